This design comes from an exercise in tuning for small area on the open sky130 flow, not from production work.
At most, simulation tests tie the RTL to the original design; equivalence was not proved.
The runs stand in the order in which they began. Some may have run side by side, so a run need not build on the results above it, and the first need not be the original design.
Not every run is shown, and edits may drop behaviour that the tests do not exercise.
The RTL of runs 13 to 15 was laid out without a check of its function.
The flow treats the clock pin as an ideal source, which a real chip does not have.

`design/flow/design.v`:
```
module uart_receiver
(
    input  clock,
    input  reset_n,
    input  rx,
    output reg [7:0] byte_data,
    output           byte_ready
);
    parameter  clock_frequency        = 50000000;
    parameter  baud_rate              = 9600;
    localparam clock_cycles_in_symbol = clock_frequency / baud_rate;
    reg rx_sync1, rx_sync;
    always @(posedge clock or negedge reset_n)
    begin
        if (! reset_n)
        begin
            rx_sync1 <= 1;
            rx_sync  <= 1;
        end
        else
        begin
            rx_sync1 <= rx;
            rx_sync  <= rx_sync1;
        end
    end
    reg prev_rx_sync;
    always @(posedge clock or negedge reset_n)
    begin
        if (! reset_n)
            prev_rx_sync <= 1;
        else
            prev_rx_sync <= rx_sync;
    end
    wire start_bit_edge = prev_rx_sync & ! rx_sync;
    reg [31:0] counter;
    reg        load_counter;
    reg [31:0] load_counter_value;
    always @(posedge clock or negedge reset_n)
    begin
        if (! reset_n)
            counter <= 0;
        else if (load_counter)
            counter <= load_counter_value;
        else if (counter != 0)
            counter <= counter - 1;
    end
    wire counter_done = counter == 1;
    reg       shift;
    reg [7:0] shifted_1;
    assign    byte_ready = shifted_1 [0];
    always @ (posedge clock or negedge reset_n)
    begin
        if (! reset_n)
        begin
            shifted_1 <= 0;
        end
        else if (shift)
        begin
            if (shifted_1 == 0)
                shifted_1 <= 8'b10000000;
            else
                shifted_1 <= shifted_1 >> 1;
            byte_data <= { rx, byte_data [7:1] };
        end
        else if (byte_ready)
        begin
            shifted_1 <= 0;
        end
    end
    reg idle, idle_r;
    always @*
    begin
        idle  = idle_r;
        shift = 0;
        load_counter        = 0;
        load_counter_value  = 0;
        if (idle)
        begin
            if (start_bit_edge)
            begin
                load_counter       = 1;
                load_counter_value = clock_cycles_in_symbol * 3 / 2;
                idle = 0;
            end
        end
        else if (counter_done)
        begin
            shift = 1;
            load_counter       = 1;
            load_counter_value = clock_cycles_in_symbol;
        end
        else if (byte_ready)
        begin
            idle = 1;
        end
    end
    always @ (posedge clock or negedge reset_n)
    begin
        if (! reset_n)
            idle_r <= 1;
        else
            idle_r <= idle;
    end
endmodule
module sonn
(
    input  clock,
    input  reset_n,
    input  rx,
	 output reg [15:0]hword
);
reg [1:0]count2;
wire [7:0]byte_data;
reg [31:0]wordd;
reg wready;
wire byte_ready;
always@(posedge clock)
if (! reset_n)
hword=16'b0;
else if (wready)
hword={4'b0000,wordd[19:16],wordd[11:8],wordd[3:0]};
always @(posedge clock)
    if (! reset_n)
	     begin
	     wordd <= 32'b0;
	     count2 <= 2'd0;
	     wready <= 1'b0;
	     end
	  else if (byte_ready)
	     	case(count2)
			2'd0:begin 
				wready<=1'b0;
					if(byte_data==8'h52)
						count2<=2'd1;
					end
			2'd1:begin wordd[23:16]<=byte_data; count2<=2'd2;end
			2'd2:begin wordd[15:8]<=byte_data; count2<=2'd3;end
			2'd3:begin wordd[7:0]<=byte_data; count2<=2'd0;wready<=1'b1;end
			default begin 
				wready<=1'b0;
					if(byte_data==8'h52)
						count2<=count2+1'b1;
					end
			endcase
uart_receiver uart(clock,reset_n,rx,byte_data,byte_ready);
endmodule
module note(clk,reset_n,notein,noteout);
input clk,reset_n;
input [6:0]notein;
output reg noteout;
reg [19:0]div;
reg [19:0]cnt;
reg eocnt; 
always @*
begin
  case (notein)
    0: div = 191114;  
    1: div = 180385;  
    2: div = 170262;  
    3: div = 160705;  
    4: div = 151686;  
    5: div = 143173;  
    6: div = 135136;  
    7: div = 127552;  
    8: div = 120389;  
    9: div = 113636;  
    10:div = 107259;  
    11:div = 101239;  
    12:div = 95558;  
    13:div = 90194;  
    14:div = 85132;  
    15:div = 80354;  
    16:div = 75845;  
    17:div = 71558;  
    18:div = 67567;  
    19:div = 63775;  
    20:div = 60197;  
    21:div = 28403;  
    22:div = 53629;  
    23:div = 50619;  
    24:div = 47777;  
    25:div = 45097;  
    26:div = 42566;  
    27:div = 40176;  
    28:div = 37921;  
  default: div = 1; 
  endcase
end
always @(posedge clk)
begin 
if(~reset_n)
begin
  noteout<=0;
  cnt <= 0;
end
else
    if(cnt == div)
	 begin
        cnt <= 0;
		  noteout <= ~noteout;
	 end
    else
        cnt <= cnt + 1'b1;
end
endmodule
module buzz(clk,reset_n,en,tim,tone);
input clk,reset_n,en;
input [1:0]tim;
output reg tone;
wire [6:0]notein;
wire noteout;
assign notein=21;
reg [27:0]counter,div,div1;
reg ene;
note note1(clk,reset_n,notein,noteout);
always@(posedge clk)
if(~reset_n)
begin
 counter<=28'b0;
 ene<=1'b0;
end
else
begin
  counter<=counter+1;
  if(counter==div)
	 ene<=1'b1;
  if(counter==div1 | counter>60_000_000)
   begin
	 counter<=28'b0;
	 ene<=1'b0;
   end
end
always@(posedge clk)
begin
  case(tim)
	0:begin div<=28'd 5_000_000; div1<=28'd 12_000_000; end
	1:begin div<=28'd 10_000_000; div1<=28'd 20_000_000; end
	2:begin div<=28'd 25_000_000; div1<=28'd 35_000_000; end
	3:begin div<=28'd 50_000_000; div1<=28'd 60_000_000; end
   default begin div<=28'd 10_000_000; div1<=28'd 20_000_000; end
  endcase
end
always@(posedge clk)
tone<=en&noteout&ene;
endmodule
module sonic(clk,trig,reset_n,en,echo,out);
input clk,echo,reset_n,en;
output reg trig;
output reg[23:0]out;
reg [23:0]count;
reg [23:0]countp;
always@(posedge clk)
if(~reset_n)
begin
 countp<=24'b0;
 count<=24'b0;
 trig<=1'b0;
 out<=24'b0;
end
else 
if(en)
begin
	countp<=countp+1'b1;
	if(countp==1)
	 trig<=1'b1;
	if(echo)
		count<=count+1'b1;	
	if(countp==501)
		trig<=1'b0;
	if(countp==2500001)
		begin
			if (count>1800001)			
				out<=24'hfff;
			else
				out<=count/24'd2900; 
			countp<=24'b0;
			count<=24'b0;
		end
end
endmodule					
module usonic_top
(
    input         clk,
    input         reset_n,
    input         rx,         
    input         echo,       
    input  [ 3:0] control,    
    output [15:0] hword,      
    output [23:0] usonic,     
    output        trig,       
    output        tone        
);
sonn sonna
(
 .clock   ( clk     ),
 .reset_n ( reset_n ),
 .rx      ( rx      ),
 .hword   ( hword   )
);
buzz buzz
(
 .clk     ( clk          ),
 .reset_n ( reset_n      ),
 .en      ( control[0]   ),
 .tim     ( control[2:1] ),
 .tone    ( tone         )
);
sonic sonica
(
 .clk     ( clk        ),
 .trig    ( trig       ),
 .reset_n ( reset_n    ),
 .en      ( control[3] ),
 .echo    ( echo       ),
 .out     ( usonic     )
);
endmodule
```
`design/flow/run.sh`:
```
#!/bin/bash
# synth_recipe.tcl (not shown) runs the flow's synth.tcl, then flattens the netlist and writes it again
# the make line also repeats each setting of config.mk as NAME=value (left out here)
make -C /OpenROAD-flow-scripts/flow DESIGN_CONFIG=/design/flow/config.mk WORK_HOME=/design/flow/orfs CLKGATE_MAP_FILE= SYNTH_SCRIPT=/design/flow/synth_recipe.tcl finish
```
`design/flow/config.mk`:
```
export PLATFORM = sky130hd
export DESIGN_NAME = usonic_top
export DESIGN_NICKNAME = usonic_top
export VERILOG_FILES = /design/flow/design.v
export SDC_FILE = /design/flow/constraint.sdc
export NUM_CORES = 4
export LEC_CHECK = 0
export CAP_MARGIN = 20
export CORE_MARGIN = 2
export CORE_UTILIZATION = 40
export SLEW_MARGIN = 20
```
`design/flow/constraint.sdc`:
```
create_clock -name core_clock -period 20.0 [get_ports {clk}]
set_input_delay 4.0000 -clock core_clock [delete_from_list [all_inputs] [get_ports {clk}]]
set_output_delay 4.0000 -clock core_clock [all_outputs]
set_load 0.01 [all_outputs]
```
==> qor.csv, run 1 <==
stage,metric,value,unit
status,status,finished clean,
critical_path,"delay-heaviest family, CP",compound AO/OA/AOI/OAI gates,
critical_path,Crit. End Element,flip-flop,
hold_path,Hold Crit Class,reg2reg,
floorplan,row count,72,
critical_path,maximum fanout along the worst path,24,
sta,Worst Tran Pin Value,1030,ps
cells_and_area,register area,4410,µm²
sta,RSZ-0062 raised after global routing,false,
sta,Final Hold Fails,0,
placement,RD Place Congestion,0.923,
cells_and_area,fillers,3948,
critical_path,CP max stage delay,840,ps
clocking,TritonCTS buffer count,23,
critical_path,CP Launch Type,flip-flop,
logic_synthesis,Synth Warn #,5,
cells_and_area,fin cells,2474,
floorplan,die area,41000,µm²
clocking,clk buf depth,3,
logic_synthesis,Post-synth EDFFs,8,
clocking,CTS Root Cell,clkbuf_16,
sta,Final Cycle Share,65.9,%
cells_and_area,most frequent cells in the layout,"236 x nor2_1, 176 x nand2_1, 153 x dfxtp_1",
route,initial drt markers,1013,
grt,GRT Overall Usage,18.9,%
sta,Slew HR,31.7,%
sta,Tmin final,13190,ps
clocking,CTS resizes,0,
clocking,Post-CTS Setup Repair Bufs,0,
cells_and_area,Antenna Cells,0,
route,routed len/inst,15.7,µm
cells_and_area,"most common cell after layout, fill and taps aside",nor2_1,
route,DRT Pass-1 Iters,5,
sta,setup_tns,0,ps
floorplan,Die Width,203,µm
logic_synthesis,"Seq/Total Area, Yosys",28.0,%
route,post-route ant nets,0,
critical_path,CP arrival,13650,ps
clocking,H-tree depth,1,
sta,worst clock skew,12.8,ps
placement,PortBufs,34,
placement,final HPWL from detailed placement,28.3,mm
run,Max-Cap Viols,0,
clocking,CTS Hold Bufs,0,
floorplan,Initial Utilization,40.7,%
sta,final setup vio count,0,
clocking,clock-pin slew on the worst setup and hold paths,60,ps
grt,number of global-route vias before repair,13500,
sta,"Slew Viols, Final",0,
clocking,Worst-Skew Late Latency,530,ps
route,Detailed Route WL,38.9,mm
placement,placed cells,2438,
cells_and_area,share of cells above drive strength 1,8.28,%
cells_and_area,Final #Nets,1972,
critical_path,worst path bufs/invs,1,
cells_and_area,synth-to-layout area growth,7.40,%
floorplan,Die Y,203,µm
floorplan,Ports,50,
grt,first-pass GRT wire length,66.8,mm
grt,largest net degree at the start of global routing,73,
route,Vias per Instance,5.81,
grt,initial antenna violation count,1,
route,vias,14400,
cells_and_area,combined area of the multi-input logic cells,10600,µm²
clocking,TritonCTS clock tree,built,
critical_path,worst path required time,20470,ps
critical_path,Crit Path Category,reg2reg,
route,Residual DRC,0,
sta,Max Clk Rate,0.0758,GHz
logic_synthesis,top_reg_cell synth,dfxtp_1,
logic_synthesis,Syn Area/Cell,7.94,µm²
logic_synthesis,Synth Cell Area,15800,µm²
logic_synthesis,ys async rst share,21.5,%
critical_path,slowest CP cell,a21oi_1,
grt,total congestion overflow,0,
logic_synthesis,Yosys reg bits,205,
logic_synthesis,unique cell type count in the Yosys netlist,137,
floorplan,Core Region,38700,µm²
clocking,CTS sink count,205,
logic_synthesis,Post-Syn Instances,1987,
==> sequential cells by signal, summed over array words and instances (netlist names), 10 cells and up <==
| name | flops |
|---|---|
| sonna.uart.counter | 32 |
| sonica.countp | 24 |
| buzz.div | 10 |
| sonna.hword | 12 |
| buzz.note1.cnt | 20 |
| sonica.count | 24 |
| buzz.counter | 28 |
| sonica.out | 13 |
| sonna.wordd | 12 |
==> cell type report <==
cell class / count / area share, %
clock buffers: 33 / 3.80
clock inverters: 3 / 0.199
inverters: 44 / 0.975
repair buffers: 42 / 2.35
multi-input cells: 1629 / 62.8
well taps: 518 / 3.83
flip-flops and latches: 205 / 26.0
==> stage by stage <==
stage / cell area [µm²] / hold slack, ps / util (%) / setup WS [ps]
4_1_cts: 16900 / 360 / 43.7 / 6970
3_5_place_dp: 16300 / 348 / 42.0 / 7030
6_report: 16900 / 359 / 43.7 / 6810
3_3_place_gp: 16300 / 347 / 42.0 / 7480
2_1_floorplan: 15800 / 345 / - / 10360
5_1_grt: 16900 / 364 / 43.7 / 5690
==> worst reg2reg max path: cells and delay by family (launching register included) <==
| family | cells | cell delay, ps |
|---|---|---|
| buffers and inverters | 1 | 190 |
| and+or+nand+nor | 9 | 2500 |
| AOI/OAI and AO/OA | 25 | 8930 |
| muxes | 2 | 760 |
| DFF | 1 | 780 |
==> cells by family after synthesis <==
| logic type | Yosys count | synth area share, % |
|---|---|---|
| muxes | 50 | 3.34 |
| AOI/OAI and AO/OA | 533 | 25.6 |
| buffers and inverters | 169 | 5.01 |
| DFF | 205 | 28.0 |
| xor gates and xnor gates | 177 | 10.1 |
| and+or+nand+nor | 831 | 26.4 |
| adders and majority gates | 21 | 1.63 |
| other | 1 | 0.0238 |
==> per-layer routing <==
layer	vias up	global-route usage (%)	share of wire (%)
met5	-	0	0
met4	0	4.46	1.9
met3	57	2.52	4.3
met2	316	30.3	45
met1	6851	26.8	49
li1	7162	-	-
==> path summary, 6_finish.rpt <==
| check | slack [ps] | cells past startpoint | endpoint | from |
|---|---|---|---|---|
| max reg2reg | 6810 | 37 | sonica.out[0]$_SDFFE_PN0P_ | sonica.count[14]$_SDFFE_PN0P_ |
| min reg2reg | 360 | 0 | sonna.uart.rx_sync$_DFF_PN1_ | sonna.uart.rx_sync1$_DFF_PN1_ |
| min in group asynchronous | 3940 | 2 | sonna.uart.counter[9]$_DFFE_PN0P_ | reset_n |
| max | 6810 | 37 | sonica.out[0]$_SDFFE_PN0P_ | sonica.count[14]$_SDFFE_PN0P_ |
| max in group asynchronous | 15570 | 2 | sonna.uart.shifted_1[1]$_DFFE_PN0P_ | reset_n |
| min | 360 | 0 | sonna.uart.rx_sync$_DFF_PN1_ | sonna.uart.rx_sync1$_DFF_PN1_ |
==> synthesized netlist by cell type (11+ instances only) <==
library cell    n  area, µm²
nor2b_1        25        156
buf_2          18       90.1
o221ai_1       11       96.3
and3_1         38        238
inv_1          39        146
a211oi_1       20        150
nor2_1        236        886
o211ai_1       25        188
a21o_1         14        105
buf_4          27        203
nor4_1         28        175
nor3_1         72        360
and2_1         20        125
o31ai_1        11       82.6
nand2b_1       15       93.8
xnor2_1        93        815
ha_1           19        238
or3_1          30        188
o22ai_1        21        131
xor2_1         79        692
a22oi_1        11       82.6
nand4_1        23        144
dfxtp_1       153       3060
a21oi_1        82        410
o21ai_0        92        460
mux2i_1        37        370
nand3_1        99        495
a21boi_0       17        128
o21ai_1        19       95.1
o21a_1         18        135
dfrtp_1        40       1000
a31oi_1        20        125
nand2_1       176        661
clkbuf_1       70        263
Power of run 1 is not shown: the default activity estimate is doubtful for this run.
==> run 2: changes to the inputs <==
==> design/flow/design.v (replaced) <==
module uart_receiver
(
    input            clock,
    input            reset_n,
    input            rx,
    output reg [3:0] nib,
    output           is_r,
    output           byte_ready
);
    reg rx_sync1, rx_sync, prev_rx_sync;
    always @(posedge clock or negedge reset_n)
        if (!reset_n) begin
            rx_sync1     <= 1'b1;
            rx_sync      <= 1'b1;
            prev_rx_sync <= 1'b1;
        end else begin
            rx_sync1     <= rx;
            rx_sync      <= rx_sync1;
            prev_rx_sync <= rx_sync;
        end
    wire start_bit_edge = prev_rx_sync & !rx_sync;
    reg [3:0]  st;
    reg [12:0] cnt;
    reg        hi_r;
    wire idle  = (st == 4'd0);
    wire done  = (cnt == 13'd1412);
    wire load  = idle & start_bit_edge;
    wire shift = !idle & !byte_ready & done;
    assign byte_ready = (st == 4'd9);
    assign is_r = hi_r & (nib == 4'h2);
    always @(posedge clock or negedge reset_n)
        if (!reset_n)
            st <= 4'd0;
        else if (byte_ready)
            st <= 4'd0;
        else if (load | shift)
            st <= st + 4'd1;
    always @(posedge clock) begin
        if (load)
            cnt <= 13'd0;
        else if (done)
            cnt <= 13'd2347;
        else
            cnt <= {cnt[11:0], ~(cnt[12]^cnt[3]^cnt[2]^cnt[0])};
        if (shift & (st <= 4'd4))
            nib <= {rx, nib[3:1]};
        if (shift & (st >= 4'd5))
            hi_r <= (hi_r | (st == 4'd5)) & (rx == st[0]);
    end
endmodule
module sonn
(
    input         clock,
    input         reset_n,
    input         rx,
    output [15:0] hword
);
wire [3:0] nib;
wire       is_r;
wire       byte_ready;
reg  [1:0]  count2;
reg  [7:0]  digits;    
reg         wload;     
reg  [11:0] hw;
always @(posedge clock)
    if (!reset_n) begin
        count2 <= 2'd0;
        wload  <= 1'b0;
        hw     <= 12'd0;
    end else begin
        wload <= byte_ready & (count2 == 2'd3);
        if (wload)
            hw <= {digits, nib};
        if (byte_ready)
            case (count2)
                2'd0: if (is_r) count2 <= 2'd1;
                2'd1: count2 <= 2'd2;
                2'd2: count2 <= 2'd3;
                2'd3: count2 <= 2'd0;
            endcase
    end
always @(posedge clock)
    if (byte_ready) begin
        if (count2 == 2'd1) digits[7:4] <= nib;
        if (count2 == 2'd2) digits[3:0] <= nib;
    end
assign hword = {4'b0000, hw};
uart_receiver uart(.clock(clock), .reset_n(reset_n), .rx(rx),
                   .nib(nib), .is_r(is_r), .byte_ready(byte_ready));
endmodule
module note(clk, reset_n, noteout);
input clk, reset_n;
output reg noteout;
reg [14:0] cnt;
always @(posedge clk)
    if (!reset_n) begin
        noteout <= 1'b0;
        cnt     <= 15'd0;
    end else if (cnt == 15'd17151) begin
        cnt     <= 15'd0;
        noteout <= ~noteout;
    end else
        cnt <= {cnt[13:0], ~(cnt[14]^cnt[13])};
endmodule
module buzz(clk, reset_n, en, tim, tone);
input clk, reset_n, en;
input [1:0] tim;
output reg tone;
wire noteout;
note note1(.clk(clk), .reset_n(reset_n), .noteout(noteout));
reg [1:0]  tim_r;
reg [19:0] lo;
reg        lo_z, lo_o;
reg [5:0]  hi;
reg        ene;
reg [5:0] hon, hoff;
always @*
    case (tim_r)
        2'd0: begin hon = 6'd5;  hoff = 6'd12; end
        2'd1: begin hon = 6'd10; hoff = 6'd20; end
        2'd2: begin hon = 6'd25; hoff = 6'd35; end
        default: begin hon = 6'd50; hoff = 6'd60; end
    endcase
wire lo_wrap = (lo == 20'd801525);
wire restart = (lo_z & (hi == hoff)) | (lo_o & (hi == 6'd60));
wire lo_clr  = restart | lo_wrap;
always @(posedge clk) begin
    tim_r <= tim;
    lo_o  <= lo_z;
    if (!reset_n) begin
        lo   <= 20'd0;
        lo_z <= 1'b1;
        hi   <= 6'd0;
        ene  <= 1'b0;
    end else begin
        lo_z <= lo_clr;
        lo   <= lo_clr ? 20'd0 : {lo[18:0], ~(lo[19]^lo[16])};
        hi   <= restart ? 6'd0 : hi + {5'd0, lo_wrap};
        if (restart)
            ene <= 1'b0;
        else if (lo_z & (hi == hon))
            ene <= 1'b1;
    end
end
always @(posedge clk)
    tone <= en & noteout & ene;
endmodule
module sonic(clk, trig, reset_n, en, echo, out);
input clk, echo, reset_n, en;
output reg trig;
output [23:0] out;
reg [21:0] cp;
reg [11:0] r;
reg [9:0]  q;
reg [9:0]  oq;
wire cend  = (cp == 22'd3080819);
wire rwrap = (r == 12'd2214);
wire qsat  = q[9] & q[8];
always @(posedge clk)
    if (!reset_n) begin
        cp   <= 22'd0;
        r    <= 12'd0;
        q    <= 10'd0;
        trig <= 1'b0;
        oq   <= 10'd0;
    end else if (en) begin
        cp <= cend ? 22'd0 : {cp[20:0], ~(cp[21]^cp[20])};
        if (cp == 22'd1)
            trig <= 1'b1;
        if (cp == 22'd1791997)
            trig <= 1'b0;
        if (cend) begin
            oq <= q;
            r  <= 12'd0;
            q  <= 10'd0;
        end else if (echo) begin
            r <= rwrap ? 12'd0 : {r[10:0], ~(r[11]^r[5]^r[3]^r[0])};
            if ((q == 10'd620) & (r == 12'd3349))
                q <= 10'h3ff;
            else if (rwrap & !qsat)
                q <= q + 10'd1;
        end
    end
assign out = {12'd0, {2{oq[9] & oq[8]}}, oq};
endmodule
module usonic_top
(
    input         clk,
    input         reset_n,
    input         rx,         
    input         echo,       
    input  [ 3:0] control,    
    output [15:0] hword,      
    output [23:0] usonic,     
    output        trig,       
    output        tone        
);
sonn sonna
(
 .clock   ( clk     ),
 .reset_n ( reset_n ),
 .rx      ( rx      ),
 .hword   ( hword   )
);
buzz buzz
(
 .clk     ( clk          ),
 .reset_n ( reset_n      ),
 .en      ( control[0]   ),
 .tim     ( control[2:1] ),
 .tone    ( tone         )
);
sonic sonica
(
 .clk     ( clk        ),
 .trig    ( trig       ),
 .reset_n ( reset_n    ),
 .en      ( control[3] ),
 .echo    ( echo       ),
 .out     ( usonic     )
);
endmodule
==> qor.csv, run 2 <==
stage,metric,value,unit
logic_synthesis,Post-Syn Instances,599,
clocking,TritonCTS buffer count,17,
critical_path,CP Launch Type,input port,
logic_synthesis,Syn Area/Cell,10.1,µm²
cells_and_area,Antenna Cells,0,
placement,PortBufs,33,
sta,"Slew Viols, Final",0,
sta,RSZ-0062 raised after global routing,false,
status,status,finished clean,
floorplan,Core Region,15000,µm²
critical_path,Crit. End Element,flip-flop,
floorplan,row count,45,
logic_synthesis,ys async rst share,4.64,%
sta,Tmin final,6110,ps
critical_path,maximum fanout along the worst path,29,
critical_path,CP arrival,6400,ps
sta,worst clock skew,7.51,ps
cells_and_area,biggest regs,"sonica.cp: 22 flops, buzz.lo: 20 flops, buzz.note1.cnt: 15 flops",
grt,number of global-route vias before repair,4149,
clocking,TritonCTS clock tree,built,
sta,Final Hold Fails,0,
floorplan,Ports,50,
sta,final setup vio count,0,
clocking,CTS Root Cell,clkbuf_16,
critical_path,worst path required time,20300,ps
logic_synthesis,Synth Warn #,5,
logic_synthesis,main area contributors after synthesis,"dfxtp_1 43%, edfxtp_1 6.4%, mux2i_1 5.6%",
cells_and_area,max reg flops,22,
sta,Max Clk Rate,0.164,GHz
logic_synthesis,top-area cell type share of the netlist area,43.2,%
route,Residual DRC,0,
run,Max-Cap Viols,0,
cells_and_area,"most common cell after layout, fill and taps aside",dfxtp_1,
route,Vias per Instance,5.10,
logic_synthesis,Yosys reg bits,151,
cells_and_area,share of cells above drive strength 1,7.18,%
logic_synthesis,unique cell type count in the Yosys netlist,63,
logic_synthesis,Synth top cells by count,"131 x dfxtp_1, 59 x nor2_1, 47 x nand2_1",
logic_synthesis,top_reg_cell synth,dfxtp_1,
sta,Slew HR,44.6,%
critical_path,CP max stage delay,750,ps
logic_synthesis,Synth Cell Area,6070,µm²
sta,Final Cycle Share,30.5,%
route,vias,4228,
route,initial drt markers,219,
grt,initial antenna violation count,0,
logic_synthesis,Post-synth EDFFs,13,
grt,total congestion overflow,0,
cells_and_area,synth-to-layout area growth,17.0,%
clocking,clk buf depth,2,
logic_synthesis,most frequent cell after synthesis,dfxtp_1,
clocking,CTS Hold Bufs,0,
route,DRT Pass-1 Iters,5,
floorplan,Die Y,127,µm
grt,GRT Overall Usage,15.0,%
cells_and_area,most frequent cells in the layout,"131 x dfxtp_1, 59 x nor2_1, 47 x nand2_1",
route,post-route ant nets,0,
grt,largest net degree at the start of global routing,47,
clocking,clock-pin slew on the worst setup and hold paths,60,ps
route,routed len/inst,13.5,µm
clocking,H-tree depth,4,
clocking,CTS resizes,0,
critical_path,crit-path cells,clkdlybuf4s50_1 > buf_4 > clkinv_1 > o31ai_4 > or2_2 > o221ai_1,
cells_and_area,Largest Register,sonica.cp,
clocking,Worst-Skew Late Latency,430,ps
cells_and_area,Final #Nets,652,
sta,Worst Tran Pin Value,827,ps
logic_synthesis,"Seq/Total Area, Yosys",52.6,%
clocking,CTS sink count,151,
sta,setup_tns,0,ps
floorplan,die area,16200,µm²
floorplan,Initial Utilization,40.4,%
hold_path,Hold Crit Class,reg2reg,
critical_path,Crit Path Category,in2reg,
floorplan,Die Width,127,µm
logic_synthesis,Synth area leader,dfxtp_1,
grt,first-pass GRT wire length,19.4,mm
critical_path,slowest CP cell,o31ai_4,
placement,RD Place Congestion,0.845,
placement,final HPWL from detailed placement,7.58,mm
clocking,Post-CTS Setup Repair Bufs,0,
route,Detailed Route WL,11.2,mm
-- run 2: cell types whose count changed after synthesis, moves of 53 or more --
cell	previous run	this run
nand2_1	176	47
nor3_1	72	11
a21oi_1	82	29
nand3_1	99	11
xor2_1	79	7
o21ai_0	92	9
xnor2_1	93	11
nor2_1	236	59
-- run 2: worst paths after layout --
kind | endpoint | startpoint | slack [ps] | depth (start not counted)
max | sonica.q[8]$_SDFFE_PN0P_ | control[3] | 13890 | 6
min | sonna.uart.rx_sync$_DFF_PN1_ | sonna.uart.rx_sync1$_DFF_PN1_ | 360 | 0
max reg2reg | sonica.q[8]$_SDFFE_PN0P_ | sonica.cp[8]$_SDFFE_PN0P_ | 17300 | 5
min reg2reg | sonna.uart.rx_sync$_DFF_PN1_ | sonna.uart.rx_sync1$_DFF_PN1_ | 360 | 0
max in group asynchronous | sonna.uart.prev_rx_sync$_DFF_PN1_ | reset_n | 15790 | 2
min in group asynchronous | sonna.uart.st[1]$_DFFE_PN0P_ | reset_n | 3930 | 2
-- run 2: stage by stage --
stage	setup slack, ps	instances	hold slack (ps)	area [µm²]	utilization (%)
finish	13890	829	359	7100	47.2
global route	13700	829	366	7100	47.2
CTS	13910	829	363	7100	47.2
detailed placement	13460	797	350	6490	43.2
global placement	13510	797	348	6490	43.2
floorplan	14450	614	345	6130	-
-- run 2: routing by layer --
layer  global-route usage, %  wire [µm]
met1                    17.9       5330
met3                    6.28        479
met5                       0          0
met2                    24.2       5280
met4                    5.56        138
-- run 2: logic make-up (layout without fill, tap and decap cells) --
group / count (synthesis) / after routing / synth area share (%)
AND/OR/NAND/NOR: 232 / 232 / 20.7
flip-flops: 151 / 151 / 52.6
AO/OA/AOI/OAI: 86 / 86 / 9.79
buffers and inverters: 59 / 86 / 4.78
multiplexers: 35 / 35 / 5.79
XOR/XNOR: 19 / 19 / 2.97
adder cells (fa/ha/maj): 16 / 16 / 3.30
other: 1 / 16 / 0.0618
-- run 2: final cells by class --
cell class | instances | area (µm²)
clock buffer | 18 | 450
clock inverter | 14 | 161
fill | 1409 | 7930
inverter | 19 | 71.3
multi-input combinational | 404 | 2640
sequential | 151 | 3190
tap | 188 | 235
timing repair buffer | 35 | 345
-- run 2: critical path, delay by kind of cell --
kind | cells | cell delay [ps]
simple gates | 1 | 280
compound gates | 2 | 870
buf+inv | 3 | 1230
Power of run 2 is not shown: the default activity estimate is doubtful for this run.
==> run 3: changes to the inputs <==
--- a/design/flow/config.mk
+++ b/design/flow/config.mk
@@ -9,3 +9,3 @@
 export CORE_MARGIN = 2
-export CORE_UTILIZATION = 40
+export CORE_UTILIZATION = 70
 export SLEW_MARGIN = 20
==> qor.csv, run 3 <==
stage,metric,value,unit
floorplan,row count,33,
sta,final setup vio count,0,
cells_and_area,fin area,6960,µm²
sta,Final Hold Fails,0,
clocking,Worst-Skew Late Latency,520,ps
critical_path,R2R Path Start,sonica.cp[8]$_SDFFE_PN0P_,
sta,post-route setup slack,13980,ps
placement,final HPWL from detailed placement,7.69,mm
grt,number of global-route vias before repair,4309,
route,Detailed Route WL,11.9,mm
logic_synthesis,Synth area leader,dfxtp_1,
hold_path,Min-Delay Startpoint,sonna.uart.rx_sync1$_DFF_PN1_,
logic_synthesis,Yosys reg bits,151,
clocking,CTS sink count,151,
clocking,clk buf depth,2,
hold_path,Hold Crit Class,reg2reg,
floorplan,Die Width,97.1,µm
cells_and_area,synth-to-layout area growth,14.6,%
placement,Place WS,13500,ps
critical_path,Crit. End Element,flip-flop,
cells_and_area,biggest regs,"sonica.cp: 22 flops, buzz.lo: 20 flops, buzz.note1.cnt: 15 flops",
logic_synthesis,ys async rst share,4.64,%
placement,PortBufs,33,
clocking,TritonCTS buffer count,17,
status,status,finished clean,
logic_synthesis,mux contribution to synthesized area,5.79,%
sta,WHS,364,ps
sta,setup_tns,0,ps
route,routed len/inst,15.9,µm
run,Max-Cap Viols,0,
logic_synthesis,Synth top cells by count,"131 x dfxtp_1, 59 x nor2_1, 47 x nand2_1",
clocking,H-tree depth,4,
logic_synthesis,main area contributors after synthesis,"dfxtp_1 43%, edfxtp_1 6.4%, mux2i_1 5.6%",
logic_synthesis,Post-Syn Instances,599,
sta,Max Clk Rate,0.166,GHz
route,vias,4409,
cells_and_area,most frequent cells in the layout,"131 x dfxtp_1, 59 x nor2_1, 47 x nand2_1",
logic_synthesis,Synth Cell Area,6070,µm²
cells_and_area,Final #Nets,652,
logic_synthesis,most frequent cell after synthesis,dfxtp_1,
logic_synthesis,Post-Synth XOR/XNOR Area,2.97,%
logic_synthesis,largest family of logic cells by synthesized area,simple AND/OR/NAND/NOR gates,
sta,Tmin final,6020,ps
critical_path,CP startpoint,control[3],
clocking,clock-pin slew on the worst setup and hold paths,60,ps
sta,Final Cycle Share,30.1,%
cells_and_area,share of cells above drive strength 1,7.02,%
route,Residual DRC,0,
placement,Placed Area,6380,µm²
grt,first-pass GRT wire length,20.8,mm
cells_and_area,Largest Register,sonica.cp,
floorplan,Core Region,8300,µm²
route,Vias per Instance,5.91,
route,DRT Pass-1 Iters,6,
logic_synthesis,Simple-Gate Fraction of Synth Area,20.7,%
sta,worst clock skew,10.4,ps
critical_path,CP Launch Type,input port,
logic_synthesis,"Seq/Total Area, Yosys",52.6,%
grt,largest net degree at the start of global routing,47,
critical_path,CP arrival,6400,ps
logic_synthesis,unique cell type count in the Yosys netlist,63,
grt,total congestion overflow,0,
clocking,CTS Hold Bufs,0,
route,initial drt markers,191,
cells_and_area,Antenna Cells,0,
floorplan,die area,9430,µm²
cells_and_area,max reg flops,22,
critical_path,worst path required time,20380,ps
floorplan,Die Y,97.1,µm
logic_synthesis,complex-gate fraction of the synthesized area,9.79,%
logic_synthesis,Post-synth EDFFs,13,
sta,Slew HR,46.6,%
clocking,TritonCTS clock tree,built,
grt,GRT Overall Usage,26.7,%
critical_path,Crit Path Category,in2reg,
route,post-route ant nets,0,
clocking,CTS Root Cell,clkbuf_8,
grt,initial antenna violation count,0,
clocking,CTS resizes,0,
sta,RSZ-0062 raised after global routing,false,
logic_synthesis,Syn Area/Cell,10.1,µm²
floorplan,Initial Utilization,73.1,%
logic_synthesis,post-synthesis adder-cell area fraction,3.30,%
floorplan,Ports,50,
critical_path,maximum fanout along the worst path,29,
placement,RD Place Congestion,0.925,
sta,"Slew Viols, Final",0,
cells_and_area,"most common cell after layout, fill and taps aside",dfxtp_1,
logic_synthesis,Synth Warn #,5,
sta,Worst Tran Pin Value,799,ps
clocking,Post-CTS Setup Repair Bufs,0,
logic_synthesis,top-area cell type share of the netlist area,43.2,%
logic_synthesis,top_reg_cell synth,dfxtp_1,
run 3: changes by cell type in the layout (fill, tap and decap cells not counted):
cell / change
clkinv_4: -2
bufinv_16: -1
clkbuf_1: +1
clkbuf_16: -1
clkbuf_8: +1
inv_4: +1
inv_8: +1
run 3: per-layer routing:
layer | GRT usage (%) | vias to the layer above | routed length, µm
met5 | 0 | - | 0
met4 | 9.21 | 0 | 257
met3 | 6.04 | 29 | 593
met2 | 45.5 | 135 | 5970
met1 | 33.7 | 2101 | 5070
li1 | - | 2144 | -
run 3: layout make-up:
type / instances / area, µm²
Sequential cell: 151 / 3190
Multi-Input combinational cell: 404 / 2640
Fill cell: 470 / 1340
Clock buffer: 19 / 443
Timing Repair Buffer: 35 / 345
Clock inverter: 13 / 131
Tap cell: 105 / 131
Inverter: 19 / 71.3
run 3: kinds of logic after synthesis:
| kind of cell | count (synthesis) |
|---|---|
| muxes | 35 |
| DFF | 151 |
| other | 1 |
| buffers and inverters | 59 |
| xor gates and xnor gates | 19 |
| and+or+nand+nor | 232 |
| AOI/OAI and AO/OA | 86 |
| adders and majority gates | 16 |
run 3: path summary, 6_finish.rpt:
| kind | end | slack, ps | cells past startpoint |
|---|---|---|---|
| min in group asynchronous | sonna.uart.st[1]$_DFFE_PN0P_ | 3830 | 2 |
| min reg2reg | sonna.uart.rx_sync$_DFF_PN1_ | 360 | 0 |
| min | sonna.uart.rx_sync$_DFF_PN1_ | 360 | 0 |
| max reg2reg | sonica.q[3]$_SDFFE_PN0P_ | 17280 | 5 |
| max in group asynchronous | sonna.uart.prev_rx_sync$_DFF_PN1_ | 15890 | 2 |
| max | sonica.q[3]$_SDFFE_PN0P_ | 13980 | 6 |
run 3: worst max-delay path, stage by stage:
cell             delay [ps]
clkdlybuf4s50_1         460
buf_4                   360
clkinv_1                400
o31ai_4                 760
or2_2                   280
o221ai_1                120
run 3: per-stage QoR:
stage	cells	util, %
3_3_place_gp	714	76.9
6_report	746	83.8
5_1_grt	746	83.8
4_1_cts	746	83.8
2_1_floorplan	614	-
3_5_place_dp	714	76.9
Power of run 3 is not shown: the default activity estimate is doubtful for this run.
==> run 4: changes to the inputs <==
--- a/design/flow/config.mk
+++ b/design/flow/config.mk
@@ -10,2 +10,3 @@
 export CORE_UTILIZATION = 70
+export CTS_BUF_LIST = sky130_fd_sc_hd__clkbuf_8
 export SLEW_MARGIN = 20
==> qor.csv, run 4 <==
stage,metric,value,unit
critical_path,worst path required time,20310,ps
clocking,clk buf depth,2,
critical_path,CP Launch Type,input port,
floorplan,Initial Utilization,73.1,%
placement,PortBufs,33,
logic_synthesis,Post-synth EDFFs,13,
critical_path,Crit. End Element,flip-flop,
floorplan,Die Y,97.1,µm
route,vias,4369,
critical_path,CP arrival,6400,ps
floorplan,Core Region,8300,µm²
grt,total congestion overflow,0,
clocking,CTS Root Cell,clkbuf_8,
sta,worst clock skew,13.0,ps
clocking,TritonCTS buffer count,17,
status,status,finished clean,
logic_synthesis,most frequent cell after synthesis,dfxtp_1,
logic_synthesis,"Seq/Total Area, Yosys",52.6,%
clocking,CTS sink count,151,
sta,final setup vio count,0,
logic_synthesis,Synth area leader,dfxtp_1,
grt,GRT Overall Usage,25.9,%
sta,Tmin final,6090,ps
floorplan,row count,33,
floorplan,die area,9430,µm²
placement,final HPWL from detailed placement,7.69,mm
cells_and_area,Largest Register,sonica.cp,
floorplan,Ports,50,
logic_synthesis,top-area cell type share of the netlist area,43.2,%
placement,RD Place Congestion,0.925,
logic_synthesis,Syn Area/Cell,10.1,µm²
sta,Worst Tran Pin Value,830,ps
clocking,Worst-Skew Late Latency,450,ps
clocking,H-tree depth,4,
cells_and_area,max reg flops,22,
sta,Final Cycle Share,30.4,%
sta,Slew HR,44.4,%
logic_synthesis,unique cell type count in the Yosys netlist,63,
cells_and_area,most frequent cells in the layout,"131 x dfxtp_1, 59 x nor2_1, 47 x nand2_1",
grt,largest net degree at the start of global routing,47,
hold_path,Hold Crit Class,reg2reg,
clocking,Post-CTS Setup Repair Bufs,0,
clocking,TritonCTS clock tree,built,
route,routed len/inst,15.4,µm
cells_and_area,share of cells above drive strength 1,7.02,%
route,Detailed Route WL,11.5,mm
run,Max-Cap Viols,0,
logic_synthesis,Synth Cell Area,6070,µm²
route,DRT Pass-1 Iters,5,
route,Residual DRC,0,
sta,RSZ-0062 raised after global routing,false,
cells_and_area,biggest regs,"sonica.cp: 22 flops, buzz.lo: 20 flops, buzz.note1.cnt: 15 flops",
logic_synthesis,Synth Warn #,5,
cells_and_area,Final #Nets,652,
grt,first-pass GRT wire length,20.1,mm
cells_and_area,synth-to-layout area growth,11.8,%
logic_synthesis,main area contributors after synthesis,"dfxtp_1 43%, edfxtp_1 6.4%, mux2i_1 5.6%",
floorplan,Die Width,97.1,µm
logic_synthesis,top_reg_cell synth,dfxtp_1,
cells_and_area,"most common cell after layout, fill and taps aside",dfxtp_1,
logic_synthesis,ys async rst share,4.64,%
clocking,CTS Hold Bufs,0,
cells_and_area,Antenna Cells,0,
route,post-route ant nets,0,
grt,number of global-route vias before repair,4263,
logic_synthesis,Yosys reg bits,151,
logic_synthesis,Post-Syn Instances,599,
route,initial drt markers,146,
critical_path,maximum fanout along the worst path,29,
logic_synthesis,Synth top cells by count,"131 x dfxtp_1, 59 x nor2_1, 47 x nand2_1",
sta,Max Clk Rate,0.164,GHz
sta,setup_tns,0,ps
sta,"Slew Viols, Final",0,
clocking,CTS resizes,0,
grt,initial antenna violation count,0,
route,Vias per Instance,5.86,
critical_path,Crit Path Category,in2reg,
clocking,clock-pin slew on the worst setup and hold paths,80,ps
sta,Final Hold Fails,0,
[run 4: cell counts after synthesis]
No cell type changed its count.
[run 4: cell type report]
| class | count | area, µm² |
|---|---|---|
| tap | 105 | 131 |
| timing repair buffer | 35 | 345 |
| clock buffer | 17 | 234 |
| fill | 502 | 1520 |
| sequential | 151 | 3190 |
| clock inverter | 15 | 165 |
| multi-input combinational | 404 | 2640 |
| inverter | 19 | 71.3 |
[run 4: cell families after synthesis]
| kind of cell | count (synthesis) | synth area share, % |
|---|---|---|
| and+or+nand+nor | 232 | 20.7 |
| DFF | 151 | 52.6 |
| AOI/OAI and AO/OA | 86 | 9.79 |
| buffers and inverters | 59 | 4.78 |
| muxes | 35 | 5.79 |
| xor gates and xnor gates | 19 | 2.97 |
| adders and majority gates | 16 | 3.30 |
| other | 1 | 0.0618 |
[run 4: worst paths after layout]
| check | cells past startpoint | endpoint | start | slack [ps] |
|---|---|---|---|---|
| max in group asynchronous | 2 | sonna.uart.prev_rx_sync$_DFF_PN1_ | reset_n | 15820 |
| min in group asynchronous | 2 | sonna.uart.st[1]$_DFFE_PN0P_ | reset_n | 3900 |
| worst min register to register | 0 | sonna.uart.rx_sync$_DFF_PN1_ | sonna.uart.rx_sync1$_DFF_PN1_ | 370 |
| worst min-delay path | 0 | sonna.uart.rx_sync$_DFF_PN1_ | sonna.uart.rx_sync1$_DFF_PN1_ | 370 |
| worst max register to register | 5 | sonica.q[8]$_SDFFE_PN0P_ | sonica.cp[8]$_SDFFE_PN0P_ | 17280 |
| worst max-delay path | 6 | sonica.q[8]$_SDFFE_PN0P_ | control[3] | 13910 |
[run 4: metrics by stage]
step / worst slack [ps] / instances / area [µm²] / hold WS [ps] / util (%)
finish: 13910 / 746 / 6780 / 368 / 81.7
global route: 13750 / 746 / 6780 / 372 / 81.7
CTS: 13950 / 746 / 6780 / 368 / 81.7
detailed placement: 13500 / 714 / 6380 / 353 / 76.9
global placement: 13560 / 714 / 6380 / 350 / 76.9
floorplan: 14450 / 614 / 6130 / 345 / -
[run 4: layer usage]
metal	wire, µm	GRT usage (%)	vias to the layer above	share of wire [%]
met5	0	0	-	0
met4	221	10.3	0	1.9
met2	5760	43.7	114	50
li1	-	-	2137	-
met3	469	5.04	23	4.1
met1	5050	32.8	2095	44
[run 4: worst max-delay path, stage by stage]
cell and delay [ps]:
clkdlybuf4s50_1 460, buf_4 370, clkinv_1 400, o31ai_4 750, or2_2 290, o221ai_1 120
Power of run 4 is not shown: the default activity estimate is doubtful for this run.
==> run 5: changes to the inputs <==
==> design/flow/flow/run.sh (new file) <==
#!/bin/bash
# Own layout flow: the standard flow (standard.sh, unchanged synthesis),
# with the port buffers made of the smallest buffer cell and one tie cell
# for all constant outputs. Each tool's output goes to its own log here.
set -euo pipefail
bash standard.sh \
  "BUFFER_PORTS_ARGS=-buffer_cell sky130_fd_sc_hd__buf_1" \
  "SKIP_REPAIR_TIE_FANOUT=1" \
  finish > flow_orfs.log 2>&1
==> design/flow/standard.sh (new file) <==
#!/bin/bash
# synth_recipe.tcl (not shown) runs the flow's synth.tcl, then flattens the netlist and writes it again
# the make line also repeats each setting of config.mk as NAME=value (left out here)
make -C /OpenROAD-flow-scripts/flow DESIGN_CONFIG=/design/flow/config.mk WORK_HOME=/design/flow/orfs CLKGATE_MAP_FILE= SYNTH_SCRIPT=/design/flow/synth_recipe.tcl "${@:-finish}"
removed: design/flow/run.sh
==> qor.csv, run 5 <==
stage,metric,value,unit
grt,most used routing layer,met2,
sta,Slew HR,43.4,%
critical_path,maximum fanout along the worst path,29,
grt,total congestion overflow,0,
floorplan,Initial Utilization,73.1,%
clocking,TritonCTS clock tree,built,
critical_path,Crit. End Element,flip-flop,
critical_path,worst path required time,20300,ps
clocking,CTS Root Cell,clkbuf_8,
route,Residual DRC,0,
route,initial drt markers,182,
logic_synthesis,most frequent cell after synthesis,dfxtp_1,
cells_and_area,Largest Register,sonica.cp,
critical_path,CP max stage delay,740,ps
logic_synthesis,main area contributors after synthesis,"dfxtp_1 43%, edfxtp_1 6.4%, mux2i_1 5.6%",
floorplan,row count,33,
route,DRT Pass-1 Iters,5,
sta,Final Cycle Share,28.5,%
placement,final HPWL from detailed placement,7.50,mm
critical_path,R2R Path Start,sonica.cp[10]$_SDFFE_PN0P_,
cells_and_area,Final #Nets,637,
logic_synthesis,top_reg_cell synth,dfxtp_1,
grt,largest net degree at the start of global routing,47,
critical_path,Crit Path Category,in2reg,
logic_synthesis,"Seq/Total Area, Yosys",52.6,%
logic_synthesis,Yosys reg bits,151,
critical_path,"delay-heaviest family, CP",compound AO/OA/AOI/OAI gates,
cells_and_area,"most common cell after layout, fill and taps aside",dfxtp_1,
grt,first-pass GRT wire length,19.0,mm
route,post-route ant nets,0,
clocking,CTS Hold Bufs,0,
route,routed len/inst,15.4,µm
hold_path,Hold Crit Class,reg2reg,
critical_path,worst path bufs/invs,3,
clocking,TritonCTS buffer count,17,
grt,met3 GRT Util,5.68,%
cells_and_area,biggest regs,"sonica.cp: 22 flops, buzz.lo: 20 flops, buzz.note1.cnt: 15 flops",
logic_synthesis,top-area cell type share of the netlist area,43.2,%
floorplan,die area,9430,µm²
clocking,Worst-Skew Late Latency,440,ps
placement,RD Place Congestion,0.868,
critical_path,slowest CP cell,o31ai_4,
clocking,H-tree depth,4,
clocking,clk buf depth,2,
clocking,Post-CTS Setup Repair Bufs,0,
grt,number of global-route vias before repair,4139,
logic_synthesis,unique cell type count in the Yosys netlist,63,
cells_and_area,Antenna Cells,0,
critical_path,CP Launch Type,input port,
grt,initial antenna violation count,0,
logic_synthesis,Post-synth EDFFs,13,
critical_path,crit-path cells,buf_1 > buf_4 > clkinv_1 > o31ai_4 > or2_2 > o221ai_1,
sta,Final Hold Fails,0,
floorplan,Ports,50,
sta,worst clock skew,12.4,ps
floorplan,Die Y,97.1,µm
logic_synthesis,Synth top cells by count,"131 x dfxtp_1, 59 x nor2_1, 47 x nand2_1",
cells_and_area,synth-to-layout area growth,7.75,%
critical_path,CP startpoint,control[3],
critical_path,R2R Setup Slk,17290,ps
clocking,clock-pin slew on the worst setup and hold paths,90,ps
logic_synthesis,ys async rst share,4.64,%
logic_synthesis,Synth area leader,dfxtp_1,
cells_and_area,share of cells above drive strength 1,7.35,%
grt,GR Layer Usage met1,29.7,%
run,Max-Cap Viols,0,
route,Detailed Route WL,11.2,mm
critical_path,CP arrival,6010,ps
critical_path,R2R depth,5,
grt,grt met2 use,42.3,%
grt,GRT Overall Usage,24.5,%
logic_synthesis,Syn Area/Cell,10.1,µm²
critical_path,WP depth,6,
critical_path,crit path to,sonica.q[8]$_SDFFE_PN0P_,
sta,Tmin final,5710,ps
logic_synthesis,Synth Warn #,5,
sta,Worst Tran Pin Value,843,ps
cells_and_area,fillers,550,
placement,PortBufs,33,
sta,setup_tns,0,ps
sta,RSZ-0062 raised after global routing,false,
sta,final setup vio count,0,
clocking,CTS sink count,151,
floorplan,Core Region,8300,µm²
cells_and_area,most frequent cells in the layout,"131 x dfxtp_1, 59 x nor2_1, 47 x nand2_1",
logic_synthesis,Synth Cell Area,6070,µm²
route,Vias per Instance,5.83,
route,vias,4261,
logic_synthesis,Post-Syn Instances,599,
cells_and_area,combined area of the multi-input logic cells,2590,µm²
clocking,CTS resizes,0,
floorplan,Die Width,97.1,µm
sta,Max Clk Rate,0.175,GHz
status,status,finished clean,
cells_and_area,register area,3190,µm²
cells_and_area,max reg flops,22,
critical_path,R2R Path End,sonica.q[8]$_SDFFE_PN0P_,
sta,"Slew Viols, Final",0,
run 5: stage by stage:
stage                     utilization (%)  cells  setup WS, ps  hold slack (ps)  instance area, µm²
after floorplan                         -    599         14450              345                6070
after global placement               73.8    699         13940              351                6120
after detailed placement             73.8    699         13850              348                6120
after CTS                            78.8    731         14310              365                6540
after global routing                 78.8    731         14160              370                6540
final                                78.8    731         14290              364                6540
run 5: layout make-up:
class / instances / share of cell area (%)
clock buffer: 17 / 3.58
sequential: 151 / 48.8
inverter: 19 / 1.09
timing repair buffer: 35 / 2.12
tap: 105 / 2.01
clock inverter: 15 / 2.83
multi-input combinational: 389 / 39.6
run 5: kinds of logic after synthesis:
kind of cell | Yosys count | synth area share (%)
adder cells (fa/ha/maj) | 16 | 3.30
AND/OR/NAND/NOR | 232 | 20.7
other | 1 | 0.0618
multiplexers | 35 | 5.79
AO/OA/AOI/OAI | 86 | 9.79
XOR/XNOR | 19 | 2.97
buffers and inverters | 59 | 4.78
flip-flops | 151 | 52.6
run 5: how the worst min path moves through the flow:
stage	from	endpoint	slack (ps)	cells past startpoint
final	sonna.uart.rx_sync1$_DFF_PN1_	sonna.uart.rx_sync$_DFF_PN1_	360	0
after global routing	sonna.uart.rx_sync1$_DFF_PN1_	sonna.uart.rx_sync$_DFF_PN1_	370	0
after CTS	sonna.uart.rx_sync1$_DFF_PN1_	sonna.uart.rx_sync$_DFF_PN1_	360	0
after detailed placement	sonna.uart.rx_sync1$_DFF_PN1_	sonna.uart.rx_sync$_DFF_PN1_	350	0
after global placement	sonna.uart.rx_sync1$_DFF_PN1_	sonna.uart.rx_sync$_DFF_PN1_	350	0
after floorplan	sonna.uart.rx_sync1$_DFF_PN1_	sonna.uart.rx_sync$_DFF_PN1_	350	0
run 5: per-layer routing:
layer  share of wire (%)  wire length, µm
met1                  43             4800
met2                  51             5690
met3                 4.9              546
met4                 1.8              198
met5                   0                0
Power of run 5 is not shown: the default activity estimate is doubtful for this run.
==> run 6: changes to the inputs <==
==> design/flow/flow/run.sh (replaced) <==
#!/bin/bash
# Own layout flow: the standard flow (standard.sh) with
#  - synthesis as standard, but ABC maps the logic with flow/abc_map.script
#    (area-oriented); registers are mapped before ABC, so they are unchanged;
#  - port buffers made of the smallest buffer cell, one tie cell for all
#    constant outputs;
#  - clock tree of clkbuf_8 without dummy loads.
# Each step's output goes to its own log file here.
set -euo pipefail
HERE=$PWD
rm -rf "$HERE/scripts_abc"
cp -r "$FLOW_HOME/scripts" "$HERE/scripts_abc"
cp "$HERE/flow/abc_map.script" "$HERE/scripts_abc/abc_speed.script"
bash standard.sh "SCRIPTS_DIR=$HERE/scripts_abc" synth > "$HERE/log_synth.log" 2>&1
bash standard.sh \
  "BUFFER_PORTS_ARGS=-buffer_cell sky130_fd_sc_hd__buf_1" \
  "SKIP_REPAIR_TIE_FANOUT=1" \
  "CTS_ARGS=-sink_clustering_enable -repair_clock_nets -dont_use_dummy_load -buf_list sky130_fd_sc_hd__clkbuf_8" \
  finish > "$HERE/log_layout.log" 2>&1
==> design/flow/flow/abc_map.script (new file) <==
strash
&get -n
&st
&dch
&nf
&st
&syn2
&if -g -K 6
&synch2
&nf
&put
strash
dch -f
amap
strash
dch -f
amap
topo
dnsize -c
--- a/design/flow/config.mk
+++ b/design/flow/config.mk
@@ -10,3 +10,2 @@
 export CORE_UTILIZATION = 70
-export CTS_BUF_LIST = sky130_fd_sc_hd__clkbuf_8
 export SLEW_MARGIN = 20
==> qor.csv, run 6 <==
stage,metric,value,unit
cells_and_area,most frequent cells in the layout,"131 x dfxtp_1, 108 x nor2_1, 72 x clkinv_1",
logic_synthesis,Yosys reg bits,151,
sta,Tmin final,6200,ps
critical_path,CP max stage delay,610,ps
sta,post-route setup slack,13800,ps
cells_and_area,synth-to-layout area growth,7.13,%
critical_path,slowest CP cell,clkinv_1,
sta,Final Cycle Share,31.0,%
floorplan,Die Y,94.5,µm
sta,Final Hold Fails,0,
sta,final setup vio count,0,
status,status,finished clean,
route,DRT Pass-1 Iters,5,
cells_and_area,max reg flops,22,
hold_path,Hold Crit Class,reg2reg,
placement,Place WS,13460,ps
logic_synthesis,Synth Warn #,5,
cells_and_area,"most common cell after layout, fill and taps aside",dfxtp_1,
clocking,TritonCTS buffer count,17,
critical_path,Crit Path Category,in2reg,
clocking,CTS sink count,151,
route,Detailed Route WL,10.8,mm
placement,PortBufs,33,
floorplan,row count,33,
logic_synthesis,top-area cell type share of the netlist area,45.7,%
floorplan,Core Region,8090,µm²
floorplan,Ports,50,
sta,"Slew Viols, Final",0,
logic_synthesis,Post-Syn Instances,617,
critical_path,crit-path cells,buf_1 > buf_4 > clkinv_1 > buf_4 > nor2_1 > clkinv_1 > a221oi_1,
cells_and_area,share of cells above drive strength 1,3.97,%
grt,total congestion overflow,0,
cells_and_area,Final #Nets,681,
clocking,Worst-Skew Late Latency,430,ps
clocking,Post-CTS Setup Repair Bufs,0,
logic_synthesis,most frequent cell after synthesis,dfxtp_1,
clocking,TritonCTS clock tree,built,
route,initial drt markers,271,
sta,Slew HR,44.0,%
logic_synthesis,Synth area leader,dfxtp_1,
cells_and_area,Largest Register,sonica.cp,
grt,first-pass GRT wire length,18.2,mm
route,vias,4469,
grt,number of global-route vias before repair,4194,
logic_synthesis,top_reg_cell synth,dfxtp_1,
logic_synthesis,Post-synth EDFFs,13,
grt,initial antenna violation count,0,
critical_path,"delay-heaviest family, CP",buffers and inverters,
route,Residual DRC,0,
critical_path,worst path required time,20300,ps
cells_and_area,Antenna Cells,0,
critical_path,CP arrival,6500,ps
floorplan,die area,8940,µm²
critical_path,worst path bufs/invs,5,
cells_and_area,fillers,605,
route,routed len/inst,14.3,µm
cells_and_area,biggest regs,"sonica.cp: 22 flops, buzz.lo: 20 flops, buzz.note1.cnt: 15 flops",
clocking,CTS Hold Bufs,0,
grt,GRT Overall Usage,25.9,%
cells_and_area,combined area of the multi-input logic cells,2150,µm²
sta,RSZ-0062 raised after global routing,false,
critical_path,maximum fanout along the worst path,27,
logic_synthesis,"Seq/Total Area, Yosys",55.6,%
sta,worst clock skew,27.5,ps
route,Vias per Instance,5.88,
placement,final HPWL from detailed placement,7.63,mm
logic_synthesis,Synth top cells by count,"131 x dfxtp_1, 108 x nor2_1, 72 x clkinv_1",
sta,Worst Tran Pin Value,833,ps
logic_synthesis,main area contributors after synthesis,"dfxtp_1 46%, nor2_1 7.1%, edfxtp_1 6.8%",
sta,Max Clk Rate,0.161,GHz
grt,largest net degree at the start of global routing,29,
clocking,clock-pin slew on the worst setup and hold paths,60,ps
floorplan,Die Width,94.5,µm
placement,RD Place Congestion,0.924,
floorplan,Initial Utilization,70.9,%
logic_synthesis,Syn Area/Cell,9.30,µm²
cells_and_area,register area,3190,µm²
logic_synthesis,ys async rst share,4.64,%
clocking,H-tree depth,4,
critical_path,CP Launch Type,input port,
critical_path,Crit. End Element,flip-flop,
route,post-route ant nets,0,
logic_synthesis,unique cell type count in the Yosys netlist,39,
clocking,clk buf depth,2,
clocking,CTS Root Cell,clkbuf_8,
clocking,CTS resizes,0,
run,Max-Cap Viols,0,
sta,setup_tns,0,ps
logic_synthesis,Synth Cell Area,5740,µm²
==> run 6: cell types whose count changed in the layout (fill, tap and decap cells not counted), moves of 8 or more <==
cell      before  now
mux2i_1       34    0
inv_1         17    0
nor2_1        59  108
o22ai_1        5   46
nand2_1       47   22
and2_1        43    0
xnor2_1       11    0
clkinv_1       1   72
a21oi_1       29   20
nor4b_1        9    1
nand4_1       12   21
nor2b_1        0   19
==> run 6: path summary, 6_finish.rpt <==
path / startpoint / endpoint / slack, ps / cells past startpoint
worst min register to register: sonna.uart.rx_sync1$_DFF_PN1_ / sonna.uart.rx_sync$_DFF_PN1_ / 360 / 0
max in group asynchronous: reset_n / sonna.uart.rx_sync$_DFF_PN1_ / 16190 / 2
worst min-delay path: sonna.uart.rx_sync1$_DFF_PN1_ / sonna.uart.rx_sync$_DFF_PN1_ / 360 / 0
worst max-delay path: reset_n / sonica.cp[17]$_SDFFE_PN0P_ / 13800 / 7
min in group asynchronous: reset_n / sonna.uart.st[2]$_DFFE_PN0P_ / 3540 / 2
worst max register to register: sonica.cp[20]$_SDFFE_PN0P_ / sonica.cp[17]$_SDFFE_PN0P_ / 16840 / 10
==> run 6: logic make-up after synthesis <==
logic type      synth area share [%]
simple gates                    20.5
buf+inv                         6.93
other cells                   0.0654
flops                           55.6
compound gates                  13.3
fa+ha+maj                       3.49
==> run 6: layout make-up <==
class | instances | area share, %
clock buffers | 17 | 3.81
well taps | 105 | 2.14
multi-input cells | 377 | 35.0
repair buffers | 38 | 2.69
inverters | 72 | 4.40
flip-flops and latches | 151 | 51.9
==> run 6: per-stage QoR <==
step | cells | hold WS (ps) | utilization (%) | instance area, µm²
after CTS | 759 | 365 | 75.8 | 6140
final | 760 | 364 | 76.0 | 6150
after global placement | 742 | 358 | 72.9 | 5900
after global routing | 760 | 368 | 76.0 | 6150
after floorplan | 617 | 338 | - | 5740
after detailed placement | 742 | 357 | 72.9 | 5900
==> run 6: routing by layer <==
layer  share of wire (%)  GRT usage (%)  wire length [µm]
met1                  44           33.0              4820
met4                 1.3           9.42               146
met3                 6.4           7.98               695
met2                  48           41.9              5170
met5                   0              0                 0
Power of run 6 is not shown: the default activity estimate is doubtful for this run.
==> run 7: changes to the inputs <==
--- a/design/flow/flow/run.sh
+++ b/design/flow/flow/run.sh
@@ -17,3 +17,3 @@
   "SKIP_REPAIR_TIE_FANOUT=1" \
-  "CTS_ARGS=-sink_clustering_enable -repair_clock_nets -dont_use_dummy_load -buf_list sky130_fd_sc_hd__clkbuf_8" \
+  "CTS_ARGS=-sink_clustering_enable -repair_clock_nets -dont_use_dummy_load -buf_list {sky130_fd_sc_hd__clkbuf_4 sky130_fd_sc_hd__clkbuf_8} -sink_clustering_size 10" \
   finish > "$HERE/log_layout.log" 2>&1
==> qor.csv, run 7 <==
stage,metric,value,unit
grt,initial antenna violation count,0,
clocking,clock-pin slew on the worst setup and hold paths,60,ps
cells_and_area,Largest Register,sonica.cp,
floorplan,Die Y,94.5,µm
sta,Final Cycle Share,31.0,%
critical_path,CP arrival,6500,ps
placement,RD Place Congestion,0.924,
clocking,TritonCTS clock tree,built,
cells_and_area,Antenna Cells,0,
logic_synthesis,Post-Syn Instances,617,
critical_path,worst path bufs/invs,5,
sta,Final Hold Fails,0,
logic_synthesis,Post-synth EDFFs,13,
logic_synthesis,Synth Cell Area,5740,µm²
sta,Max Clk Rate,0.161,GHz
status,status,finished clean,
grt,number of global-route vias before repair,4194,
logic_synthesis,"Seq/Total Area, Yosys",55.6,%
placement,final HPWL from detailed placement,7.63,mm
grt,GRT Overall Usage,25.9,%
critical_path,maximum fanout along the worst path,27,
clocking,CTS sink count,151,
grt,largest net degree at the start of global routing,29,
logic_synthesis,top-area cell type share of the netlist area,45.7,%
sta,setup_tns,0,ps
route,initial drt markers,271,
sta,final setup vio count,0,
cells_and_area,Final #Nets,681,
clocking,clk buf depth,2,
critical_path,worst path required time,20300,ps
floorplan,Initial Utilization,70.9,%
sta,"Slew Viols, Final",0,
critical_path,WP depth,7,
critical_path,R2R depth,10,
logic_synthesis,Synth Warn #,5,
sta,worst clock skew,27.5,ps
critical_path,CP max stage delay,610,ps
critical_path,crit-path cells,buf_1 > buf_4 > clkinv_1 > buf_4 > nor2_1 > clkinv_1 > a221oi_1,
run,Max-Cap Viols,0,
logic_synthesis,Syn Area/Cell,9.30,µm²
logic_synthesis,Synth area leader,dfxtp_1,
floorplan,Die Width,94.5,µm
floorplan,die area,8940,µm²
logic_synthesis,ys async rst share,4.64,%
grt,total congestion overflow,0,
critical_path,Crit Path Category,in2reg,
critical_path,Crit. End Element,flip-flop,
hold_path,Hold Crit Class,reg2reg,
route,DRT Pass-1 Iters,5,
route,vias,4469,
critical_path,"delay-heaviest family, CP",buffers and inverters,
cells_and_area,"most common cell after layout, fill and taps aside",dfxtp_1,
critical_path,CP Launch Type,input port,
route,Detailed Route WL,10.8,mm
logic_synthesis,unique cell type count in the Yosys netlist,39,
floorplan,row count,33,
sta,Slew HR,44.0,%
logic_synthesis,Synth top cells by count,"131 x dfxtp_1, 108 x nor2_1, 72 x clkinv_1",
floorplan,Core Region,8090,µm²
clocking,Post-CTS Setup Repair Bufs,0,
placement,PortBufs,33,
route,routed len/inst,14.3,µm
sta,Tmin final,6200,ps
route,post-route ant nets,0,
cells_and_area,fillers,605,
logic_synthesis,main area contributors after synthesis,"dfxtp_1 46%, nor2_1 7.1%, edfxtp_1 6.8%",
clocking,CTS Hold Bufs,0,
critical_path,R2R Setup Slk,16840,ps
logic_synthesis,Yosys reg bits,151,
clocking,TritonCTS buffer count,17,
cells_and_area,biggest regs,"sonica.cp: 22 flops, buzz.lo: 20 flops, buzz.note1.cnt: 15 flops",
floorplan,Ports,50,
clocking,H-tree depth,4,
clocking,CTS resizes,0,
critical_path,slowest CP cell,clkinv_1,
route,Residual DRC,0,
sta,Worst Tran Pin Value,833,ps
logic_synthesis,most frequent cell after synthesis,dfxtp_1,
cells_and_area,most frequent cells in the layout,"131 x dfxtp_1, 108 x nor2_1, 72 x clkinv_1",
cells_and_area,synth-to-layout area growth,7.13,%
logic_synthesis,top_reg_cell synth,dfxtp_1,
sta,RSZ-0062 raised after global routing,false,
clocking,CTS Root Cell,clkbuf_8,
grt,first-pass GRT wire length,18.2,mm
clocking,Worst-Skew Late Latency,430,ps
cells_and_area,max reg flops,22,
cells_and_area,share of cells above drive strength 1,3.97,%
hold_path,worst hold path cell count,0,
route,Vias per Instance,5.88,
-- run 7: cell counts after synthesis --
Identical to the previous run, type by type.
-- run 7: layout make-up --
cell class,count,area (µm²),area share (%)
Clock buffer,17,234,3.81
Inverter,72,270,4.40
Multi-Input combinational cell,377,2150,35.0
Sequential cell,151,3190,51.9
Tap cell,105,131,2.14
Timing Repair Buffer,38,165,2.69
-- run 7: logic make-up after synthesis --
logic type / share of synthesized area (%)
AND/OR/NAND/NOR: 20.5
flip-flops: 55.6
AO/OA/AOI/OAI: 13.3
buffers and inverters: 6.93
adder cells (fa/ha/maj): 3.49
other: 0.0654
-- run 7: worst paths after layout --
kind | from | end
max in group asynchronous | reset_n | sonna.uart.rx_sync$_DFF_PN1_
max | reset_n | sonica.cp[17]$_SDFFE_PN0P_
min | sonna.uart.rx_sync1$_DFF_PN1_ | sonna.uart.rx_sync$_DFF_PN1_
max reg2reg | sonica.cp[20]$_SDFFE_PN0P_ | sonica.cp[17]$_SDFFE_PN0P_
min in group asynchronous | reset_n | sonna.uart.st[2]$_DFFE_PN0P_
min reg2reg | sonna.uart.rx_sync1$_DFF_PN1_ | sonna.uart.rx_sync$_DFF_PN1_
-- run 7: per-layer routing --
metal / part of all wire, % / GRT usage [%] / vias to the layer above
met1: 44 / 33.0 / 2068
met2: 48 / 41.9 / 155
li1: - / - / 2224
met5: 0 / 0 / -
met4: 1.3 / 9.42 / 0
met3: 6.4 / 7.98 / 22
-- run 7: stage by stage --
stage	setup slack [ps]	instances	util, %	hold WS (ps)	cell area (µm²)
2_1_floorplan	14240	617	-	338	5740
3_3_place_gp	13660	742	72.9	358	5900
3_5_place_dp	13460	742	72.9	357	5900
4_1_cts	13900	759	75.8	365	6140
5_1_grt	13590	760	76.0	368	6150
6_report	13800	760	76.0	364	6150
Power of run 7 is not shown: the default activity estimate is doubtful for this run.
==> run 8: changes to the inputs <==
--- a/design/flow/design.v
+++ b/design/flow/design.v
@@ -24,4 +24,6 @@
     reg        hi_r;
+wire [12:0] cnt_x  = cnt ^ 13'h1555;
+wire [12:0] cnt_nx = {cnt_x[11:0], ~(cnt_x[12]^cnt_x[3]^cnt_x[2]^cnt_x[0])} ^ 13'h1555;
     wire idle  = (st == 4'd0);
-    wire done  = (cnt == 13'd1412);
+    wire done  = (cnt == 13'h37c);
     wire load  = idle & start_bit_edge;
@@ -39,7 +41,7 @@
         if (load)
-            cnt <= 13'd0;
+            cnt <= 13'h0;
         else if (done)
-            cnt <= 13'd2347;
+            cnt <= 13'h719;
         else
-            cnt <= {cnt[11:0], ~(cnt[12]^cnt[3]^cnt[2]^cnt[0])};
+            cnt <= cnt_nx;
         if (shift & (st <= 4'd4))
@@ -94,2 +96,4 @@
 reg [14:0] cnt;
+wire [14:0] cnt_x  = cnt ^ 15'h5555;
+wire [14:0] cnt_nx = {cnt_x[13:0], ~(cnt_x[14]^cnt_x[13])} ^ 15'h5555;
 always @(posedge clk)
@@ -97,8 +101,8 @@
         noteout <= 1'b0;
-        cnt     <= 15'd0;
-    end else if (cnt == 15'd17151) begin
-        cnt     <= 15'd0;
+        cnt     <= 15'h0;
+    end else if (cnt == 15'h41aa) begin
+        cnt     <= 15'h0;
         noteout <= ~noteout;
     end else
-        cnt <= {cnt[13:0], ~(cnt[14]^cnt[13])};
+        cnt <= cnt_nx;
 endmodule
@@ -115,2 +119,4 @@
 reg        ene;
+wire [19:0] lo_x  = lo ^ 20'h55555;
+wire [19:0] lo_nx = {lo_x[18:0], ~(lo_x[19]^lo_x[16])} ^ 20'h55555;
 reg [5:0] hon, hoff;
@@ -123,3 +129,3 @@
     endcase
-wire lo_wrap = (lo == 20'd801525);
+wire lo_wrap = (lo == 20'h41653);
 wire restart = (lo_z & (hi == hoff)) | (lo_o & (hi == 6'd60));
@@ -130,3 +136,3 @@
     if (!reset_n) begin
-        lo   <= 20'd0;
+        lo   <= 20'h0;
         lo_z <= 1'b1;
@@ -136,3 +142,3 @@
         lo_z <= lo_clr;
-        lo   <= lo_clr ? 20'd0 : {lo[18:0], ~(lo[19]^lo[16])};
+        lo   <= lo_clr ? 20'h0 : lo_nx;
         hi   <= restart ? 6'd0 : hi + {5'd0, lo_wrap};
@@ -152,2 +158,4 @@
 reg [21:0] cp;
+wire [21:0] cp_x  = cp ^ 22'h155555;
+wire [21:0] cp_nx = {cp_x[20:0], ~(cp_x[21]^cp_x[20])} ^ 22'h155555;
 reg [11:0] r;
@@ -155,25 +163,27 @@
 reg [9:0]  oq;
-wire cend  = (cp == 22'd3080819);
-wire rwrap = (r == 12'd2214);
+wire [11:0] r_x  = r ^ 12'h0;
+wire [11:0] r_nx = {r_x[10:0], ~(r_x[11]^r_x[5]^r_x[3]^r_x[0])} ^ 12'h0;
+wire rwrap = (r == 12'h8a6);
 wire qsat  = q[9] & q[8];
+wire wend = (cp == 22'h1afe2e);
 always @(posedge clk)
     if (!reset_n) begin
-        cp   <= 22'd0;
-        r    <= 12'd0;
+        cp   <= 22'h0;
+        trig <= 1'b0;
+        r    <= 12'h0;
         q    <= 10'd0;
-        trig <= 1'b0;
         oq   <= 10'd0;
     end else if (en) begin
-        cp <= cend ? 22'd0 : {cp[20:0], ~(cp[21]^cp[20])};
-        if (cp == 22'd1)
+        cp <= wend ? 22'h0 : cp_nx;
+        if (cp == 22'h3fffff)
             trig <= 1'b1;
-        if (cp == 22'd1791997)
+        if (cp == 22'h932ab)
             trig <= 1'b0;
-        if (cend) begin
+        if (wend) begin
             oq <= q;
-            r  <= 12'd0;
+            r  <= 12'h0;
             q  <= 10'd0;
         end else if (echo) begin
-            r <= rwrap ? 12'd0 : {r[10:0], ~(r[11]^r[5]^r[3]^r[0])};
-            if ((q == 10'd620) & (r == 12'd3349))
+            r <= rwrap ? 12'h0 : r_nx;
+            if ((q == 10'd620) & (r == 12'hd15))
                 q <= 10'h3ff;
--- a/design/flow/flow/run.sh
+++ b/design/flow/flow/run.sh
@@ -17,3 +17,3 @@
   "SKIP_REPAIR_TIE_FANOUT=1" \
-  "CTS_ARGS=-sink_clustering_enable -repair_clock_nets -dont_use_dummy_load -buf_list {sky130_fd_sc_hd__clkbuf_4 sky130_fd_sc_hd__clkbuf_8} -sink_clustering_size 10" \
+  "CTS_ARGS=-sink_clustering_enable -repair_clock_nets -dont_use_dummy_load -buf_list sky130_fd_sc_hd__clkbuf_8" \
   finish > "$HERE/log_layout.log" 2>&1
==> qor.csv, run 8 <==
stage,metric,value,unit
run,Max-Cap Viols,0,
logic_synthesis,Syn Area/Cell,9.53,µm²
logic_synthesis,mux contribution to synthesized area,0,%
hold_path,Hold Path Sink,sonna.uart.rx_sync$_DFF_PN1_,
cells_and_area,Final #Nets,655,
critical_path,R2R depth,9,
cells_and_area,synth-to-layout area growth,6.86,%
route,met3 WL post-DR,456,µm
critical_path,crit-path cells,clkbuf_2 > clkinv_1 > nor4_2 > buf_4 > clkinv_1 > nand2_1 > o22a_1 > nor2_1,
clocking,TritonCTS buffer count,17,
grt,GRT Overall Usage,27.1,%
floorplan,die area,8810,µm²
cells_and_area,max reg flops,22,
critical_path,Crit. End Element,flip-flop,
floorplan,row count,32,
grt,number of global-route vias before repair,4121,
hold_path,worst hold path cell count,0,
logic_synthesis,Post-Syn Instances,593,
route,Detailed Route WL,11.3,mm
sta,"Slew Viols, Final",0,
critical_path,CP arrival,6600,ps
clocking,clk buf depth,2,
logic_synthesis,main area contributors after synthesis,"dfxtp_1 46%, nor2_1 8.6%, edfxtp_1 6.9%",
sta,Slew HR,36.1,%
sta,Worst Tran Pin Value,952,ps
placement,RD Place Congestion,0.867,
sta,Max Clk Rate,0.158,GHz
route,DRT Pass-1 Iters,4,
cells_and_area,Largest Register,sonica.cp,
logic_synthesis,Synth top cells by count,"131 x dfxtp_1, 129 x nor2_1, 62 x clkinv_1",
clocking,clock-pin slew on the worst setup and hold paths,60,ps
route,Vias per Instance,5.96,
hold_path,Min-Delay Startpoint,sonna.uart.rx_sync1$_DFF_PN1_,
logic_synthesis,Yosys reg bits,151,
floorplan,Die Width,93.9,µm
logic_synthesis,complex-gate fraction of the synthesized area,15.4,%
cells_and_area,most frequent cells in the layout,"131 x dfxtp_1, 129 x nor2_1, 62 x clkinv_1",
floorplan,Die Y,93.9,µm
logic_synthesis,most frequent cell after synthesis,dfxtp_1,
route,routed len/inst,15.5,µm
grt,largest net degree at the start of global routing,44,
cells_and_area,share of cells above drive strength 1,3.97,%
logic_synthesis,unique cell type count in the Yosys netlist,44,
sta,RSZ-0062 raised after global routing,false,
critical_path,CP max stage delay,660,ps
placement,PortBufs,33,
critical_path,R2R Setup Slk,17030,ps
logic_synthesis,Synth area leader,dfxtp_1,
logic_synthesis,Synth Cell Area,5650,µm²
logic_synthesis,Synth Warn #,5,
grt,total congestion overflow,0,
logic_synthesis,post-synthesis adder-cell area fraction,3.54,%
clocking,CTS Hold Bufs,0,
floorplan,Core Region,7770,µm²
clocking,CTS Root Cell,clkbuf_8,
logic_synthesis,Simple-Gate Fraction of Synth Area,18.0,%
logic_synthesis,Post-synth EDFFs,13,
critical_path,slowest CP cell,clkinv_1,
critical_path,R2R Path End,buzz.lo[10]$_SDFF_PP0_,
route,initial drt markers,244,
clocking,H-tree depth,4,
grt,first-pass GRT wire length,18.8,mm
hold_path,Hold Crit Class,reg2reg,
route,post-route ant nets,0,
clocking,Worst-Skew Late Latency,450,ps
logic_synthesis,"Seq/Total Area, Yosys",56.5,%
cells_and_area,Antenna Cells,0,
clocking,CTS sink count,151,
clocking,CTS resizes,0,
cells_and_area,biggest regs,"sonica.cp: 22 flops, buzz.lo: 20 flops, buzz.note1.cnt: 15 flops",
route,Highest Signal Layer,met4,
logic_synthesis,top_reg_cell synth,dfxtp_1,
sta,post-route setup slack,13680,ps
grt,initial antenna violation count,0,
sta,final setup vio count,0,
route,met2 WL post-DR,5.75,mm
cells_and_area,"most common cell after layout, fill and taps aside",dfxtp_1,
logic_synthesis,Post-Synth XOR/XNOR Area,0.155,%
sta,worst clock skew,36.4,ps
logic_synthesis,ys async rst share,4.64,%
route,vias,4358,
route,Residual DRC,0,
critical_path,Crit Path Category,in2reg,
sta,Final Hold Fails,0,
sta,setup_tns,0,ps
placement,Place WS,12750,ps
route,M1 WL,5.00,mm
sta,Final Cycle Share,31.6,%
clocking,Post-CTS Setup Repair Bufs,0,
logic_synthesis,top-area cell type share of the netlist area,46.4,%
logic_synthesis,largest family of logic cells by synthesized area,simple AND/OR/NAND/NOR gates,
critical_path,worst path required time,20270,ps
critical_path,R2R Path Start,buzz.tim_r[0]$_DFF_P_,
status,status,finished clean,
floorplan,Initial Utilization,72.8,%
placement,final HPWL from detailed placement,7.87,mm
sta,Tmin final,6320,ps
clocking,TritonCTS clock tree,built,
critical_path,most frequent CP cell,clkinv_1,
critical_path,CP Launch Type,input port,
floorplan,Ports,50,
critical_path,maximum fanout along the worst path,26,
run 8: cell types whose count changed in the layout (fill, tap and decap cells not counted), sizes merged, moves of 5 or more:
cell / previous run / this run
o22ai: 46 / 20
nor2: 108 / 129
and3: 17 / 3
nor2b: 19 / 6
a221oi: 4 / 15
o221a: 0 / 11
o22a: 0 / 11
clkinv: 72 / 62
nand4: 21 / 12
nor3: 15 / 21
o311a: 5 / 0
or3: 7 / 2
run 8: area by class of cell:
type	count	area (µm²)
Multi-Input combinational cell	363	2110
Clock buffer	17	234
Inverter	62	233
Tap cell	102	128
Sequential cell	151	3190
Timing Repair Buffer	36	148
Fill cell	556	1730
run 8: stage by stage:
step	utilization (%)	instances	hold WS, ps	cell area [µm²]
floorplan	-	593	345	5650
global placement	74.8	714	346	5810
detailed placement	74.8	714	351	5810
CTS	77.8	731	360	6040
global route	77.8	731	361	6040
finish	77.8	731	361	6040
run 8: worst max-delay path by stage:
stage	start	to	slack, ps
finish	control[3]	sonica.r[1]$_SDFFE_PN0P_	13680
global route	control[3]	sonica.r[11]$_SDFFE_PN0P_	13390
CTS	control[3]	sonica.r[1]$_SDFFE_PN0P_	13150
detailed placement	control[3]	sonica.r[11]$_SDFFE_PN0P_	12750
global placement	control[3]	sonica.r[3]$_SDFFE_PN0P_	12930
floorplan	control[3]	sonica.r[10]$_SDFFE_PN0P_	13230
run 8: per-layer routing:
layer / global-route usage [%] / vias up
met2: 46.5 / 105
met1: 33.8 / 2088
met5: 0 / -
met4: 7.73 / 0
li1: - / 2155
met3: 7.06 / 10
run 8: cell families after synthesis:
family	Yosys count
simple gates	225
flops	151
compound gates	120
buf+inv	79
fa+ha+maj	16
xor+xnor	1
other cells	1
run 8: worst max-delay path, delay by kind of cell:
family	cells	cell delay, ps
AOI/OAI and AO/OA	1	190
buffers and inverters	4	1610
and+or+nand+nor	3	780
Power of run 8 is not shown: the default activity estimate is doubtful for this run.
==> run 9: changes to the inputs <==
--- a/design/flow/flow/run.sh
+++ b/design/flow/flow/run.sh
@@ -6,3 +6,4 @@
 #    constant outputs;
-#  - clock tree of clkbuf_8 without dummy loads.
+#  - clock tree of clkbuf_4 without dummy loads; flow/post_cts.tcl then swaps
+#    the clock buffers whose flip-flops see a slow clock edge for clkbuf_8.
 # Each step's output goes to its own log file here.
@@ -17,3 +18,4 @@
   "SKIP_REPAIR_TIE_FANOUT=1" \
-  "CTS_ARGS=-sink_clustering_enable -repair_clock_nets -dont_use_dummy_load -buf_list sky130_fd_sc_hd__clkbuf_8" \
+  "CTS_ARGS=-sink_clustering_enable -repair_clock_nets -dont_use_dummy_load -buf_list sky130_fd_sc_hd__clkbuf_4" \
+  "POST_CTS_TCL=$HERE/flow/post_cts.tcl" \
   finish > "$HERE/log_layout.log" 2>&1
==> design/flow/flow/abc_map.script (replaced) <==
strash
&get -n
&deepsyn -T 120
&put
strash
dch -f
amap
strash
dch -f
amap
topo
dnsize -c
==> design/flow/flow/post_cts.tcl (new file) <==
# Clock-tree touch-up after CTS: a clock buffer whose flip-flop clock pins
# see a slow edge (estimated from placement) is swapped for the next larger
# clkbuf, then the placement is legalised again.
set clkbuf_up [dict create sky130_fd_sc_hd__clkbuf_2 sky130_fd_sc_hd__clkbuf_4 sky130_fd_sc_hd__clkbuf_4 sky130_fd_sc_hd__clkbuf_8 sky130_fd_sc_hd__clkbuf_8 sky130_fd_sc_hd__clkbuf_16]
set slew_limit 0.100
set swapped 0
for {set pass 0} {$pass < 4} {incr pass} {
  estimate_parasitics -placement
  set todo [dict create]
  foreach p [get_pins */CLK] {
    set s [expr max([get_property $p slew_max_rise], [get_property $p slew_max_fall])]
    if {$s <= $slew_limit} continue
    set net [get_nets -of_objects $p]
    foreach d [get_pins -of_objects $net] {
      if {[get_property $d direction] ne "output"} continue
      set inst [get_cells -of_objects $d]
      dict set todo [get_full_name $inst] [get_property $inst ref_name]
    }
  }
  if {[dict size $todo] == 0} break
  dict for {name ref} $todo {
    if {![dict exists $clkbuf_up $ref]} continue
    replace_cell [get_cells $name] [dict get $clkbuf_up $ref]
    incr swapped
  }
}
puts "post_cts: swapped $swapped clock buffers"
if {$swapped > 0} {
  estimate_parasitics -placement
  detailed_placement
  check_placement -verbose
}
==> qor.csv, run 9 <==
stage,metric,value,unit
status,status,finished clean,
route,initial drt markers,154,
floorplan,Core Region,7650,µm²
hold_path,Hold Path Sink,sonna.uart.rx_sync$_DFF_PN1_,
cells_and_area,most frequent cells in the layout,"131 x dfxtp_1, 99 x clkinv_1, 83 x nor2_1",
sta,Slew HR,37.1,%
sta,Final Hold Fails,0,
logic_synthesis,Synth area leader,dfxtp_1,
route,Vias per Instance,5.52,
logic_synthesis,Synth top cells by count,"131 x dfxtp_1, 99 x clkinv_1, 84 x nor2_1",
logic_synthesis,ys async rst share,4.64,%
sta,Final Cycle Share,32.8,%
sta,Worst Tran Pin Value,944,ps
route,routed len/inst,13.3,µm
floorplan,Die Width,92.4,µm
clocking,TritonCTS clock tree,built,
critical_path,R2R Setup Slk,16080,ps
logic_synthesis,Synth Cell Area,5460,µm²
critical_path,CP Launch Type,input port,
grt,number of global-route vias before repair,3703,
floorplan,Die Y,92.4,µm
clocking,clock-pin slew on the worst setup and hold paths,90,ps
logic_synthesis,mux contribution to synthesized area,0,%
logic_synthesis,Post-synth EDFFs,13,
route,DRT Pass-1 Iters,5,
route,vias,3970,
grt,GRT Overall Usage,24.3,%
route,post-route ant nets,0,
run,Max-Cap Viols,0,
critical_path,CP arrival,6980,ps
cells_and_area,Antenna Cells,0,
hold_path,Min-Delay Startpoint,sonna.uart.rx_sync1$_DFF_PN1_,
cells_and_area,combined area of the multi-input logic cells,1780,µm²
cells_and_area,fillers,583,
logic_synthesis,top-area cell type share of the netlist area,48.0,%
sta,setup_tns,0,ps
critical_path,R2R Path End,sonica.q[8]$_SDFFE_PN0P_,
hold_path,Hold Crit Class,reg2reg,
grt,largest net degree at the start of global routing,21,
logic_synthesis,"Seq/Total Area, Yosys",58.4,%
sta,"Slew Viols, Final",0,
critical_path,worst path required time,20420,ps
clocking,Worst-Skew Late Latency,530,ps
cells_and_area,max reg flops,22,
logic_synthesis,Simple-Gate Fraction of Synth Area,15.6,%
critical_path,Crit. End Element,flip-flop,
floorplan,Ports,50,
grt,initial antenna violation count,0,
floorplan,Initial Utilization,71.4,%
floorplan,row count,32,
cells_and_area,"most common cell after layout, fill and taps aside",dfxtp_1,
cells_and_area,register area,3190,µm²
critical_path,Crit Path Category,in2reg,
logic_synthesis,complex-gate fraction of the synthesized area,12.9,%
logic_synthesis,post-synthesis adder-cell area fraction,3.66,%
placement,PortBufs,33,
hold_path,worst hold path cell count,0,
sta,Max Clk Rate,0.152,GHz
sta,worst clock skew,31.8,ps
placement,final HPWL from detailed placement,6.96,mm
cells_and_area,Final #Nets,643,
logic_synthesis,unique cell type count in the Yosys netlist,39,
critical_path,R2R depth,13,
sta,final setup vio count,0,
logic_synthesis,Post-Synth XOR/XNOR Area,0.160,%
route,Residual DRC,0,
route,Detailed Route WL,9.54,mm
grt,total congestion overflow,0,
logic_synthesis,top_reg_cell synth,dfxtp_1,
logic_synthesis,most frequent cell after synthesis,dfxtp_1,
cells_and_area,biggest regs,"sonica.cp: 22 flops, buzz.lo: 20 flops, buzz.note1.cnt: 15 flops",
logic_synthesis,Synth Warn #,5,
cells_and_area,synth-to-layout area growth,5.36,%
clocking,CTS sink count,151,
sta,RSZ-0062 raised after global routing,false,
sta,Tmin final,6560,ps
critical_path,R2R Path Start,sonica.cp[3]$_SDFFE_PN0P_,
logic_synthesis,main area contributors after synthesis,"dfxtp_1 48%, edfxtp_1 7.1%, clkinv_1 6.8%",
cells_and_area,share of cells above drive strength 1,3.57,%
logic_synthesis,Post-Syn Instances,583,
logic_synthesis,largest family of logic cells by synthesized area,simple AND/OR/NAND/NOR gates,
critical_path,maximum fanout along the worst path,14,
floorplan,die area,8530,µm²
logic_synthesis,Yosys reg bits,151,
placement,RD Place Congestion,0.840,
cells_and_area,Largest Register,sonica.cp,
grt,first-pass GRT wire length,16.5,mm
logic_synthesis,Syn Area/Cell,9.37,µm²
-- run 9: critical path, stage by stage --
cell	delay [ps]
buf_1	520
nand2_1	470
nor2_1	470
clkinv_1	410
nor2_1	260
clkinv_1	140
nor2_1	260
a211oi_1	120
a311o_1	340
-- run 9: layout make-up --
type,count,share of cell area (%)
well taps,102,2.22
multi-input cells,316,30.8
inverters,99,6.46
flip-flops and latches,151,55.4
clock buffers,17,2.76
repair buffers,34,2.28
-- run 9: logic make-up (layout without fill, tap and decap cells) --
kind of cell,Yosys count,count (layout)
DFF,151,151
and+or+nand+nor,186,186
other,1,1
AOI/OAI and AO/OA,112,112
buffers and inverters,116,150
xor gates and xnor gates,1,1
adders and majority gates,16,16
-- run 9: how the worst max path moves through the flow --
| stage | startpoint | endpoint | slack [ps] | cells after the start |
|---|---|---|---|---|
| after global routing | reset_n | sonica.q[8]$_SDFFE_PN0P_ | 13160 | 9 |
| after global placement | reset_n | sonica.q[8]$_SDFFE_PN0P_ | 12760 | 10 |
| final | reset_n | sonica.q[8]$_SDFFE_PN0P_ | 13440 | 9 |
| after floorplan | reset_n | sonica.q[8]$_SDFFE_PN0P_ | 13650 | 9 |
| after detailed placement | reset_n | sonica.q[8]$_SDFFE_PN0P_ | 12940 | 9 |
-- run 9: metal layers --
metal | track usage, % | vias up | routed length (µm)
li1 | - | 2045 | -
met1 | 31.6 | 1838 | 4510
met2 | 38.4 | 77 | 4570
met3 | 7.73 | 10 | 368
met4 | 8.83 | 0 | 89
met5 | 0 | - | 0
-- run 9: per-stage QoR --
step	setup slack [ps]	instances	hold WS [ps]	area, µm²	util, %
final	13440	719	355	5760	75.3
after global placement	12760	702	347	5600	73.2
after detailed placement	12940	702	351	5600	73.2
after floorplan	13650	583	345	5460	-
after global routing	13160	719	361	5760	75.3
Power of run 9 is not shown: the default activity estimate is doubtful for this run.
==> run 10: changes to the inputs <==
==> design/flow/flow/abc_map.script (replaced) <==
strash
&get -n
&deepsyn -T 60
&put
strash
&get -n
&dch -f
&nf -R 1000
&put
strash
&get -n
&dch -f
&nf -R 1000
&put
topo
dnsize -c
--- a/design/flow/flow/post_cts.tcl
+++ b/design/flow/flow/post_cts.tcl
@@ -4,3 +4,3 @@
 set clkbuf_up [dict create sky130_fd_sc_hd__clkbuf_2 sky130_fd_sc_hd__clkbuf_4 sky130_fd_sc_hd__clkbuf_4 sky130_fd_sc_hd__clkbuf_8 sky130_fd_sc_hd__clkbuf_8 sky130_fd_sc_hd__clkbuf_16]
-set slew_limit 0.100
+set slew_limit 0.110
 set swapped 0
==> qor.csv, run 10 <==
stage,metric,value,unit
grt,first-pass GRT wire length,16.6,mm
route,initial drt markers,308,
sta,Worst Tran Pin Value,948,ps
route,DRT Pass-1 Iters,4,
logic_synthesis,"Seq/Total Area, Yosys",59.6,%
floorplan,Die Width,91.5,µm
cells_and_area,max reg flops,22,
critical_path,CP arrival,6750,ps
critical_path,CP Launch Type,input port,
cells_and_area,fin area,5630,µm²
run,Max-Cap Viols,0,
placement,RD Place Congestion,0.829,
cells_and_area,biggest regs,"sonica.cp: 22 flops, buzz.lo: 20 flops, buzz.note1.cnt: 15 flops",
cells_and_area,most frequent cells in the layout,"131 x dfxtp_1, 67 x nor2_1, 40 x nand2_1",
floorplan,Core Region,7330,µm²
route,post-route ant nets,0,
sta,Slew HR,35.2,%
critical_path,Crit. End Element,flip-flop,
logic_synthesis,most frequent cell after synthesis,dfxtp_1,
logic_synthesis,Synth Cell Area,5360,µm²
clocking,TritonCTS clock tree,built,
grt,met3 GRT Util,6.64,%
logic_synthesis,main area contributors after synthesis,"dfxtp_1 49%, edfxtp_1 7.3%, a22o_1 5.6%",
clocking,clock-pin slew on the worst setup and hold paths,100,ps
logic_synthesis,Syn Area/Cell,10.4,µm²
sta,Final Hold Fails,0,
cells_and_area,Largest Register,sonica.cp,
grt,number of global-route vias before repair,3653,
critical_path,maximum fanout along the worst path,20,
hold_path,Hold Crit Class,reg2reg,
sta,final setup vio count,0,
cells_and_area,fillers,516,
floorplan,Ports,50,
sta,RSZ-0062 raised after global routing,false,
clocking,CTS sink count,151,
route,vias,3711,
floorplan,Initial Utilization,73.1,%
placement,final HPWL from detailed placement,6.59,mm
sta,WHS,353,ps
grt,total congestion overflow,0,
cells_and_area,synth-to-layout area growth,5.16,%
route,Residual DRC,0,
floorplan,die area,8370,µm²
route,routed len/inst,14.5,µm
sta,Final Cycle Share,31.8,%
cells_and_area,share of cells above drive strength 1,4.02,%
floorplan,Die Y,91.5,µm
logic_synthesis,top-area cell type share of the netlist area,49.0,%
cells_and_area,Util after Layout,76.8,%
logic_synthesis,Post-Syn Instances,513,
logic_synthesis,Synth Warn #,5,
sta,Tmin final,6360,ps
route,Detailed Route WL,9.34,mm
logic_synthesis,Synth area leader,dfxtp_1,
critical_path,Crit Path Category,in2reg,
grt,most used routing layer,met2,
logic_synthesis,top_reg_cell synth,dfxtp_1,
grt,GR Layer Usage met1,31.8,%
logic_synthesis,ys async rst share,4.64,%
cells_and_area,"most common cell after layout, fill and taps aside",dfxtp_1,
logic_synthesis,unique cell type count in the Yosys netlist,43,
route,Vias per Instance,5.74,
sta,Max Clk Rate,0.157,GHz
logic_synthesis,Post-synth EDFFs,13,
sta,"Slew Viols, Final",0,
grt,GRT Overall Usage,24.6,%
hold_path,worst hold path cell count,0,
critical_path,R2R depth,9,
grt,initial antenna violation count,0,
logic_synthesis,Synth top cells by count,"131 x dfxtp_1, 68 x nor2_1, 40 x nand2_1",
cells_and_area,Final #Nets,573,
clocking,Worst-Skew Late Latency,510,ps
cells_and_area,Antenna Cells,0,
critical_path,worst path required time,20400,ps
status,status,finished clean,
logic_synthesis,Yosys reg bits,151,
placement,PortBufs,33,
grt,largest net degree at the start of global routing,21,
placement,Placed Area,5480,µm²
sta,setup_tns,0,ps
grt,grt met2 use,39.1,%
sta,worst clock skew,30.9,ps
floorplan,row count,31,
-- run 10: layer usage --
layer	routed length (µm)	vias up
met5	0	-
met4	58	0
met3	453	5
met2	4410	79
met1	4420	1751
li1	-	1876
-- run 10: per-stage QoR --
stage	setup WS [ps]	std cells
3_5_place_dp	12830	629
3_3_place_gp	12950	629
6_report	13640	646
5_1_grt	13270	646
2_1_floorplan	13850	513
-- run 10: final cells by class --
cell class | count | area, µm² | area share (%)
multi-input cells | 329 | 1980 | 35.1
well taps | 99 | 124 | 2.20
repair buffers | 34 | 131 | 2.33
clock buffers | 17 | 146 | 2.60
inverters | 16 | 60.1 | 1.07
flip-flops and latches | 151 | 3190 | 56.7
-- run 10: kinds of logic (layout without fill, tap and decap cells) --
group	Yosys count	in the layout	synth area share, %
buffers and inverters	33	67	3.50
flip-flops	151	151	59.6
AO/OA/AOI/OAI	104	104	13.1
XOR/XNOR	20	20	3.27
other	1	1	0.0700
adder cells (fa/ha/maj)	16	16	3.74
multiplexers	1	1	0.210
AND/OR/NAND/NOR	187	187	16.5
-- run 10: path summary, 6_finish.rpt --
kind	endpoint	slack [ps]	startpoint
setup / recovery	sonica.q[4]$_SDFFE_PN0P_	13640	reset_n
hold / removal	sonna.uart.rx_sync$_DFF_PN1_	350	sonna.uart.rx_sync1$_DFF_PN1_
setup reg to reg	buzz.lo[0]$_SDFF_PP0_	16690	buzz.tim_r[0]$_DFF_P_
hold reg to reg	sonna.uart.rx_sync$_DFF_PN1_	350	sonna.uart.rx_sync1$_DFF_PN1_
max in group asynchronous	sonna.uart.prev_rx_sync$_DFF_PN1_	16310	reset_n
min in group asynchronous	sonna.uart.st[3]$_DFFE_PN0P_	3420	reset_n
-- run 10: worst max-delay path, stage by stage --
cell      delay (ps)
buf_1             70
buf_4            250
clkinv_1         190
nor2_2           560
clkinv_1         260
a22oi_1          810
o21bai_1         350
o21ai_0          170
o31ai_1           90
Power of run 10 is not shown: the default activity estimate is doubtful for this run.
==> run 11: changes to the inputs <==
--- a/design/flow/flow/run.sh
+++ b/design/flow/flow/run.sh
@@ -3,3 +3,4 @@
 #  - synthesis as standard, but ABC maps the logic with flow/abc_map.script
-#    (area-oriented); registers are mapped before ABC, so they are unchanged;
+#    (area-oriented) and no separate half-adder mapping (ADDER_MAP_FILE
+#    empty); registers are mapped before ABC, so they are unchanged;
 #  - port buffers made of the smallest buffer cell, one tie cell for all
@@ -14,3 +15,3 @@
 cp "$HERE/flow/abc_map.script" "$HERE/scripts_abc/abc_speed.script"
-bash standard.sh "SCRIPTS_DIR=$HERE/scripts_abc" synth > "$HERE/log_synth.log" 2>&1
+bash standard.sh "SCRIPTS_DIR=$HERE/scripts_abc" "ADDER_MAP_FILE=" synth > "$HERE/log_synth.log" 2>&1
 bash standard.sh \
==> qor.csv, run 11 <==
stage,metric,value,unit
sta,Worst Tran Pin Value,894,ps
sta,Max Clk Rate,0.160,GHz
run,Max-Cap Viols,0,
logic_synthesis,Synth Warn #,5,
sta,"Slew Viols, Final",0,
cells_and_area,most frequent cells in the layout,"131 x dfxtp_1, 74 x nor2_1, 48 x nand2_1",
clocking,Worst-Skew Late Latency,510,ps
route,Residual DRC,0,
status,status,finished clean,
placement,final HPWL from detailed placement,6.02,mm
floorplan,Ports,50,
sta,final setup vio count,0,
grt,first-pass GRT wire length,14.7,mm
critical_path,maximum fanout along the worst path,22,
critical_path,Crit. End Element,flip-flop,
cells_and_area,Antenna Cells,0,
route,initial drt markers,215,
hold_path,worst hold path cell count,0,
logic_synthesis,main area contributors after synthesis,"dfxtp_1 51%, edfxtp_1 7.6%, a22o_1 5.6%",
cells_and_area,fillers,511,
logic_synthesis,top-area cell type share of the netlist area,51.0,%
logic_synthesis,ys async rst share,4.64,%
critical_path,CP max stage delay,540,ps
grt,number of global-route vias before repair,3342,
critical_path,WP depth,12,
sta,RSZ-0062 raised after global routing,false,
clocking,CTS sink count,151,
floorplan,Core Region,7180,µm²
cells_and_area,share of cells above drive strength 1,4.10,%
clocking,clock-pin slew on the worst setup and hold paths,80,ps
placement,PortBufs,33,
critical_path,CP arrival,6660,ps
cells_and_area,"most common cell after layout, fill and taps aside",dfxtp_1,
route,Vias per Instance,5.67,
logic_synthesis,Syn Area/Cell,10.3,µm²
floorplan,Initial Utilization,71.7,%
critical_path,slowest CP cell,nor2_1,
logic_synthesis,Synth top cells by count,"131 x dfxtp_1, 74 x nor2_1, 48 x nand2_1",
clocking,TritonCTS clock tree,built,
critical_path,CP startpoint,reset_n,
route,DRT Pass-1 Iters,5,
critical_path,"delay-heaviest family, CP",simple AND/OR/NAND/NOR gates,
floorplan,die area,8050,µm²
logic_synthesis,"Seq/Total Area, Yosys",62.1,%
logic_synthesis,top_reg_cell synth,dfxtp_1,
critical_path,worst path bufs/invs,2,
sta,Final Cycle Share,31.2,%
cells_and_area,Final #Nets,546,
route,routed len/inst,13.4,µm
critical_path,crit path to,sonica.q[9]$_SDFFE_PN0P_,
cells_and_area,Largest Register,sonica.cp,
logic_synthesis,Synth Cell Area,5140,µm²
floorplan,Die Y,89.7,µm
route,Detailed Route WL,8.53,mm
cells_and_area,max reg flops,22,
logic_synthesis,unique cell type count in the Yosys netlist,38,
grt,initial antenna violation count,0,
critical_path,CP Launch Type,input port,
grt,GRT Overall Usage,22.4,%
logic_synthesis,Post-synth EDFFs,13,
cells_and_area,biggest regs,"sonica.cp: 22 flops, buzz.lo: 20 flops, buzz.note1.cnt: 15 flops",
grt,total congestion overflow,0,
critical_path,R2R depth,13,
logic_synthesis,Post-Syn Instances,501,
sta,Slew HR,40.4,%
logic_synthesis,most frequent cell after synthesis,dfxtp_1,
floorplan,row count,31,
sta,setup_tns,0,ps
hold_path,Hold Crit Class,reg2reg,
critical_path,R2R Setup Slk,16940,ps
critical_path,Crit Path Category,in2reg,
route,post-route ant nets,0,
critical_path,crit-path cells,buf_1 > buf_4 > nand3_1 > nor2_1 > and3_1 > nand3_1 > nor3_1 > nand2_1 > and2_0 > nor2b_1 > a21oi_1 > nor2_1,
critical_path,worst path required time,20430,ps
route,vias,3602,
logic_synthesis,Yosys reg bits,151,
sta,Tmin final,6230,ps
sta,worst clock skew,29.1,ps
floorplan,Die Width,89.7,µm
sta,Final Hold Fails,0,
logic_synthesis,Synth area leader,dfxtp_1,
critical_path,R2R Path Start,sonica.cp[21]$_SDFFE_PN0P_,
cells_and_area,Util after Layout,75.7,%
grt,largest net degree at the start of global routing,23,
placement,RD Place Congestion,0.890,
cells_and_area,synth-to-layout area growth,5.60,%
critical_path,R2R Path End,sonica.q[9]$_SDFFE_PN0P_,
-- run 11: cell types whose count changed after synthesis, moves of 6 or more --
cell / before / now
o21ai_0: 36 / 28
nor3_1: 16 / 24
clkinv_1: 16 / 7
nor2_1: 68 / 74
nand2_1: 40 / 48
a21oi_1: 12 / 21
ha_1: 16 / 0
-- run 11: worst reg2reg max path: stages, from the launching register on --
cell and delay [ps]:
dfxtp_1 420, nand4b_1 140, nor4_1 50, nand3_1 110
nand3_1 310, nor2_1 540, and3_1 310, nand3_1 100
nor3_1 280, nand2_1 120, and2_0 180, nor2b_1 220
a21oi_1 110, nor2_1 90
-- run 11: logic make-up after synthesis --
family / count (synthesis) / synth area share, %
simple gates: 215 / 20.0
flops: 151 / 62.1
compound gates: 95 / 12.4
buf+inv: 24 / 2.99
xor+xnor: 15 / 2.55
other cells: 1 / 0.0729
-- run 11: per-stage QoR --
step | instance area [µm²] | hold slack (ps) | setup slack, ps | instances
after floorplan | 5140 | 343 | 14100 | 501
after global placement | 5280 | 347 | 13390 | 618
after detailed placement | 5280 | 347 | 13270 | 618
after global routing | 5430 | 371 | 13500 | 635
final | 5430 | 358 | 13770 | 635
-- run 11: worst min-delay path by stage --
stage                                       start                            to  slack, ps
floorplan                    buzz.lo_z$_SDFF_PN1_             buzz.lo_o$_DFF_P_        340
global placement    sonna.uart.rx_sync1$_DFF_PN1_  sonna.uart.rx_sync$_DFF_PN1_        350
detailed placement  sonna.uart.rx_sync1$_DFF_PN1_  sonna.uart.rx_sync$_DFF_PN1_        350
global route        sonna.uart.rx_sync1$_DFF_PN1_  sonna.uart.rx_sync$_DFF_PN1_        370
finish              sonna.uart.rx_sync1$_DFF_PN1_  sonna.uart.rx_sync$_DFF_PN1_        360
-- run 11: cell type report --
class	count	area (µm²)	area share (%)
well taps	99	124	2.28
clock buffers	17	153	2.81
multi-input cells	326	1800	33.1
flip-flops and latches	151	3190	58.8
inverters	7	26.3	0.484
repair buffers	35	139	2.56
-- run 11: metal layers --
| layer | up-vias | global-route usage (%) | part of all wire (%) |
|---|---|---|---|
| met1 | 1713 | 28.4 | 48 |
| met4 | 0 | 9.62 | 0.56 |
| met5 | - | 0 | 0 |
| li1 | 1834 | - | - |
| met2 | 51 | 36.2 | 48 |
| met3 | 4 | 6.29 | 3.4 |
Power of run 11 is not shown: the default activity estimate is doubtful for this run.
==> run 12: changes to the inputs <==
--- a/design/flow/design.v
+++ b/design/flow/design.v
@@ -117,3 +117,3 @@
 reg        lo_z, lo_o;
-reg [5:0]  hi;
+reg [5:0]  hi;          
 reg        ene;
@@ -121,2 +121,4 @@
 wire [19:0] lo_nx = {lo_x[18:0], ~(lo_x[19]^lo_x[16])} ^ 20'h55555;
+wire [5:0] hi_x  = hi ^ 6'h0;
+wire [5:0] hi_nx = {hi_x[4:0], ~(hi_x[5]^hi_x[4])} ^ 6'h0;
 reg [5:0] hon, hoff;
@@ -124,9 +126,9 @@
     case (tim_r)
-        2'd0: begin hon = 6'd5;  hoff = 6'd12; end
-        2'd1: begin hon = 6'd10; hoff = 6'd20; end
-        2'd2: begin hon = 6'd25; hoff = 6'd35; end
-        default: begin hon = 6'd50; hoff = 6'd60; end
+        2'd0: begin hon = 6'h1f;  hoff = 6'h3c; end
+        2'd1: begin hon = 6'h2f; hoff = 6'h2b; end
+        2'd2: begin hon = 6'h21; hoff = 6'h6; end
+        default: begin hon = 6'h13; hoff = 6'h28; end
     endcase
 wire lo_wrap = (lo == 20'h41653);
-wire restart = (lo_z & (hi == hoff)) | (lo_o & (hi == 6'd60));
+wire restart = (lo_z & (hi == hoff)) | (lo_o & (hi == 6'h28));
 wire lo_clr  = restart | lo_wrap;
@@ -138,3 +140,3 @@
         lo_z <= 1'b1;
-        hi   <= 6'd0;
+        hi   <= 6'h0;
         ene  <= 1'b0;
@@ -143,3 +145,3 @@
         lo   <= lo_clr ? 20'h0 : lo_nx;
-        hi   <= restart ? 6'd0 : hi + {5'd0, lo_wrap};
+        hi   <= restart ? 6'h0 : lo_wrap ? hi_nx : hi;
         if (restart)
==> qor.csv, run 12 <==
stage,metric,value,unit
grt,largest net degree at the start of global routing,25,
clocking,Worst-Skew Late Latency,520,ps
cells_and_area,share of cells above drive strength 1,4.38,%
status,status,finished clean,
placement,final HPWL from detailed placement,6.16,mm
logic_synthesis,Synth Warn #,5,
grt,first-pass GRT wire length,14.2,mm
route,Detailed Route WL,8.78,mm
floorplan,Initial Utilization,71.5,%
critical_path,worst path required time,20370,ps
logic_synthesis,complex-gate fraction of the synthesized area,14.9,%
sta,setup_tns,0,ps
critical_path,CP Launch Type,input port,
sta,Max Clk Rate,0.165,GHz
logic_synthesis,unique cell type count in the Yosys netlist,38,
route,post-route ant nets,0,
sta,Final Hold Fails,0,
cells_and_area,most frequent cells in the layout,"131 x dfxtp_1, 68 x nor2_1, 40 x nand2_1",
critical_path,CP arrival,6420,ps
route,vias,3586,
logic_synthesis,main area contributors after synthesis,"dfxtp_1 51%, edfxtp_1 7.6%, a22o_1 6.3%",
logic_synthesis,Synth top cells by count,"131 x dfxtp_1, 68 x nor2_1, 40 x nand2_1",
cells_and_area,Antenna Cells,0,
sta,final setup vio count,0,
logic_synthesis,Synth Cell Area,5100,µm²
cells_and_area,synth-to-layout area growth,5.71,%
logic_synthesis,largest family of logic cells by synthesized area,simple AND/OR/NAND/NOR gates,
run,Max-Cap Viols,0,
cells_and_area,"most common cell after layout, fill and taps aside",dfxtp_1,
route,routed len/inst,14.1,µm
route,DRT Pass-1 Iters,4,
route,Residual DRC,0,
floorplan,Core Region,7140,µm²
logic_synthesis,Syn Area/Cell,10.4,µm²
critical_path,Crit. End Element,flip-flop,
logic_synthesis,mux contribution to synthesized area,0,%
sta,RSZ-0062 raised after global routing,false,
logic_synthesis,Yosys reg bits,151,
route,Vias per Instance,5.75,
cells_and_area,Largest Register,sonica.cp,
floorplan,Die Y,89.4,µm
clocking,TritonCTS clock tree,built,
floorplan,die area,7990,µm²
floorplan,Die Width,89.4,µm
route,met3 WL post-DR,406,µm
cells_and_area,max reg flops,22,
cells_and_area,fin cells,624,
sta,Final Cycle Share,30.3,%
logic_synthesis,Synth area leader,dfxtp_1,
sta,"Slew Viols, Final",0,
grt,total congestion overflow,0,
logic_synthesis,Post-Synth XOR/XNOR Area,2.06,%
logic_synthesis,post-synthesis adder-cell area fraction,0,%
logic_synthesis,ys async rst share,4.64,%
cells_and_area,Util after Layout,75.6,%
logic_synthesis,Post-Syn Instances,491,
clocking,clock-pin slew on the worst setup and hold paths,80,ps
sta,worst clock skew,27.0,ps
cells_and_area,biggest regs,"sonica.cp: 22 flops, buzz.lo: 20 flops, buzz.note1.cnt: 15 flops",
grt,GRT Overall Usage,23.3,%
floorplan,row count,31,
logic_synthesis,top_reg_cell synth,dfxtp_1,
sta,Tmin final,6050,ps
floorplan,Ports,50,
sta,WHS,360,ps
logic_synthesis,top-area cell type share of the netlist area,51.4,%
placement,placed cells,607,
route,initial drt markers,193,
route,Highest Signal Layer,met4,
logic_synthesis,Post-synth EDFFs,13,
placement,PortBufs,33,
route,met2 WL post-DR,4.32,mm
sta,Slew HR,36.4,%
logic_synthesis,most frequent cell after synthesis,dfxtp_1,
logic_synthesis,"Seq/Total Area, Yosys",62.5,%
grt,number of global-route vias before repair,3232,
critical_path,maximum fanout along the worst path,24,
grt,initial antenna violation count,0,
route,M1 WL,3.91,mm
hold_path,Hold Crit Class,reg2reg,
placement,RD Place Congestion,0.788,
clocking,CTS sink count,151,
logic_synthesis,Simple-Gate Fraction of Synth Area,17.6,%
cells_and_area,Final #Nets,535,
critical_path,Crit Path Category,in2reg,
sta,Worst Tran Pin Value,946,ps
## run 12: changes by cell type after synthesis, sizes merged, moves of 5 or more
cell,previous run,this run
o21ai,28,33
nand4,13,8
nor2,74,68
nand2,48,40
nand3,15,9
a21oi,21,29
## run 12: critical path, cell delays in order
cell and delay (ps):
buf_1 70, buf_4 250, nand2_1 350, nor2_1 340
and2_0 430, a21boi_0 520, o21ai_0 230, nand3_1 130
o21ai_0 100
## run 12: logic make-up (layout without fill, tap and decap cells)
logic type / count (synthesis) / after routing
simple gates: 189 / 189
flops: 151 / 151
compound gates: 116 / 116
buf+inv: 22 / 56
xor+xnor: 12 / 12
other cells: 1 / 1
## run 12: layer usage
layer	vias to the layer above	GRT usage [%]
li1	1793	-
met1	1682	29.8
met2	94	37.5
met3	17	6.46
met4	0	9.77
met5	-	0
## run 12: layout make-up
cell class,count,area (µm²)
repair buffers,34,131
multi-input cells,318,1770
fillers,520,1740
clock buffers,17,159
inverters,5,18.8
flip-flops and latches,151,3190
well taps,99,124
## run 12: path summary, 6_finish.rpt
kind	to	slack, ps	start	depth (start not counted)
setup / recovery	sonica.q[4]$_SDFFE_PN0P_	13950	reset_n	9
hold / removal	sonna.uart.rx_sync$_DFF_PN1_	360	sonna.uart.rx_sync1$_DFF_PN1_	0
setup reg to reg	sonica.q[8]$_SDFFE_PN0P_	17050	sonica.cp[8]$_SDFFE_PN0P_	10
hold reg to reg	sonna.uart.rx_sync$_DFF_PN1_	360	sonna.uart.rx_sync1$_DFF_PN1_	0
max in group asynchronous	sonna.uart.rx_sync1$_DFF_PN1_	16300	reset_n	2
min in group asynchronous	sonna.uart.st[2]$_DFFE_PN0P_	3440	reset_n	2
## run 12: per-stage QoR
| step | area, µm² | setup WS [ps] |
|---|---|---|
| 2_1_floorplan | 5100 | 14350 |
| 3_3_place_gp | 5230 | 13570 |
| 3_5_place_dp | 5240 | 13440 |
| 5_1_grt | 5400 | 13660 |
| 6_report | 5400 | 13950 |
Power of run 12 is not shown: the default activity estimate is doubtful for this run.
==> run 13: changes to the inputs <==
--- a/design/flow/design.v
+++ b/design/flow/design.v
@@ -157,7 +157,10 @@
 input clk, echo, reset_n, en;
-output reg trig;
+output trig;
 output [23:0] out;
-reg [21:0] cp;
-wire [21:0] cp_x  = cp ^ 22'h155555;
-wire [21:0] cp_nx = {cp_x[20:0], ~(cp_x[21]^cp_x[20])} ^ 22'h155555;
+reg [8:0] lo;
+reg [12:0] hi;
+wire [8:0] lo_x  = lo ^ 9'h155;
+wire [8:0] lo_nx = {lo_x[7:0], ~(lo_x[8]^lo_x[4])} ^ 9'h155;
+wire [12:0] hi_x  = hi ^ 13'h1555;
+wire [12:0] hi_nx = {hi_x[11:0], ~(hi_x[12]^hi_x[3]^hi_x[2]^hi_x[0])} ^ 13'h1555;
 reg [11:0] r;
@@ -169,7 +172,9 @@
 wire qsat  = q[9] & q[8];
-wire wend = (cp == 22'h1afe2e);
+wire ev   = (lo == 9'h1c1);
+wire wend = ev & (hi == 13'h481);
+assign trig = (hi == 13'h1fff);
 always @(posedge clk)
     if (!reset_n) begin
-        cp   <= 22'h0;
-        trig <= 1'b0;
+        lo   <= 9'h1f;
+        hi   <= 13'h0;
         r    <= 12'h0;
@@ -178,7 +183,5 @@
     end else if (en) begin
-        cp <= wend ? 22'h0 : cp_nx;
-        if (cp == 22'h3fffff)
-            trig <= 1'b1;
-        if (cp == 22'h932ab)
-            trig <= 1'b0;
+        lo <= wend ? 9'h1f : ev ? 9'h0 : lo_nx;
+        if (ev)
+            hi <= wend ? 13'h0 : hi_nx;
         if (wend) begin
==> qor.csv, run 13 <==
stage,metric,value,unit
logic_synthesis,top_reg_cell synth,dfxtp_1,
sta,Worst Tran Pin Value,997,ps
route,routed len/inst,14.3,µm
route,post-route ant nets,0,
cells_and_area,Final #Nets,538,
logic_synthesis,most frequent cell after synthesis,dfxtp_1,
sta,RSZ-0062 raised after global routing,false,
placement,final HPWL from detailed placement,6.18,mm
cells_and_area,most frequent cells in the layout,"130 x dfxtp_1, 78 x nor2_1, 39 x nand2_1",
grt,GRT Overall Usage,23.6,%
route,M1 WL,4.09,mm
logic_synthesis,Post-Syn Instances,494,
sta,"Slew Viols, Final",0,
floorplan,die area,8020,µm²
sta,Max Clk Rate,0.160,GHz
clocking,clock-pin slew on the worst setup and hold paths,90,ps
logic_synthesis,Synth Cell Area,5120,µm²
route,met2 WL post-DR,4.41,mm
logic_synthesis,Syn Area/Cell,10.4,µm²
logic_synthesis,complex-gate fraction of the synthesized area,14.4,%
logic_synthesis,Synth Warn #,5,
critical_path,worst path required time,20390,ps
cells_and_area,Largest Register,buzz.lo,
route,Vias per Instance,5.81,
clocking,TritonCTS clock tree,built,
sta,final setup vio count,0,
floorplan,Initial Utilization,71.4,%
logic_synthesis,ys async rst share,4.67,%
logic_synthesis,"Seq/Total Area, Yosys",61.9,%
placement,RD Place Congestion,0.824,
grt,initial antenna violation count,0,
logic_synthesis,mux contribution to synthesized area,0,%
hold_path,Hold Crit Class,reg2reg,
logic_synthesis,Post-synth EDFFs,13,
logic_synthesis,Post-Synth XOR/XNOR Area,2.91,%
logic_synthesis,Simple-Gate Fraction of Synth Area,17.8,%
floorplan,Ports,50,
sta,Slew HR,33.5,%
route,Highest Signal Layer,met4,
logic_synthesis,Synth top cells by count,"130 x dfxtp_1, 78 x nor2_1, 39 x nand2_1",
sta,Tmin final,6240,ps
critical_path,maximum fanout along the worst path,17,
clocking,CTS sink count,150,
grt,first-pass GRT wire length,14.5,mm
route,DRT Pass-1 Iters,5,
floorplan,Die Width,89.6,µm
logic_synthesis,unique cell type count in the Yosys netlist,41,
cells_and_area,biggest regs,"buzz.lo: 20 flops, buzz.note1.cnt: 15 flops",
logic_synthesis,Yosys reg bits,150,
route,initial drt markers,148,
status,status,finished clean,
run,Max-Cap Viols,0,
critical_path,Crit. End Element,flip-flop,
cells_and_area,share of cells above drive strength 1,3.98,%
floorplan,row count,31,
logic_synthesis,main area contributors after synthesis,"dfxtp_1 51%, edfxtp_1 7.6%, a22o_1 6.5%",
cells_and_area,"most common cell after layout, fill and taps aside",dfxtp_1,
cells_and_area,max reg flops,20,
logic_synthesis,largest family of logic cells by synthesized area,simple AND/OR/NAND/NOR gates,
route,met3 WL post-DR,381,µm
cells_and_area,fillers,519,
logic_synthesis,top-area cell type share of the netlist area,50.8,%
floorplan,Die Y,89.6,µm
clocking,Worst-Skew Late Latency,520,ps
floorplan,Core Region,7180,µm²
placement,PortBufs,33,
sta,worst clock skew,27.4,ps
route,vias,3644,
grt,total congestion overflow,0,
cells_and_area,Antenna Cells,0,
logic_synthesis,post-synthesis adder-cell area fraction,0,%
route,Residual DRC,0,
critical_path,CP arrival,6640,ps
route,Detailed Route WL,8.99,mm
sta,setup_tns,0,ps
critical_path,Crit Path Category,in2reg,
grt,number of global-route vias before repair,3322,
sta,Final Cycle Share,31.2,%
logic_synthesis,Synth area leader,dfxtp_1,
sta,Final Hold Fails,0,
sta,WHS,360,ps
cells_and_area,synth-to-layout area growth,5.59,%
grt,largest net degree at the start of global routing,26,
critical_path,CP Launch Type,input port,
## run 13: cell count changes after synthesis, sizes merged, moves of 2 or more
cell    before  now
o22ai        2    0
a21boi       4    0
nor2b        9    7
o31ai        3    1
xnor2        5   11
and3         8    5
nor4         4    6
a211oi       1    5
o21ai       33   24
nor2        68   78
## run 13: per-stage QoR
stage | setup WS (ps) | std cells | utilization, % | area [µm²]
3_5_place_dp | 13260 | 610 | 73.2 | 5250
5_1_grt | 13430 | 627 | 75.4 | 5410
2_1_floorplan | 14370 | 494 | - | 5120
6_report | 13760 | 627 | 75.4 | 5410
3_3_place_gp | 13410 | 610 | 73.2 | 5250
## run 13: layout make-up
cell class                 count  area, µm²  share of cell area [%]
tap                           99        124                    2.29
clock buffer                  17        159                    2.94
inverter                       6       22.5                   0.416
multi-input combinational    321       1800                    33.3
sequential                   150       3170                    58.6
timing repair buffer          34        131                    2.43
## run 13: final timing paths
path                                          startpoint                            end  slack [ps]  depth (start not counted)
max                                           control[3]      sonica.r[10]$_SDFFE_PN0P_       13760                          6
min                        sonna.uart.rx_sync1$_DFF_PN1_   sonna.uart.rx_sync$_DFF_PN1_         360                          0
max reg2reg                    sonica.lo[1]$_SDFFE_PN1P_      sonica.r[10]$_SDFFE_PN0P_       16460                          7
min reg2reg                sonna.uart.rx_sync1$_DFF_PN1_   sonna.uart.rx_sync$_DFF_PN1_         360                          0
max in group asynchronous                        reset_n  sonna.uart.rx_sync1$_DFF_PN1_       16300                          2
min in group asynchronous                        reset_n   sonna.uart.st[3]$_DFFE_PN0P_        3430                          2
## run 13: worst max-delay path, stage by stage
cell and delay [ps]:
buf_1 500, nand2_1 180, and2_0 410, a21oi_1 860, a21oi_1 340, a22o_1 340
## run 13: layer usage
metal | track usage, % | vias up
li1 | - | 1813
met3 | 6.00 | 13
met2 | 39.0 | 98
met1 | 29.3 | 1720
met4 | 10.3 | 0
met5 | 0 | -
## run 13: cells by family after synthesis
family,count (synthesis)
other,1
and+or+nand+nor,194
DFF,150
buffers and inverters,23
xor gates and xnor gates,17
AOI/OAI and AO/OA,109
Power of run 13 is not shown: the default activity estimate is doubtful for this run.
==> run 14: changes to the inputs <==
--- a/design/flow/design.v
+++ b/design/flow/design.v
@@ -157,10 +157,7 @@
 input clk, echo, reset_n, en;
-output trig;
+output reg trig;
 output [23:0] out;
-reg [8:0] lo;
-reg [12:0] hi;
-wire [8:0] lo_x  = lo ^ 9'h155;
-wire [8:0] lo_nx = {lo_x[7:0], ~(lo_x[8]^lo_x[4])} ^ 9'h155;
-wire [12:0] hi_x  = hi ^ 13'h1555;
-wire [12:0] hi_nx = {hi_x[11:0], ~(hi_x[12]^hi_x[3]^hi_x[2]^hi_x[0])} ^ 13'h1555;
+reg [21:0] cp;
+wire [21:0] cp_x  = cp ^ 22'h155555;
+wire [21:0] cp_nx = {cp_x[20:0], ~(cp_x[21]^cp_x[20])} ^ 22'h155555;
 reg [11:0] r;
@@ -168,13 +165,11 @@
 reg [9:0]  oq;
-wire [11:0] r_x  = r ^ 12'h0;
-wire [11:0] r_nx = {r_x[10:0], ~(r_x[11]^r_x[5]^r_x[3]^r_x[0])} ^ 12'h0;
-wire rwrap = (r == 12'h8a6);
+wire [11:0] r_x  = r ^ 12'h555;
+wire [11:0] r_nx = {r_x[10:0], ~(r_x[11]^r_x[5]^r_x[3]^r_x[0])} ^ 12'h555;
+wire rwrap = (r == 12'h862);
 wire qsat  = q[9] & q[8];
-wire ev   = (lo == 9'h1c1);
-wire wend = ev & (hi == 13'h481);
-assign trig = (hi == 13'h1fff);
+wire wend = (cp == 22'h1afe2e);
 always @(posedge clk)
     if (!reset_n) begin
-        lo   <= 9'h1f;
-        hi   <= 13'h0;
+        cp   <= 22'h0;
+        trig <= 1'b0;
         r    <= 12'h0;
@@ -183,5 +178,7 @@
     end else if (en) begin
-        lo <= wend ? 9'h1f : ev ? 9'h0 : lo_nx;
-        if (ev)
-            hi <= wend ? 13'h0 : hi_nx;
+        cp <= wend ? 22'h0 : cp_nx;
+        if (cp == 22'h3fffff)
+            trig <= 1'b1;
+        if (cp == 22'h932ab)
+            trig <= 1'b0;
         if (wend) begin
@@ -192,3 +189,3 @@
             r <= rwrap ? 12'h0 : r_nx;
-            if ((q == 10'd620) & (r == 12'hd15))
+            if ((q == 10'd620) & (r == 12'h4f3))
                 q <= 10'h3ff;
==> qor.csv, run 14 <==
stage,metric,value,unit
placement,Place WS,13260,ps
hold_path,worst hold path cell count,0,
critical_path,Crit Path Category,in2reg,
clocking,TritonCTS clock tree,built,
logic_synthesis,ys async rst share,4.64,%
grt,met3 GRT Util,8.31,%
grt,total congestion overflow,0,
logic_synthesis,Synth Warn #,5,
sta,post-route setup slack,13740,ps
logic_synthesis,Post-synth EDFFs,13,
placement,final HPWL from detailed placement,6.24,mm
cells_and_area,max reg flops,22,
critical_path,CP max stage delay,540,ps
logic_synthesis,Synth Cell Area,5120,µm²
grt,GRT Overall Usage,24.1,%
route,Residual DRC,0,
placement,PortBufs,33,
floorplan,Die Width,89.5,µm
cells_and_area,Largest Register,sonica.cp,
clocking,clock-pin slew on the worst setup and hold paths,100,ps
critical_path,"delay-heaviest family, CP",simple AND/OR/NAND/NOR gates,
cells_and_area,Final #Nets,552,
grt,most used routing layer,met2,
floorplan,die area,8010,µm²
grt,first-pass GRT wire length,14.9,mm
route,post-route ant nets,0,
grt,number of global-route vias before repair,3420,
logic_synthesis,Synth top cells by count,"131 x dfxtp_1, 75 x nor2_1, 55 x nand2_1",
logic_synthesis,Syn Area/Cell,10.1,µm²
route,DRT Pass-1 Iters,4,
logic_synthesis,top-area cell type share of the netlist area,51.2,%
grt,grt met2 use,39.3,%
cells_and_area,synth-to-layout area growth,5.60,%
sta,final setup vio count,0,
hold_path,Hold Path Sink,sonna.uart.rx_sync$_DFF_PN1_,
critical_path,R2R depth,12,
critical_path,maximum fanout along the worst path,7,
logic_synthesis,Synth area leader,dfxtp_1,
critical_path,R2R Path End,sonica.q[8]$_SDFFE_PN0P_,
placement,RD Place Congestion,0.844,
critical_path,Crit. End Element,flip-flop,
route,Vias per Instance,5.71,
floorplan,Initial Utilization,71.4,%
logic_synthesis,top_reg_cell synth,dfxtp_1,
logic_synthesis,"Seq/Total Area, Yosys",62.3,%
hold_path,Min-Delay Startpoint,sonna.uart.rx_sync1$_DFF_PN1_,
clocking,CTS sink count,151,
cells_and_area,most frequent cells in the layout,"131 x dfxtp_1, 75 x nor2_1, 55 x nand2_1",
critical_path,worst path bufs/invs,1,
run,Max-Cap Viols,0,
critical_path,WP depth,12,
cells_and_area,biggest regs,"sonica.cp: 22 flops, buzz.lo: 20 flops, buzz.note1.cnt: 15 flops",
sta,worst clock skew,31.0,ps
hold_path,Hold Crit Class,reg2reg,
critical_path,R2R Setup Slk,17090,ps
floorplan,Core Region,7180,µm²
critical_path,CP Launch Type,input port,
grt,GR Layer Usage met1,30.6,%
logic_synthesis,main area contributors after synthesis,"dfxtp_1 51%, edfxtp_1 7.6%, nor2_1 5.5%",
sta,Slew HR,41.8,%
floorplan,row count,31,
logic_synthesis,most frequent cell after synthesis,dfxtp_1,
status,status,finished clean,
cells_and_area,"most common cell after layout, fill and taps aside",dfxtp_1,
critical_path,R2R Path Start,sonica.r[3]$_SDFFE_PN0P_,
sta,Tmin final,6260,ps
route,Detailed Route WL,8.79,mm
sta,Max Clk Rate,0.160,GHz
critical_path,worst path required time,20370,ps
logic_synthesis,Post-Syn Instances,507,
floorplan,Ports,50,
grt,initial antenna violation count,0,
logic_synthesis,Yosys reg bits,151,
sta,RSZ-0062 raised after global routing,false,
critical_path,slowest CP cell,or4_1,
logic_synthesis,unique cell type count in the Yosys netlist,41,
route,vias,3658,
critical_path,crit-path cells,buf_1 > nand2_1 > or4_1 > nor4_1 > nand2_1 > nor2_1 > and2_0 > and4_1 > and2_0 > o21ai_0 > nand3_1 > o21ai_0,
sta,setup_tns,0,ps
cells_and_area,share of cells above drive strength 1,4.24,%
sta,Final Cycle Share,31.3,%
sta,Worst Tran Pin Value,860,ps
critical_path,CP arrival,6630,ps
sta,"Slew Viols, Final",0,
cells_and_area,Antenna Cells,0,
sta,Final Hold Fails,0,
grt,largest net degree at the start of global routing,23,
floorplan,Die Y,89.5,µm
clocking,Worst-Skew Late Latency,510,ps
route,routed len/inst,13.7,µm
route,initial drt markers,221,
==> run 14: changes by cell type in the layout (fill, tap and decap cells not counted), sizes merged, moves of 4 or more <==
cell,change
a21oi,-12
a22o,-12
nand2,+16
nand3,+5
nor3,-8
nor4,+4
o21ai,+27
xnor2,-7
==> run 14: metal layers <==
| metal | vias to the layer above | routed length [µm] | part of all wire [%] |
|---|---|---|---|
| met5 | - | 0 | 0 |
| met4 | 0 | 108 | 1.2 |
| met3 | 11 | 341 | 3.9 |
| met2 | 86 | 4210 | 48 |
| met1 | 1710 | 4130 | 47 |
| li1 | 1851 | - | - |
==> run 14: cell type report <==
class                           instances  area [µm²]
Multi-Input combinational cell        332        1780
Inverter                                7        26.3
Sequential cell                       151        3190
Tap cell                               99         124
Fill cell                             536        1770
Clock buffer                           17         146
Timing Repair Buffer                   35         139
==> run 14: worst max-delay path by stage <==
stage | slack, ps | to | start
6_report | 13740 | sonica.q[8]$_SDFFE_PN0P_ | control[3]
5_1_grt | 13360 | sonica.q[8]$_SDFFE_PN0P_ | control[3]
3_5_place_dp | 13260 | sonica.q[8]$_SDFFE_PN0P_ | control[3]
3_3_place_gp | 13370 | sonica.q[8]$_SDFFE_PN0P_ | control[3]
2_1_floorplan | 13820 | sonica.q[8]$_SDFFE_PN0P_ | echo
==> run 14: cells by family (layout without fill, tap and decap cells) <==
| logic type | count (synthesis) | after routing | synth area share [%] |
|---|---|---|---|
| buf+inv | 24 | 59 | 3.01 |
| mux | 1 | 1 | 0.196 |
| simple gates | 208 | 208 | 18.9 |
| other cells | 1 | 1 | 0.0732 |
| xor+xnor | 10 | 10 | 1.71 |
| flops | 151 | 151 | 62.3 |
| compound gates | 112 | 112 | 13.8 |
==> run 14: per-stage QoR <==
| stage | utilization (%) | hold WS, ps | std cells | cell area, µm² |
|---|---|---|---|---|
| 5_1_grt | 75.3 | 366 | 641 | 5410 |
| 2_1_floorplan | - | 345 | 507 | 5120 |
| 6_report | 75.3 | 361 | 641 | 5410 |
| 3_3_place_gp | 73.2 | 347 | 624 | 5260 |
| 3_5_place_dp | 73.2 | 347 | 624 | 5260 |
Power of run 14 is not shown: the default activity estimate is doubtful for this run.
==> run 15: changes to the inputs <==
--- a/design/flow/design.v
+++ b/design/flow/design.v
@@ -5,3 +5,3 @@
     input            rx,
-    output reg [3:0] nib,
+    output reg [11:0] sr,
     output           is_r,
@@ -31,3 +31,3 @@
     assign byte_ready = (st == 4'd9);
-    assign is_r = hi_r & (nib == 4'h2);
+    assign is_r = hi_r & (sr[3:0] == 4'h2);
     always @(posedge clock or negedge reset_n)
@@ -47,3 +47,3 @@
         if (shift & (st <= 4'd4))
-            nib <= {rx, nib[3:1]};
+            sr <= {sr[4], sr[11:9], sr[0], sr[7:5], rx, sr[3:1]};
         if (shift & (st >= 4'd5))
@@ -59,7 +59,6 @@
 );
-wire [3:0] nib;
-wire       is_r;
+wire [11:0] sr;          
+wire        is_r;
 wire       byte_ready;
 reg  [1:0]  count2;
-reg  [7:0]  digits;    
 reg         wload;     
@@ -74,3 +73,3 @@
         if (wload)
-            hw <= {digits, nib};
+            hw <= sr;
         if (byte_ready)
@@ -83,10 +82,5 @@
     end
-always @(posedge clock)
-    if (byte_ready) begin
-        if (count2 == 2'd1) digits[7:4] <= nib;
-        if (count2 == 2'd2) digits[3:0] <= nib;
-    end
 assign hword = {4'b0000, hw};
 uart_receiver uart(.clock(clock), .reset_n(reset_n), .rx(rx),
-                   .nib(nib), .is_r(is_r), .byte_ready(byte_ready));
+                   .sr(sr), .is_r(is_r), .byte_ready(byte_ready));
 endmodule
==> qor.csv, run 15 <==
stage,metric,value,unit
logic_synthesis,Post-synth EDFFs,13,
route,DRT Pass-1 Iters,4,
critical_path,Crit. End Element,flip-flop,
cells_and_area,Largest Register,sonica.cp,
route,post-route ant nets,0,
logic_synthesis,Synth top cells by count,"131 x dfxtp_1, 74 x nor2_1, 67 x nand2_1",
route,initial drt markers,175,
cells_and_area,biggest regs,"sonica.cp: 22 flops, buzz.lo: 20 flops, buzz.note1.cnt: 15 flops",
cells_and_area,most frequent cells in the layout,"131 x dfxtp_1, 74 x nor2_1, 67 x nand2_1",
grt,GRT Overall Usage,23.4,%
critical_path,worst path required time,20380,ps
floorplan,row count,31,
cells_and_area,Antenna Cells,0,
logic_synthesis,Synth Warn #,5,
route,Residual DRC,0,
sta,Max Clk Rate,0.155,GHz
sta,final setup vio count,0,
logic_synthesis,"Seq/Total Area, Yosys",61.9,%
logic_synthesis,main area contributors after synthesis,"dfxtp_1 51%, edfxtp_1 7.6%, nor2_1 5.4%",
run,Max-Cap Viols,0,
sta,WHS,351,ps
clocking,CTS sink count,151,
floorplan,Die Y,89.8,µm
logic_synthesis,Synth Cell Area,5160,µm²
cells_and_area,share of cells above drive strength 1,3.97,%
grt,initial antenna violation count,0,
floorplan,die area,8070,µm²
hold_path,Hold Crit Class,reg2reg,
clocking,clock-pin slew on the worst setup and hold paths,100,ps
cells_and_area,fillers,556,
route,vias,3707,
logic_synthesis,Syn Area/Cell,9.93,µm²
logic_synthesis,top_reg_cell synth,dfxtp_1,
placement,RD Place Congestion,0.875,
sta,worst clock skew,30.9,ps
route,routed len/inst,13.5,µm
floorplan,Ports,50,
logic_synthesis,top-area cell type share of the netlist area,50.9,%
floorplan,Initial Utilization,71.9,%
logic_synthesis,Yosys reg bits,151,
logic_synthesis,unique cell type count in the Yosys netlist,43,
logic_synthesis,Post-Syn Instances,519,
sta,RSZ-0062 raised after global routing,false,
critical_path,CP arrival,6840,ps
sta,Tmin final,6450,ps
critical_path,maximum fanout along the worst path,20,
cells_and_area,max reg flops,22,
grt,total congestion overflow,0,
clocking,TritonCTS clock tree,built,
floorplan,Die Width,89.8,µm
cells_and_area,"most common cell after layout, fill and taps aside",dfxtp_1,
grt,first-pass GRT wire length,15.5,mm
sta,Worst Tran Pin Value,983,ps
sta,setup_tns,0,ps
placement,final HPWL from detailed placement,6.10,mm
grt,largest net degree at the start of global routing,25,
sta,Final Cycle Share,32.3,%
logic_synthesis,most frequent cell after synthesis,dfxtp_1,
sta,"Slew Viols, Final",0,
logic_synthesis,ys async rst share,4.64,%
sta,Slew HR,34.5,%
status,status,finished clean,
logic_synthesis,Synth area leader,dfxtp_1,
route,Vias per Instance,5.68,
placement,PortBufs,33,
cells_and_area,synth-to-layout area growth,5.46,%
cells_and_area,Final #Nets,564,
grt,number of global-route vias before repair,3406,
clocking,Worst-Skew Late Latency,510,ps
floorplan,Core Region,7180,µm²
sta,Final Hold Fails,0,
route,Detailed Route WL,8.79,mm
critical_path,CP Launch Type,input port,
critical_path,Crit Path Category,in2reg,
run 15: metrics by stage:
stage,setup slack (ps),std cells,utilization [%],instance area [µm²]
after global placement,13140,636,73.7,5290
after floorplan,13570,519,-,5160
after global routing,13220,653,75.8,5440
final,13550,653,75.8,5440
after detailed placement,13000,636,73.7,5290
run 15: critical path: stages:
cell and delay [ps]:
buf_1 600, and2_0 330, or2_0 780, o21ai_0 260, or2_0 390, and2_0 280, nand2_1 100, o21ai_0 80
run 15: routing by layer:
| layer | wire (µm) | global-route usage, % | up-vias | part of all wire (%) |
|---|---|---|---|---|
| li1 | - | - | 1881 | - |
| met1 | 4260 | 31.3 | 1734 | 48 |
| met2 | 4040 | 37.0 | 78 | 46 |
| met3 | 380 | 6.54 | 14 | 4.3 |
| met4 | 111 | 8.08 | 0 | 1.3 |
| met5 | 0 | 0 | - | 0 |
run 15: worst paths after layout:
kind / startpoint / to / slack [ps] / cells after the start
setup / recovery: reset_n / sonica.r[8]$_SDFFE_PN0P_ / 13550 / 8
hold / removal: sonna.uart.rx_sync1$_DFF_PN1_ / sonna.uart.rx_sync$_DFF_PN1_ / 350 / 0
setup reg to reg: sonica.cp[14]$_SDFFE_PN0P_ / sonica.r[8]$_SDFFE_PN0P_ / 16930 / 11
hold reg to reg: sonna.uart.rx_sync1$_DFF_PN1_ / sonna.uart.rx_sync$_DFF_PN1_ / 350 / 0
max in group asynchronous: reset_n / sonna.uart.st[3]$_DFFE_PN0P_ / 15910 / 1
min in group asynchronous: reset_n / sonna.uart.st[0]$_DFFE_PN0P_ / 3560 / 1
run 15: cell type report:
class,instances,area (µm²),share of cell area (%)
sequential,151,3190,58.7
tap,99,124,2.28
inverter,11,41.3,0.759
clock buffer,17,146,2.69
timing repair buffer,35,139,2.55
multi-input combinational,340,1800,33.0
run 15: kinds of logic (layout without fill, tap and decap cells):
family                    after synthesis  count (layout)  share of synthesized area, %
buffers and inverters                  28              63                          3.28
xor gates and xnor gates               11              11                          1.87
and+or+nand+nor                       219             219                          19.6
other                                   1               1                        0.0727
DFF                                   151             151                          61.9
muxes                                   1               1                         0.194
AOI/OAI and AO/OA                     108             108                          13.1
Power of run 15 is not shown: the default activity estimate is doubtful for this run.
==> run 16: changes to the inputs <==
--- a/design/flow/design.v
+++ b/design/flow/design.v
@@ -110,3 +110,3 @@
 reg [19:0] lo;
-reg        lo_z, lo_o;
+reg        lo_z;
 reg [5:0]  hi;          
@@ -126,3 +126,4 @@
 wire lo_wrap = (lo == 20'h41653);
-wire restart = (lo_z & (hi == hoff)) | (lo_o & (hi == 6'h28));
+wire restart = (lo_z & (hi == hoff)) | (hi == 6'h10);
+wire hi_step = lo_wrap | (lo_z & (hi == 6'h28));
 wire lo_clr  = restart | lo_wrap;
@@ -130,3 +131,2 @@
     tim_r <= tim;
-    lo_o  <= lo_z;
     if (!reset_n) begin
@@ -139,3 +139,3 @@
         lo   <= lo_clr ? 20'h0 : lo_nx;
-        hi   <= restart ? 6'h0 : lo_wrap ? hi_nx : hi;
+        hi   <= restart ? 6'h0 : hi_step ? hi_nx : hi;
         if (restart)
==> design/flow/flow/abc_map.script (replaced) <==
strash
&get -n
&deepsyn -J 300 -T 1200
&put
strash
&get -n
&dch -f
&nf -R 1000
&put
strash
&get -n
&dch -f
&nf -R 1000
&put
topo
dnsize -c
==> qor.csv, run 16 <==
stage,metric,value,unit
cells_and_area,biggest regs,"sonica.cp: 22 flops, buzz.lo: 20 flops, buzz.note1.cnt: 15 flops",
sta,Worst Tran Pin Value,824,ps
logic_synthesis,Post-Syn Instances,497,
cells_and_area,max reg flops,22,
grt,number of global-route vias before repair,3352,
route,vias,3627,
logic_synthesis,Synth Cell Area,5040,µm²
floorplan,die area,7890,µm²
cells_and_area,fillers,490,
cells_and_area,Antenna Cells,0,
clocking,Worst-Skew Late Latency,510,ps
sta,Final Cycle Share,31.6,%
floorplan,Die Y,88.9,µm
logic_synthesis,Synth top cells by count,"130 x dfxtp_1, 73 x nor2_1, 53 x nand2_1",
floorplan,Ports,50,
sta,Max Clk Rate,0.158,GHz
logic_synthesis,"Seq/Total Area, Yosys",62.9,%
run,Max-Cap Viols,0,
floorplan,Core Region,6870,µm²
cells_and_area,"most common cell after layout, fill and taps aside",dfxtp_1,
logic_synthesis,Synth Warn #,5,
critical_path,most frequent CP cell,and3_1,
critical_path,maximum fanout along the worst path,6,
route,Detailed Route WL,8.77,mm
grt,GRT Overall Usage,24.7,%
cells_and_area,Largest Register,sonica.cp,
logic_synthesis,top_reg_cell synth,dfxtp_1,
logic_synthesis,ys async rst share,4.67,%
route,post-route ant nets,0,
placement,final HPWL from detailed placement,5.97,mm
critical_path,CP max stage delay,300,ps
sta,final setup vio count,0,
floorplan,row count,30,
logic_synthesis,Post-synth EDFFs,13,
route,DRT Pass-1 Iters,5,
cells_and_area,most frequent cells in the layout,"130 x dfxtp_1, 73 x nor2_1, 53 x nand2_1",
sta,worst clock skew,26.4,ps
sta,Tmin final,6320,ps
critical_path,worst path required time,20430,ps
critical_path,Crit. End Element,flip-flop,
clocking,CTS sink count,150,
logic_synthesis,top-area cell type share of the netlist area,51.6,%
critical_path,Crit Path Category,in2reg,
critical_path,slowest CP cell,nor3_1,
status,status,finished clean,
grt,first-pass GRT wire length,15.0,mm
clocking,TritonCTS clock tree,built,
logic_synthesis,Synth area leader,dfxtp_1,
floorplan,Initial Utilization,73.4,%
cells_and_area,share of cells above drive strength 1,4.32,%
logic_synthesis,Syn Area/Cell,10.1,µm²
cells_and_area,synth-to-layout area growth,5.78,%
route,Vias per Instance,5.77,
critical_path,CP arrival,6750,ps
sta,Final Hold Fails,0,
sta,setup_tns,0,ps
sta,Slew HR,45.0,%
clocking,clock-pin slew on the worst setup and hold paths,90,ps
route,routed len/inst,13.9,µm
critical_path,CP Launch Type,input port,
route,initial drt markers,264,
logic_synthesis,Yosys reg bits,150,
placement,PortBufs,33,
floorplan,Die Width,88.9,µm
sta,RSZ-0062 raised after global routing,false,
grt,largest net degree at the start of global routing,23,
placement,RD Place Congestion,0.902,
logic_synthesis,unique cell type count in the Yosys netlist,36,
logic_synthesis,main area contributors after synthesis,"dfxtp_1 52%, edfxtp_1 7.7%, nor2_1 5.4%",
hold_path,Hold Crit Class,reg2reg,
grt,total congestion overflow,0,
grt,initial antenna violation count,0,
cells_and_area,Final #Nets,543,
sta,"Slew Viols, Final",0,
logic_synthesis,most frequent cell after synthesis,dfxtp_1,
critical_path,crit-path cells,buf_1 > nand2_1 > nor3_1 > nand3_1 > nor3_1 > nand3_1 > a21oi_1 > and2_0 > and3_1 > and3_1 > and3_1 > and2_0 > nor3b_1 > a211oi_1,
route,Residual DRC,0,
[run 16: kinds of logic after synthesis]
group / Yosys count / synth area share [%]
AOI/OAI and AO/OA: 101 / 12.5
xor gates and xnor gates: 12 / 2.09
buffers and inverters: 24 / 3.05
DFF: 150 / 62.9
other: 1 / 0.0744
and+or+nand+nor: 209 / 19.3
[run 16: layer usage]
layer / global-route usage (%) / vias to the layer above / wire length (µm)
met5: 0 / - / 0
met4: 8.40 / 0 / 118
met3: 7.74 / 10 / 403
met2: 39.4 / 88 / 4130
met1: 32.1 / 1718 / 4110
li1: - / 1811 / -
[run 16: cell type report]
type | count | area, µm² | share of cell area [%]
sequential | 150 | 3170 | 59.5
tap | 96 | 120 | 2.25
inverter | 7 | 26.3 | 0.493
clock buffer | 17 | 153 | 2.86
multi-input combinational | 323 | 1710 | 32.2
timing repair buffer | 36 | 146 | 2.75
[run 16: final timing paths]
kind,from,end,slack [ps],depth (start not counted)
setup / recovery,echo,sonica.q[8]$_SDFFE_PN0P_,13680,14
hold / removal,sonna.uart.rx_sync1$_DFF_PN1_,sonna.uart.rx_sync$_DFF_PN1_,370,0
setup reg to reg,buzz.hi[2]$_SDFFE_PP0P_,buzz.hi[0]$_SDFFE_PP0P_,16720,11
hold reg to reg,sonna.uart.rx_sync1$_DFF_PN1_,sonna.uart.rx_sync$_DFF_PN1_,370,0
max in group asynchronous,reset_n,sonna.uart.prev_rx_sync$_DFF_PN1_,16320,2
min in group asynchronous,reset_n,sonna.uart.st[1]$_DFFE_PN0P_,3430,2
[run 16: stage by stage]
step / hold slack, ps / util, % / cells / setup slack, ps / instance area (µm²)
after global routing: 371 / 77.6 / 629 / 13370 / 5330
after global placement: 353 / 75.4 / 612 / 13410 / 5180
after detailed placement: 350 / 75.4 / 612 / 13240 / 5180
after floorplan: 345 / - / 497 / 13810 / 5040
final: 365 / 77.6 / 629 / 13680 / 5330
[run 16: worst max-delay path, delay by kind of cell]
kind / cells / cell delay [ps]
buffers and inverters: 1 / 200
AOI/OAI and AO/OA: 2 / 420
and+or+nand+nor: 11 / 2140
Power of run 16 is not shown: the default activity estimate is doubtful for this run.
==> run 17: changes to the inputs <==
--- a/design/flow/flow/post_cts.tcl
+++ b/design/flow/flow/post_cts.tcl
@@ -4,3 +4,3 @@
 set clkbuf_up [dict create sky130_fd_sc_hd__clkbuf_2 sky130_fd_sc_hd__clkbuf_4 sky130_fd_sc_hd__clkbuf_4 sky130_fd_sc_hd__clkbuf_8 sky130_fd_sc_hd__clkbuf_8 sky130_fd_sc_hd__clkbuf_16]
-set slew_limit 0.110
+set slew_limit 0.120
 set swapped 0
==> qor.csv, run 17 <==
stage,metric,value,unit
clocking,clock-pin slew on the worst setup and hold paths,90,ps
sta,"Slew Viols, Final",0,
sta,WHS,364,ps
sta,Tmin final,6340,ps
floorplan,Core Region,6870,µm²
grt,number of global-route vias before repair,3363,
placement,final HPWL from detailed placement,5.97,mm
logic_synthesis,top_reg_cell synth,dfxtp_1,
sta,Worst Tran Pin Value,821,ps
logic_synthesis,Post-Syn Instances,497,
cells_and_area,"most common cell after layout, fill and taps aside",dfxtp_1,
logic_synthesis,main area contributors after synthesis,"dfxtp_1 52%, edfxtp_1 7.7%, nor2_1 5.4%",
logic_synthesis,Synth area leader,dfxtp_1,
floorplan,Die Y,88.9,µm
sta,Final Hold Fails,0,
cells_and_area,share of cells above drive strength 1,4.32,%
status,status,finished clean,
floorplan,die area,7890,µm²
logic_synthesis,top-area cell type share of the netlist area,51.6,%
logic_synthesis,unique cell type count in the Yosys netlist,36,
floorplan,Initial Utilization,73.4,%
cells_and_area,most frequent cells in the layout,"130 x dfxtp_1, 73 x nor2_1, 53 x nand2_1",
route,Vias per Instance,5.73,
grt,initial antenna violation count,0,
clocking,TritonCTS clock tree,built,
cells_and_area,max reg flops,22,
sta,Final Cycle Share,31.7,%
cells_and_area,Final #Nets,543,
grt,first-pass GRT wire length,14.8,mm
critical_path,R2R Path Start,buzz.hi[2]$_SDFFE_PP0P_,
sta,Max Clk Rate,0.158,GHz
floorplan,row count,30,
hold_path,Hold Path Sink,sonna.uart.rx_sync$_DFF_PN1_,
grt,largest net degree at the start of global routing,23,
placement,RD Place Congestion,0.902,
cells_and_area,fillers,492,
route,Residual DRC,0,
sta,RSZ-0062 raised after global routing,false,
logic_synthesis,"Seq/Total Area, Yosys",62.9,%
route,Detailed Route WL,8.73,mm
cells_and_area,synth-to-layout area growth,5.54,%
floorplan,Ports,50,
critical_path,R2R Path End,buzz.hi[0]$_SDFFE_PP0P_,
critical_path,maximum fanout along the worst path,6,
hold_path,worst hold path cell count,0,
route,vias,3603,
logic_synthesis,ys async rst share,4.67,%
sta,final setup vio count,0,
logic_synthesis,Synth Cell Area,5040,µm²
cells_and_area,Largest Register,sonica.cp,
critical_path,R2R depth,11,
critical_path,Crit. End Element,flip-flop,
logic_synthesis,Post-synth EDFFs,13,
grt,GRT Overall Usage,24.5,%
route,routed len/inst,13.9,µm
critical_path,CP Launch Type,input port,
placement,PortBufs,33,
critical_path,R2R Setup Slk,16730,ps
logic_synthesis,Synth Warn #,5,
clocking,Worst-Skew Late Latency,510,ps
route,DRT Pass-1 Iters,5,
sta,Slew HR,45.1,%
sta,setup_tns,0,ps
cells_and_area,biggest regs,"sonica.cp: 22 flops, buzz.lo: 20 flops, buzz.note1.cnt: 15 flops",
critical_path,Crit Path Category,in2reg,
critical_path,CP arrival,6760,ps
critical_path,worst path required time,20420,ps
run,Max-Cap Viols,0,
hold_path,Hold Crit Class,reg2reg,
logic_synthesis,Yosys reg bits,150,
hold_path,Min-Delay Startpoint,sonna.uart.rx_sync1$_DFF_PN1_,
clocking,CTS sink count,150,
grt,total congestion overflow,0,
floorplan,Die Width,88.9,µm
cells_and_area,Antenna Cells,0,
logic_synthesis,Synth top cells by count,"130 x dfxtp_1, 73 x nor2_1, 53 x nand2_1",
cells_and_area,Util after Layout,77.4,%
logic_synthesis,Syn Area/Cell,10.1,µm²
route,post-route ant nets,0,
sta,worst clock skew,30.7,ps
route,initial drt markers,268,
logic_synthesis,most frequent cell after synthesis,dfxtp_1,
[run 17: cell counts after synthesis]
Identical to the previous run, type by type.
[run 17: kinds of logic after synthesis]
group	synth area share (%)
simple gates	19.3
xor+xnor	2.09
other cells	0.0744
flops	62.9
buf+inv	3.05
compound gates	12.5
[run 17: worst max-delay path, cell delays in order]
cell      delay (ps)
buf_1            200
nand2_1           80
nor3_1           140
nand3_1          100
nor3_1           300
nand3_1          220
a21oi_1          210
and2_0           270
and3_1           270
and3_1           250
and3_1           230
and2_0           200
nor3b_1           80
a211oi_1         210
[run 17: final cells by class]
cell class / count / area [µm²] / share of cell area [%]
flip-flops and latches: 150 / 3170 / 59.6
repair buffers: 36 / 146 / 2.75
well taps: 96 / 120 / 2.26
inverters: 7 / 26.3 / 0.494
multi-input cells: 323 / 1710 / 32.2
clock buffers: 17 / 140 / 2.63
[run 17: metrics by stage]
step	instances	worst slack, ps	cell area (µm²)
finish	629	13660	5320
global placement	612	13410	5180
floorplan	497	13810	5040
global route	629	13360	5320
detailed placement	612	13240	5180
[run 17: worst max-delay path by stage]
stage | startpoint | end | slack (ps)
2_1_floorplan | echo | sonica.q[8]$_SDFFE_PN0P_ | 13810
3_3_place_gp | echo | sonica.q[8]$_SDFFE_PN0P_ | 13410
3_5_place_dp | echo | sonica.q[8]$_SDFFE_PN0P_ | 13240
5_1_grt | echo | sonica.q[8]$_SDFFE_PN0P_ | 13360
6_report | echo | sonica.q[8]$_SDFFE_PN0P_ | 13660
[run 17: metal layers]
layer	part of all wire, %	vias to the layer above	track usage (%)
met1	47	1699	31.8
met5	0	-	0
met2	47	79	38.9
met4	1.5	0	8.68
li1	-	1812	-
met3	4.1	13	7.74
Power of run 17 is not shown: the default activity estimate is doubtful for this run.

==> afterwards: timing with drivers on the ports <==
How much do the figures lean on ideal ports? The routed layouts below were timed once more, with nothing changed but the port constraints.
Step 1 assumes that a clkbuf_16 drives the clock port and a buf_2 every other input.
Step 2, shift: input delay + t, output delay - t, t = (earliest + latest rising clock arrival at the registers) / 2. This alone moves slack from input paths to output paths.
a / b / c = ideal ports / drivers / drivers and shift; a / b = the first two.
| run | t (ns) | setup WS [ns] | worst register clock-pin slew, ns | worst slew at a driven data input, ns | pins driven straight from the clock port |
|---|---|---|---|---|---|
| run 1 | 0.577 | 6.814 / 6.814 / 6.814 | 0.06 / 0.06 | 0.03 | 1 |
| run 2 | 0.468 | 13.894 / 13.906 / 13.439 | 0.06 / 0.06 | 0.03 | 1 |
| run 3 | 0.554 | 13.984 / 13.996 / 13.442 | 0.07 / 0.07 | 0.03 | 1 |
| run 4 | 0.472 | 13.913 / 13.920 / 13.449 | 0.09 / 0.09 | 0.03 | 1 |
| run 5 | 0.470 | 14.290 / 14.297 / 13.827 | 0.10 / 0.10 | 0.03 | 1 |
| run 6 | 0.446 | 13.797 / 13.807 / 13.361 | 0.08 / 0.08 | 0.03 | 1 |
| run 7 | 0.446 | 13.797 / 13.807 / 13.361 | 0.08 / 0.08 | 0.03 | 1 |
| run 8 | 0.459 | 13.677 / 13.679 / 13.221 | 0.10 / 0.10 | 0.04 | 1 |
| run 9 | 0.541 | 13.438 / 13.439 / 12.898 | 0.10 / 0.10 | 0.03 | 1 |
| run 10 | 0.532 | 13.644 / 13.653 / 13.121 | 0.10 / 0.10 | 0.03 | 1 |
| run 11 | 0.530 | 13.768 / 13.777 / 13.247 | 0.10 / 0.10 | 0.03 | 1 |
| run 12 | 0.535 | 13.950 / 13.956 / 13.421 | 0.10 / 0.10 | 0.03 | 1 |
| run 13 | 0.538 | 13.755 / 13.759 / 13.220 | 0.10 / 0.10 | 0.03 | 1 |
| run 14 | 0.522 | 13.741 / 13.747 / 13.225 | 0.11 / 0.11 | 0.03 | 1 |
| run 15 | 0.524 | 13.549 / 13.544 / 13.020 | 0.10 / 0.10 | 0.05 | 1 |
| run 16 | 0.532 | 13.682 / 13.693 / 13.161 | 0.10 / 0.10 | 0.03 | 1 |
| run 17 | 0.526 | 13.659 / 13.670 / 13.144 | 0.11 / 0.11 | 0.03 | 1 |
After both steps every run listed still meets setup and hold. For run 3, which loses most, drivers alone change the setup slack by +0.012 ns; drivers and shift together by -0.542 ns.
